Background: an optimization exercise with open tools, aiming at small area, a short achievable clock period and few clock cycles. Do not read the settings as production practice. The RTL was checked by simulation tests, not by an equivalence proof against the original design. The runs stand in the order in which they began. Some may have run side by side, so a run need not build on the results above it, and the first need not be the original design. The series may have gaps, and a smaller design here may also do less where the tests do not look. Power figures rest on the tool's default switching activity, not on a simulated workload.

--- flow/design.v ---
`timescale 1ns / 1ps
module axis_reg_map # (
    parameter REG_ADDR_WIDTH = 4,
    parameter ADDR_WIDTH = 12,
    parameter [ADDR_WIDTH -1:0] ADDR = 0,  
    parameter RESET_TYPE = 0,
    parameter PIPE_STAGE = 1
) (
    input wire clk,
    input wire rst,
    input wire [31:0] cmd_in_TDATA,
    input wire cmd_in_TVALID,
    output wire [31:0] cmd_out_TDATA,
    output wire cmd_out_TVALID,
    output wire [REG_ADDR_WIDTH -1:0] reg_addr,
    output wire [31:0] reg_data,
    output wire reg_strb
);
    wire [ADDR_WIDTH -1:0] cmd_core_addr = cmd_in_TDATA[ADDR_WIDTH + REG_ADDR_WIDTH -1 -: ADDR_WIDTH];
    wire [REG_ADDR_WIDTH -1:0] cmd_reg_addr = cmd_in_TDATA[REG_ADDR_WIDTH -1:0];  
    wire msg_for_us = (cmd_core_addr == ADDR);
    wire rst_sig; 
generate if (RESET_TYPE == 1) begin 
    assign rst_sig = rst; 
end else begin 
    assign rst_sig = ~rst; 
end endgenerate 
wire unused_dummy_in_wire_rst_sig_macro;
    localparam [1:0] CMD_FSM_ADDR = 0;
    localparam [1:0] CMD_FSM_DATA = 1;
    localparam [1:0] CMD_FSM_IGNORE = 2;
    reg [1:0] cmd_fsm_state;
    reg [REG_ADDR_WIDTH -1:0] saved_reg_addr;
generate if (RESET_TYPE == 0) begin
    always @(posedge clk) begin
        if (cmd_in_TVALID) begin
            case (cmd_fsm_state)
                CMD_FSM_ADDR: begin
                    cmd_fsm_state <= msg_for_us ? 
                        CMD_FSM_DATA : 
                        CMD_FSM_IGNORE
                    ;
                    saved_reg_addr <= cmd_reg_addr;
                end CMD_FSM_DATA: begin
                    cmd_fsm_state <= CMD_FSM_ADDR;
                end CMD_FSM_IGNORE: begin
                    cmd_fsm_state <= CMD_FSM_ADDR;
                end
            endcase
        end
    end
end else begin  
    always @(posedge clk) begin
        if (rst_sig) begin
            cmd_fsm_state <= CMD_FSM_ADDR;
        end else if (cmd_in_TVALID) begin
            case (cmd_fsm_state)
                CMD_FSM_ADDR: begin
                    cmd_fsm_state <= msg_for_us ? 
                        CMD_FSM_DATA : 
                        CMD_FSM_IGNORE
                    ;
                    saved_reg_addr <= cmd_reg_addr;
                end CMD_FSM_DATA: begin
                    cmd_fsm_state <= CMD_FSM_ADDR;
                end CMD_FSM_IGNORE: begin
                    cmd_fsm_state <= CMD_FSM_ADDR;
                end
            endcase
        end
    end
end endgenerate
    assign reg_addr = saved_reg_addr;
    assign reg_data = cmd_in_TDATA;
    assign reg_strb = cmd_in_TVALID && (cmd_fsm_state == CMD_FSM_DATA);
generate if (PIPE_STAGE) begin
    reg [31:0] cmd_out_TDATA_r;
    reg cmd_out_TVALID_r;
    always @(posedge clk) begin
        cmd_out_TDATA_r <= cmd_in_TDATA;
        cmd_out_TVALID_r <= cmd_in_TVALID;
    end
    assign cmd_out_TDATA = cmd_out_TDATA_r;
    assign cmd_out_TVALID = cmd_out_TVALID_r;
end else begin 
    assign cmd_out_TDATA = cmd_in_TDATA;
    assign cmd_out_TVALID = cmd_in_TVALID;
end endgenerate   
endmodule
`timescale 1ns / 1ps
module bhand_cycle_count # (
    parameter DATA_WIDTH = 8,
    parameter ENABLE_COUNT = 0,
    parameter COUNT_WIDTH = 4
) (
    input wire clk,
    input wire rst,
    input wire [DATA_WIDTH-1:0] idata,
    input wire idata_vld,
    output wire idata_rdy,
    output wire [DATA_WIDTH-1:0] odata,
    output wire odata_vld,
    input wire odata_rdy,
    input wire cnt_en,
    input wire [COUNT_WIDTH-1:0] icount,
    output wire [COUNT_WIDTH-1:0] ocount
);
    wire shift_in;
    assign shift_in = idata_vld && idata_rdy;
    wire shift_out;
    assign shift_out = odata_vld && odata_rdy;
    reg mem_vld;
    reg [DATA_WIDTH-1:0] extra_mem;
    reg extra_mem_vld;
    wire extra_mem_rdy;
    assign extra_mem_rdy = (extra_mem_vld == 0);
    wire extra_mem_en;
    assign extra_mem_en = shift_in && mem_vld && !shift_out;
    always @(posedge clk) begin
        if (rst) begin
            extra_mem_vld <= 0;
        end else begin
            if (extra_mem_en) begin
                extra_mem_vld <= 1;
            end else if (shift_out) begin
                extra_mem_vld <= 0;
            end
        end
        if (extra_mem_en) begin
            extra_mem <= idata;
        end
    end
    reg [DATA_WIDTH-1:0] mem;
    wire mem_rdy;
    assign mem_rdy = !mem_vld || (odata_vld && odata_rdy);
    wire mem_en;
    assign mem_en = mem_rdy && (idata_vld || extra_mem_vld);
    always @(posedge clk) begin
        if (rst) begin
            mem_vld <= 0;
        end else begin
            if (mem_en) begin
                mem_vld <= 1;
            end else if (shift_out) begin
                mem_vld <= 0;
            end
        end
        if (mem_en) begin
            mem <= extra_mem_vld ? extra_mem : idata;
        end
    end
generate if(ENABLE_COUNT) begin
    reg [COUNT_WIDTH-1:0] extra_cnt_reg;
    reg [COUNT_WIDTH-1:0] cnt_reg;
    always @(posedge clk) begin
        if (rst) begin
            extra_cnt_reg <= 0;
        end else begin
            if (extra_mem_en) begin
                extra_cnt_reg <= icount + cnt_en;
            end else begin
                extra_cnt_reg <= extra_cnt_reg + cnt_en;
            end
        end
    end
    always @(posedge clk) begin
        if (rst) begin
            cnt_reg <= 0;
        end else begin
            if (mem_en) begin
                cnt_reg <= extra_mem_vld ? extra_cnt_reg + cnt_en : icount + cnt_en;
            end else begin
                cnt_reg <= cnt_reg + cnt_en;
            end
        end
    end
    assign ocount = cnt_reg;
end endgenerate
    assign idata_rdy = extra_mem_rdy;
    assign odata = mem;
    assign odata_vld = mem_vld;
endmodule
`timescale 1ns / 1ps
module stage0 (
    input wire clk,
    input wire rst,
    input wire branch_mispredict,
    output wire inst_rd_en,
    output wire PC_en,
    input wire next_rdy,
    output wire vld
);
    assign inst_rd_en = next_rdy && !branch_mispredict;
    assign PC_en = inst_rd_en || branch_mispredict;
    reg vld_r;
    always @(posedge clk) begin
        if (rst || branch_mispredict) vld_r <= 0;
        else if (inst_rd_en) vld_r <= 1;
        else if (next_rdy) vld_r <= 0;
    end
    assign vld = vld_r;
endmodule
`timescale 1ns / 1ps
module stage1 (
    input wire clk,
    input wire rst,
    input wire [7:0] instr_in,
    input wire branch_mispredict,
    input wire stage2_writes_A,
    input wire stage2_writes_X,
    input wire stage2_writes_imm,
    output wire B_sel,
    output wire [3:0] ALU_sel,
    output wire ALU_en,
    output wire [7:0] instr_out,
    input wire PC_en,
    input wire [5:0] icount,
    output wire [5:0] ocount,
    input wire prev_vld,
    output wire rdy,
    input wire next_rdy,
    output wire vld
);
    wire stalled_i;
    wire [7:0] instr_in_i;
    wire branch_mispredict_i;
    wire B_sel_i;
    wire [3:0] ALU_sel_i;
    wire ALU_en_i;
    wire [7:0] instr_out_i;
    wire PC_en_i;
    wire [5:0] icount_i;
    wire [5:0] ocount_i;
    wire prev_vld_i;
    wire rdy_i;
    wire next_rdy_i;
    wire vld_i;
    assign instr_in_i = instr_in;
    assign branch_mispredict_i = branch_mispredict;
    assign PC_en_i = PC_en;
    assign icount_i = icount;
    assign prev_vld_i = prev_vld;
    assign next_rdy_i = next_rdy;
    wire [2:0] jmp_type = instr_in[2:0];
    wire is_lda = (instr_in[7:5] == 3'b000);
    wire is_ldx = (instr_in[7:5] == 3'b001);
    wire is_sta = (instr_in[7:5] == 3'b010);
    wire is_stx = (instr_in[7:5] == 3'b011);
    wire is_alu = (instr_in[7:5] == 3'b100);
    wire is_jmp = (instr_in[7:5] == 3'b101);
    wire is_cond_jmp = is_jmp && (jmp_type != 3'b000);
    wire is_tax = (instr_in[7:4] == 4'b1100);
    wire is_txa = (instr_in[7:4] == 4'b1101);
    wire is_set_jmp = (instr_in[7:4] == 4'b1110);
    wire is_set_imm = (instr_in[7:4] == 4'b1111);
    wire alu_b_sel_x = instr_in[4];  
    wire jmp_cmp_x = instr_in[4];  
    wire we_read_A = is_alu || is_jmp;
    wire we_read_X = (is_alu && alu_b_sel_x) || (is_cond_jmp && jmp_cmp_x);
    wire we_read_imm = (is_alu && !alu_b_sel_x) || (is_cond_jmp && !jmp_cmp_x);
    assign B_sel_i = instr_in[4];
    assign ALU_sel_i = (is_jmp) ? 0 : instr_in[3:0];
    assign ALU_en_i = is_alu || (is_cond_jmp);
    assign stalled_i = 
                        (we_read_A && stage2_writes_A)
                      ||(we_read_X && stage2_writes_X)
                      ||(we_read_imm && stage2_writes_imm)
                      || !rdy_i;
    bhand_cycle_count # (
        .DATA_WIDTH(8),
        .ENABLE_COUNT(1),
        .COUNT_WIDTH(6)
    ) handshaker (
        .clk(clk),
        .rst(rst || branch_mispredict_i),
        .idata(instr_in_i),
        .idata_vld(prev_vld_i && !stalled_i),  
        .idata_rdy(rdy_i),
        .odata(instr_out_i),
        .odata_vld(vld_i),
        .odata_rdy(next_rdy_i),
        .cnt_en(PC_en_i),
        .icount(icount_i),
        .ocount(ocount_i)
    );
    wire enable_hot;
    assign enable_hot = prev_vld && rdy && !stalled_i && !rst;
    assign B_sel              = B_sel_i;
    assign ALU_sel            = ALU_sel_i;
    assign ALU_en             = ALU_en_i && enable_hot;
    assign instr_out = instr_out_i;
    assign ocount = ocount_i;
    assign vld = vld_i;
    assign rdy = rdy_i && !stalled_i;
endmodule
`timescale 1ns / 1ps
module stage2 # (
    parameter CODE_ADDR_WIDTH = 10
) (
    input wire clk,
    input wire rst,
    input wire [7:0] instr_in,
    input wire din_TVALID,
    input wire dout_TREADY,
    input wire eq,
    input wire gt,
    input wire ge,
    input wire set,
    input wire last,
    input wire ALU_vld,
    output wire [1:0] PC_sel,  
    output wire [2:0] A_sel,
    output wire A_en,
    output wire [2:0] X_sel,
    output wire X_en,
    output wire regfile_sel,  
    output wire regfile_wr_en,
    output wire ALU_ack,
    output wire branch_mispredict,
    output wire [3:0] utility_addr,  
    output wire jmp_off_sel_en,
    output wire imm_sel_en,
    output wire last_out,
    output wire last_en,
    output wire din_TREADY,
    output wire dout_TVALID,
    output wire stage2_writes_A,
    output wire stage2_writes_X,
    output wire stage2_writes_imm,
    input wire PC_en,
    input wire [5:0] icount,
    output wire [CODE_ADDR_WIDTH-1:0] jmp_correction,
    input wire prev_vld,
    output wire rdy
);
    wire mem_vld_i;
    wire eq_i;
    wire gt_i;
    wire ge_i;
    wire set_i;
    wire ALU_vld_i;
    wire [1:0] PC_sel_i;  
    reg [2:0] A_sel_i;
    reg A_en_i;
    reg [2:0] X_sel_i;
    reg X_en_i;
    wire regfile_sel_i;  
    wire regfile_wr_en_i;
    wire ALU_ack_i;
    wire branch_mispredict_i;
    wire [3:0] utility_addr_i;  
    wire jmp_off_sel_en_i;
    wire imm_sel_en_i;
    wire last_out_i;
    wire last_en_i;
    wire last_i;
    wire din_TREADY_i;
    wire dout_TVALID_i;
    wire stage2_writes_A_i;
    wire stage2_writes_X_i;
    wire stage2_writes_imm_i;
    wire PC_en_i;
    wire [CODE_ADDR_WIDTH-1:0] jmp_correction_i;
    assign eq_i       = eq;
    assign gt_i       = gt;
    assign ge_i       = ge;
    assign set_i      = set;
    assign last_i     = last;
    assign ALU_vld_i  = ALU_vld;
    assign PC_en_i = PC_en;
    wire [2:0] jmp_type = instr_in[2:0];
    wire [1:0] addr_type = instr_in[4:3];
    wire is_lda = (instr_in[7:5] == 3'b000);
    wire is_ldx = (instr_in[7:5] == 3'b001);
    wire is_sta = (instr_in[7:5] == 3'b010);
    wire is_stx = (instr_in[7:5] == 3'b011);
    wire is_alu = (instr_in[7:5] == 3'b100);
    wire is_jmp = (instr_in[7:5] == 3'b101);
    wire is_cond_jmp = is_jmp && (jmp_type != 3'b000);
    wire is_tax = (instr_in[7:4] == 4'b1100);
    wire is_txa = (instr_in[7:4] == 4'b1101);
    wire is_set_jmp = (instr_in[7:4] == 4'b1110);
    wire is_set_imm = (instr_in[7:4] == 4'b1111);
    wire is_outa = is_sta && (instr_in[4] == 1'b1);
    wire is_outx = is_stx && (instr_in[4] == 1'b1);
    wire alu_b_sel_x = instr_in[4];  
    wire jmp_cmp_x = instr_in[4];  
    wire awaiting_ALU = is_alu || (is_jmp && jmp_type != 3'b000);
    wire awaiting_in = (is_lda || is_ldx) && (addr_type == 2'b01);
    wire awaiting_out = (is_outa || is_outx);
    wire jump_taken = 
        (jmp_type == 3'b000) ||
        (jmp_type == 3'b001 && eq_i) ||
        (jmp_type == 3'b010 && gt_i) ||
        (jmp_type == 3'b011 && ge_i) ||
        (jmp_type == 3'b100 && set_i) ||
        (jmp_type == 3'b101 && last_i)
    ;
    assign regfile_sel_i = (is_stx) ? 1'b1 : 1'b0;
    assign regfile_wr_en_i = (is_sta || is_stx);
    assign rdy = !(awaiting_ALU && !ALU_vld_i) && 
                 !(awaiting_in && !din_TVALID) &&
                 !(awaiting_out && !dout_TREADY)
    ;
    assign PC_sel_i = (prev_vld && is_jmp && jump_taken) ? 1'b1 : 1'b0;
    assign branch_mispredict_i = (prev_vld && is_jmp && jump_taken);
    always @(*) begin
        if (is_lda) begin
            A_en_i <= 1;
            case (addr_type)
                2'b00:
                    A_sel_i <= 3'b000;
                2'b01:
                    A_sel_i <= 3'b001;
                2'b10, 2'b11:
                    A_sel_i <= 3'b010;
                default:
                    A_sel_i <= 0;  
            endcase
        end else if (is_alu) begin
            A_en_i <= 1;
            A_sel_i <= 3'b011;
        end else if (is_txa) begin
            A_en_i <= 1;
            A_sel_i <= 3'b100;
        end else begin
            A_en_i <= 0;
            A_sel_i <= 0;  
        end
    end
    always @(*) begin
        if (is_ldx) begin
            X_en_i <= 1;
            case (addr_type)
                2'b00:
                    X_sel_i <= 3'b000;
                2'b01:
                    X_sel_i <= 3'b001;
                2'b10, 2'b11:
                    X_sel_i <= 3'b010;
                default:
                    X_sel_i <= 0;  
            endcase
        end else if (is_tax) begin 
            X_en_i <= 1;
            X_sel_i <= 3'b100;
        end else begin
            X_en_i <= 0;
            X_sel_i <= 0;  
        end
    end
    assign ALU_ack_i = (awaiting_ALU && ALU_vld_i);
    assign utility_addr_i = instr_in[3:0];
    assign imm_sel_en_i = is_set_imm;
    assign jmp_off_sel_en_i = is_set_jmp;
    assign din_TREADY_i = awaiting_in;
    assign dout_TVALID_i = awaiting_out;
    assign last_out_i = instr_in[0];  
    assign last_en_i = awaiting_in;  
generate if (CODE_ADDR_WIDTH > 6) begin
    assign jmp_correction_i = $signed(icount);
end else begin
    assign jmp_correction_i = icount;
end endgenerate
    assign stage2_writes_A_i = A_en_i;
    assign stage2_writes_X_i = X_en_i;
    assign stage2_writes_imm_i = imm_sel_en_i;
    wire enable_hot;
    assign enable_hot = prev_vld && rdy && !rst;
    assign PC_sel             = PC_sel_i;
    assign A_sel              = A_sel_i;
    assign A_en               = A_en_i && enable_hot;
    assign X_sel              = X_sel_i;
    assign X_en               = X_en_i && enable_hot;
    assign regfile_sel        = regfile_sel_i;
    assign regfile_wr_en      = regfile_wr_en_i && enable_hot;
    assign ALU_ack            = ALU_ack_i && enable_hot;
    assign branch_mispredict  = branch_mispredict_i && enable_hot;
    assign utility_addr       = utility_addr_i;
    assign imm_sel_en         = imm_sel_en_i && enable_hot;
    assign jmp_off_sel_en     = jmp_off_sel_en_i && enable_hot;
    assign last_en            = last_en_i && enable_hot;
    assign last_out           = last_out_i;
    assign din_TREADY         = din_TREADY_i && prev_vld;
    assign dout_TVALID        = dout_TVALID_i && prev_vld;
    assign jmp_correction = jmp_correction_i;
    assign stage2_writes_A = stage2_writes_A_i && prev_vld;
    assign stage2_writes_X = stage2_writes_X_i && prev_vld;
    assign stage2_writes_imm = stage2_writes_imm_i && prev_vld;
endmodule
`timescale 1ns / 1ps
module controller # (
    parameter CODE_ADDR_WIDTH = 10,
    parameter PESS = 0
) (
    input wire clk,
    input wire rst,
    input wire eq,
    input wire gt,
    input wire ge,
    input wire set,
    input wire last,
    input wire ALU_vld,
    input wire din_TVALID,
    output wire din_TREADY,
    input wire [7:0] instr_in,
    output wire inst_rd_en,
    output wire dout_TVALID,
    input wire dout_TREADY,
    output wire branch_mispredict,
    output wire PC_en,
    output wire B_sel,
    output wire [3:0] ALU_sel,
    output wire ALU_en,
    output wire [1:0] PC_sel,  
    output wire [2:0] A_sel,
    output wire A_en,
    output wire [2:0] X_sel,
    output wire X_en,
    output wire regfile_sel,  
    output wire regfile_wr_en,
    output wire ALU_ack,
    output wire [3:0] utility_addr,  
    output wire jmp_off_sel_en,
    output wire imm_sel_en,
    output wire last_out,
    output wire last_en,
    output wire [CODE_ADDR_WIDTH-1:0] jmp_correction,
    output wire to_guv_TVALID,
    input wire to_guv_TREADY,
    input wire from_guv_TVALID,
    output wire from_guv_TREADY
);
    wire vld_stage0;
    wire [7:0] instr_out_stage0_5;
    wire [5:0] ocount_stage0_5;
    wire rdy_stage0_5;
    wire vld_stage0_5;
    wire [7:0] instr_out_stage1;
    wire [5:0] ocount_stage1;
    wire rdy_stage1;
    wire vld_stage1;
    wire [1:0] PC_sel_stage2;  
    wire stage2_writes_A;
    wire stage2_writes_X;
    wire stage2_writes_imm;
    wire rdy_stage2;
generate if (PESS) begin : with_idle_stage
    stage0 fetch  (
        .clk(clk),
        .rst(rst),
        .branch_mispredict(branch_mispredict),
        .inst_rd_en(inst_rd_en),
        .PC_en(PC_en),
        .next_rdy(rdy_stage0_5),
        .vld(vld_stage0)
    );
    stage0_point_5 idle_stage  (
        .clk(clk),
        .rst(rst),
        .instr_in(instr_in),
        .instr_out(instr_out_stage0_5),
        .PC_en(PC_en),
        .icount(6'b0),
        .ocount(ocount_stage0_5),
        .branch_mispredict(branch_mispredict),
        .prev_vld(vld_stage0),
        .rdy(rdy_stage0_5),
        .next_rdy(to_guv_TREADY),
        .vld(to_guv_TVALID)
    );
    stage1 decode  (
		.clk(clk),
		.rst(rst),
		.instr_in(instr_out_stage0_5),
		.branch_mispredict(branch_mispredict),
		.stage2_writes_A(stage2_writes_A),
		.stage2_writes_X(stage2_writes_X),
		.stage2_writes_imm(stage2_writes_imm),
		.B_sel(B_sel),
		.ALU_sel(ALU_sel),
		.ALU_en(ALU_en),
		.instr_out(instr_out_stage1),
		.PC_en(PC_en),
		.icount(ocount_stage0_5),
		.ocount(ocount_stage1),
		.prev_vld(from_guv_TVALID),
		.rdy(from_guv_TREADY),
		.next_rdy(rdy_stage2),
		.vld(vld_stage1)
    );
end else begin : no_idle_stage   
    stage0 fetch  (
        .clk(clk),
        .rst(rst),
        .branch_mispredict(branch_mispredict),
        .inst_rd_en(inst_rd_en),
        .PC_en(PC_en),
        .next_rdy(to_guv_TREADY),
        .vld(to_guv_TVALID)
    );
    stage1 decode  (
		.clk(clk),
		.rst(rst),
		.instr_in(instr_in),
		.branch_mispredict(branch_mispredict),
		.stage2_writes_A(stage2_writes_A),
		.stage2_writes_X(stage2_writes_X),
		.stage2_writes_imm(stage2_writes_imm),
		.B_sel(B_sel),
		.ALU_sel(ALU_sel),
		.ALU_en(ALU_en),
		.instr_out(instr_out_stage1),
		.PC_en(PC_en),
		.icount(6'b0),
		.ocount(ocount_stage1),
		.prev_vld(from_guv_TVALID),
		.rdy(from_guv_TREADY),
		.next_rdy(rdy_stage2),
		.vld(vld_stage1)
    );
end endgenerate
    stage2 # (
        .CODE_ADDR_WIDTH(CODE_ADDR_WIDTH)
    ) writeback (
		.clk(clk),
		.rst(rst),
		.instr_in(instr_out_stage1),
		.din_TVALID(din_TVALID),
		.dout_TREADY(dout_TREADY),
		.eq(eq),
		.gt(gt),
		.ge(ge),
		.set(set),
		.last(last),
		.ALU_vld(ALU_vld),
		.PC_sel(PC_sel_stage2),  
		.A_sel(A_sel),
		.A_en(A_en),
		.X_sel(X_sel),
		.X_en(X_en),
		.regfile_sel(regfile_sel),  
		.regfile_wr_en(regfile_wr_en),
		.ALU_ack(ALU_ack),
		.branch_mispredict(branch_mispredict),
		.utility_addr(utility_addr),  
		.jmp_off_sel_en(jmp_off_sel_en),
		.imm_sel_en(imm_sel_en),
		.last_out(last_out),
		.last_en(last_en),
		.din_TREADY(din_TREADY),
		.dout_TVALID(dout_TVALID),
		.stage2_writes_A(stage2_writes_A),
		.stage2_writes_X(stage2_writes_X),
		.stage2_writes_imm(stage2_writes_imm),
		.PC_en(PC_en),
		.icount(ocount_stage1),
		.jmp_correction(jmp_correction),
		.prev_vld(vld_stage1),
		.rdy(rdy_stage2)
    );
    assign PC_sel = (branch_mispredict) ? PC_sel_stage2 : 1'b0;
endmodule
`timescale 1ns / 1ps
module alu # (
	parameter PESS = 0
)(
	input wire clk,
    input wire rst,
    input wire [31:0] A,
    input wire [31:0] B,
    input wire [3:0] ALU_sel,
    input wire ALU_en,
    output wire [31:0] ALU_out,
    output wire set,
    output wire eq,
    output wire gt,
    output wire ge,
    output wire ALU_vld,
    input wire ALU_ack
);
    wire [3:0] ALU_sel_i;
    reg  [3:0] ALU_sel_saved;
    reg ALU_en_r[0:4];  
    wire [31:0] ADD_res;
    wire [31:0] SUB_res;
    wire [31:0] AND_res;
    wire [31:0] OR_res;
    wire [31:0] XOR_res;
    wire [31:0] NOT_res;
    wire [31:0] LSH_res;
    wire [31:0] RSH_res;
    wire one_cycle_op_vld = ALU_en_r[0];
    wire [63:0] MUL_res;
    wire MUL_vld = ALU_en_r[4];  
    wire [31:0] DIV_res;
    wire [31:0] MOD_res;
    wire divmod_vld;  
    wire eq_i, gt_i, ge_i, set_i;
    reg [31:0] ALU_out_i;
    wire ALU_vld_i;
    wire is_one_cycle_op = ALU_en && (ALU_sel[3] == 0);
    wire ALU_sel_saved_is_one_cycle_op = (ALU_sel_saved[3] == 0);
    wire is_mul = (ALU_sel_saved == 4'b1000);
    wire is_div_mod = (ALU_sel_saved > 4'b1000);
    always @(posedge clk) begin
        if(rst) begin
            ALU_en_r[0] <= 0;
        end else begin
            ALU_en_r[0] <= ALU_en && (ALU_sel == 4'b1000);
        end
    end
    genvar i;
    for (i = 1; i < 5; i = i + 1) begin
        always @(posedge clk) begin
            if (rst) begin
                ALU_en_r[i] <= 0;
            end else begin
                ALU_en_r[i] <= ALU_en_r[i - 1];
            end
        end
    end
    always @(posedge clk) begin
        if (ALU_en) begin
            ALU_sel_saved <= ALU_sel;
        end
    end
    assign ALU_sel_i = is_one_cycle_op ? ALU_sel : ALU_sel_saved;  
    mult_unsigned # (32,32) mult (clk, A, B, MUL_res);
    divmod divider (
		.clk(clk),
		.rst(rst),
		.A(A),
		.B(B),
		.start(ALU_en),
		.div(DIV_res),
		.mod(MOD_res),
		.res_vld(divmod_vld)
    );
    assign ADD_res = A + B;
    assign SUB_res = A - B;
    assign AND_res = A & B;
    assign  OR_res = A | B;
    assign XOR_res = A ^ B;
    assign NOT_res = ~A;
    assign LSH_res = A << B[5:0];
    assign RSH_res = A >> B[5:0];
    always @(*) begin
        case (ALU_sel_i)
        4'b0000:
            ALU_out_i <= ADD_res;
        4'b0001:
            ALU_out_i <= SUB_res;
        4'b0100:
            ALU_out_i <= AND_res;
        4'b0011:
            ALU_out_i <= OR_res;
        4'b0010:
            ALU_out_i <= XOR_res;
        4'b0111:
            ALU_out_i <= NOT_res;
        4'b0101:
            ALU_out_i <= LSH_res;
        4'b0110:
            ALU_out_i <= RSH_res;
        4'b1000:
            ALU_out_i <= MUL_res[31:0];
        4'b1001:
            ALU_out_i <= DIV_res;
        4'b1010:
            ALU_out_i <= MOD_res;
        default:
            ALU_out_i <= 32'h2BADDEAD;
        endcase
    end
    assign eq_i = (A == B) ? 1'b1 : 1'b0;
    assign gt_i = (A > B) ? 1'b1 : 1'b0;
    assign ge_i = gt_i | eq_i;
    assign set_i = ((A & B) != 32'h00000000) ? 1'b1 : 1'b0;
    assign ALU_vld_i = is_one_cycle_op | (is_mul ? MUL_vld : is_div_mod && divmod_vld);
    reg [31:0] ALU_out_r;
    reg ALU_vld_r;
    reg eq_r;
    reg gt_r;
    reg ge_r;
    reg set_r;
    always @(posedge clk) begin
    	if (rst) begin
            ALU_vld_r <= 0;
    	end else begin
            ALU_vld_r <= ALU_vld_i | ((ALU_ack) ? 0 : ALU_vld_r);
		end
        if (ALU_vld_i) begin
            ALU_out_r <= ALU_out_i;
        end 
        if (ALU_en) begin
            eq_r <= eq_i;
            gt_r <= gt_i;
            ge_r <= ge_i;
            set_r <= set_i;
        end
    end
    assign ALU_out = ALU_out_r;
    assign eq = eq_r;
    assign gt = gt_r;
    assign ge = ge_r;
    assign set = set_r;
    assign ALU_vld = ALU_vld_r;
endmodule
module divmod(
    input wire clk,
    input wire rst,
    input wire [31:0] A,
    input wire [31:0] B,
    input wire start,
    output wire [31:0] div,
    output wire [31:0] mod,
    output wire res_vld
);
    reg [31:0] mod_r;
    reg [31:0] div_r;
    reg [62:0] div_shifted;
    wire upper_zeroes = !(|div_shifted[62:32]);  
    wire [31:0] subtrahend = div_shifted[31:0];
    wire do_subtract = upper_zeroes && (mod_r >= subtrahend);
    reg [5:0] cycles_left;
    reg calc_done;
    always @(posedge clk) begin
        if (rst) begin
            cycles_left <= 0;
            calc_done <= 0;
        end else begin
            calc_done <= !start && (cycles_left == 1);
            if (start) begin
                cycles_left <= 'd32;
                div_shifted <= {B, {31{1'b0}}};
                mod_r <= A;
                div_r <= 0;
            end else if(cycles_left != 0) begin
                div_r <= {div_r[30:0], do_subtract};
                div_shifted <= {1'b0, div_shifted[62:1]};
                if (do_subtract) begin
                    mod_r <= mod_r - subtrahend;
                end
                if (cycles_left > 0) begin
                    cycles_left <= cycles_left - 1;
                end
            end
        end
    end
    assign div = div_r;
    assign mod = mod_r;
    assign res_vld = calc_done;
endmodule
module mult_unsigned (clk, A, B, RES);
parameter WIDTHA = 16;
parameter WIDTHB = 24;
input clk;
input [WIDTHA-1:0] A;
input [WIDTHB-1:0] B;
output [WIDTHA+WIDTHB-1:0] RES;
reg [WIDTHA-1:0] rA;
reg [WIDTHB-1:0] rB;
reg [WIDTHA+WIDTHB-1:0] M [3:0];
integer i;
always @(posedge clk)
 begin
 rA <= A;
 rB <= B;
 M[0] <= rA * rB;
 for (i = 0; i < 3; i = i+1)
 M[i+1] <= M[i];
 end
assign RES = M[3];
endmodule
`timescale 1ns / 1ps
module regfile(
    input wire clk,
    input wire rst,
    input wire [3:0] addr,
    input wire [31:0] idata,
    input wire wr_en,
    output wire [31:0] odata
);
reg [31:0] scratch [0:15];
assign odata = scratch[addr];
always @(posedge clk) begin
	if (rst) begin
		scratch[0] <= 0;
		scratch[1] <= 0;
		scratch[2] <= 0;
		scratch[3] <= 0;
		scratch[4] <= 0;
		scratch[5] <= 0;
		scratch[6] <= 0;
		scratch[7] <= 0;
		scratch[8] <= 0;
		scratch[9] <= 0;
		scratch[10] <= 0;
		scratch[11] <= 0;
		scratch[12] <= 0;
		scratch[13] <= 0;
		scratch[14] <= 0;
		scratch[15] <= 0;
	end else if (wr_en == 1'b1) begin
        scratch[addr] <= idata;
    end
end
endmodule
module sdp_lut_ram #(
    parameter DATA_WIDTH = 8,
    parameter ADDR_WIDTH = 4
)(
    input wire clk, 
    input wire wr_en, 
    input wire [ADDR_WIDTH -1:0] rd_addr, 
    input wire [ADDR_WIDTH -1:0] wr_addr, 
    input wire [DATA_WIDTH -1:0] din,
    output wire [DATA_WIDTH -1:0] rd_data_out
);
    reg [DATA_WIDTH-1:0] ram [0:2**(ADDR_WIDTH)-1];
    always @(posedge clk) begin
        if (wr_en)
        ram[wr_addr] <= din;
    end
    assign rd_data_out = ram[rd_addr];
endmodule
`timescale 1ns / 1ps
module sdpram # (parameter
    ADDR_WIDTH = 10,
    DATA_WIDTH = 64  
)(
    input wire clk,
    input wire en,  
    input wire [ADDR_WIDTH-1:0] wr_addr,
    input wire [DATA_WIDTH-1:0] wr_data,
    input wire wr_en,
    input wire [ADDR_WIDTH-1:0] rd_addr,
    output reg [DATA_WIDTH-1:0] rd_data
);
    localparam DEPTH = 2**ADDR_WIDTH;
    reg [DATA_WIDTH-1:0] data[0:DEPTH-1];
    always @(posedge clk) begin
        if (en) begin
            if (wr_en) begin
                data[wr_addr] <= wr_data;
            end
            rd_data <= data[rd_addr];
        end
    end
endmodule
module inst_mem # (
	parameter ADDR_WIDTH = 10,
    parameter DATA_WIDTH = 64
)(
    input wire clk,
    input wire [ADDR_WIDTH-1:0] wr_addr,
    input wire [DATA_WIDTH-1:0] wr_data,
    input wire wr_en,
    input wire [ADDR_WIDTH-1:0] rd_addr,
    output wire [DATA_WIDTH-1:0] rd_data,
    input wire rd_en
);
wire clock_en;
assign clock_en = rd_en | wr_en;
sdpram # (.ADDR_WIDTH(ADDR_WIDTH),.DATA_WIDTH(DATA_WIDTH)) myram (
    .clk(clk),
    .en(clock_en),
    .wr_addr(wr_addr),
    .wr_data(wr_data),
    .wr_en(wr_en),
    .rd_addr(rd_addr),
    .rd_data(rd_data)
);
endmodule
`timescale 1ns / 1ps
module datapath # (
    parameter CODE_ADDR_WIDTH = 10
) (
    input wire clk,
    input wire rst,
    input wire inst_rd_en,
    output wire [7:0] instr,
    input wire [2:0] A_sel,
    input wire A_en,
    input wire [2:0] X_sel,
    input wire X_en,
    input wire [1:0] PC_sel,
    input wire PC_en,
    input wire B_sel,
    input wire [3:0] ALU_sel,
    input wire ALU_en,
    output wire eq,
    output wire gt,
    output wire ge,
    output wire set,
    output wire ALU_vld,
    input wire ALU_ack,
    input wire [31:0] din_TDATA,
    input wire din_TLAST,
    output wire [31:0] dout_TDATA,
    output wire dout_TLAST,
    input wire last_en,
    input wire last_out,  
    output wire last,
    input wire [3:0] utility_addr,
    input wire regfile_sel,  
    input wire regfile_wr_en,
    input wire imm_sel_en,
    input wire [31:0] imm_wr_data,
    input wire [3:0] imm_wr_addr,
    input wire imm_wr_en,
    input wire jmp_off_sel_en,
    input wire [7:0] jmp_off_wr_data,
    input wire [3:0] jmp_off_wr_addr,
    input wire jmp_off_wr_en,
    input wire [CODE_ADDR_WIDTH -1:0] inst_mem_wr_addr,
    input wire [7:0] inst_mem_wr_data,
    input wire inst_mem_wr_en,
    input wire [CODE_ADDR_WIDTH -1:0] jmp_correction,
    input wire branch_mispredict,
    output wire [79:0] to_guv_TDATA
);
    reg [31:0] A;
    reg [31:0] X;
    reg [CODE_ADDR_WIDTH-1:0] PC;
    reg [3:0] jmp_off_sel_r;
    reg [3:0] imm_sel_r;
    reg last_r;
    wire [31:0] regfile_idata;
    wire [31:0] regfile_odata;
    wire [31:0] B;
    wire [31:0] ALU_out;
    wire [31:0] imm;
    wire [CODE_ADDR_WIDTH -1:0] jmp_off;
    always @(posedge clk) begin
        if (A_en == 1'b1) begin
            case (A_sel)
                3'b000:
                    A <= imm;
                3'b010:
                    A <= regfile_odata; 
                3'b011:
                    A <= ALU_out;
                3'b001:  
                    A <= din_TDATA;
                3'b100:  
                    A <= X;
            endcase
        end
    end
    always @(posedge clk) begin
        if (X_en == 1'b1) begin
            case (X_sel)
                3'b000:
                    X <= imm; 
                3'b010:
                    X <= regfile_odata;
                3'b001:  
                    X <= din_TDATA;
                3'b100:  
                    X <= A;
            endcase
        end
    end
    always @(posedge clk) begin
        if (rst) PC <= 0;
        else if (PC_en == 1'b1) begin
            case (PC_sel)
                1'b0:
                    PC <= PC + 1;
                1'b1:
                    PC <= PC + jmp_off - jmp_correction; 
            endcase
        end
    end
    assign B = (B_sel == 1'b0) ? imm : X; 
    alu the_alu (
        .clk(clk),
        .rst(rst || branch_mispredict),
        .A(A),
        .B(B),
        .ALU_sel(ALU_sel),
        .ALU_en(ALU_en),
        .ALU_out(ALU_out),
        .set(set),
        .eq(eq),
        .gt(gt),
        .ge(ge),
        .ALU_vld(ALU_vld),
        .ALU_ack(ALU_ack)
    );
    assign regfile_idata = (regfile_sel == 1'b0) ? A : X;
    regfile scratch_mem (
        .clk(clk),
        .rst(rst),
        .addr(utility_addr),
        .idata(regfile_idata),
        .wr_en(regfile_wr_en),
        .odata(regfile_odata)
    );
    assign dout_TDATA = regfile_idata;
    always @(posedge clk) begin
        if (rst) begin
            last_r <= 0;
        end else begin
            if (last_en)
                last_r <= din_TLAST;
        end
    end
    assign last = last_r;
    assign dout_TLAST = last_out;
    always @(posedge clk) begin
        if (jmp_off_sel_en) 
            jmp_off_sel_r <= utility_addr;
    end
    wire [7:0] jmp_off_unextended;
    localparam SIGN_BITS = CODE_ADDR_WIDTH - 8;
    sdp_lut_ram #(
        .DATA_WIDTH(8),
        .ADDR_WIDTH(4)
    ) jmp_table (
		.clk(clk), 
		.wr_en(jmp_off_wr_en), 
		.rd_addr(jmp_off_sel_r), 
		.wr_addr(jmp_off_wr_addr), 
		.din(jmp_off_wr_data),
		.rd_data_out(jmp_off_unextended)
    );
generate if(SIGN_BITS <= 0) begin
    assign jmp_off = jmp_off_unextended[CODE_ADDR_WIDTH -1:0];
end else begin 
    assign jmp_off = {{SIGN_BITS{jmp_off_unextended[7]}}, jmp_off_unextended};
end endgenerate
    always @(posedge clk) begin
        if (imm_sel_en) 
            imm_sel_r <= utility_addr;
    end
    sdp_lut_ram #(
        .DATA_WIDTH(32),
        .ADDR_WIDTH(4)
    ) imm_table (
		.clk(clk), 
		.wr_en(imm_wr_en), 
		.rd_addr(imm_sel_r), 
		.wr_addr(imm_wr_addr), 
		.din(imm_wr_data),
		.rd_data_out(imm)
    );
    inst_mem # (
        .ADDR_WIDTH(CODE_ADDR_WIDTH),
        .DATA_WIDTH(8)
    ) insts (
		.clk(clk),
		.wr_addr(inst_mem_wr_addr),
		.wr_data(inst_mem_wr_data),
		.wr_en(inst_mem_wr_en),
		.rd_addr(PC),
		.rd_data(instr),
		.rd_en(inst_rd_en)
    );
    assign to_guv_TDATA = {A, X, jmp_off_sel_r, imm_sel_r, instr};
endmodule
`timescale 1ns / 1ps
module axis_cpu # (
    parameter CODE_ADDR_WIDTH = 7,
    parameter REG_ADDR_WIDTH = 4,  
    parameter CPU_ID_WIDTH = 12,
    parameter [CPU_ID_WIDTH-1:0] CPU_ID = 0,  
    parameter PESS = 0,
    parameter ENABLE_DEBUG = 0
) (
    input wire clk,
    input wire rst,
    input wire [32 -1:0] din_TDATA,
    input wire din_TVALID,
    output wire din_TREADY,
    input wire din_TLAST,
    output wire [32 -1:0] dout_TDATA,
    output wire dout_TVALID,
    input wire dout_TREADY,
    output wire dout_TLAST,
    input wire [31:0] cmd_in_TDATA,
    input wire cmd_in_TVALID,
    output wire [31:0] cmd_out_TDATA,
    output wire cmd_out_TVALID
);
    reg programming;  
    reg [CODE_ADDR_WIDTH -1:0] inst_mem_wr_addr;
    wire inst_mem_wr_en;
    reg [3:0] jmp_off_wr_addr;
    wire jmp_off_wr_en;
    reg [3:0] imm_wr_addr;
    wire imm_wr_en;
    wire [REG_ADDR_WIDTH -1:0] reg_addr;
    wire reg_strb;
    wire [31:0] reg_data;
    axis_reg_map # (
        .REG_ADDR_WIDTH(REG_ADDR_WIDTH),
        .ADDR_WIDTH(CPU_ID_WIDTH),
        .ADDR(CPU_ID),  
        .RESET_TYPE(1),
        .PIPE_STAGE(PESS || (CPU_ID%2 == 1))
    ) regmap (
		.clk(clk),
		.rst(rst),
		.cmd_in_TDATA(cmd_in_TDATA),
		.cmd_in_TVALID(cmd_in_TVALID),
		.cmd_out_TDATA(cmd_out_TDATA),
		.cmd_out_TVALID(cmd_out_TVALID),
		.reg_addr(reg_addr),
		.reg_data(reg_data),
		.reg_strb(reg_strb)
    );
    always @(posedge clk) begin
        if (rst) begin
            programming <= 0;
        end else begin
            if (reg_strb) begin
                case (reg_addr)
                4'b0000: begin
                    programming <= reg_data[0];
                    inst_mem_wr_addr <= 0;
                    jmp_off_wr_addr <= 0;
                    imm_wr_addr <= 0;
                end
                4'b0001: begin
                    inst_mem_wr_addr <= inst_mem_wr_addr + 1;
                end
                4'b0010: begin
                    jmp_off_wr_addr <= jmp_off_wr_addr + 1;
                end
                4'b0011: begin
                    imm_wr_addr <= imm_wr_addr + 1;
                end
                endcase
            end
        end
    end
    assign inst_mem_wr_en = (reg_addr == 4'b0001) && reg_strb;
    assign jmp_off_wr_en = (reg_addr == 4'b0010) && reg_strb;
    assign imm_wr_en = (reg_addr == 4'b0011) && reg_strb;
    wire hold_in_rst = programming;
    wire [1:0] PC_sel; 
    wire PC_en;
    wire inst_rd_en;
    wire B_sel;
    wire [3:0] ALU_sel;
    wire ALU_en;
    wire addr_sel;
    wire regfile_sel;  
    wire regfile_wr_en;
    wire [3:0] utility_addr;  
    wire jmp_off_sel_en;
    wire imm_sel_en;
    wire [2:0] A_sel;
    wire A_en;
    wire [2:0] X_sel;
    wire X_en;
    wire ALU_ack;
    wire last_en;
    wire last_out;  
    wire last;
    wire [CODE_ADDR_WIDTH -1:0] jmp_correction;
    wire branch_mispredict;
    wire eq;
    wire gt;
    wire ge;
    wire set;
    wire ALU_vld;
    wire [7:0] instr_from_datapath;
    wire to_guv_TVALID;
    wire from_guv_TREADY;
    wire [79:0] to_guv_TDATA;
    wire from_guv_TVALID_i;
    wire to_guv_TREADY_i;
    wire [7:0] instr;
    assign instr = instr_from_datapath;
    assign to_guv_TREADY_i = from_guv_TREADY;
    assign from_guv_TVALID_i = to_guv_TVALID;
    controller # (
        .CODE_ADDR_WIDTH(CODE_ADDR_WIDTH),
        .PESS(PESS)
    ) ctrl (
		.clk(clk),
		.rst(rst || hold_in_rst),
		.eq(eq),
		.gt(gt),
		.ge(ge),
		.set(set),
		.last(last),
		.ALU_vld(ALU_vld),
		.din_TVALID(din_TVALID),
		.din_TREADY(din_TREADY),
		.instr_in(instr),
		.inst_rd_en(inst_rd_en),
		.dout_TVALID(dout_TVALID),
		.dout_TREADY(dout_TREADY),
        .branch_mispredict(branch_mispredict),
		.PC_en(PC_en),
		.B_sel(B_sel),
		.ALU_sel(ALU_sel),
		.ALU_en(ALU_en),
		.PC_sel(PC_sel),  
		.A_sel(A_sel),
		.A_en(A_en),
		.X_sel(X_sel),
		.X_en(X_en),
		.regfile_sel(regfile_sel),  
		.regfile_wr_en(regfile_wr_en),
		.ALU_ack(ALU_ack),
		.utility_addr(utility_addr),  
		.jmp_off_sel_en(jmp_off_sel_en),
		.imm_sel_en(imm_sel_en),
		.last_out(last_out),
		.last_en(last_en),
		.jmp_correction(jmp_correction),
        .to_guv_TVALID(to_guv_TVALID),
        .to_guv_TREADY(to_guv_TREADY_i),
        .from_guv_TVALID(from_guv_TVALID_i),
        .from_guv_TREADY(from_guv_TREADY)
    );
    datapath # (
        .CODE_ADDR_WIDTH(CODE_ADDR_WIDTH)
    ) dpath (
        .clk(clk),
        .rst(rst || hold_in_rst),
        .inst_rd_en(inst_rd_en),
        .instr(instr_from_datapath),
        .A_sel(A_sel),
        .A_en(A_en),
        .X_sel(X_sel),
        .X_en(X_en),
        .PC_sel(PC_sel),
        .PC_en(PC_en),
        .B_sel(B_sel),
        .ALU_sel(ALU_sel),
        .ALU_en(ALU_en),
        .eq(eq),
        .gt(gt),
        .ge(ge),
        .set(set),
        .ALU_vld(ALU_vld),
        .ALU_ack(ALU_ack),
        .din_TDATA(din_TDATA),
        .din_TLAST(din_TLAST),
        .dout_TDATA(dout_TDATA),
        .dout_TLAST(dout_TLAST),
        .last_en(last_en),
        .last_out(last_out),  
        .last(last),
        .utility_addr(utility_addr),
        .regfile_sel(regfile_sel),  
        .regfile_wr_en(regfile_wr_en),
        .imm_sel_en(imm_sel_en),
        .imm_wr_data(reg_data),
        .imm_wr_addr(imm_wr_addr),
        .imm_wr_en(imm_wr_en),
        .jmp_off_sel_en(jmp_off_sel_en),
        .jmp_off_wr_data(reg_data[7:0]),
        .jmp_off_wr_addr(jmp_off_wr_addr),
        .jmp_off_wr_en(jmp_off_wr_en),
        .inst_mem_wr_addr(inst_mem_wr_addr),
        .inst_mem_wr_data(reg_data[7:0]),
        .inst_mem_wr_en(inst_mem_wr_en),
        .jmp_correction(jmp_correction),
        .branch_mispredict(branch_mispredict),
        .to_guv_TDATA(to_guv_TDATA)
    );
endmodule
--- flow/run.sh ---
#!/bin/bash
# synth_recipe.tcl (not shown) runs the flow's synth.tcl, then flattens the netlist and writes it again
# the make line also repeats each setting of config.mk as NAME=value (left out here)
make -C /OpenROAD-flow-scripts/flow DESIGN_CONFIG=/design/flow/config.mk WORK_HOME=/design/flow/orfs CLKGATE_MAP_FILE= SYNTH_SCRIPT=/design/flow/synth_recipe.tcl finish
--- flow/config.mk ---
export PLATFORM = sky130hd
export DESIGN_NAME = axis_cpu
export DESIGN_NICKNAME = axis_cpu
export VERILOG_FILES = /design/flow/design.v
export SDC_FILE = /design/flow/constraint.sdc
export NUM_CORES = 4
export LEC_CHECK = 0
export CAP_MARGIN = 20
export CORE_MARGIN = 2
export CORE_UTILIZATION = 40
export PLACE_DENSITY = 0.6
export SLEW_MARGIN = 20
--- flow/constraint.sdc ---
create_clock -name core_clock -period 9.0 [get_ports {clk}]
set_input_delay 1.8000 -clock core_clock [delete_from_list [all_inputs] [get_ports {clk}]]
set_output_delay 1.8000 -clock core_clock [all_outputs]
set_load 0.01 [all_outputs]
==> flow_summary.toml, run 1 <==
[global_route]
globalRouteOverflowTotal = 0
grt_pass1_vias = 79300
grt_max_degree = 136
grt_pass1_wl_mm = 587
track_usage = 0.245
antenna_found_initial = 18

[setup_path]
cpPeakStageDelay_ns = 1.01
crit_required_ns = 9.73
worstPathArrival_ns = 8.40
path_max_fanout = 27
cp-start-kind = "flip-flop"
crit_type = "flip-flop to flip-flop"
cpMaxStageDelayCell = "dfxtp_1"
path_cells = "and2_1 -> fa_1 -> fa_1 -> inv_1 -> fa_1 -> fa_1 -> inv_1 -> ha_1 -> ha_1 -> fa_1 -> fa_1 -> ha_1 -> nand3_1 -> nor4_1 -> nor2_1 -> a31oi_1 -> a221oi_1 -> o31ai_1 -> buf_4 -> nand3_1 -> a21oi_1 -> a31oi_1 -> xnor2_1"
cp_common_cell = "fa_1"
end_kind = "flip-flop"

[clocking]
cts_hold_buffers = 0
clk_pin_slew_ns = 0.06
post_cts_buffers = 0
cts_resized = 0
cts_tree = "done"
htreeDepth = 5
cts_root_buffer = "clkbuf_16"
clk_latency_ns = 0.92
numCtsBuffers = 291
clock_sinks = 2685
cts_buffer_depth = 4

[drt]
first_pass_iters = 10
routedWlPerCell_um = 30.2
drt-initial-drc-count = 8817
vias_per_cell = 5.78
drc = 0
ant_nets = 0
totalWireLength_mm = 409
vias = 78400

[sta]
grt_setup_unrepaired = "false"
worstMarginPinSlew_ns = 1.31
finalSetupViolCount = 0
fin_crit_sh = 0.853
fin_skew_ns = 0.0864
tns_ns = 0
min_period_ns = 7.68
fmax_mhz = 130
hold_ws_ns = 0.314
slew-limit-headroom = 0.116
slew_violations = 0
hold_violations = 0

[job]
cap_viol_max_count = 0

[synth]
syn_area_per_cell_um2 = 14.7
synth_top_area_cell = "edfxtp_1"
ys_types = 96
synth_edf_count = 2442
synth.net_count = 9643
netlist_top_cells_count = "edfxtp_1, nor2_1, mux4_2"
yosys_warnings = 15
ys_ff_latch = 2685
ys.flop_type = "edfxtp_1"
ys_seq_area_frac = 0.598
yosys-top-cells-area = "edfxtp_1, mux4_2, fa_1"
netlist.area_leader.share = 0.560
syn_inst = 8878
syn-cell-area_um2 = 131000
async_flop_share = 0
yosysMostFrequentCell = "edfxtp_1"

[final_layout]
fin_nets = 9757
drive_gt1_frac = 0.170
area_growth_pct = 12.3
largest_register_ffs = 1024
top_register = "dpath.insts.myram.data"
reg_top3 = "dpath.insts.myram.data (1024), dpath.imm_table.ram (512), dpath.scratch_mem.scratch (512)"
fin_area_um2 = 147000
n_fill_cell = 28700

[placement]
portBuffers = 137
dp_hpwl_mm = 278
place_congestion = 1.00
dpl_cell_area_um2 = 138000

[outcome]
status = "no timing/DRC/antenna violations"

[floorplanning]
dieArea_um2 = 332000
initial_core_util = 0.401
rows = 210
die_h_um = 576
core-area_um2 = 326000
die_x_um = 576
io_pins = 138

[worst_hold_path]
holdCritPathClass = "flip-flop to flip-flop"
==> worst max-delay path, delay by kind of cell (launching register included) <==
family,cells,cell delay [ns]
adder cells (fa/ha/maj),9,3.81
buffers and inverters,3,0.36
AND/OR/NAND/NOR,5,0.84
XOR/XNOR,1,0.13
flip-flops,1,1.01
AO/OA/AOI/OAI,5,1.38
==> cell type report <==
cell class | count | area (µm²) | share of cell area
Antenna cell | 4 | 10.0 | 0.0000681
Clock buffer | 366 | 7900 | 0.0538
Clock inverter | 153 | 1260 | 0.00857
Inverter | 598 | 2250 | 0.0153
Multi-Input combinational cell | 5020 | 48400 | 0.330
Sequential cell | 2685 | 78200 | 0.533
Tap cell | 4346 | 5440 | 0.0370
Timing Repair Buffer | 396 | 3380 | 0.0230
==> path summary, 6_finish.rpt <==
path | endpoint | slack [ns] | from | cells after the start
worst max register to register | dpath.the_alu.mult.M[0][31] | 1.32 | dpath.the_alu.mult.rB[5] | 23
worst min register to register | dpath.the_alu.mult.M[3][3] | 0.31 | dpath.the_alu.mult.M[2][3] | 0
worst max-delay path | dpath.the_alu.mult.M[0][31] | 1.32 | dpath.the_alu.mult.rB[5] | 23
worst min-delay path | dpath.the_alu.mult.M[3][3] | 0.31 | dpath.the_alu.mult.M[2][3] | 0
==> through the flow <==
step | instances | util | setup slack (ns)
floorplan | 8878 | - | 0.701
global placement | 13000 | 0.422 | 1.33
detailed placement | 13000 | 0.422 | 1.36
CTS | 13600 | 0.450 | 1.33
global route | 13600 | 0.450 | 0.734
finish | 13600 | 0.450 | 1.32
==> layout by cell type (no fill, tap or decap), drive strengths merged, types with 30 or more instances in the layout <==
| cell type | n |
|---|---|
| a211oi | 37 |
| nand4 | 32 |
| a21oi | 210 |
| nand2 | 598 |
| o21ai | 174 |
| a222oi | 62 |
| nor2 | 969 |
| ha | 278 |
| mux2 | 51 |
| a22oi | 52 |
| buf | 267 |
| xnor2 | 104 |
| inv | 609 |
| nand2b | 30 |
| clkdlybuf4s50 | 129 |
| and2 | 332 |
| dfxtp | 243 |
| clkinv | 119 |
| clkbuf | 366 |
| mux4 | 675 |
| o211ai | 32 |
| nor3 | 84 |
| o22ai | 41 |
| nor4 | 35 |
| a21o | 57 |
| xor2 | 45 |
| or3 | 34 |
| fa | 417 |
| edfxtp | 2442 |
| mux2i | 256 |
| nand3 | 72 |
==> metal layers <==
metal  up-vias  part of all wire  track usage  wire (µm)
li1      33100                 -            -          -
met1     41100              0.41        0.333     167000
met2      3456              0.47        0.390     192000
met3       695             0.077       0.0438      31700
met4         8             0.046       0.0977      18900
met5         -           0.00021            0         85
==> logic make-up after synthesis <==
| group | Yosys count | synth area share |
|---|---|---|
| fa+ha+maj | 695 | 0.0904 |
| flops | 2685 | 0.598 |
| buf+inv | 1173 | 0.0359 |
| mux | 982 | 0.140 |
| simple gates | 2290 | 0.0789 |
| compound gates | 904 | 0.0468 |
| xor+xnor | 149 | 0.00997 |
Testbench counts, summed over its fixed seeds: cycles 66,030.
Power of run 1 is not shown: default switching activity piles up to over one toggle a cycle in this logic, so the estimate is an artifact.
==> run 2: changes to the inputs <==
==> flow/design.v (replaced) <==
`timescale 1ns / 1ps
module axis_cpu (
    input wire clk,
    input wire rst,
    input wire [31:0] din_TDATA,
    input wire din_TVALID,
    output wire din_TREADY,
    input wire din_TLAST,
    output wire [31:0] dout_TDATA,
    output wire dout_TVALID,
    input wire dout_TREADY,
    output wire dout_TLAST,
    input wire [31:0] cmd_in_TDATA,
    input wire cmd_in_TVALID,
    output wire [31:0] cmd_out_TDATA,
    output wire cmd_out_TVALID
);
    assign cmd_out_TDATA = cmd_in_TDATA;
    assign cmd_out_TVALID = cmd_in_TVALID;
    reg [1:0] cmd_state;  
    reg [3:0] cmd_reg;
    always @(posedge clk) begin
        if (rst) begin
            cmd_state <= 2'd0;
        end else if (cmd_in_TVALID) begin
            if (cmd_state == 2'd0) begin
                cmd_state <= (cmd_in_TDATA[15:4] == 12'd0) ? 2'd1 : 2'd2;
                cmd_reg <= cmd_in_TDATA[3:0];
            end else begin
                cmd_state <= 2'd0;
            end
        end
    end
    wire strb = cmd_in_TVALID && (cmd_state == 2'd1);
    reg programming;
    reg [6:0] ip;
    reg [3:0] jp;
    reg [3:0] mp;
    wire prog_wr = strb && (cmd_reg == 4'd0);
    wire inst_wr = strb && programming && (cmd_reg == 4'd1);
    wire jmp_wr = strb && programming && (cmd_reg == 4'd2);
    wire imm_wr = strb && programming && (cmd_reg == 4'd3);
    always @(posedge clk) begin
        if (rst) programming <= 1'b0;
        else if (prog_wr) programming <= cmd_in_TDATA[0];
        if (prog_wr) begin
            ip <= 7'd0;
            jp <= 4'd0;
            mp <= 4'd0;
        end else begin
            if (inst_wr) ip <= ip + 7'd1;
            if (jmp_wr) jp <= jp + 4'd1;
            if (imm_wr) mp <= mp + 4'd1;
        end
    end
    reg [7:0] imem_e [0:63];
    reg [7:0] imem_o [0:63];
    reg [6:0] jtab [0:15];
    reg [31:0] itab [0:15];
    always @(posedge clk) begin
        if (inst_wr && !ip[0]) imem_e[ip[6:1]] <= cmd_in_TDATA[7:0];
        if (inst_wr && ip[0]) imem_o[ip[6:1]] <= cmd_in_TDATA[7:0];
        if (jmp_wr) jtab[jp] <= cmd_in_TDATA[6:0];
        if (imm_wr) itab[mp] <= cmd_in_TDATA;
    end
    wire halt = rst || programming;
    reg [6:0] pc;       
    reg [5:0] pce;      
    reg [3:0] isel;
    reg [3:0] jsel;
    wire [7:0] ev = imem_e[pce];
    wire [7:0] od = imem_o[pc[6:1]];
    wire [7:0] i0 = pc[0] ? od : ev;
    wire [7:0] i1 = pc[0] ? ev : od;
    wire fuse = (i0[7:5] == 3'b111);
    wire [7:0] mi = fuse ? i1 : i0;
    wire [3:0] iidx = (fuse && i0[4]) ? i0[3:0] : isel;
    wire [3:0] jidx = (fuse && !i0[4]) ? i0[3:0] : jsel;
    wire [31:0] f_imm = itab[iidx];
    wire [6:0] f_j = jtab[jidx];
    wire [6:0] f_next = pc + {5'd0, fuse, !fuse};
    wire [6:0] f_next1 = pc + {6'd0, fuse} + 7'd2;
    wire [3:0] isel_n = (mi[7:4] == 4'hF) ? mi[3:0] : iidx;
    wire [3:0] jsel_n = (mi[7:4] == 4'hE) ? mi[3:0] : jidx;
    reg e_v;
    reg [7:0] ei;
    reg [31:0] eimm;
    reg [6:0] ej;
    reg [6:0] enext;
    reg [31:0] A;
    reg [31:0] X;
    reg last_f;
    reg [31:0] R [0:15];
    reg [15:0] rvalid;
    wire [2:0] cls = ei[7:5];
    wire is_lda = (cls == 3'b000);
    wire is_ldx = (cls == 3'b001);
    wire is_ld = (ei[7:6] == 2'b00);
    wire is_in = is_ld && (ei[4:3] == 2'b01);
    wire is_st = (ei[7:6] == 2'b01);
    wire is_out = is_st && ei[4];
    wire is_alu = (cls == 3'b100);
    wire is_jmp = (cls == 3'b101);
    wire is_tax = (ei[7:4] == 4'b1100);
    wire is_txa = (ei[7:4] == 4'b1101);
    wire is_mul = is_alu && ei[3] && (ei[1:0] == 2'b00);
    wire is_dm = is_alu && ei[3] && (ei[1:0] != 2'b00);
    wire dm_div = ei[0];
    wire [31:0] B = ei[4] ? X : eimm;
    wire sub = !(is_alu && (ei[3:0] == 4'd0));
    wire [32:0] addsub = {1'b0, A} + {1'b0, B ^ {32{sub}}} + {32'd0, sub};
    wire ge = addsub[32];
    wire eq = (A == B);
    wire gt = ge && !eq;
    wire set = |(A & B);
    wire [31:0] shl = B[5] ? 32'd0 : (A << B[4:0]);
    wire [31:0] shr = B[5] ? 32'd0 : (A >> B[4:0]);
    reg [31:0] alu1;
    always @(*) begin
        case (ei[2:0])
            3'd0: alu1 = addsub[31:0];
            3'd1: alu1 = addsub[31:0];
            3'd2: alu1 = A ^ B;
            3'd3: alu1 = A | B;
            3'd4: alu1 = A & B;
            3'd5: alu1 = shl;
            3'd6: alu1 = shr;
            default: alu1 = ~A;
        endcase
    end
    reg taken;
    always @(*) begin
        case (ei[2:0])
            3'd0: taken = 1'b1;
            3'd1: taken = eq;
            3'd2: taken = gt;
            3'd3: taken = ge;
            3'd4: taken = set;
            3'd5: taken = last_f;
            default: taken = 1'b0;
        endcase
    end
    wire az = ~|A;
    wire bz = ~|B;
    reg mbusy;
    reg [31:0] mc;
    reg [31:0] mpl;
    reg [31:0] acc;
    wire [31:0] mprod = acc + mc * {24'd0, mpl[7:0]};
    wire mlast = ~|mpl[31:8];
    wire [1:0] nbA = (|A[31:24]) ? 2'd3 : (|A[23:16]) ? 2'd2 : (|A[15:8]) ? 2'd1 : 2'd0;
    wire [1:0] nbB = (|B[31:24]) ? 2'd3 : (|B[23:16]) ? 2'd2 : (|B[15:8]) ? 2'd1 : 2'd0;
    wire mswap = nbA < nbB;
    wire mquick = az || bz;
    wire mul_done = mbusy ? mlast : mquick;
    function [4:0] clz32(input [31:0] v);
        integer k;
        begin
            clz32 = 5'd0;
            for (k = 0; k < 32; k = k + 1)
                if (v[k]) clz32 = 5'd31 - k[4:0];
        end
    endfunction
    reg dbusy;
    reg [31:0] dr;
    reg [32:0] dd;
    reg [31:0] dq;
    reg [3:0] dcnt;
    wire dquick = bz || !ge;
    wire [4:0] dshift = (clz32(B) - clz32(A)) | 5'd1;
    wire [4:0] dsteps = clz32(B) - clz32(A);
    wire [33:0] t1 = {2'b00, dr} - {1'b0, dd};
    wire ge1 = !t1[33];
    wire [31:0] r1 = ge1 ? t1[31:0] : dr;
    wire [31:0] d1 = dd[32:1];
    wire [32:0] t2 = {1'b0, r1} - {1'b0, d1};
    wire ge2 = !t2[32];
    wire [31:0] r2 = ge2 ? t2[31:0] : r1;
    wire [31:0] q2 = {dq[29:0], ge1, ge2};
    wire div_done = dbusy ? (dcnt == 4'd0) : dquick;
    wire [31:0] div_res = dbusy ? (dm_div ? q2 : r2)
                                : (dm_div ? {32{bz}} : A);
    wire e_busy = (is_in && !din_TVALID) || (is_out && !dout_TREADY) ||
                  (is_mul && !mul_done) || (is_dm && !div_done);
    wire fire = e_v && !e_busy;
    wire adv = !e_v || !e_busy;
    wire squash = fire && is_jmp && taken;
    wire [6:0] tgt = enext + ej;
    wire [6:0] tgt1 = enext + ej + 7'd1;
    wire [31:0] rd_mem = rvalid[ei[3:0]] ? R[ei[3:0]] : 32'd0;
    reg [31:0] ldval;
    always @(*) begin
        case (ei[4:3])
            2'b00: ldval = eimm;
            2'b01: ldval = din_TDATA;
            default: ldval = rd_mem;
        endcase
    end
    wire [31:0] alures = !ei[3] ? alu1 : is_mul ? (mbusy ? mprod : 32'd0) : div_res;
    always @(posedge clk) begin
        if (halt) begin
            pc <= 7'd0;
            pce <= 6'd0;
            e_v <= 1'b0;
        end else if (squash) begin
            pc <= tgt;
            pce <= tgt1[6:1];
            e_v <= 1'b0;
        end else if (adv) begin
            pc <= f_next;
            pce <= f_next1[6:1];
            e_v <= 1'b1;
            ei <= mi;
            eimm <= f_imm;
            ej <= f_j;
            enext <= f_next;
            isel <= isel_n;
            jsel <= jsel_n;
        end
    end
    always @(posedge clk) begin
        if (fire) begin
            if (is_lda) A <= ldval;
            else if (is_alu) A <= alures;
            else if (is_txa) A <= X;
            if (is_ldx) X <= ldval;
            else if (is_tax) X <= A;
            if (is_st) R[ei[3:0]] <= ei[5] ? X : A;
        end
    end
    always @(posedge clk) begin
        if (halt) begin
            rvalid <= 16'd0;
            last_f <= 1'b0;
        end else if (fire) begin
            if (is_st) rvalid[ei[3:0]] <= 1'b1;
            if (is_in) last_f <= din_TLAST;
        end
    end
    always @(posedge clk) begin
        if (halt) begin
            mbusy <= 1'b0;
        end else if (e_v && is_mul) begin
            if (!mbusy) begin
                if (!mquick) mbusy <= 1'b1;
            end else if (mlast) begin
                mbusy <= 1'b0;
            end
        end
    end
    always @(posedge clk) begin
        if (!mbusy) begin
            mc <= mswap ? B : A;
            mpl <= mswap ? A : B;
            acc <= 32'd0;
        end else begin
            mc <= {mc[23:0], 8'd0};
            mpl <= {8'd0, mpl[31:8]};
            acc <= mprod;
        end
    end
    always @(posedge clk) begin
        if (halt) begin
            dbusy <= 1'b0;
        end else if (e_v && is_dm) begin
            if (!dbusy) begin
                if (!dquick) dbusy <= 1'b1;
            end else if (dcnt == 4'd0) begin
                dbusy <= 1'b0;
            end
        end
    end
    always @(posedge clk) begin
        if (!dbusy) begin
            dr <= A;
            dd <= {1'b0, B} << dshift;
            dq <= 32'd0;
            dcnt <= dsteps[4:1];
        end else begin
            dr <= r2;
            dd <= {2'b00, dd[32:2]};
            dq <= q2;
            dcnt <= dcnt - 4'd1;
        end
    end
    assign din_TREADY = e_v && is_in;
    assign dout_TVALID = e_v && is_out;
    assign dout_TDATA = ei[5] ? X : A;
    assign dout_TLAST = ei[0];
endmodule
==> flow_summary.toml, run 2 <==
[floorplanning]
io_pins = 138
die_x_um = 554
core-area_um2 = 301000
die_h_um = 554
rows = 201
initial_core_util = 0.403
dieArea_um2 = 307000

[clocking]
cts_tree = "done"
clk_pin_slew_ns = 0.07
clock_sinks = 2552
htreeDepth = 5
clk_latency_ns = 0.93
cts_root_buffer = "clkbuf_16"
cts_hold_buffers = 0
numCtsBuffers = 278
cts_buffer_depth = 4
cts_resized = 0
post_cts_buffers = 0

[sta]
slew-limit-headroom = 0.162
slew_violations = 0
worstMarginPinSlew_ns = 1.25
grt_setup_unrepaired = "false"
finalSetupViolCount = 0
fin_skew_ns = 0.0823
min_period_ns = 8.34
fmax_mhz = 120
fin_crit_sh = 0.927
tns_ns = 0
hold_violations = 0

[setup_path]
crit_required_ns = 9.59
reg2reg_depth = 28
reg2reg_slack_ns = 0.66
cp-start-kind = "flip-flop"
end_kind = "flip-flop"
crit_type = "flip-flop to flip-flop"
cpPeakStageDelay_ns = 0.74
r2r-start = "dd[2]"
worstPathArrival_ns = 8.93
cpMaxStageDelayCell = "a2111oi_0"
r2r-end = "A[17]"
path_max_fanout = 20

[global_route]
globalRouteOverflowTotal = 0
grt_pass1_vias = 74900
grt_pass1_wl_mm = 537
track_usage = 0.239
antenna_found_initial = 13
grt_max_degree = 142

[drt]
vias_per_cell = 5.90
ant_nets = 0
dr.max_layer_used = "met5"
totalWireLength_mm = 374
route.met2.wl_mm = 170
vias = 75400
drt-initial-drc-count = 8599
drc = 0
drt-met1-wl_mm = 157
routedWlPerCell_um = 29.3
wl_met3_mm = 30.9
first_pass_iters = 6

[worst_hold_path]
holdCritPathClass = "flip-flop to flip-flop"
hold_start = "dq[2]"
hold-path-cell-count = 1
min_to = "dq[4]"

[synth]
yosysMostFrequentCell = "edfxtp_1"
synthSimpleGateAreaFrac = 0.0685
syn_inst = 8479
synth.net_count = 8974
async_flop_share = 0
synth_compound_area_frac = 0.0797
syn_area_per_cell_um2 = 14.3
ys.flop_type = "edfxtp_1"
synth_top_area_cell = "edfxtp_1"
synth_top_family_by_area = "multiplexers"
synth_xor_area_frac = 0.0129
ys_types = 89
synth_mux_area_frac = 0.138
ys_seq_area_frac = 0.611
yosys-top-cells-area = "edfxtp_1, mux4_2, dfxtp_1"
synth_edf_count = 2290
synth_fa_ha_area_frac = 0.0558
yosys_warnings = 1
netlist.area_leader.share = 0.568
syn-cell-area_um2 = 121000
ys_ff_latch = 2552
netlist_top_cells_count = "edfxtp_1, nand2_1, nor2_1"

[outcome]
status = "no timing/DRC/antenna violations"

[final_layout]
area_growth_pct = 12.7
final_common_cell = "edfxtp_1"
mostFrequentLayoutCells = "edfxtp_1, nand2_1, nor2_1, mux4_2, mux2i_1"
fin_area_um2 = 136000
finalNonFillerCells = 12800
fin_nets = 9106
final_util = 0.454
drive_gt1_frac = 0.163

[placement]
dpl_cell_area_um2 = 127000
dp_hpwl_mm = 253
dp.cells = 12300
portBuffers = 137
place_congestion = 1.04

[job]
cap_viol_max_count = 0
run 2: cell count changes in the layout (fill, tap and decap cells not counted), sizes merged, moves of 54 or more:
cell / change
o21ai: +242
mux2i: +150
nor2: -389
edfxtp: -152
a211oi: +54
mux2: +111
a21oi: +66
and2: -161
fa: -225
inv: -202
nand2: +112
mux4: -195
a222oi: -59
o211ai: +134
run 2: layer usage:
layer,vias up,track usage
li1,32500,-
met1,39000,0.328
met2,3198,0.370
met3,758,0.0532
met4,10,0.0940
met5,-,0
run 2: worst max-delay path: cells and delay by family (launching register included):
kind / cells / cell delay (ns)
compound gates: 16 / 5.18
simple gates: 2 / 0.35
buf+inv: 5 / 0.83
flops: 1 / 0.31
fa+ha+maj: 3 / 0.97
mux: 2 / 0.39
run 2: worst max-delay path by stage:
stage / from / to / slack [ns]
after floorplan: ei[0] / A[0] / 1.52
after CTS: dd[2] / A[1] / 0.76
final: dd[2] / A[17] / 0.66
after detailed placement: dd[2] / A[1] / 0.82
after global placement: dd[2] / A[1] / 0.78
after global routing: dd[2] / A[17] / 0.22
run 2: kinds of logic after synthesis:
| kind of cell | after synthesis |
|---|---|
| buffers and inverters | 940 |
| xor gates and xnor gates | 178 |
| and+or+nand+nor | 1857 |
| DFF | 2552 |
| muxes | 1048 |
| AOI/OAI and AO/OA | 1479 |
| adders and majority gates | 425 |
run 2: cell type report:
class	instances	area [µm²]
antenna	6	15.0
clock buffer	355	7430
fill	26300	164000
multi-input combinational	4987	43500
timing repair buffer	393	3430
inverter	399	1500
sequential	2552	74000
tap	3958	4950
clock inverter	139	1540
run 2: metrics by stage:
step                      hold WS (ns)  setup slack (ns)
after floorplan                  0.409              1.52
after global placement           0.445             0.781
after detailed placement         0.442             0.824
after CTS                        0.448             0.762
after global routing             0.479             0.218
final                            0.446             0.655
Testbench counts for the RTL of run 2, summed over its fixed seeds: cycles 26,874.
Power of run 2 is left out for the same reason.
==> run 3: changes to the inputs <==
==> flow/design.v (replaced) <==
`timescale 1ns / 1ps
module axis_cpu (
    input wire clk,
    input wire rst,
    input wire [31:0] din_TDATA,
    input wire din_TVALID,
    output wire din_TREADY,
    input wire din_TLAST,
    output wire [31:0] dout_TDATA,
    output wire dout_TVALID,
    input wire dout_TREADY,
    output wire dout_TLAST,
    input wire [31:0] cmd_in_TDATA,
    input wire cmd_in_TVALID,
    output wire [31:0] cmd_out_TDATA,
    output wire cmd_out_TVALID
);
    assign cmd_out_TDATA = cmd_in_TDATA;
    assign cmd_out_TVALID = cmd_in_TVALID;
    reg [1:0] cmd_state;  
    reg [3:0] cmd_reg;
    always @(posedge clk) begin
        if (rst) begin
            cmd_state <= 2'd0;
        end else if (cmd_in_TVALID) begin
            if (cmd_state == 2'd0) begin
                cmd_state <= (cmd_in_TDATA[15:4] == 12'd0) ? 2'd1 : 2'd2;
                cmd_reg <= cmd_in_TDATA[3:0];
            end else begin
                cmd_state <= 2'd0;
            end
        end
    end
    wire strb = cmd_in_TVALID && (cmd_state == 2'd1);
    reg programming;
    reg [6:0] ip;
    reg [3:0] jp;
    reg [3:0] mp;
    wire prog_wr = strb && (cmd_reg == 4'd0);
    wire inst_wr = strb && programming && (cmd_reg == 4'd1);
    wire jmp_wr = strb && programming && (cmd_reg == 4'd2);
    wire imm_wr = strb && programming && (cmd_reg == 4'd3);
    always @(posedge clk) begin
        if (rst) programming <= 1'b0;
        else if (prog_wr) programming <= cmd_in_TDATA[0];
        if (prog_wr) begin
            ip <= 7'd0;
            jp <= 4'd0;
            mp <= 4'd0;
        end else begin
            if (inst_wr) ip <= ip + 7'd1;
            if (jmp_wr) jp <= jp + 4'd1;
            if (imm_wr) mp <= mp + 4'd1;
        end
    end
    reg [7:0] imem_e [0:63];
    reg [7:0] imem_o [0:63];
    reg [6:0] jtab [0:15];
    reg [31:0] itab [0:15];
    always @(posedge clk) begin
        if (inst_wr && !ip[0]) imem_e[ip[6:1]] <= cmd_in_TDATA[7:0];
        if (inst_wr && ip[0]) imem_o[ip[6:1]] <= cmd_in_TDATA[7:0];
        if (jmp_wr) jtab[jp] <= cmd_in_TDATA[6:0];
        if (imm_wr) itab[mp] <= cmd_in_TDATA;
    end
    wire halt = rst || programming;
    reg [6:0] pc;       
    reg [5:0] pce;      
    wire [7:0] ev = imem_e[pce];
    wire [7:0] od = imem_o[pc[6:1]];
    wire [7:0] i0 = pc[0] ? od : ev;
    wire [7:0] i1 = pc[0] ? ev : od;
    wire fuse = (i0[7:5] == 3'b111);
    wire [6:0] pc1 = pc + 7'd1;
    wire [6:0] pc2 = pc + 7'd2;
    wire [6:0] pc3 = pc + 7'd3;
    wire [6:0] f_seq = fuse ? pc2 : pc1;
    wire [6:0] f_seq1 = fuse ? pc3 : pc2;
    localparam NBTB = 4;
    reg [NBTB-1:0] btb_v;
    reg [6:0] btb_pc [0:NBTB-1];
    reg [6:0] btb_t [0:NBTB-1];
    reg [5:0] btb_te [0:NBTB-1];
    reg [1:0] btb_ptr;
    reg btb_hit;
    reg [6:0] btb_tgt;
    reg [5:0] btb_tgte;
    integer bi;
    always @(*) begin
        btb_hit = 1'b0;
        btb_tgt = 7'd0;
        btb_tgte = 6'd0;
        for (bi = 0; bi < NBTB; bi = bi + 1)
            if (btb_v[bi] && (btb_pc[bi] == pc)) begin
                btb_hit = 1'b1;
                btb_tgt = btb_tgt | btb_t[bi];
                btb_tgte = btb_tgte | btb_te[bi];
            end
    end
    wire [6:0] f_next = btb_hit ? btb_tgt : f_seq;
    wire [5:0] f_nexte = btb_hit ? btb_tgte : f_seq1[6:1];
    reg d_v;
    reg [7:0] d_mi;     
    reg d_fuse;         
    reg d_sel;          
    reg [15:0] d_soh;   
    reg [6:0] d_next;   
    reg [6:0] d_next1;  
    reg [6:0] d_pc;     
    reg d_pred;         
    reg [15:0] isel;    
    reg [15:0] jsel;    
    wire [15:0] ioh = (d_fuse && d_sel) ? d_soh : isel;
    wire [15:0] joh = (d_fuse && !d_sel) ? d_soh : jsel;
    reg [31:0] f_imm;
    reg [6:0] f_j;
    integer k;
    always @(*) begin
        f_imm = 32'd0;
        f_j = 7'd0;
        for (k = 0; k < 16; k = k + 1) begin
            f_imm = f_imm | ({32{ioh[k]}} & itab[k]);
            f_j = f_j | ({7{joh[k]}} & jtab[k]);
        end
    end
    wire [15:0] mi_oh = 16'd1 << d_mi[3:0];
    wire [15:0] isel_n = (d_mi[7:4] == 4'hF) ? mi_oh : ioh;
    wire [15:0] jsel_n = (d_mi[7:4] == 4'hE) ? mi_oh : joh;
    wire d_out = (d_mi[7:6] == 2'b01) && d_mi[4];
    wire d_in = (d_mi[7:6] == 2'b00) && (d_mi[4:3] == 2'b01);
    wire d_sub = !((d_mi[7:5] == 3'b100) && (d_mi[3:0] == 4'd0));
    wire d_ja = (d_mi[7:5] == 3'b101) && (d_mi[2:0] == 3'd0);
    wire d_cj = (d_mi[7:5] == 3'b101) && (d_mi[2:0] != 3'd0);
    reg [1:0] bctr [0:31];
    wire d_bp = d_cj && bctr[d_next[4:0]][1];
    function [6:0] add7(input [6:0] a, input [6:0] b);
        reg [6:0] g;
        reg [6:0] p;
        reg [6:0] p0;
        integer i;
        integer d;
        begin
            p0 = a ^ b;
            g = a & b;
            p = p0;
            for (d = 1; d < 7; d = d * 2)
                for (i = 6; i >= d; i = i - 1) begin
                    g[i] = g[i] | (p[i] & g[i - d]);
                    p[i] = p[i] & p[i - d];
                end
            add7 = p0 ^ {g[5:0], 1'b0};
        end
    endfunction
    wire [6:0] ptgt = add7(d_next, f_j);
    wire [6:0] ptgt1 = add7(d_next1, f_j);
    reg e_v;
    reg [7:0] ei;
    reg [31:0] B;       
    reg [6:0] ej;
    reg [6:0] enext;
    reg [6:0] enext1;
    reg epred;          
    reg e_sub;          
    reg [31:0] Bx;      
    reg o_valid;        
    reg i_ready;        
    reg o_last;
    reg [31:0] o_data;
    reg [31:0] A;
    reg [31:0] X;
    reg last_f;
    reg [31:0] R [0:15];
    reg [15:0] rvalid;
    wire [2:0] cls = ei[7:5];
    wire is_lda = (cls == 3'b000);
    wire is_ldx = (cls == 3'b001);
    wire is_in = (ei[7:6] == 2'b00) && (ei[4:3] == 2'b01);
    wire is_st = (ei[7:6] == 2'b01);
    wire is_out = is_st && ei[4];
    wire is_alu = (cls == 3'b100);
    wire is_jmp = (cls == 3'b101);
    wire is_tax = (ei[7:4] == 4'b1100);
    wire is_txa = (ei[7:4] == 4'b1101);
    wire is_mul = is_alu && ei[3] && (ei[1:0] == 2'b00);
    wire is_dm = is_alu && ei[3] && (ei[1:0] != 2'b00);
    wire dm_div = ei[0];
    function [32:0] pfx_add(input [31:0] a, input [31:0] b, input cin);
        reg [31:0] g;
        reg [31:0] p;
        reg [31:0] p0;
        integer i;
        integer d;
        begin
            p0 = a ^ b;
            g = a & b;
            p = p0;
            g[0] = g[0] | (p0[0] & cin);
            for (d = 1; d < 32; d = d * 2)
                for (i = 31; i >= d; i = i - 1) begin
                    g[i] = g[i] | (p[i] & g[i - d]);
                    p[i] = p[i] & p[i - d];
                end
            pfx_add = {g[31], p0 ^ {g[30:0], cin}};
        end
    endfunction
    wire [32:0] addsub = pfx_add(A, Bx, e_sub);
    wire ge = (A >= B);
    wire eq = (A == B);
    wire gt = (A > B);
    wire set = |(A & B);
    wire [31:0] shl = B[5] ? 32'd0 : (A << B[4:0]);
    wire [31:0] shr = B[5] ? 32'd0 : (A >> B[4:0]);
    reg [31:0] alu1;
    always @(*) begin
        case (ei[2:0])
            3'd0: alu1 = addsub[31:0];
            3'd1: alu1 = addsub[31:0];
            3'd2: alu1 = A ^ B;
            3'd3: alu1 = A | B;
            3'd4: alu1 = A & B;
            3'd5: alu1 = shl;
            3'd6: alu1 = shr;
            default: alu1 = ~A;
        endcase
    end
    reg taken;
    always @(*) begin
        case (ei[2:0])
            3'd0: taken = 1'b1;
            3'd1: taken = eq;
            3'd2: taken = gt;
            3'd3: taken = ge;
            3'd4: taken = set;
            3'd5: taken = last_f;
            default: taken = 1'b0;
        endcase
    end
    wire az = ~|A;
    wire bz = ~|B;
    reg [1:0] mst;
    reg [31:0] ms;
    reg [31:0] mcy;
    wire mquick = az || bz;
    wire mlast = ~|B[31:8];
    wire [31:0] mc = A;
    wire [7:0] mpl = B[7:0];
    wire m_step = e_v && is_mul && ((mst == 2'd0) ? !mquick : (mst == 2'd1));
    wire [31:0] pp0 = mpl[0] ? mc : 32'd0;
    wire [31:0] pp1 = mpl[1] ? {mc[30:0], 1'b0} : 32'd0;
    wire [31:0] pp2 = mpl[2] ? {mc[29:0], 2'b0} : 32'd0;
    wire [31:0] pp3 = mpl[3] ? {mc[28:0], 3'b0} : 32'd0;
    wire [31:0] pp4 = mpl[4] ? {mc[27:0], 4'b0} : 32'd0;
    wire [31:0] pp5 = mpl[5] ? {mc[26:0], 5'b0} : 32'd0;
    wire [31:0] pp6 = mpl[6] ? {mc[25:0], 6'b0} : 32'd0;
    wire [31:0] pp7 = mpl[7] ? {mc[24:0], 7'b0} : 32'd0;
    wire [31:0] s1 = pp0 ^ pp1 ^ pp2;
    wire [31:0] c1 = {((pp0 & pp1) | (pp0 & pp2) | (pp1 & pp2)), 1'b0};
    wire [31:0] s2 = pp3 ^ pp4 ^ pp5;
    wire [31:0] c2 = {((pp3 & pp4) | (pp3 & pp5) | (pp4 & pp5)), 1'b0};
    wire [31:0] s3 = pp6 ^ pp7 ^ ms;
    wire [31:0] c3 = {((pp6 & pp7) | (pp6 & ms) | (pp7 & ms)), 1'b0};
    wire [31:0] s4 = s1 ^ c1 ^ s2;
    wire [31:0] c4 = {((s1 & c1) | (s1 & s2) | (c1 & s2)), 1'b0};
    wire [31:0] s5 = c2 ^ s3 ^ c3;
    wire [31:0] c5 = {((c2 & s3) | (c2 & c3) | (s3 & c3)), 1'b0};
    wire [31:0] s6 = s4 ^ c4 ^ s5;
    wire [31:0] c6 = {((s4 & c4) | (s4 & s5) | (c4 & s5)), 1'b0};
    wire [31:0] s7 = s6 ^ c6 ^ c5;
    wire [31:0] c7 = {((s6 & c6) | (s6 & c5) | (c6 & c5)), 1'b0};
    wire [31:0] s8 = s7 ^ c7 ^ mcy;
    wire [31:0] c8 = {((s7 & c7) | (s7 & mcy) | (c7 & mcy)), 1'b0};
    wire [31:0] mul_res = (mst == 2'd2) ? (ms + mcy) : 32'd0;
    wire mul_done = (mst == 2'd2) || ((mst == 2'd0) && mquick);
    function [4:0] clz32(input [31:0] v);
        reg [15:0] nz1;
        reg [15:0] c1;
        reg [7:0] nz2;
        reg [15:0] c2;
        reg [3:0] nz3;
        reg [11:0] c3;
        reg [1:0] nz4;
        reg [7:0] c4;
        integer j;
        begin
            for (j = 0; j < 16; j = j + 1) begin
                nz1[j] = v[2*j+1] | v[2*j];
                c1[j] = !v[2*j+1];
            end
            for (j = 0; j < 8; j = j + 1) begin
                nz2[j] = nz1[2*j+1] | nz1[2*j];
                c2[2*j +: 2] = nz1[2*j+1] ? {1'b0, c1[2*j+1]} : {1'b1, c1[2*j]};
            end
            for (j = 0; j < 4; j = j + 1) begin
                nz3[j] = nz2[2*j+1] | nz2[2*j];
                c3[3*j +: 3] = nz2[2*j+1] ? {1'b0, c2[2*(2*j+1) +: 2]} : {1'b1, c2[2*(2*j) +: 2]};
            end
            for (j = 0; j < 2; j = j + 1) begin
                nz4[j] = nz3[2*j+1] | nz3[2*j];
                c4[4*j +: 4] = nz3[2*j+1] ? {1'b0, c3[3*(2*j+1) +: 3]} : {1'b1, c3[3*(2*j) +: 3]};
            end
            clz32 = nz4[1] ? {1'b0, c4[7:4]} : {1'b1, c4[3:0]};
        end
    endfunction
    reg [1:0] dst;  
    wire dbusy = dst[1];
    reg [4:0] dsh_r;
    reg [31:0] dr;
    reg [31:0] dd;
    reg [31:0] dq;
    reg [4:0] dcnt;
    wire dquick = az || bz;
    wire [4:0] cla = clz32(A);
    wire [4:0] clb = clz32(B);
    wire [4:0] dsh = (clb > cla) ? (clb - cla) : 5'd0;
    wire [32:0] t1 = {1'b0, dr} - {1'b0, dd};
    wire ge1 = !t1[32];
    wire [31:0] r1 = ge1 ? t1[31:0] : dr;
    wire [31:0] q1 = {dq[30:0], ge1};
    wire div_done = dbusy ? (dcnt == 5'd0) : (dst == 2'd0) && dquick;
    wire [31:0] div_res = dbusy ? (dm_div ? q1 : r1)
                                : (dm_div ? {32{bz}} : A);
    wire e_busy = (i_ready && !din_TVALID) || (o_valid && !dout_TREADY) ||
                  (is_mul && !mul_done) || (is_dm && !div_done);
    wire fire = e_v && !e_busy;
    wire e_adv = !e_v || !e_busy;           
    wire d_take = !d_v || e_adv;            
    wire e_cj = e_v && is_jmp && (ei[2:0] != 3'd0);
    wire sq_e = e_cj && (taken != epred);
    wire sq_d = d_v && e_adv && ((d_ja && !d_pred) || d_bp);
    wire btb_ins = sq_d && d_ja && d_fuse && !d_sel;
    wire [6:0] tgt = epred ? enext : enext + ej;
    wire [6:0] tgt1 = epred ? enext1 : enext1 + ej;
    wire [31:0] rd_mem = rvalid[ei[3:0]] ? R[ei[3:0]] : 32'd0;
    reg [31:0] ldval;
    always @(*) begin
        case (ei[4:3])
            2'b00: ldval = B;
            2'b01: ldval = din_TDATA;
            default: ldval = rd_mem;
        endcase
    end
    wire [31:0] alures = !ei[3] ? alu1 : is_mul ? mul_res : div_res;
    wire a_we = e_v && (is_lda ? (!is_in || din_TVALID) :
                        is_alu ? (!ei[3] || (is_mul ? mul_done : div_done)) :
                        is_txa);
    wire x_we = e_v && (is_ldx ? (!is_in || din_TVALID) : is_tax);
    wire [31:0] a_n = !a_we ? (m_step ? {A[23:0], 8'd0} : A) :
                      is_lda ? ldval : is_alu ? alures : X;
    wire [31:0] x_n = !x_we ? X : is_ldx ? ldval : A;
    wire r_we = e_v && is_st && (!ei[4] || dout_TREADY);
    wire [31:0] b_n = d_mi[4] ? x_n : f_imm;
    always @(posedge clk) begin
        if (halt) begin
            pc <= 7'd0;
            pce <= 6'd0;
            d_v <= 1'b0;
            e_v <= 1'b0;
        end else if (sq_e) begin
            pc <= tgt;
            pce <= tgt1[6:1];
            d_v <= 1'b0;
            e_v <= 1'b0;
        end else begin
            if (sq_d) begin
                pc <= ptgt;
                pce <= ptgt1[6:1];
                d_v <= 1'b0;
            end else if (d_take) begin
                pc <= f_next;
                pce <= f_nexte;
                d_v <= 1'b1;
            end
            if (e_adv) begin
                e_v <= d_v;
                if (d_v) begin
                    isel <= isel_n;
                    jsel <= jsel_n;
                end
            end
        end
        if (d_take) begin
            d_mi <= fuse ? i1 : i0;
            d_fuse <= fuse;
            d_sel <= i0[4];
            d_soh <= 16'd1 << i0[3:0];
            d_next <= f_seq;
            d_next1 <= f_seq1;
            d_pc <= pc;
            d_pred <= btb_hit;
        end
        if (e_adv) begin
            ei <= d_mi;
            B <= b_n;
        end else if (m_step) begin
            B <= {8'd0, B[31:8]};
        end
        if (e_adv) begin
            ej <= f_j;
            enext <= d_next;
            enext1 <= d_next1;
            epred <= d_bp;
            e_sub <= d_sub;
            Bx <= b_n ^ {32{d_sub}};
            o_last <= d_mi[0] && d_out;
            o_data <= d_mi[5] ? x_n : a_n;
        end
        if (halt || sq_e) begin
            o_valid <= 1'b0;
            i_ready <= 1'b0;
        end else if (e_adv) begin
            o_valid <= d_v && d_out;
            i_ready <= d_v && d_in;
        end
    end
    always @(posedge clk) begin
        A <= a_n;
        X <= x_n;
        if (r_we) R[ei[3:0]] <= ei[5] ? X : A;
    end
    always @(posedge clk) begin
        if (halt) begin
            rvalid <= 16'd0;
            last_f <= 1'b0;
        end else begin
            if (r_we) rvalid[ei[3:0]] <= 1'b1;
            if (i_ready && din_TVALID) last_f <= din_TLAST;
        end
    end
    always @(posedge clk) begin
        if (halt) begin
            btb_v <= {NBTB{1'b0}};
            btb_ptr <= 2'd0;
        end else if (btb_ins) begin
            btb_v[btb_ptr] <= 1'b1;
            btb_pc[btb_ptr] <= d_pc;
            btb_t[btb_ptr] <= ptgt;
            btb_te[btb_ptr] <= ptgt1[6:1];
            btb_ptr <= (btb_ptr == NBTB - 1) ? 2'd0 : btb_ptr + 2'd1;
        end
    end
    integer bj;
    always @(posedge clk) begin
        if (halt) begin
            for (bj = 0; bj < 32; bj = bj + 1) bctr[bj] <= 2'b01;
        end else if (e_cj) begin
            if (taken && bctr[enext[4:0]] != 2'b11) bctr[enext[4:0]] <= bctr[enext[4:0]] + 2'b01;
            else if (!taken && bctr[enext[4:0]] != 2'b00) bctr[enext[4:0]] <= bctr[enext[4:0]] - 2'b01;
        end
    end
    always @(posedge clk) begin
        if (halt) begin
            mst <= 2'd0;
        end else if (e_v && is_mul) begin
            case (mst)
                2'd0: if (!mquick) mst <= mlast ? 2'd2 : 2'd1;
                2'd1: if (mlast) mst <= 2'd2;
                default: mst <= 2'd0;
            endcase
        end
    end
    always @(posedge clk) begin
        if (m_step) begin
            ms <= s8;
            mcy <= c8;
        end else begin
            ms <= 32'd0;
            mcy <= 32'd0;
        end
    end
    always @(posedge clk) begin
        if (halt) begin
            dst <= 2'd0;
        end else if (e_v && is_dm) begin
            case (dst)
                2'd0: if (!dquick) dst <= 2'd1;
                2'd1: dst <= 2'd2;
                default: if (dcnt == 5'd0) dst <= 2'd0;
            endcase
        end
    end
    always @(posedge clk) begin
        case (dst)
            2'd0: begin
                dr <= A;
                dd <= B;
                dsh_r <= dsh;
            end
            2'd1: begin
                dd <= dd << dsh_r;
                dq <= 32'd0;
                dcnt <= dsh_r;
            end
            default: begin
                dr <= r1;
                dd <= {1'b0, dd[31:1]};
                dq <= q1;
                dcnt <= dcnt - 5'd1;
            end
        endcase
    end
    assign din_TREADY = i_ready;
    assign dout_TVALID = o_valid;
    assign dout_TDATA = o_data;
    assign dout_TLAST = o_last;
endmodule
--- a/flow/config.mk
+++ b/flow/config.mk
@@ -5,8 +5,10 @@
 export SDC_FILE = /design/flow/constraint.sdc
 export NUM_CORES = 4
 export LEC_CHECK = 0
+export ABC_CLOCK_PERIOD_IN_PS = 3500
 export CAP_MARGIN = 20
 export CORE_MARGIN = 2
-export CORE_UTILIZATION = 40
-export PLACE_DENSITY = 0.6
+export CORE_UTILIZATION = 50
+export PLACE_DENSITY = 0.65
+export SETUP_SLACK_MARGIN = 5
 export SLEW_MARGIN = 20
==> flow_summary.toml, run 3 <==
[final_layout]
n_fill_cell = 20100
area_growth_pct = 18.9
final_common_cell = "edfxtp_1"
final_util = 0.596
fin_nets = 10300
mostFrequentLayoutCells = "edfxtp_1, nor2_1, nand2_1, mux4_2, buf_4"
finalNonFillerCells = 13600
drive_gt1_frac = 0.250
fin_area_um2 = 158000

[drt]
vias = 89500
drc = 0
routedWlPerCell_um = 34.7
vias_per_cell = 6.59
ant_nets = 0
first_pass_iters = 10
totalWireLength_mm = 472
drt-initial-drc-count = 12400

[power]
finalPower_mw = 60.7
p_leak_nw = 54.4
ir_drop_mv = 0.316
powerDensity_nw_per_um2 = 384

[placement]
dp_hpwl_mm = 292
place_congestion = 1.06
dpl_cell_area_um2 = 139000
dp.cells = 12600
portBuffers = 137

[setup_path]
crit_type = "flip-flop to flip-flop"
path_max_fanout = 25
cp-start-kind = "flip-flop"
end_kind = "flip-flop"
worstPathArrival_ns = 4.96
crit_required_ns = 9.55

[sta]
fin_crit_sh = 0.490
fmax_mhz = 227
fin_skew_ns = 0.0791
slew-limit-headroom = 0.129
slew_violations = 0
hold_violations = 0
finalSetupViolCount = 0
tns_ns = 0
grt_setup_unrepaired = "true"
worstMarginPinSlew_ns = 1.31
min_period_ns = 4.41

[synth]
synth_edf_count = 2589
ys_ff_latch = 2834
async_flop_share = 0
syn_area_per_cell_um2 = 14.4
yosysMostFrequentCell = "edfxtp_1"
ys.flop_type = "edfxtp_1"
syn_inst = 9244
syn-cell-area_um2 = 133000
yosys_warnings = 1
netlist_top_cells_count = "edfxtp_1, nor2_1, nand2_1"
ys_types = 95
netlist.area_leader.share = 0.585
yosys-top-cells-area = "edfxtp_1, mux4_2, dfxtp_1"
ys_seq_area_frac = 0.622
synth.net_count = 9791
synth_top_area_cell = "edfxtp_1"

[worst_hold_path]
holdCritPathClass = "flip-flop to flip-flop"

[job]
cap_viol_max_count = 0

[floorplanning]
dieArea_um2 = 270000
die_h_um = 520
initial_core_util = 0.502
rows = 189
io_pins = 138
core-area_um2 = 265000
die_x_um = 520

[global_route]
antenna_found_initial = 25
grt_pass1_vias = 86400
grt_max_degree = 108
track_usage = 0.339
grt_pass1_wl_mm = 652
globalRouteOverflowTotal = 0

[clocking]
cts_root_buffer = "clkbuf_16"
clk_latency_ns = 0.94
cts_tree = "done"
htreeDepth = 5
clk_pin_slew_ns = 0.06
cts_buffer_depth = 4
numCtsBuffers = 302
clock_sinks = 2834

[outcome]
status = "no timing/DRC/antenna violations"
-- run 3: cell count changes after synthesis, sizes merged, moves of 71 or more --
| cell | previous run | this run |
|---|---|---|
| clkbuf | 326 | 418 |
| inv | 395 | 505 |
| a221oi | 43 | 115 |
| o211ai | 166 | 47 |
| edfxtp | 2290 | 2589 |
| nor2 | 580 | 720 |
| mux4 | 480 | 551 |
| nand2 | 710 | 601 |
| mux2i | 406 | 188 |
| a22oi | 69 | 221 |
| a21oi | 276 | 376 |
-- run 3: cell families after synthesis --
family | Yosys count | share of synthesized area
compound gates | 1742 | 0.0876
simple gates | 2027 | 0.0699
flops | 2834 | 0.622
xor+xnor | 190 | 0.0125
mux | 841 | 0.116
fa+ha+maj | 477 | 0.0574
buf+inv | 1133 | 0.0344
-- run 3: final timing paths --
path	slack [ns]	from	to	cells after the start
worst max-delay path	4.59	A[12]	bctr[28][1]	18
worst min-delay path	0.47	rvalid[11]	rvalid[11]	2
worst max register to register	4.59	A[12]	bctr[28][1]	18
worst min register to register	0.47	rvalid[11]	rvalid[11]	2
-- run 3: timing repair --
item,CTS,global route
setup endpoints to repair,2039,570
resized for setup,1013,384
hold buffers,0,0
cloned,41,29
pin swaps,111,107
buffers inserted,214,148
-- run 3: power breakdown --
group          leakage [nW]  switching (mW)  internal (mW)  total (mW)
clock network          4.79            5.34           7.08        12.4
registers              25.8            1.31           16.0        17.3
logic                  23.9            19.0           12.0        30.9
total                  54.4            25.6           35.1        60.7
-- run 3: cell type report --
cell class / count / area (µm²) / area share
Multi-Input combinational cell: 5295 / 49600 / 0.314
Sequential cell: 2834 / 82700 / 0.524
Antenna cell: 33 / 82.6 / 0.000523
Clock buffer: 372 / 8130 / 0.0515
Clock inverter: 179 / 1700 / 0.0108
Tap cell: 3533 / 4420 / 0.0280
Timing Repair Buffer: 807 / 9120 / 0.0577
Inverter: 524 / 2190 / 0.0139
Timing Repair inverter: 2 / 18.8 / 0.000119
-- run 3: worst max-delay path, stage by stage (launching register included) --
cell and delay [ns]:
dfxtp_1 0.32, buf_6 0.31, clkinvlp_4 0.23, ha_1 0.41, nor4_4 0.28, and3_4 0.26, nand4_1 0.11, buf_6 0.17
o311ai_4 0.24, o32a_1 0.25, o41ai_4 0.10, buf_6 0.17, buf_6 0.13, nand3_2 0.06, o211ai_1 0.13, clkbuf_16 0.21
nor2_4 0.25, nand2_8 0.17, o21ai_4 0.24
-- run 3: through the flow --
stage          setup slack (ns)  hold slack (ns)
2_1_floorplan              4.52            0.406
3_3_place_gp               3.21            0.443
3_5_place_dp               3.08            0.458
4_1_cts                    4.71            0.471
5_1_grt                    4.56            0.481
6_report                   4.59            0.469
-- run 3: per-layer routing --
metal | global-route usage | wire, µm
met5 | 0.000176 | 241
met4 | 0.183 | 32800
met3 | 0.0876 | 52200
met2 | 0.520 | 212000
met1 | 0.445 | 174000
Testbench counts for the RTL of run 3, summed over its fixed seeds: cycles 27,709.
==> run 4: changes to the inputs <==
--- a/flow/design.v
+++ b/flow/design.v
@@ -71,11 +71,15 @@
     wire [7:0] i0 = pc[0] ? od : ev;
     wire [7:0] i1 = pc[0] ? ev : od;
     wire fuse = (i0[7:5] == 3'b111);
+    wire st0 = (i0[7:6] == 2'b01) && !i0[4];
+    wire stf = st0 && (i1[7:6] != 2'b01) &&
+               !((i1[7:6] == 2'b00) && i1[4] && (i1[3:0] == i0[3:0]));
+    wire take2 = fuse || stf;
     wire [6:0] pc1 = pc + 7'd1;
     wire [6:0] pc2 = pc + 7'd2;
     wire [6:0] pc3 = pc + 7'd3;
-    wire [6:0] f_seq = fuse ? pc2 : pc1;
-    wire [6:0] f_seq1 = fuse ? pc3 : pc2;
+    wire [6:0] f_seq = take2 ? pc2 : pc1;
+    wire [6:0] f_seq1 = take2 ? pc3 : pc2;
     localparam NBTB = 4;
     reg [NBTB-1:0] btb_v;
     reg [6:0] btb_pc [0:NBTB-1];
@@ -102,6 +106,9 @@
     reg d_v;
     reg [7:0] d_mi;     
     reg d_fuse;         
+    reg d_st;           
+    reg d_stx;          
+    reg [3:0] d_stn;    
     reg d_sel;          
     reg [15:0] d_soh;   
     reg [6:0] d_next;   
@@ -161,6 +168,10 @@
     reg [6:0] enext1;
     reg epred;          
     reg e_sub;          
+    reg e_st;           
+    reg e_stx;
+    reg [3:0] e_stn;
+    reg e_first;        
     reg [31:0] Bx;      
     reg o_valid;        
     reg i_ready;        
@@ -347,7 +358,11 @@
     wire [31:0] a_n = !a_we ? (m_step ? {A[23:0], 8'd0} : A) :
                       is_lda ? ldval : is_alu ? alures : X;
     wire [31:0] x_n = !x_we ? X : is_ldx ? ldval : A;
-    wire r_we = e_v && is_st && (!ei[4] || dout_TREADY);
+    wire r_we_m = e_v && is_st && (!ei[4] || dout_TREADY);
+    wire r_we_s = e_v && e_st && e_first;
+    wire r_we = r_we_m || r_we_s;
+    wire [3:0] r_wa = e_st ? e_stn : ei[3:0];
+    wire r_wx = e_st ? e_stx : ei[5];
     wire [31:0] b_n = d_mi[4] ? x_n : f_imm;
     always @(posedge clk) begin
         if (halt) begin
@@ -379,8 +394,11 @@
             end
         end
         if (d_take) begin
-            d_mi <= fuse ? i1 : i0;
+            d_mi <= take2 ? i1 : i0;
             d_fuse <= fuse;
+            d_st <= stf;
+            d_stx <= i0[5];
+            d_stn <= i0[3:0];
             d_sel <= i0[4];
             d_soh <= 16'd1 << i0[3:0];
             d_next <= f_seq;
@@ -400,10 +418,14 @@
             enext1 <= d_next1;
             epred <= d_bp;
             e_sub <= d_sub;
+            e_st <= d_st;
+            e_stx <= d_stx;
+            e_stn <= d_stn;
             Bx <= b_n ^ {32{d_sub}};
             o_last <= d_mi[0] && d_out;
             o_data <= d_mi[5] ? x_n : a_n;
         end
+        e_first <= e_adv;
         if (halt || sq_e) begin
             o_valid <= 1'b0;
             i_ready <= 1'b0;
@@ -415,14 +437,14 @@
     always @(posedge clk) begin
         A <= a_n;
         X <= x_n;
-        if (r_we) R[ei[3:0]] <= ei[5] ? X : A;
+        if (r_we) R[r_wa] <= r_wx ? X : A;
     end
     always @(posedge clk) begin
         if (halt) begin
             rvalid <= 16'd0;
             last_f <= 1'b0;
         end else begin
-            if (r_we) rvalid[ei[3:0]] <= 1'b1;
+            if (r_we) rvalid[r_wa] <= 1'b1;
             if (i_ready && din_TVALID) last_f <= din_TLAST;
         end
     end
--- a/flow/config.mk
+++ b/flow/config.mk
@@ -8,7 +8,7 @@
 export ABC_CLOCK_PERIOD_IN_PS = 3500
 export CAP_MARGIN = 20
 export CORE_MARGIN = 2
-export CORE_UTILIZATION = 50
-export PLACE_DENSITY = 0.65
+export CORE_UTILIZATION = 40
+export PLACE_DENSITY = 0.6
 export SETUP_SLACK_MARGIN = 5
 export SLEW_MARGIN = 20
==> flow_summary.toml, run 4 <==
[clocking]
cts_buffer_depth = 4
clk_pin_slew_ns = 0.06
clk_latency_ns = 0.97
numCtsBuffers = 309
cts_tree = "done"
htreeDepth = 5
clock_sinks = 2847
cts_root_buffer = "clkbuf_16"

[global_route]
busiest_layer = "met2"
antenna_found_initial = 31
grt_max_degree = 134
met2_usage = 0.431
met1_usage = 0.370
met3_usage = 0.0740
track_usage = 0.279
globalRouteOverflowTotal = 0
grt_pass1_wl_mm = 679
grt_pass1_vias = 89500

[worst_hold_path]
hold-path-cell-count = 0
holdCritPathClass = "flip-flop to flip-flop"

[placement]
portBuffers = 137
dp_hpwl_mm = 301
place_congestion = 1.07

[setup_path]
crit_required_ns = 9.83
path_cells = "buf_12 -> buf_12 -> mux4_2 -> mux4_2 -> and3_4 -> a211oi_4 -> mux2_4 -> nand4_1 -> a41o_4 -> buf_6 -> buf_8 -> mux2i_4 -> or2_4 -> a311oi_2 -> a21oi_2"
path_max_fanout = 5
end_kind = "flip-flop"
reg2reg_depth = 15
cpPeakStageDelay_ns = 0.56
cpMaxStageDelayCell = "mux4_2"
crit_buf_inv = 4
cp-start-kind = "flip-flop"
worstPathArrival_ns = 5.14
cp.depth = 15
crit_type = "flip-flop to flip-flop"
path_delay_family = "multiplexers"

[synth]
yosys_warnings = 1
ys_ff_latch = 2847
yosysMostFrequentCell = "edfxtp_1"
synth_mux_area_frac = 0.110
netlist_top_cells_count = "edfxtp_1, nor2_1, nand2_1"
syn_area_per_cell_um2 = 14.1
synth_top_area_cell = "edfxtp_1"
synth_edf_count = 2601
syn_inst = 9502
netlist.area_leader.share = 0.583
synth_xor_area_frac = 0.0129
syn-cell-area_um2 = 134000
ys.flop_type = "edfxtp_1"
ys_seq_area_frac = 0.619
synth_top_family_by_area = "multiplexers"
synth.net_count = 10000
synthSimpleGateAreaFrac = 0.0714
yosys-top-cells-area = "edfxtp_1, mux4_2, dfxtp_1"
synth_compound_area_frac = 0.0939
ys_types = 96
synth_fa_ha_area_frac = 0.0566
async_flop_share = 0

[sta]
worstMarginPinSlew_ns = 1.31
slew_violations = 0
fin_skew_ns = 0.104
finalSetupViolCount = 0
tns_ns = 0
hold_ws_ns = 0.426
grt_setup_unrepaired = "true"
hold_violations = 0
fmax_mhz = 232
fin_crit_sh = 0.479
slew-limit-headroom = 0.121
min_period_ns = 4.31

[power]
comb_power_share = 0.527
swShare = 0.423
p_leak_nw = 56.4
powerDensity_nw_per_um2 = 385
p_clk_frac = 0.197
finalPower_mw = 62.9
ir_drop_mv = 0.289
seq_power_share = 0.276
intPower_mw = 36.2
p_switching_mw = 26.6

[drt]
first_pass_iters = 12
drt-initial-drc-count = 12300
ant_nets = 0
drc = 0
vias = 91900
vias_per_cell = 6.22
routedWlPerCell_um = 33.1
totalWireLength_mm = 489

[final_layout]
mostFrequentLayoutCells = "edfxtp_1, nor2_1, nand2_1, mux4_2, buf_4"
drive_gt1_frac = 0.276
n_fill_cell = 28000
area_growth_pct = 21.7
fin_nets = 10700
final_common_cell = "edfxtp_1"

[floorplanning]
rows = 212
die_x_um = 583
io_pins = 138
die_h_um = 583
dieArea_um2 = 340000
core-area_um2 = 333000
initial_core_util = 0.402

[job]
cap_viol_max_count = 0

[outcome]
status = "no timing/DRC/antenna violations"
run 4: kinds of logic (layout without fill, tap and decap cells):
logic type	count (synthesis)	after routing
AOI/OAI and AO/OA	1869	1869
xor gates and xnor gates	195	195
adders and majority gates	474	474
buffers and inverters	1174	2029
DFF	2847	2847
muxes	828	828
other	0	25
and+or+nand+nor	2115	2133
run 4: final timing paths:
check | start | endpoint | slack [ns]
hold / removal | d_stx | e_stx | 0.43
setup reg to reg | flip-flop | flip-flop | 4.69
hold reg to reg | d_stx | e_stx | 0.43
setup / recovery | flip-flop | flip-flop | 4.69
run 4: timing repair:
item                                     CTS  global route
gates resized for setup                 1238           692
buffers inserted                         304           158
hold buffers                               0             0
pin swaps                                187           269
gates cloned                              58            14
endpoints found under the setup margin  2700          1041
run 4: through the flow:
step | worst slack, ns | std cells | util | instance area (µm²)
detailed placement | 2.82 | 13700 | 0.422 | 141000
global route | 4.56 | 14800 | 0.489 | 163000
CTS | 4.79 | 14600 | 0.476 | 159000
floorplan | 4.60 | 9502 | - | 135000
global placement | 2.80 | 13700 | 0.422 | 141000
finish | 4.69 | 14800 | 0.489 | 163000
run 4: cell type report:
type                            count  area (µm²)  share of cell area
Antenna cell                       25        62.6            0.000383
Clock buffer                      388        8200              0.0502
Clock inverter                    163        1550             0.00948
Inverter                          561        2270              0.0139
Multi-Input combinational cell   5499       52000               0.319
Sequential cell                  2847       83100               0.509
Tap cell                         4387        5490              0.0336
Timing Repair Buffer              916       10500              0.0641
Timing Repair inverter              1        8.76           0.0000537
run 4: per-layer routing:
layer  share of wire  vias to the layer above
li1                -                    37600
met1            0.38                    47200
met2            0.45                     5748
met3            0.11                     1327
met4           0.053                       22
met5         0.00059                        -
run 4: power by group through the flow:
stage,Combinational [mW],Sequential (mW),Clock (mW)
detailed placement,25.2,17.7,0
finish,33.1,17.3,12.4
global route,35.1,17.4,13.0
global placement,25.0,17.7,0
CTS,29.6,17.2,12.5
floorplan,16.7,16.9,0
Testbench counts for the RTL of run 4, summed over its fixed seeds: cycles 26,931.
==> run 5: changes to the inputs <==
--- a/flow/design.v
+++ b/flow/design.v
@@ -57,13 +57,26 @@
     reg [7:0] imem_o [0:63];
     reg [6:0] jtab [0:15];
     reg [31:0] itab [0:15];
+    reg w_inst;
+    reg w_jmp;
+    reg w_imm;
+    reg [6:0] w_addr;
+    reg [31:0] w_data;
     always @(posedge clk) begin
-        if (inst_wr && !ip[0]) imem_e[ip[6:1]] <= cmd_in_TDATA[7:0];
-        if (inst_wr && ip[0]) imem_o[ip[6:1]] <= cmd_in_TDATA[7:0];
-        if (jmp_wr) jtab[jp] <= cmd_in_TDATA[6:0];
-        if (imm_wr) itab[mp] <= cmd_in_TDATA;
+        w_inst <= inst_wr;
+        w_jmp <= jmp_wr;
+        w_imm <= imm_wr;
+        w_addr <= inst_wr ? ip : jmp_wr ? {3'd0, jp} : {3'd0, mp};
+        w_data <= cmd_in_TDATA;
     end
-    wire halt = rst || programming;
+    always @(posedge clk) begin
+        if (w_inst && !w_addr[0]) imem_e[w_addr[6:1]] <= w_data[7:0];
+        if (w_inst && w_addr[0]) imem_o[w_addr[6:1]] <= w_data[7:0];
+        if (w_jmp) jtab[w_addr[3:0]] <= w_data[6:0];
+        if (w_imm) itab[w_addr[3:0]] <= w_data;
+    end
+    reg halt;
+    always @(posedge clk) halt <= rst || programming;
     reg [6:0] pc;       
     reg [5:0] pce;      
     wire [7:0] ev = imem_e[pce];
@@ -139,6 +152,9 @@
     wire d_ja = (d_mi[7:5] == 3'b101) && (d_mi[2:0] == 3'd0);
     wire d_cj = (d_mi[7:5] == 3'b101) && (d_mi[2:0] != 3'd0);
     reg [1:0] bctr [0:31];
+    reg bu_v;
+    reg bu_t;
+    reg [4:0] bu_i;
     wire d_bp = d_cj && bctr[d_next[4:0]][1];
     function [6:0] add7(input [6:0] a, input [6:0] b);
         reg [6:0] g;
@@ -176,7 +192,7 @@
     reg o_valid;        
     reg i_ready;        
     reg o_last;
-    reg [31:0] o_data;
+    reg o_sel;          
     reg [31:0] A;
     reg [31:0] X;
     reg last_f;
@@ -315,18 +331,16 @@
     reg [1:0] dst;  
     wire dbusy = dst[1];
     reg [4:0] dsh_r;
-    reg [31:0] dr;
-    reg [31:0] dd;
-    reg [31:0] dq;
     reg [4:0] dcnt;
     wire dquick = az || bz;
     wire [4:0] cla = clz32(A);
     wire [4:0] clb = clz32(B);
     wire [4:0] dsh = (clb > cla) ? (clb - cla) : 5'd0;
-    wire [32:0] t1 = {1'b0, dr} - {1'b0, dd};
-    wire ge1 = !t1[32];
-    wire [31:0] r1 = ge1 ? t1[31:0] : dr;
-    wire [31:0] q1 = {dq[30:0], ge1};
+    wire d_step = e_v && is_dm && dbusy;
+    wire ge1 = addsub[32];
+    wire [31:0] r1 = ge1 ? addsub[31:0] : A;
+    wire [31:0] q1 = {ms[30:0], ge1};
+    wire [31:0] dnorm = B << dsh_r;
     wire div_done = dbusy ? (dcnt == 5'd0) : (dst == 2'd0) && dquick;
     wire [31:0] div_res = dbusy ? (dm_div ? q1 : r1)
                                 : (dm_div ? {32{bz}} : A);
@@ -355,10 +369,10 @@
                         is_alu ? (!ei[3] || (is_mul ? mul_done : div_done)) :
                         is_txa);
     wire x_we = e_v && (is_ldx ? (!is_in || din_TVALID) : is_tax);
-    wire [31:0] a_n = !a_we ? (m_step ? {A[23:0], 8'd0} : A) :
+    wire [31:0] a_n = !a_we ? (m_step ? {A[23:0], 8'd0} : d_step ? r1 : A) :
                       is_lda ? ldval : is_alu ? alures : X;
     wire [31:0] x_n = !x_we ? X : is_ldx ? ldval : A;
-    wire r_we_m = e_v && is_st && (!ei[4] || dout_TREADY);
+    wire r_we_m = e_v && is_st;
     wire r_we_s = e_v && e_st && e_first;
     wire r_we = r_we_m || r_we_s;
     wire [3:0] r_wa = e_st ? e_stn : ei[3:0];
@@ -411,6 +425,10 @@
             B <= b_n;
         end else if (m_step) begin
             B <= {8'd0, B[31:8]};
+        end else if (e_v && is_dm && (dst == 2'd1)) begin
+            B <= dnorm;
+        end else if (d_step) begin
+            B <= {1'b0, B[31:1]};
         end
         if (e_adv) begin
             ej <= f_j;
@@ -422,8 +440,14 @@
             e_stx <= d_stx;
             e_stn <= d_stn;
             Bx <= b_n ^ {32{d_sub}};
+        end else if (e_v && is_dm && (dst == 2'd1)) begin
+            Bx <= ~dnorm;
+        end else if (d_step) begin
+            Bx <= {1'b1, Bx[31:1]};
+        end
+        if (e_adv) begin
             o_last <= d_mi[0] && d_out;
-            o_data <= d_mi[5] ? x_n : a_n;
+            o_sel <= d_mi[5] && d_out;
         end
         e_first <= e_adv;
         if (halt || sq_e) begin
@@ -464,12 +488,17 @@
     always @(posedge clk) begin
         if (halt) begin
             for (bj = 0; bj < 32; bj = bj + 1) bctr[bj] <= 2'b01;
-        end else if (e_cj) begin
-            if (taken && bctr[enext[4:0]] != 2'b11) bctr[enext[4:0]] <= bctr[enext[4:0]] + 2'b01;
-            else if (!taken && bctr[enext[4:0]] != 2'b00) bctr[enext[4:0]] <= bctr[enext[4:0]] - 2'b01;
+        end else if (bu_v) begin
+            if (bu_t && bctr[bu_i] != 2'b11) bctr[bu_i] <= bctr[bu_i] + 2'b01;
+            else if (!bu_t && bctr[bu_i] != 2'b00) bctr[bu_i] <= bctr[bu_i] - 2'b01;
         end
     end
     always @(posedge clk) begin
+        bu_v <= e_cj && !halt;
+        bu_t <= taken;
+        bu_i <= enext[4:0];
+    end
+    always @(posedge clk) begin
         if (halt) begin
             mst <= 2'd0;
         end else if (e_v && is_mul) begin
@@ -484,6 +513,9 @@
         if (m_step) begin
             ms <= s8;
             mcy <= c8;
+        end else if (d_step && (dcnt != 5'd0)) begin
+            ms <= q1;
+            mcy <= 32'd0;
         end else begin
             ms <= 32'd0;
             mcy <= 32'd0;
@@ -502,26 +534,13 @@
     end
     always @(posedge clk) begin
         case (dst)
-            2'd0: begin
-                dr <= A;
-                dd <= B;
-                dsh_r <= dsh;
-            end
-            2'd1: begin
-                dd <= dd << dsh_r;
-                dq <= 32'd0;
-                dcnt <= dsh_r;
-            end
-            default: begin
-                dr <= r1;
-                dd <= {1'b0, dd[31:1]};
-                dq <= q1;
-                dcnt <= dcnt - 5'd1;
-            end
+            2'd0: dsh_r <= dsh;
+            2'd1: dcnt <= dsh_r;
+            default: dcnt <= dcnt - 5'd1;
         endcase
     end
-    assign din_TREADY = i_ready;
-    assign dout_TVALID = o_valid;
-    assign dout_TDATA = o_data;
+    assign din_TREADY = i_ready && !halt;
+    assign dout_TVALID = o_valid && !halt;
+    assign dout_TDATA = o_sel ? X : A;
     assign dout_TLAST = o_last;
 endmodule
==> flow_summary.toml, run 5 <==
[synth]
yosysMostFrequentCell = "edfxtp_1"
async_flop_share = 0
ys_types = 101
syn_area_per_cell_um2 = 14.3
synth_edf_count = 2539
syn-cell-area_um2 = 130000
ys.flop_type = "edfxtp_1"
yosys_warnings = 1
synth.net_count = 9554
syn_inst = 9048
netlist.area_leader.share = 0.587
yosys-top-cells-area = "edfxtp_1, mux4_2, dfxtp_1"
ys_ff_latch = 2766
ys_seq_area_frac = 0.622
synth_top_area_cell = "edfxtp_1"
netlist_top_cells_count = "edfxtp_1, nor2_1, nand2_1"

[drt]
vias = 88200
vias_per_cell = 6.17
drc = 0
totalWireLength_mm = 487
first_pass_iters = 8
drt-initial-drc-count = 11500
ant_nets = 0
routedWlPerCell_um = 34.1

[sta]
hold_violations = 0
grt_setup_unrepaired = "true"
min_period_ns = 4.59
finalSetupViolCount = 0
fmax_mhz = 218
slew_violations = 0
fin_crit_sh = 0.510
worst_slack_ns = 4.41
worstMarginPinSlew_ns = 1.18
slew-limit-headroom = 0.189
fin_skew_ns = 0.105
tns_ns = 0

[global_route]
grt_pass1_vias = 86000
globalRouteOverflowTotal = 0
track_usage = 0.286
grt_pass1_wl_mm = 671
grt_max_degree = 109
antenna_found_initial = 40

[floorplanning]
core-area_um2 = 323000
die_h_um = 574
io_pins = 138
rows = 209
die_x_um = 574
dieArea_um2 = 329000
initial_core_util = 0.401

[final_layout]
final_common_cell = "edfxtp_1"
fin_area_um2 = 157000
fin_nets = 10200
mostFrequentLayoutCells = "edfxtp_1, nor2_1, nand2_1, mux4_2, buf_4"
drive_gt1_frac = 0.261
final_util = 0.485
area_growth_pct = 20.8

[clocking]
cts_tree = "done"
cts_buffer_depth = 4
htreeDepth = 5
clock_sinks = 2766
cts_hold_buffers = 0
clk_pin_slew_ns = 0.06
numCtsBuffers = 302
clk_latency_ns = 0.96
cts_root_buffer = "clkbuf_16"

[setup_path]
end_kind = "flip-flop"
cpMaxStageDelayCell = "edfxtp_1"
cpPeakStageDelay_ns = 0.39
path_delay_family = "compound AO/OA/AOI/OAI gates"
worstPathArrival_ns = 5.42
crit_type = "flip-flop to flip-flop"
path_cells = "nand2b_4 -> buf_8 -> mux2_4 -> a22o_1 -> a221oi_2 -> and4_4 -> inv_4 -> ha_4 -> inv_2 -> fa_2 -> inv_2 -> a21o_1 -> a21oi_2 -> o21bai_1 -> a21oi_2 -> xnor2_2 -> xnor2_2 -> inv_1 -> a22o_1 -> or3_1 -> or3_1 -> a31oi_2"
cp-start-kind = "flip-flop"
crit_buf_inv = 5
crit_required_ns = 9.83
path_max_fanout = 8

[placement]
place_congestion = 1.04
portBuffers = 137
dpl_cell_area_um2 = 136000
post-place-ws_ns = 3.11
dp_hpwl_mm = 301

[outcome]
status = "no timing/DRC/antenna violations"

[power]
ir_drop_mv = 0.293
p_leak_nw = 54.5
powerDensity_nw_per_um2 = 341
finalPower_mw = 53.5

[job]
cap_viol_max_count = 0

[worst_hold_path]
holdCritPathClass = "flip-flop to flip-flop"
run 5: changes by cell type after synthesis, moves of 30 or more:
cell / delta
inv_1: -63
a21oi_1: -132
nor2_1: -88
xnor2_1: -30
a22oi_1: +61
ha_1: -37
o21ai_0: +32
edfxtp_1: -62
and2_1: -63
run 5: report_power, final:
| part | internal, mW | total, mW | switching (mW) |
|---|---|---|---|
| logic | 9.90 | 24.9 | 15.0 |
| clock network | 6.94 | 12.2 | 5.29 |
| registers | 15.3 | 16.4 | 1.03 |
run 5: cell type report:
type	count	area (µm²)
fill	27600	167000
sequential	2766	80900
multi-input combinational	5203	48200
timing repair buffer	926	10500
clock buffer	403	8270
tap	4325	5410
inverter	488	2060
clock inverter	148	1400
antenna	25	62.6
timing repair inverter	1	8.76
run 5: kinds of logic after synthesis:
logic type,Yosys count,share of synthesized area
AOI/OAI and AO/OA,1767,0.0931
xor gates and xnor gates,180,0.0121
adders and majority gates,436,0.0548
buffers and inverters,1100,0.0350
DFF,2766,0.622
muxes,819,0.113
and+or+nand+nor,1980,0.0697
run 5: path summary, 6_finish.rpt:
path             from   endpoint  slack [ns]  cells past startpoint
max reg2reg     d_sel  flip-flop        4.41                     22
min          d_stn[0]   e_stn[0]        0.36                      0
max             d_sel  flip-flop        4.41                     22
min reg2reg  d_stn[0]   e_stn[0]        0.36                      0
run 5: metrics by stage:
stage	hold slack, ns	instances
3_3_place_gp	0.409	13100
6_report	0.360	14300
2_1_floorplan	0.374	9048
5_1_grt	0.370	14300
4_1_cts	0.373	14100
3_5_place_dp	0.405	13100
run 5: layer usage:
metal  vias to the layer above  share of wire  global-route usage  wire, µm
met5                         -        0.00026                   0       126
met3                      1396          0.098              0.0637     47700
met2                      5198           0.45               0.437    218000
met4                        20          0.069               0.164     33700
li1                      36100              -                   -         -
met1                     45500           0.39               0.378    188000
run 5: repair_timing:
item,CTS,global route
cloned,69,11
pin swaps,140,167
endpoints found under the setup margin,650,425
setup buffers,358,137
gates resized for setup,1141,446
Testbench counts for the RTL of run 5, summed over its fixed seeds: cycles 26,979.
==> run 6: changes to the inputs <==
--- a/flow/design.v
+++ b/flow/design.v
@@ -83,11 +83,16 @@
     wire [7:0] od = imem_o[pc[6:1]];
     wire [7:0] i0 = pc[0] ? od : ev;
     wire [7:0] i1 = pc[0] ? ev : od;
-    wire fuse = (i0[7:5] == 3'b111);
-    wire st0 = (i0[7:6] == 2'b01) && !i0[4];
-    wire stf = st0 && (i1[7:6] != 2'b01) &&
-               !((i1[7:6] == 2'b00) && i1[4] && (i1[3:0] == i0[3:0]));
-    wire take2 = fuse || stf;
+    function is_sel(input [7:0] a);
+        is_sel = (a[7:5] == 3'b111);
+    endfunction
+    function st_ok(input [7:0] a, input [7:0] b);
+        st_ok = (a[7:6] == 2'b01) && !a[4] && (b[7:6] != 2'b01) &&
+                !((b[7:6] == 2'b00) && b[4]);
+    endfunction
+    wire fuse = pc[0] ? is_sel(od) : is_sel(ev);
+    wire take2 = pc[0] ? (is_sel(od) || st_ok(od, ev)) : (is_sel(ev) || st_ok(ev, od));
+    wire stf = take2 && !fuse;
     wire [6:0] pc1 = pc + 7'd1;
     wire [6:0] pc2 = pc + 7'd2;
     wire [6:0] pc3 = pc + 7'd3;
@@ -123,15 +128,16 @@
     reg d_stx;          
     reg [3:0] d_stn;    
     reg d_sel;          
-    reg [15:0] d_soh;   
+    reg [15:0] d_ioh;   
+    reg [15:0] d_joh;   
     reg [6:0] d_next;   
     reg [6:0] d_next1;  
     reg [6:0] d_pc;     
     reg d_pred;         
     reg [15:0] isel;    
     reg [15:0] jsel;    
-    wire [15:0] ioh = (d_fuse && d_sel) ? d_soh : isel;
-    wire [15:0] joh = (d_fuse && !d_sel) ? d_soh : jsel;
+    wire [15:0] ioh = d_ioh;
+    wire [15:0] joh = d_joh;
     reg [31:0] f_imm;
     reg [6:0] f_j;
     integer k;
@@ -192,7 +198,7 @@
     reg o_valid;        
     reg i_ready;        
     reg o_last;
-    reg o_sel;          
+    reg [31:0] o_data;  
     reg [31:0] A;
     reg [31:0] X;
     reg last_f;
@@ -331,17 +337,23 @@
     reg [1:0] dst;  
     wire dbusy = dst[1];
     reg [4:0] dsh_r;
-    reg [4:0] dcnt;
-    wire dquick = az || bz;
+    reg [3:0] dcnt;
+    reg [33:0] D3;
+    wire dquick = az || bz || !ge;
     wire [4:0] cla = clz32(A);
     wire [4:0] clb = clz32(B);
-    wire [4:0] dsh = (clb > cla) ? (clb - cla) : 5'd0;
+    wire [4:0] dsh0 = (clb > cla) ? (clb - cla) : 5'd0;
+    wire [4:0] dsh = {dsh0[4:1], 1'b0};
     wire d_step = e_v && is_dm && dbusy;
     wire ge1 = addsub[32];
-    wire [31:0] r1 = ge1 ? addsub[31:0] : A;
-    wire [31:0] q1 = {ms[30:0], ge1};
+    wire [33:0] t2 = {2'b00, A} - {1'b0, B, 1'b0};
+    wire [34:0] t3 = {3'b000, A} - {1'b0, D3};
+    wire ge2 = !t2[33];
+    wire ge3 = !t3[34];
+    wire [31:0] r1 = ge3 ? t3[31:0] : ge2 ? t2[31:0] : ge1 ? addsub[31:0] : A;
+    wire [31:0] q1 = {ms[29:0], ge3 || ge2, ge3 || (!ge2 && ge1)};
     wire [31:0] dnorm = B << dsh_r;
-    wire div_done = dbusy ? (dcnt == 5'd0) : (dst == 2'd0) && dquick;
+    wire div_done = dbusy ? (dcnt == 4'd0) : (dst == 2'd0) && dquick;
     wire [31:0] div_res = dbusy ? (dm_div ? q1 : r1)
                                 : (dm_div ? {32{bz}} : A);
     wire e_busy = (i_ready && !din_TVALID) || (o_valid && !dout_TREADY) ||
@@ -379,24 +391,20 @@
     wire r_wx = e_st ? e_stx : ei[5];
     wire [31:0] b_n = d_mi[4] ? x_n : f_imm;
     always @(posedge clk) begin
+        if (halt || sq_e || sq_d || d_take) begin
+            pc <= (sq_d && !sq_e && !halt) ? ptgt : halt ? 7'd0 : sq_e ? tgt : f_next;
+            pce <= (sq_d && !sq_e && !halt) ? ptgt1[6:1] : halt ? 6'd0 : sq_e ? tgt1[6:1] : f_nexte;
+        end
         if (halt) begin
-            pc <= 7'd0;
-            pce <= 6'd0;
             d_v <= 1'b0;
             e_v <= 1'b0;
         end else if (sq_e) begin
-            pc <= tgt;
-            pce <= tgt1[6:1];
             d_v <= 1'b0;
             e_v <= 1'b0;
         end else begin
             if (sq_d) begin
-                pc <= ptgt;
-                pce <= ptgt1[6:1];
                 d_v <= 1'b0;
             end else if (d_take) begin
-                pc <= f_next;
-                pce <= f_nexte;
                 d_v <= 1'b1;
             end
             if (e_adv) begin
@@ -414,7 +422,8 @@
             d_stx <= i0[5];
             d_stn <= i0[3:0];
             d_sel <= i0[4];
-            d_soh <= 16'd1 << i0[3:0];
+            d_ioh <= (fuse && i0[4]) ? (16'd1 << i0[3:0]) : (d_v && e_adv) ? isel_n : isel;
+            d_joh <= (fuse && !i0[4]) ? (16'd1 << i0[3:0]) : (d_v && e_adv) ? jsel_n : jsel;
             d_next <= f_seq;
             d_next1 <= f_seq1;
             d_pc <= pc;
@@ -428,7 +437,7 @@
         end else if (e_v && is_dm && (dst == 2'd1)) begin
             B <= dnorm;
         end else if (d_step) begin
-            B <= {1'b0, B[31:1]};
+            B <= {2'b00, B[31:2]};
         end
         if (e_adv) begin
             ej <= f_j;
@@ -443,11 +452,11 @@
         end else if (e_v && is_dm && (dst == 2'd1)) begin
             Bx <= ~dnorm;
         end else if (d_step) begin
-            Bx <= {1'b1, Bx[31:1]};
+            Bx <= {2'b11, Bx[31:2]};
         end
         if (e_adv) begin
             o_last <= d_mi[0] && d_out;
-            o_sel <= d_mi[5] && d_out;
+            o_data <= d_mi[5] ? x_n : a_n;
         end
         e_first <= e_adv;
         if (halt || sq_e) begin
@@ -513,7 +522,7 @@
         if (m_step) begin
             ms <= s8;
             mcy <= c8;
-        end else if (d_step && (dcnt != 5'd0)) begin
+        end else if (d_step && (dcnt != 4'd0)) begin
             ms <= q1;
             mcy <= 32'd0;
         end else begin
@@ -528,19 +537,25 @@
             case (dst)
                 2'd0: if (!dquick) dst <= 2'd1;
                 2'd1: dst <= 2'd2;
-                default: if (dcnt == 5'd0) dst <= 2'd0;
+                default: if (dcnt == 4'd0) dst <= 2'd0;
             endcase
         end
     end
     always @(posedge clk) begin
         case (dst)
             2'd0: dsh_r <= dsh;
-            2'd1: dcnt <= dsh_r;
-            default: dcnt <= dcnt - 5'd1;
+            2'd1: begin
+                dcnt <= dsh_r[4:1];
+                D3 <= {2'b00, dnorm} + {1'b0, dnorm, 1'b0};
+            end
+            default: begin
+                dcnt <= dcnt - 4'd1;
+                D3 <= {2'b00, D3[33:2]};
+            end
         endcase
     end
     assign din_TREADY = i_ready && !halt;
     assign dout_TVALID = o_valid && !halt;
-    assign dout_TDATA = o_sel ? X : A;
+    assign dout_TDATA = o_data;
     assign dout_TLAST = o_last;
 endmodule
==> flow_summary.toml, run 6 <==
[sta]
slew-limit-headroom = 0.0769
fin_crit_sh = 0.528
worstMarginPinSlew_ns = 1.38
grt_setup_unrepaired = "true"
worst_slack_ns = 4.25
finalSetupViolCount = 0
hold_violations = 0
fmax_mhz = 211
min_period_ns = 4.75
slew_violations = 0
tns_ns = 0
fin_skew_ns = 0.0945

[clocking]
clk_pin_slew_ns = 0.06
clock_sinks = 2845
htreeDepth = 5
cts_tree = "done"
clk_latency_ns = 0.97
cts_root_buffer = "clkbuf_16"
numCtsBuffers = 312
cts_buffer_depth = 4

[floorplanning]
core-area_um2 = 344000
rows = 215
die_x_um = 592
initial_core_util = 0.403
io_pins = 138
dieArea_um2 = 351000
die_h_um = 592

[final_layout]
seq_area_um2 = 83100
multi_input_area_um2 = 56400
mostFrequentLayoutCells = "edfxtp_1, nand2_1, nor2_1, mux4_2, buf_4"
area_growth_pct = 22.9
fin_nets = 11500
fin_area_um2 = 170000
final_util = 0.495
n_fill_cell = 29000
final_common_cell = "edfxtp_1"
drive_gt1_frac = 0.272

[synth]
yosysMostFrequentCell = "edfxtp_1"
synth.net_count = 10800
netlist.area_leader.share = 0.564
syn_area_per_cell_um2 = 13.6
yosys-top-cells-area = "edfxtp_1, mux4_2, dfxtp_1"
ys_types = 104
netlist_top_cells_count = "edfxtp_1, nor2_1, nand2_1"
yosys_warnings = 1
async_flop_share = 0
ys_ff_latch = 2845
syn-cell-area_um2 = 138000
synth_top_area_cell = "edfxtp_1"
synth_edf_count = 2599
ys.flop_type = "edfxtp_1"
syn_inst = 10200
ys_seq_area_frac = 0.599

[drt]
routedWlPerCell_um = 34.8
vias_per_cell = 6.36
drt-initial-drc-count = 14000
drc = 0
totalWireLength_mm = 546
ant_nets = 0
vias = 99800
first_pass_iters = 14

[global_route]
grt_max_degree = 113
grt_pass1_wl_mm = 753
track_usage = 0.304
antenna_found_initial = 48
grt_pass1_vias = 96900
globalRouteOverflowTotal = 0

[setup_path]
crit_type = "flip-flop to flip-flop"
end_kind = "flip-flop"
r2r-start = "B[24]"
worstPathArrival_ns = 5.38
reg2reg_slack_ns = 4.25
reg2reg_depth = 17
r2r-end = "pc[4]"
path_max_fanout = 8
cp-start-kind = "flip-flop"
crit_required_ns = 9.63

[placement]
dpl_cell_area_um2 = 146000
dp_hpwl_mm = 336
portBuffers = 137
post-place-ws_ns = 2.62
place_congestion = 1.07

[worst_hold_path]
hold-path-cell-count = 0
hold_start = "enext[3]"
min_to = "bu_i[3]"
holdCritPathClass = "flip-flop to flip-flop"

[job]
cap_viol_max_count = 0

[outcome]
status = "no timing/DRC/antenna violations"
==> run 6: changes by cell type after synthesis, moves of 53 or more <==
cell      previous run  this run
inv_1              469       541
nor2_1             716       811
nand3_1             86       148
a211oi_1            44       100
clkbuf_1           437       500
a21oi_1            333       434
nor3_1              81       136
ha_1               216       320
xnor2_1            110       169
nand2_1            597       756
a22o_1             160       107
o21ai_0            391       447
edfxtp_1          2539      2599
==> run 6: area by class of cell <==
| cell class | instances | area share |
|---|---|---|
| Inverter | 563 | 0.0135 |
| Antenna cell | 37 | 0.000544 |
| Timing Repair Buffer | 1025 | 0.0720 |
| Sequential cell | 2845 | 0.488 |
| Timing Repair inverter | 6 | 0.000596 |
| Clock inverter | 165 | 0.0108 |
| Multi-Input combinational cell | 6104 | 0.332 |
| Tap cell | 4557 | 0.0335 |
| Clock buffer | 402 | 0.0491 |
==> run 6: repair_timing <==
action | 4_1_cts | 5_1_grt
resized for setup | 1331 | 533
pin swaps | 242 | 233
setup endpoints to repair | 747 | 664
hold buffers | 0 | 0
gates cloned | 104 | 6
setup buffers | 410 | 138
==> run 6: logic make-up after synthesis <==
group / share of synthesized area
compound gates: 0.101
buf+inv: 0.0351
mux: 0.112
flops: 0.599
simple gates: 0.0763
fa+ha+maj: 0.0612
xor+xnor: 0.0152
==> run 6: metrics by stage <==
stage / instances / hold WS, ns
CTS: 15500 / 0.440
detailed placement: 14400 / 0.413
finish: 15700 / 0.454
global route: 15700 / 0.463
global placement: 14400 / 0.408
floorplan: 10200 / 0.374
==> run 6: worst max-delay path, cell delays in order, from the launching register on <==
cell	delay, ns
edfxtp_1	0.55
inv_6	0.15
ha_4	0.21
or4_4	0.42
or3_4	0.42
or4_4	0.61
o211ai_4	0.12
a211oi_4	0.08
a2111oi_4	0.41
buf_6	0.18
nor4b_4	0.07
or3_4	0.44
buf_12	0.15
nor3_4	0.18
buf_6	0.16
nor2_2	0.05
a2bb2oi_2	0.16
o21ai_1	0.08
==> run 6: layer usage <==
| metal | vias to the layer above | share of wire | GRT usage |
|---|---|---|---|
| met5 | - | 0.0012 | 0.00798 |
| met4 | 42 | 0.070 | 0.171 |
| met3 | 1917 | 0.12 | 0.0963 |
| met2 | 6628 | 0.44 | 0.455 |
| met1 | 50900 | 0.38 | 0.389 |
| li1 | 40300 | - | - |
==> run 6: worst max-delay path by stage <==
stage | endpoint | cells past startpoint | start | slack, ns
after floorplan | flip-flop | 20 | B[2] | 4.65
after global placement | o_data[1] | 15 | A[3] | 2.38
after detailed placement | flip-flop | 14 | B[21] | 2.62
after CTS | pce[4] | 15 | B[28] | 4.44
after global routing | pc[4] | 18 | B[29] | 4.24
final | pc[4] | 17 | B[24] | 4.25
Testbench counts for the RTL of run 6, summed over its fixed seeds: cycles 25,495.
Power of run 6 is not shown: the default activity estimate is doubtful for this run.
==> run 7: changes to the inputs <==
--- a/flow/design.v
+++ b/flow/design.v
@@ -237,9 +237,9 @@
         end
     endfunction
     wire [32:0] addsub = pfx_add(A, Bx, e_sub);
-    wire ge = (A >= B);
+    wire ge = addsub[32];
     wire eq = (A == B);
-    wire gt = (A > B);
+    wire gt = ge && !eq;
     wire set = |(A & B);
     wire [31:0] shl = B[5] ? 32'd0 : (A << B[4:0]);
     wire [31:0] shr = B[5] ? 32'd0 : (A >> B[4:0]);
@@ -337,23 +337,17 @@
     reg [1:0] dst;  
     wire dbusy = dst[1];
     reg [4:0] dsh_r;
-    reg [3:0] dcnt;
-    reg [33:0] D3;
+    reg [4:0] dcnt;
     wire dquick = az || bz || !ge;
     wire [4:0] cla = clz32(A);
     wire [4:0] clb = clz32(B);
-    wire [4:0] dsh0 = (clb > cla) ? (clb - cla) : 5'd0;
-    wire [4:0] dsh = {dsh0[4:1], 1'b0};
+    wire [4:0] dsh = (clb > cla) ? (clb - cla) : 5'd0;
     wire d_step = e_v && is_dm && dbusy;
     wire ge1 = addsub[32];
-    wire [33:0] t2 = {2'b00, A} - {1'b0, B, 1'b0};
-    wire [34:0] t3 = {3'b000, A} - {1'b0, D3};
-    wire ge2 = !t2[33];
-    wire ge3 = !t3[34];
-    wire [31:0] r1 = ge3 ? t3[31:0] : ge2 ? t2[31:0] : ge1 ? addsub[31:0] : A;
-    wire [31:0] q1 = {ms[29:0], ge3 || ge2, ge3 || (!ge2 && ge1)};
+    wire [31:0] r1 = ge1 ? addsub[31:0] : A;
+    wire [31:0] q1 = {ms[30:0], ge1};
     wire [31:0] dnorm = B << dsh_r;
-    wire div_done = dbusy ? (dcnt == 4'd0) : (dst == 2'd0) && dquick;
+    wire div_done = dbusy ? (dcnt == 5'd0) : (dst == 2'd0) && dquick;
     wire [31:0] div_res = dbusy ? (dm_div ? q1 : r1)
                                 : (dm_div ? {32{bz}} : A);
     wire e_busy = (i_ready && !din_TVALID) || (o_valid && !dout_TREADY) ||
@@ -437,7 +431,7 @@
         end else if (e_v && is_dm && (dst == 2'd1)) begin
             B <= dnorm;
         end else if (d_step) begin
-            B <= {2'b00, B[31:2]};
+            B <= {1'b0, B[31:1]};
         end
         if (e_adv) begin
             ej <= f_j;
@@ -452,7 +446,7 @@
         end else if (e_v && is_dm && (dst == 2'd1)) begin
             Bx <= ~dnorm;
         end else if (d_step) begin
-            Bx <= {2'b11, Bx[31:2]};
+            Bx <= {1'b1, Bx[31:1]};
         end
         if (e_adv) begin
             o_last <= d_mi[0] && d_out;
@@ -522,7 +516,7 @@
         if (m_step) begin
             ms <= s8;
             mcy <= c8;
-        end else if (d_step && (dcnt != 4'd0)) begin
+        end else if (d_step && (dcnt != 5'd0)) begin
             ms <= q1;
             mcy <= 32'd0;
         end else begin
@@ -537,21 +531,15 @@
             case (dst)
                 2'd0: if (!dquick) dst <= 2'd1;
                 2'd1: dst <= 2'd2;
-                default: if (dcnt == 4'd0) dst <= 2'd0;
+                default: if (dcnt == 5'd0) dst <= 2'd0;
             endcase
         end
     end
     always @(posedge clk) begin
         case (dst)
             2'd0: dsh_r <= dsh;
-            2'd1: begin
-                dcnt <= dsh_r[4:1];
-                D3 <= {2'b00, dnorm} + {1'b0, dnorm, 1'b0};
-            end
-            default: begin
-                dcnt <= dcnt - 4'd1;
-                D3 <= {2'b00, D3[33:2]};
-            end
+            2'd1: dcnt <= dsh_r;
+            default: dcnt <= dcnt - 5'd1;
         endcase
     end
     assign din_TREADY = i_ready && !halt;
--- a/flow/config.mk
+++ b/flow/config.mk
@@ -6,9 +6,9 @@
 export NUM_CORES = 4
 export LEC_CHECK = 0
 export ABC_CLOCK_PERIOD_IN_PS = 3500
-export CAP_MARGIN = 20
+export CAP_MARGIN = 30
 export CORE_MARGIN = 2
 export CORE_UTILIZATION = 40
 export PLACE_DENSITY = 0.6
 export SETUP_SLACK_MARGIN = 5
-export SLEW_MARGIN = 20
+export SLEW_MARGIN = 30
==> flow_summary.toml, run 7 <==
[outcome]
status = "no timing/DRC/antenna violations"

[final_layout]
multi_input_area_um2 = 48900
seq_area_um2 = 82200
fin_nets = 10300
mostFrequentLayoutCells = "edfxtp_1, nor2_1, nand2_1, mux4_2"
n_fill_cell = 28100
drive_gt1_frac = 0.244
fin_area_um2 = 158000
area_growth_pct = 19.4
final_util = 0.481
finalNonFillerCells = 14400
final_common_cell = "edfxtp_1"

[setup_path]
r2r-start = "B[1]"
end_kind = "flip-flop"
cp-startpoint = "B[1]"
crit_type = "flip-flop to flip-flop"
cp-start-kind = "flip-flop"
path_max_fanout = 8
worstPathArrival_ns = 5.21
crit_required_ns = 9.78

[clocking]
numCtsBuffers = 307
cts_root_buffer = "clkbuf_16"
clk_pin_slew_ns = 0.06
clock_sinks = 2813
clk_latency_ns = 0.97
cts_buffer_depth = 4
cts_tree = "done"
htreeDepth = 5

[synth]
yosys-top-cells-area = "edfxtp_1, mux4_2, dfxtp_1"
ys_ff_latch = 2813
synth_mux_area_frac = 0.117
syn-cell-area_um2 = 132000
synthSimpleGateAreaFrac = 0.0711
synth.net_count = 9823
synth_edf_count = 2567
yosys_warnings = 1
synth_compound_area_frac = 0.0933
syn_inst = 9351
synth_xor_area_frac = 0.0113
netlist.area_leader.share = 0.584
synth_fa_ha_area_frac = 0.0506
synth_top_area_cell = "edfxtp_1"
syn_area_per_cell_um2 = 14.1
ys_seq_area_frac = 0.621
async_flop_share = 0
yosysMostFrequentCell = "edfxtp_1"
ys_types = 102
netlist_top_cells_count = "edfxtp_1, nor2_1, nand2_1"
synth_top_family_by_area = "multiplexers"
ys.flop_type = "edfxtp_1"

[sta]
fin_crit_sh = 0.493
hold_violations = 0
slew_violations = 0
min_period_ns = 4.44
fmax_mhz = 225
tns_ns = 0
grt_setup_unrepaired = "true"
fin_skew_ns = 0.0860
worstMarginPinSlew_ns = 1.33
finalSetupViolCount = 0
slew-limit-headroom = 0.0998

[drt]
vias_per_cell = 6.23
vias = 89700
ant_nets = 0
first_pass_iters = 9
drt-initial-drc-count = 12100
routedWlPerCell_um = 34.5
totalWireLength_mm = 496
drc = 0

[global_route]
antenna_found_initial = 36
grt_pass1_vias = 86700
grt_pass1_wl_mm = 684
globalRouteOverflowTotal = 0
grt_max_degree = 113
track_usage = 0.289

[placement]
dp.cells = 13400
portBuffers = 137
dpl_cell_area_um2 = 139000
dp_hpwl_mm = 310
place_congestion = 1.03

[floorplanning]
die_h_um = 579
dieArea_um2 = 335000
core-area_um2 = 328000
io_pins = 138
initial_core_util = 0.403
die_x_um = 579
rows = 210

[power]
powerDensity_nw_per_um2 = 377
finalPower_mw = 59.5
p_leak_nw = 54.1
ir_drop_mv = 0.298

[worst_hold_path]
holdCritPathClass = "flip-flop to flip-flop"
hold_start = "enext[0]"

[job]
cap_viol_max_count = 0
## run 7: changes by cell type in the layout (fill, tap and decap cells not counted), sizes merged, moves of 39 or more
cell,before,now
a21oi,434,380
ha,320,182
nor2,815,748
buf,890,635
nor3,140,101
xnor2,169,111
o21ai,455,354
nand2,768,655
mux2i,265,312
inv,553,474
## run 7: what timing repair did
action,CTS,global route
pin swaps,75,141
buffers inserted,193,116
gates resized for setup,901,443
setup endpoints to repair,931,420
hold buffers,0,0
gates cloned,51,15
## run 7: through the flow
step | hold slack [ns] | setup WS (ns)
2_1_floorplan | 0.374 | 4.80
3_3_place_gp | 0.394 | 3.11
3_5_place_dp | 0.389 | 3.29
4_1_cts | 0.411 | 4.77
5_1_grt | 0.422 | 4.61
6_report | 0.404 | 4.56
## run 7: final cells by class
type | instances | area share
antenna | 15 | 0.000238
clock inverter | 167 | 0.0117
multi-input combinational | 5390 | 0.310
clock buffer | 390 | 0.0519
sequential | 2813 | 0.521
tap | 4346 | 0.0345
timing repair inverter | 2 | 0.000111
inverter | 495 | 0.0132
timing repair buffer | 774 | 0.0571
## run 7: report_power, final
| part | total, mW | internal, mW | switching (mW) |
|---|---|---|---|
| Combinational | 29.8 | 11.1 | 18.8 |
| Clock | 12.7 | 7.29 | 5.36 |
| Sequential | 17.0 | 15.9 | 1.14 |
| Total | 59.5 | 34.2 | 25.3 |
## run 7: worst paths after layout
path | end | slack (ns) | cells past startpoint
hold / removal | bu_i[0] | 0.40 | 0
setup / recovery | flip-flop | 4.56 | 14
setup reg to reg | flip-flop | 4.56 | 14
hold reg to reg | bu_i[0] | 0.40 | 0
## run 7: cell families (layout without fill, tap and decap cells)
| kind of cell | count (synthesis) | in the layout |
|---|---|---|
| muxes | 915 | 915 |
| buffers and inverters | 1159 | 1828 |
| DFF | 2813 | 2813 |
| adders and majority gates | 402 | 402 |
| xor gates and xnor gates | 171 | 171 |
| and+or+nand+nor | 2083 | 2093 |
| AOI/OAI and AO/OA | 1808 | 1809 |
| other | 0 | 15 |
## run 7: metal layers
layer | routed length, µm | GRT usage
met5 | 583 | 0.00440
met4 | 27100 | 0.131
met3 | 52500 | 0.0762
met2 | 219000 | 0.436
met1 | 196000 | 0.392
## run 7: critical path: stages, from the launching register on
cell and delay [ns]:
edfxtp_1 0.39, buf_12 0.16, clkinvlp_4 0.14, buf_6 0.14, ha_4 0.22, nor4_4 0.36, nand4_1 0.45, or2_4 0.43
a221o_1 0.41, a311oi_2 0.33, o311ai_4 0.16, buf_6 0.17, or3b_4 0.44, buf_12 0.16, mux2_4 0.30
Testbench counts for the RTL of run 7, summed over its fixed seeds: cycles 26,635.
==> run 8: changes to the inputs <==
--- a/flow/config.mk
+++ b/flow/config.mk
@@ -12,3 +12,4 @@
 export PLACE_DENSITY = 0.6
 export SETUP_SLACK_MARGIN = 5
 export SLEW_MARGIN = 30
+export TNS_END_PERCENT = 10
==> flow_summary.toml, run 8 <==
[clocking]
numCtsBuffers = 304
clk_pin_slew_ns = 0.07
clock_sinks = 2813
cts_hold_buffers = 0
cts_buffer_depth = 4
cts_tree = "done"
cts_root_buffer = "clkbuf_16"
clk_latency_ns = 0.95
htreeDepth = 5

[synth]
synth_top_area_cell = "edfxtp_1"
syn_inst = 9351
async_flop_share = 0
yosys_warnings = 1
synth.net_count = 9823
netlist_top_cells_count = "edfxtp_1, nor2_1, nand2_1"
ys_ff_latch = 2813
syn-cell-area_um2 = 132000
ys_types = 102
yosysMostFrequentCell = "edfxtp_1"
synth_edf_count = 2567
syn_area_per_cell_um2 = 14.1
ys_seq_area_frac = 0.621
yosys-top-cells-area = "edfxtp_1, mux4_2, dfxtp_1"
ys.flop_type = "edfxtp_1"
netlist.area_leader.share = 0.584

[global_route]
grt_max_degree = 109
met2_usage = 0.413
met1_usage = 0.372
met3_usage = 0.0813
grt_pass1_wl_mm = 660
grt_pass1_vias = 85900
busiest_layer = "met2"
globalRouteOverflowTotal = 0
track_usage = 0.277
antenna_found_initial = 38

[floorplanning]
initial_core_util = 0.403
io_pins = 138
die_h_um = 579
dieArea_um2 = 335000
die_x_um = 579
core-area_um2 = 328000
rows = 210

[worst_hold_path]
holdCritPathClass = "flip-flop to flip-flop"
hold_start = "enext[4]"
min_to = "bu_i[4]"
hold-path-cell-count = 0

[setup_path]
crit_type = "flip-flop to flip-flop"
r2r-start = "B[6]"
cp-start-kind = "flip-flop"
end_kind = "flip-flop"
reg2reg_depth = 13
crit_required_ns = 9.79
path_max_fanout = 10
worstPathArrival_ns = 5.34
reg2reg_slack_ns = 4.45

[job]
cap_viol_max_count = 0

[sta]
fin_skew_ns = 0.0888
tns_ns = 0
fin_crit_sh = 0.506
grt_setup_unrepaired = "true"
slew-limit-headroom = 0.198
fmax_mhz = 220
worstMarginPinSlew_ns = 1.19
finalSetupViolCount = 0
min_period_ns = 4.55
slew_violations = 0
hold_violations = 0
hold_ws_ns = 0.409

[placement]
portBuffers = 137
dp_hpwl_mm = 294
dp.cells = 13400
place_congestion = 1.05

[power]
finalPower_mw = 57.2
p_leak_nw = 53.0
intPower_mw = 33.0
powerDensity_nw_per_um2 = 370
seq_power_share = 0.298
p_clk_frac = 0.214
comb_power_share = 0.488
swShare = 0.423
ir_drop_mv = 0.263
p_switching_mw = 24.2

[final_layout]
final_common_cell = "edfxtp_1"
area_growth_pct = 17.2
multi_input_area_um2 = 47500
mostFrequentLayoutCells = "edfxtp_1, nor2_1, nand2_1, mux4_2, inv_1"
drive_gt1_frac = 0.206
fin_nets = 10200
seq_area_um2 = 82100
final_util = 0.472
n_fill_cell = 28300
finalNonFillerCells = 14300

[drt]
first_pass_iters = 13
drc = 0
drt-initial-drc-count = 12200
vias_per_cell = 6.23
totalWireLength_mm = 476
routedWlPerCell_um = 33.3
ant_nets = 0
vias = 89000

[outcome]
status = "no timing/DRC/antenna violations"
-- run 8: cell count changes in the layout (fill, tap and decap cells not counted), moves of 24 or more --
cell	delta
buf_4	-50
dlygate4sd2_1	+38
fa_1	+24
fa_2	-24
inv_1	+37
inv_2	-39
nor2_1	+28
-- run 8: cell type report --
cell class              count  area share
flip-flops and latches   2813       0.531
multi-input cells        5382       0.307
clock buffers             385      0.0526
repair buffers            692      0.0513
well taps                4346      0.0351
inverters                 495      0.0133
clock inverters           154     0.00953
diodes                     26    0.000421
repair inverters            2    0.000113
-- run 8: critical path: stages, from the launching register on --
cell and delay (ns):
edfxtp_1 0.42, clkinvlp_4 0.34, ha_4 0.37, nor4_4 0.36, nand4_1 0.41, or2_4 0.41
a221o_1 0.37, a311oi_2 0.35, o311ai_4 0.19, buf_6 0.19, or3b_4 0.40, buf_12 0.16
and3_1 0.19, a221oi_2 0.23
-- run 8: cells by family (layout without fill, tap and decap cells) --
kind of cell	count (synthesis)	after routing	share of synthesized area
fa+ha+maj	402	402	0.0506
mux	915	915	0.117
xor+xnor	171	171	0.0113
compound gates	1808	1808	0.0933
buf+inv	1159	1728	0.0356
other cells	0	26	0
simple gates	2083	2086	0.0711
flops	2813	2813	0.621
-- run 8: worst max path at each step --
stage,startpoint,to,slack [ns],cells after the start
after detailed placement,A[1],B[8],2.82,13
after global routing,B[4],flip-flop,4.59,15
after CTS,Bx[0],o_data[17],4.70,15
after floorplan,B[2],ms[13],4.80,18
after global placement,A[1],d_joh[13],2.83,14
final,B[6],flip-flop,4.45,13
-- run 8: timing repair --
action,4_1_cts,5_1_grt
buffers inserted,190,78
pin swaps,56,62
gates resized for setup,586,189
cloned,30,11
endpoints found under the setup margin,770,717
-- run 8: through the flow --
| stage | setup WS, ns | area [µm²] |
|---|---|---|
| after floorplan | 4.80 | 132000 |
| after global placement | 2.83 | 138000 |
| after detailed placement | 2.82 | 138000 |
| after CTS | 4.70 | 153000 |
| after global routing | 4.59 | 155000 |
| final | 4.45 | 155000 |
-- run 8: power by group through the flow --
stage | clock network (mW) | registers (mW) | logic [mW]
2_1_floorplan | 0 | 16.6 | 15.3
3_3_place_gp | 0 | 17.5 | 23.0
3_5_place_dp | 0 | 17.6 | 23.3
4_1_cts | 12.4 | 17.0 | 26.1
5_1_grt | 12.9 | 17.1 | 29.4
6_report | 12.2 | 17.1 | 27.9
-- run 8: routing by layer --
layer | share of wire | wire (µm)
met4 | 0.056 | 26600
met3 | 0.11 | 53500
met1 | 0.39 | 188000
met5 | 0.00037 | 178
met2 | 0.44 | 208000
==> run 9: changes to the inputs <==
--- a/flow/design.v
+++ b/flow/design.v
@@ -198,7 +198,7 @@
     reg o_valid;        
     reg i_ready;        
     reg o_last;
-    reg [31:0] o_data;  
+    reg o_sel;          
     reg [31:0] A;
     reg [31:0] X;
     reg last_f;
@@ -450,7 +450,7 @@
         end
         if (e_adv) begin
             o_last <= d_mi[0] && d_out;
-            o_data <= d_mi[5] ? x_n : a_n;
+            o_sel <= d_mi[5] && d_out;
         end
         e_first <= e_adv;
         if (halt || sq_e) begin
@@ -544,6 +544,6 @@
     end
     assign din_TREADY = i_ready && !halt;
     assign dout_TVALID = o_valid && !halt;
-    assign dout_TDATA = o_data;
+    assign dout_TDATA = o_sel ? X : A;
     assign dout_TLAST = o_last;
 endmodule
--- a/flow/config.mk
+++ b/flow/config.mk
@@ -12,4 +12,3 @@
 export PLACE_DENSITY = 0.6
 export SETUP_SLACK_MARGIN = 5
 export SLEW_MARGIN = 30
-export TNS_END_PERCENT = 10
==> flow_summary.toml, run 9 <==
[job]
cap_viol_max_count = 0

[drt]
routedWlPerCell_um = 33.2
vias_per_cell = 6.16
vias = 87600
drt-initial-drc-count = 11900
first_pass_iters = 9
ant_nets = 0
drc = 0
totalWireLength_mm = 471

[clocking]
cts_tree = "done"
clk_pin_slew_ns = 0.07
cts_root_buffer = "clkbuf_16"
clk_latency_ns = 0.94
clock_sinks = 2782
cts_buffer_depth = 4
cts_hold_buffers = 0
htreeDepth = 5
numCtsBuffers = 301

[synth]
ys.flop_type = "edfxtp_1"
ys_types = 92
syn_area_per_cell_um2 = 14.4
netlist_top_cells_count = "edfxtp_1, nor2_1, nand2_1"
async_flop_share = 0
ys_ff_latch = 2782
ys_seq_area_frac = 0.626
yosysMostFrequentCell = "edfxtp_1"
netlist.area_leader.share = 0.593
yosys_warnings = 1
yosys-top-cells-area = "edfxtp_1, mux4_2, fa_1"
synth_edf_count = 2568
synth.net_count = 9512
syn_inst = 9040
syn-cell-area_um2 = 130000
synth_top_area_cell = "edfxtp_1"

[floorplanning]
core-area_um2 = 324000
io_pins = 138
dieArea_um2 = 330000
initial_core_util = 0.402
die_x_um = 574
rows = 209
die_h_um = 574

[final_layout]
fin_area_um2 = 157000
n_fill_cell = 27700
area_growth_pct = 20.5
seq_area_um2 = 81500
fin_nets = 10100
finalNonFillerCells = 14200
final_util = 0.484
multi_input_area_um2 = 47400
mostFrequentLayoutCells = "edfxtp_1, nor2_1, nand2_1, mux4_2, buf_4"
final_common_cell = "edfxtp_1"
drive_gt1_frac = 0.254

[sta]
min_period_ns = 4.39
fmax_mhz = 228
grt_setup_unrepaired = "true"
hold_violations = 0
fin_crit_sh = 0.488
tns_ns = 0
slew_violations = 0
slew-limit-headroom = 0.265
finalSetupViolCount = 0
worstMarginPinSlew_ns = 1.09
fin_skew_ns = 0.0573

[setup_path]
worstPathArrival_ns = 2.59
cp-startpoint = "A[29]"
r2r-start = "A[18]"
crit_required_ns = 7.20
worstSetupEndpoint = "dout_TDATA[29]"
reg2reg_slack_ns = 4.63
path_max_fanout = 3
cp-start-kind = "flip-flop"
end_kind = "output pin"
crit_type = "flip-flop to output pin"
reg2reg_depth = 17

[power]
p_leak_nw = 53.8
powerDensity_nw_per_um2 = 343
ir_drop_mv = 0.327

[worst_hold_path]
holdCritPathClass = "flip-flop to flip-flop"

[placement]
portBuffers = 137
dp_hpwl_mm = 285
dp.cells = 13100
place_congestion = 1.02
dpl_cell_area_um2 = 136000

[global_route]
grt_pass1_vias = 85100
grt_pass1_wl_mm = 651
track_usage = 0.275
globalRouteOverflowTotal = 0
antenna_found_initial = 35
grt_max_degree = 129

[outcome]
status = "no timing/DRC/antenna violations"
==> run 9: cell types whose count changed in the layout (fill, tap and decap cells not counted), moves of 26 or more <==
cell,before,now
clkdlybuf4s50_1,75,35
mux4_2,490,529
inv_1,444,384
nand2b_1,50,24
a22o_1,136,181
buf_4,357,469
a21o_1,77,49
nand2_2,7,34
buf_6,39,111
a22oi_1,194,97
dlygate4sd2_1,40,7
inv_2,4,31
a221oi_1,119,173
mux2i_1,309,281
==> run 9: timing repair <==
action,CTS,global route
resized for setup,969,458
setup endpoints to repair,722,549
cloned,66,30
pin swaps,116,173
buffers inserted,317,155
==> run 9: cell families (layout without fill, tap and decap cells) <==
group,Yosys count,in the layout,share of synthesized area
DFF,2782,2782,0.626
AOI/OAI and AO/OA,1667,1668,0.0873
buffers and inverters,1112,1922,0.0346
and+or+nand+nor,2013,2034,0.0685
other,0,15,0
adders and majority gates,402,402,0.0514
muxes,917,917,0.122
xor gates and xnor gates,147,147,0.00990
==> run 9: how the worst min path moves through the flow <==
stage / startpoint / to / slack, ns / cells past startpoint
2_1_floorplan: enext[0] / bu_i[0] / 0.37 / 0
3_3_place_gp: d_stn[0] / e_stn[0] / 0.40 / 0
3_5_place_dp: d_stn[0] / e_stn[0] / 0.40 / 0
4_1_cts: d_stn[3] / e_stn[3] / 0.41 / 0
5_1_grt: d_stn[3] / e_stn[3] / 0.41 / 0
6_report: d_stn[3] / e_stn[3] / 0.41 / 0
==> run 9: metal layers <==
metal	vias up	share of wire	GRT usage
met2	5290	0.45	0.430
met3	1446	0.10	0.0729
li1	36000	-	-
met4	22	0.066	0.145
met1	44800	0.37	0.352
met5	-	0.00049	0.000717
==> run 9: per-stage QoR <==
step | power [mW] | setup WS, ns | hold slack [ns]
3_5_place_dp | 37.3 | 2.61 | 0.405
5_1_grt | 55.9 | 4.63 | 0.411
4_1_cts | 51.8 | 4.68 | 0.409
3_3_place_gp | 37.1 | 2.61 | 0.404
2_1_floorplan | 29.9 | 4.81 | 0.374
6_report | 53.7 | 4.61 | 0.409
==> run 9: area by class of cell <==
cell class,count,area share
clock inverter,159,0.0107
timing repair inverter,4,0.000367
tap,4325,0.0345
timing repair buffer,907,0.0671
multi-input combinational,5168,0.303
clock buffer,392,0.0517
inverter,460,0.0125
antenna,15,0.000240
sequential,2782,0.520
==> run 9: power breakdown <==
part	internal (mW)	switching (mW)	leakage, nW
Combinational	9.52	15.1	23.8
Clock	7.05	5.29	4.74
Sequential	15.6	1.14	25.2
Total	32.1	21.6	53.8
==> run 9: critical path: stages, from the launching register on <==
cell and delay (ns):
edfxtp_1 0.38, buf_12 0.12, clkinvlp_4 0.22, buf_6 0.20
buf_6 0.11, buf_6 0.12, o21ai_4 0.33, buf_6 0.16
Testbench counts for the RTL of run 9, summed over its fixed seeds: cycles 26,635.
==> run 10: changes to the inputs <==
--- a/flow/design.v
+++ b/flow/design.v
@@ -198,7 +198,7 @@
     reg o_valid;        
     reg i_ready;        
     reg o_last;
-    reg o_sel;          
+    reg [31:0] o_data;  
     reg [31:0] A;
     reg [31:0] X;
     reg last_f;
@@ -450,7 +450,7 @@
         end
         if (e_adv) begin
             o_last <= d_mi[0] && d_out;
-            o_sel <= d_mi[5] && d_out;
+            o_data <= d_mi[5] ? x_n : a_n;
         end
         e_first <= e_adv;
         if (halt || sq_e) begin
@@ -544,6 +544,6 @@
     end
     assign din_TREADY = i_ready && !halt;
     assign dout_TVALID = o_valid && !halt;
-    assign dout_TDATA = o_sel ? X : A;
+    assign dout_TDATA = o_data;
     assign dout_TLAST = o_last;
 endmodule
--- a/flow/config.mk
+++ b/flow/config.mk
@@ -8,7 +8,7 @@
 export ABC_CLOCK_PERIOD_IN_PS = 3500
 export CAP_MARGIN = 30
 export CORE_MARGIN = 2
-export CORE_UTILIZATION = 40
-export PLACE_DENSITY = 0.6
+export CORE_UTILIZATION = 45
+export PLACE_DENSITY = 0.62
 export SETUP_SLACK_MARGIN = 5
 export SLEW_MARGIN = 30
==> flow_summary.toml, run 10 <==
[clocking]
clk_latency_ns = 0.95
cts_tree = "done"
cts_buffer_depth = 4
htreeDepth = 5
cts_hold_buffers = 0
clock_sinks = 2813
clk_pin_slew_ns = 0.06
cts_root_buffer = "clkbuf_16"
numCtsBuffers = 304

[global_route]
met3_usage = 0.0928
grt_pass1_wl_mm = 658
busiest_layer = "met2"
met2_usage = 0.462
met1_usage = 0.409
grt_pass1_vias = 86300
track_usage = 0.308
antenna_found_initial = 34
grt_max_degree = 101
globalRouteOverflowTotal = 0

[power]
powerDensity_nw_per_um2 = 375
ir_drop_mv = 0.376
p_leak_nw = 53.7

[setup_path]
cp-start-kind = "flip-flop"
crit_buf_inv = 4
cpPeakStageDelay_ns = 0.53
cpMaxStageDelayCell = "edfxtp_1"
r2r-start = "B[1]"
path_delay_family = "compound AO/OA/AOI/OAI gates"
end_kind = "flip-flop"
path_cells = "buf_12 -> buf_12 -> ha_4 -> nor4_4 -> nand4_1 -> o32ai_4 -> a221o_1 -> nor2_1 -> a311oi_2 -> o311ai_4 -> buf_6 -> or3b_4 -> buf_12 -> mux2_2"
cp_common_cell = "buf_12"
crit_type = "flip-flop to flip-flop"
crit_required_ns = 9.77
path_max_fanout = 6
cp-startpoint = "B[1]"
worstPathArrival_ns = 5.12

[synth]
ys_seq_area_frac = 0.621
syn-cell-area_um2 = 132000
synth_top_area_cell = "edfxtp_1"
netlist_top_cells_count = "edfxtp_1, nor2_1, nand2_1"
ys_types = 102
netlist.area_leader.share = 0.584
syn_inst = 9351
ys.flop_type = "edfxtp_1"
syn_area_per_cell_um2 = 14.1
ys_ff_latch = 2813
yosysMostFrequentCell = "edfxtp_1"
yosys-top-cells-area = "edfxtp_1, mux4_2, dfxtp_1"
async_flop_share = 0
synth.net_count = 9823
yosys_warnings = 1
synth_edf_count = 2567

[sta]
worstMarginPinSlew_ns = 1.16
fmax_mhz = 230
slew_violations = 0
fin_crit_sh = 0.484
min_period_ns = 4.36
hold_violations = 0
slew-limit-headroom = 0.219
finalSetupViolCount = 0
fin_skew_ns = 0.0770
grt_setup_unrepaired = "true"
tns_ns = 0

[drt]
drc = 0
ant_nets = 0
vias_per_cell = 6.46
vias = 89900
totalWireLength_mm = 475
first_pass_iters = 9
drt-initial-drc-count = 12000
routedWlPerCell_um = 34.1

[floorplanning]
rows = 198
core-area_um2 = 292000
die_x_um = 546
dieArea_um2 = 298000
initial_core_util = 0.453
die_h_um = 546
io_pins = 138

[final_layout]
final_util = 0.534
fin_nets = 10200
area_growth_pct = 18.0
seq_area_um2 = 82100
multi_input_area_um2 = 48400
drive_gt1_frac = 0.231
n_fill_cell = 23800
final_common_cell = "edfxtp_1"
mostFrequentLayoutCells = "edfxtp_1, nor2_1, nand2_1, mux4_2, inv_1"

[job]
cap_viol_max_count = 0

[placement]
dp_hpwl_mm = 292
place_congestion = 1.06
portBuffers = 137

[outcome]
status = "no timing/DRC/antenna violations"

[worst_hold_path]
holdCritPathClass = "flip-flop to flip-flop"
hold_start = "d_stx"
[run 10: changes by cell type in the layout (fill, tap and decap cells not counted), moves of 33 or more]
cell / change
a221oi_1: -56
buf_6: -60
a21oi_2: +33
buf_4: -53
mux4_2: -39
inv_1: +51
clkdlybuf4s50_1: +33
a22o_1: -45
a22oi_1: +96
[run 10: repair_timing]
item,4_1_cts,5_1_grt
endpoints found under the setup margin,681,469
buffers inserted,203,121
resized for setup,714,358
cloned,33,13
pin swaps,80,114
[run 10: final cells by class]
class                           count  share of cell area
Timing Repair Buffer              748              0.0531
Tap cell                         3900              0.0313
Inverter                          495              0.0128
Clock inverter                    188              0.0129
Antenna cell                       19            0.000305
Sequential cell                  2813               0.527
Multi-Input combinational cell   5388               0.310
Clock buffer                      371              0.0519
Timing Repair inverter              1           0.0000562
[run 10: path summary, 6_finish.rpt]
kind | endpoint | slack (ns) | depth (start not counted)
worst max-delay path | flip-flop | 4.64 | 14
worst min-delay path | e_stx | 0.42 | 0
worst max register to register | flip-flop | 4.64 | 14
worst min register to register | e_stx | 0.42 | 0
[run 10: logic make-up after synthesis]
group | count (synthesis) | share of synthesized area
DFF | 2813 | 0.621
adders and majority gates | 402 | 0.0506
AOI/OAI and AO/OA | 1808 | 0.0933
muxes | 915 | 0.117
and+or+nand+nor | 2083 | 0.0711
buffers and inverters | 1159 | 0.0356
xor gates and xnor gates | 171 | 0.0113
[run 10: power breakdown]
group	internal [mW]	total, mW	switching (mW)
sequential	15.9	17.1	1.20
combinational	10.7	28.7	18.0
clock	7.32	12.7	5.38
[run 10: through the flow]
stage	cells	hold WS, ns	instance area, µm²	total power, mW	setup WS, ns
after floorplan	9351	0.374	132000	32.0	4.80
after global placement	13000	0.413	138000	40.5	3.01
after detailed placement	13000	0.410	138000	40.8	3.19
after CTS	13800	0.422	153000	56.0	4.79
after global routing	13900	0.436	156000	60.6	4.74
final	13900	0.424	156000	58.5	4.64
[run 10: per-layer routing]
metal	part of all wire	routed length (µm)
met5	0.0010	493
met2	0.44	209000
met3	0.11	53800
met4	0.061	28800
met1	0.38	183000
Testbench counts for the RTL of run 10, summed over its fixed seeds: cycles 26,635.
==> run 11: changes to the inputs <==
--- a/flow/design.v
+++ b/flow/design.v
@@ -198,7 +198,7 @@
     reg o_valid;        
     reg i_ready;        
     reg o_last;
-    reg [31:0] o_data;  
+    reg o_sel;          
     reg [31:0] A;
     reg [31:0] X;
     reg last_f;
@@ -450,7 +450,7 @@
         end
         if (e_adv) begin
             o_last <= d_mi[0] && d_out;
-            o_data <= d_mi[5] ? x_n : a_n;
+            o_sel <= d_mi[5] && d_out;
         end
         e_first <= e_adv;
         if (halt || sq_e) begin
@@ -544,6 +544,6 @@
     end
     assign din_TREADY = i_ready && !halt;
     assign dout_TVALID = o_valid && !halt;
-    assign dout_TDATA = o_data;
+    assign dout_TDATA = o_sel ? X : A;
     assign dout_TLAST = o_last;
 endmodule
==> flow_summary.toml, run 11 <==
[power]
p_switching_mw = 20.5
ir_drop_mv = 0.225
p_clk_frac = 0.236
seq_power_share = 0.320
powerDensity_nw_per_um2 = 338
swShare = 0.395
p_leak_nw = 52.7
intPower_mw = 31.4
comb_power_share = 0.444

[drt]
vias = 86600
routedWlPerCell_um = 33.1
totalWireLength_mm = 448
drt-initial-drc-count = 11200
drc = 0
first_pass_iters = 10
vias_per_cell = 6.41
ant_nets = 0

[synth]
synth.net_count = 9512
syn_inst = 9040
async_flop_share = 0
synth_xor_area_frac = 0.00990
yosys-top-cells-area = "edfxtp_1, mux4_2, fa_1"
synth_edf_count = 2568
ys_types = 92
yosysMostFrequentCell = "edfxtp_1"
netlist.area_leader.share = 0.593
yosys_warnings = 1
synth_top_area_cell = "edfxtp_1"
synth_compound_area_frac = 0.0873
ys_seq_area_frac = 0.626
ys_ff_latch = 2782
syn_area_per_cell_um2 = 14.4
synth_top_family_by_area = "multiplexers"
syn-cell-area_um2 = 130000
synthSimpleGateAreaFrac = 0.0685
ys.flop_type = "edfxtp_1"
synth_mux_area_frac = 0.122
netlist_top_cells_count = "edfxtp_1, nor2_1, nand2_1"
synth_fa_ha_area_frac = 0.0514

[global_route]
globalRouteOverflowTotal = 0
antenna_found_initial = 22
grt_pass1_wl_mm = 627
track_usage = 0.297
grt_pass1_vias = 84900
grt_max_degree = 101

[final_layout]
area_growth_pct = 18.0
fin_nets = 9957
drive_gt1_frac = 0.231
mostFrequentLayoutCells = "edfxtp_1, nor2_1, nand2_1, mux4_2, buf_4"
fin_area_um2 = 153000
final_util = 0.533
final_common_cell = "edfxtp_1"

[floorplanning]
dieArea_um2 = 293000
die_h_um = 542
die_x_um = 542
rows = 197
initial_core_util = 0.452
io_pins = 138
core-area_um2 = 288000

[worst_hold_path]
holdCritPathClass = "flip-flop to flip-flop"

[setup_path]
crit_required_ns = 9.67
crit_type = "flip-flop to flip-flop"
worstPathArrival_ns = 4.90
path_max_fanout = 6
end_kind = "flip-flop"
cp-start-kind = "flip-flop"

[clocking]
cts_hold_buffers = 0
clk_latency_ns = 0.93
clk_pin_slew_ns = 0.06
htreeDepth = 5
clock_sinks = 2782
cts_buffer_depth = 4
cts_tree = "done"
numCtsBuffers = 295
cts_root_buffer = "clkbuf_16"

[job]
cap_viol_max_count = 0

[placement]
portBuffers = 137
place_congestion = 1.05
post-place-ws_ns = 2.72
dp_hpwl_mm = 272
dpl_cell_area_um2 = 136000

[sta]
slew_violations = 0
fin_crit_sh = 0.469
worstMarginPinSlew_ns = 1.10
fin_skew_ns = 0.0626
slew-limit-headroom = 0.259
tns_ns = 0
grt_setup_unrepaired = "true"
fmax_mhz = 237
worst_slack_ns = 4.78
finalSetupViolCount = 0
min_period_ns = 4.22
hold_violations = 0

[outcome]
status = "no timing/DRC/antenna violations"
==> run 11: changes by cell type in the layout (fill, tap and decap cells not counted), moves of 28 or more <==
| cell | previous run | this run |
|---|---|---|
| a221oi_1 | 117 | 180 |
| a22o_1 | 136 | 181 |
| a21o_1 | 77 | 49 |
| clkdlybuf4s50_1 | 68 | 37 |
| inv_1 | 435 | 405 |
| mux4_2 | 490 | 529 |
| a22oi_1 | 193 | 95 |
| a21oi_2 | 44 | 14 |
| buf_6 | 51 | 81 |
==> run 11: logic make-up after synthesis <==
logic type | after synthesis
multiplexers | 917
XOR/XNOR | 147
buffers and inverters | 1112
adder cells (fa/ha/maj) | 402
flip-flops | 2782
AND/OR/NAND/NOR | 2013
AO/OA/AOI/OAI | 1667
==> run 11: area by class of cell <==
cell class                      count  area, µm²
Fill cell                       23400     134000
Sequential cell                  2782      81500
Multi-Input combinational cell   5165      46800
Timing Repair Buffer              778       8810
Clock buffer                      393       8090
Tap cell                         3781       4730
Inverter                          460       1940
Clock inverter                    146       1580
Antenna cell                       11       27.5
Timing Repair inverter              3       25.0
==> run 11: critical path, cell delays in order (launching register included) <==
cell and delay, ns:
edfxtp_1 0.43, buf_12 0.15, buf_4 0.16, ha_2 0.34, a21o_1 0.20, a21o_1 0.18
a2111oi_2 0.44, or3b_4 0.27, nand2_1 0.13, a41oi_2 0.28, buf_4 0.17, xnor2_1 0.20
o21ai_0 0.18, o311ai_0 0.38, a21oi_1 0.14, o31ai_1 0.36
==> run 11: repair_timing <==
| item | CTS | global route |
|---|---|---|
| setup buffers | 239 | 125 |
| pin swaps | 59 | 90 |
| hold endpoints to repair | 0 | 0 |
| resized for setup | 819 | 337 |
| setup endpoints to repair | 679 | 482 |
| cloned | 56 | 17 |
==> run 11: final timing paths <==
path / startpoint / to / slack, ns / depth (start not counted)
worst max-delay path: A[8] / A[25] / 4.78 / 15
worst min-delay path: d_st / e_st / 0.42 / 0
worst max register to register: A[8] / A[25] / 4.78 / 15
worst min register to register: d_st / e_st / 0.42 / 0
==> run 11: power by group through the flow <==
stage	logic [mW]	clock network, mW	registers, mW
4_1_cts	21.6	12.4	16.6
5_1_grt	24.5	12.9	16.7
3_5_place_dp	19.7	0	17.1
6_report	23.1	12.2	16.6
2_1_floorplan	13.7	0	16.2
3_3_place_gp	19.6	0	17.1
==> run 11: metal layers <==
| layer | vias to the layer above | GRT usage | part of all wire |
|---|---|---|---|
| met5 | - | 0 | 0.00021 |
| met1 | 44300 | 0.384 | 0.37 |
| met4 | 14 | 0.144 | 0.060 |
| met3 | 1336 | 0.0697 | 0.11 |
| met2 | 5298 | 0.472 | 0.46 |
| li1 | 35700 | - | - |
==> run 11: per-stage QoR <==
| step | instances | hold slack, ns | total power, mW |
|---|---|---|---|
| floorplan | 9040 | 0.374 | 29.9 |
| global placement | 12500 | 0.404 | 36.7 |
| detailed placement | 12500 | 0.406 | 36.9 |
| CTS | 13400 | 0.421 | 50.6 |
| global route | 13500 | 0.423 | 54.1 |
| finish | 13500 | 0.418 | 51.9 |
Testbench counts for the RTL of run 11, summed over its fixed seeds: cycles 26,635.
==> run 12: changes to the inputs <==
--- a/flow/config.mk
+++ b/flow/config.mk
@@ -8,7 +8,7 @@
 export ABC_CLOCK_PERIOD_IN_PS = 3500
 export CAP_MARGIN = 30
 export CORE_MARGIN = 2
-export CORE_UTILIZATION = 45
-export PLACE_DENSITY = 0.62
+export CORE_UTILIZATION = 50
+export PLACE_DENSITY = 0.65
 export SETUP_SLACK_MARGIN = 5
 export SLEW_MARGIN = 30
==> flow_summary.toml, run 12 <==
[setup_path]
path_max_fanout = 4
cp-start-kind = "flip-flop"
cpPeakStageDelay_ns = 0.43
cpMaxStageDelayCell = "edfxtp_1"
crit_required_ns = 7.20
path_cells = "buf_12 -> clkinvlp_4 -> buf_4 -> buf_6 -> buf_6 -> o21ai_4 -> buf_2"
end_kind = "output pin"
crit_type = "flip-flop to output pin"
worstPathArrival_ns = 2.56
cp_common_cell = "buf_6"

[clocking]
htreeDepth = 5
cts_root_buffer = "clkbuf_16"
numCtsBuffers = 299
clk_latency_ns = 0.91
clk_pin_slew_ns = 0.07
cts_buffer_depth = 4
clock_sinks = 2782
cts_tree = "done"

[global_route]
antenna_found_initial = 25
track_usage = 0.336
globalRouteOverflowTotal = 0
grt_pass1_wl_mm = 633
grt_max_degree = 113
grt_pass1_vias = 84900

[synth]
syn-cell-area_um2 = 130000
yosysMostFrequentCell = "edfxtp_1"
synth_top_area_cell = "edfxtp_1"
yosys-top-cells-area = "edfxtp_1, mux4_2, fa_1"
netlist_top_cells_count = "edfxtp_1, nor2_1, nand2_1"
syn_area_per_cell_um2 = 14.4
ys.flop_type = "edfxtp_1"
synth_edf_count = 2568
ys_seq_area_frac = 0.626
async_flop_share = 0
yosys_warnings = 1
ys_ff_latch = 2782
syn_inst = 9040
synth.net_count = 9512
netlist.area_leader.share = 0.593
ys_types = 92

[drt]
routedWlPerCell_um = 34.2
vias_per_cell = 6.56
drc = 0
vias = 86500
first_pass_iters = 9
totalWireLength_mm = 451
ant_nets = 0
drt-initial-drc-count = 10900

[final_layout]
final_common_cell = "edfxtp_1"
n_fill_cell = 19800
area_growth_pct = 18.1
fin_nets = 10000
mostFrequentLayoutCells = "edfxtp_1, nor2_1, nand2_1, mux4_2, buf_4"
seq_area_um2 = 81500
multi_input_area_um2 = 47100
drive_gt1_frac = 0.236
finalNonFillerCells = 13200

[power]
p_leak_nw = 53.0
powerDensity_nw_per_um2 = 339
ir_drop_mv = 0.415

[floorplanning]
initial_core_util = 0.502
io_pins = 138
core-area_um2 = 259000
die_h_um = 514
rows = 187
dieArea_um2 = 264000
die_x_um = 514

[sta]
fin_crit_sh = 0.484
grt_setup_unrepaired = "true"
fmax_mhz = 229
finalSetupViolCount = 0
slew-limit-headroom = 0.166
hold_violations = 0
tns_ns = 0
worstMarginPinSlew_ns = 1.22
slew_violations = 0
fin_skew_ns = 0.0720
min_period_ns = 4.36

[placement]
portBuffers = 137
dp.cells = 12200
place_congestion = 1.03
dp_hpwl_mm = 275

[outcome]
status = "no timing/DRC/antenna violations"

[worst_hold_path]
holdCritPathClass = "flip-flop to flip-flop"

[job]
cap_viol_max_count = 0
run 12: where the power goes:
part	switching, mW	internal [mW]	total [mW]
combinational	14.4	9.01	23.5
sequential	1.06	15.5	16.6
clock	5.12	6.95	12.1
run 12: worst max-delay path, delay by kind of cell (launching register included):
kind            cells  cell delay [ns]
buf+inv             6             1.08
flops               1             0.43
compound gates      1             0.19
run 12: logic make-up after synthesis:
kind of cell | share of synthesized area
flip-flops | 0.626
AND/OR/NAND/NOR | 0.0685
AO/OA/AOI/OAI | 0.0873
buffers and inverters | 0.0346
multiplexers | 0.122
adder cells (fa/ha/maj) | 0.0514
XOR/XNOR | 0.00990
run 12: final timing paths:
| path | start | end | slack [ns] | cells after the start |
|---|---|---|---|---|
| hold / removal | enext[0] | bu_i[0] | 0.41 | 0 |
| setup reg to reg | A[14] | flip-flop | 4.71 | 15 |
| setup / recovery | A[14] | dout_TDATA[14] | 4.64 | 7 |
| hold reg to reg | enext[0] | bu_i[0] | 0.41 | 0 |
run 12: layout make-up:
cell class,instances,area share
Sequential cell,2782,0.530
Multi-Input combinational cell,5167,0.306
Timing Repair Buffer,819,0.0604
Clock buffer,399,0.0536
Tap cell,3402,0.0277
Inverter,460,0.0126
Clock inverter,136,0.00829
Timing Repair inverter,5,0.000326
Antenna cell,16,0.000261
run 12: per-layer routing:
layer | up-vias | routed length (µm) | GRT usage
met5 | - | 81 | 0
met4 | 12 | 30400 | 0.182
met3 | 1347 | 43400 | 0.0759
met2 | 5048 | 210000 | 0.534
met1 | 44200 | 167000 | 0.430
li1 | 35800 | - | -
run 12: timing repair:
item / CTS / global route
setup endpoints to repair: 683 / 554
pin swaps: 102 / 86
gates resized for setup: 919 / 301
cloned: 68 / 15
hold buffers: 0 / 0
buffers inserted: 286 / 107
run 12: per-stage QoR:
step	util	instance area [µm²]	worst slack [ns]	total power, mW	hold WS (ns)
2_1_floorplan	-	130000	4.81	29.9	0.374
3_3_place_gp	0.521	135000	2.83	36.8	0.408
3_5_place_dp	0.522	135000	3.05	37.0	0.405
4_1_cts	0.583	151000	4.76	50.9	0.411
5_1_grt	0.592	154000	4.65	54.3	0.429
6_report	0.592	154000	4.64	52.1	0.408

-- what the ideal ports hide --
No port has a modelled driver above. Below, the same layouts with a new extraction and two added sets of constraints. Step 1 sets driving cells, clkbuf_16 on the clock port and buf_2 on the other inputs (assumed; they add their load-dependent delay and slew). Step 2 also shifts input and output timing later by t, the mid clock arrival at the registers, as if the neighbouring blocks saw the same clock. Slacks: ideal ports / drivers / drivers and shift; pairs: ideal ports / drivers.
run | t (ns) | setup WS [ns] | hold WS [ns]
run 1 | 0.986 | 1.323 / 1.323 / 1.323 | 0.314 / 0.314 / 0.314
run 2 | 0.988 | 0.655 / 0.655 / 0.655 | 0.446 / 0.446 / 0.446
run 3 | 1.006 | 4.590 / 4.590 / 3.939 | 0.469 / 0.469 / 0.469
run 4 | 1.018 | 4.688 / 4.688 / 4.049 | 0.426 / 0.426 / 0.426
run 5 | 1.002 | 4.410 / 4.410 / 3.867 | 0.360 / 0.360 / 0.360
run 6 | 1.036 | 4.250 / 4.250 / 3.648 | 0.454 / 0.454 / 0.454
run 7 | 1.027 | 4.564 / 4.564 / 3.652 | 0.404 / 0.404 / 0.404
run 8 | 1.006 | 4.450 / 4.450 / 3.531 | 0.409 / 0.409 / 0.409
run 9 | 1.020 | 4.606 / 4.493 / 3.976 | 0.409 / 0.409 / 0.409
run 10 | 1.006 | 4.645 / 4.645 / 4.023 | 0.424 / 0.424 / 0.424
run 11 | 0.992 | 4.775 / 4.769 / 4.044 | 0.418 / 0.418 / 0.418
run 12 | 0.958 | 4.641 / 4.545 / 4.147 | 0.408 / 0.408 / 0.408
After both steps every run listed still meets setup and hold. For run 8, which loses most, drivers alone change the setup slack by 0.000 ns; drivers and shift together by -0.919 ns.
